From an optimization exercise on the open Yosys and OpenROAD flow, aimed at small area, a short achievable clock period and few clock cycles; shortcuts taken in it are not production practice. Where RTL was checked, it was by simulation tests only, not by an equivalence proof against the original. Runs are listed by start time; runs that overlapped did not see each other's results, and the first one shown may already differ from the original design. Not every run is shown, and edits may drop behaviour that the tests do not exercise. The RTL of runs 15 to 17, 21 and 22 was laid out without a check of its function. No driver is modelled on the clock port, so clocking that relies on it looks cheaper here than on a real chip. Power figures rest on the tool's default switching activity, not on a simulated workload.

==> run.sh <==
#!/bin/bash
# synth_recipe.tcl (not shown) runs the flow's synth.tcl, then flattens the netlist and writes it again
# the make line also repeats each setting of config.mk as NAME=value (left out here)
make -C /OpenROAD-flow-scripts/flow DESIGN_CONFIG=/design/flow/config.mk WORK_HOME=/design/flow/orfs CLKGATE_MAP_FILE= SYNTH_SCRIPT=/design/flow/synth_recipe.tcl finish
==> config.mk <==
export PLATFORM = sky130hd
export DESIGN_NAME = Top
export DESIGN_NICKNAME = Top
export VERILOG_FILES = /design/flow/design.v
export SDC_FILE = /design/flow/constraint.sdc
export NUM_CORES = 4
export LEC_CHECK = 0
export CAP_MARGIN = 20
export CORE_MARGIN = 2
export CORE_UTILIZATION = 40
export SLEW_MARGIN = 20
==> constraint.sdc <==
create_clock -name core_clock -period 74.0 [get_ports {clk}]
set_input_delay 14.8000 -clock core_clock [delete_from_list [all_inputs] [get_ports {clk}]]
set_output_delay 14.8000 -clock core_clock [all_outputs]
set_load 0.01 [all_outputs]
==> design.v <==
`timescale 1ns / 1ps
module SRegister_Decoder(
    input  [3:0] sel,
    output [7:0] sreg_wr_ctrl_signals   
);
parameter
Rcol = 4'b0001,
Rrow = 4'b0010,
Ri   = 4'b0011, 
Rj   = 4'b0100, 
Rtotal = 4'b0101, 
Raddress = 4'b0110, 
Rbnd = 4'b0111, 
RcolTemp = 4'b1000;
parameter
Rcol_write = 8'b10_00_00_00,
Rrow_write = 8'b01_00_00_00,
Ri_write   = 8'b00_10_00_00,
Rj_write   = 8'b00_01_00_00,
Rtotal_write     = 8'b00_00_10_00,
Raddress_write   = 8'b00_00_01_00,
Rbnd_write       = 8'b00_00_00_10,
RcolTemp_write   = 8'b00_00_00_01 ;
assign sreg_wr_ctrl_signals = (sel == Rcol)? Rcol_write:
                              (sel == Rrow)? Rrow_write: 
                              (sel == Ri)? Ri_write:
                              (sel == Rj)? Rj_write:
                              (sel == Rtotal)? Rtotal_write:
                              (sel == Raddress)? Raddress_write:
                              (sel == Rbnd)? Rbnd_write:
                              (sel == RcolTemp)? RcolTemp_write:
                              8'b0;
endmodule
module AC (
    input clk,
    input rst,
    input write,
    input [17:0] din,
    output reg[17:0] dout
);
always @(posedge clk)
	begin
        if (rst) dout <= 18'b0;
        else if (write) dout <= din;
	end
endmodule
`timescale 1ns / 1ps
module ALU(
    input clk,
    input rst,
    input [3:0] alu_sel,
    input [17:0] a,b,
    output reg[17:0] c,
    output lsb,neg
);
always @(posedge clk) begin
    if (rst) c <= 18'b0;
    else
    case(alu_sel)
    4'b0001: c <= a;
    4'b0010: c <= b;
    4'b0011: c <= b+1;
    4'b0100: c <= b+2;
    4'b0101: c <= b+3;
    4'b0110: c <= b-1;
    4'b0111: c <= b-2;
    4'b1000: c <= b-3;
    4'b1001: c <= b+a;
    4'b1010: c <= b-a;
    4'b1011: c <= b*a;
    4'b1100: c <= b/a;
    4'b1101: c <= {a[8:0],b[8:0]};
    default: c <= c;
    endcase
end
assign lsb = c[0];
assign neg = c[17];
endmodule
`timescale 1ns / 1ps
module ALU_Mux_A(
    input [3:0] select,
    input [17:0] dout1_idr, dout_mdr, 
    dout_rcol, dout_rrow, dout_ri, dout_rj, dout_rtotal, dout_address, dout_rbnd, dout_rcoltemp,
    output [17:0] alu_a
);
parameter 
idr1_sel = 4'b0001,
mdr_sel  = 4'b0010,
rcol_sel = 4'b0011,
rrow_sel = 4'b0100,
ri_sel   = 4'b0101,
rj_sel   = 4'b0110,
rtotal_sel   = 4'b0111,
raddress_sel = 4'b1000,
rbnd_sel     = 4'b1001,
rcoltemp_sel = 4'b1010;
assign alu_a = (select == idr1_sel)? dout1_idr:
               (select == mdr_sel)? dout_mdr:
               (select == rcol_sel)? dout_rcol:
               (select == rrow_sel)? dout_rrow:
               (select == ri_sel)? dout_ri:
               (select == rj_sel)? dout_rj:
               (select == rtotal_sel)? dout_rtotal:
               (select == raddress_sel)? dout_address:
               (select == rbnd_sel)? dout_rbnd:
               (select == rcoltemp_sel)? dout_rcoltemp:
               18'b0;
endmodule 
`timescale 1ns / 1ps
module ALU_Mux_B(
    input [1:0] select,
    input [17:0] dout_tr, dout_ac,
    output [17:0] alu_b
);
parameter 
tr_sel = 2'b01,
ac_sel = 2'b10;
assign alu_b = (select == tr_sel)? dout_tr:
               (select == ac_sel)? dout_ac:
               18'b0;
endmodule 
module control_unit(
input clk,
input rst,
input N_flag,
input lsb,
input [8:0] addr,  
input [8:0] IR,  
output reg [35:0] MIR
);
function [35:0] rom_word;
    input [8:0] a;
    begin
        if (a[8:7] != 2'b00) rom_word = 36'b0;
        else case (a[6:0])
        7'd0: rom_word = 36'b000000001_010000000_0000_0_00_0000_0000_00_0;
        7'd1: rom_word = 36'b000000010_000000001_0000_0_01_0000_0000_00_0;
        7'd2: rom_word = 36'b000000011_010100000_0000_0_00_0000_0000_00_0;
        7'd3: rom_word = 36'b000000000_000000000_0000_0_00_0000_0000_00_0;
        7'd4: rom_word = 36'b000000101_000000001_0000_0_11_0000_0000_00_0;
        7'd5: rom_word = 36'b000000110_001000001_0000_0_01_0000_0000_00_0;
        7'd6: rom_word = 36'b000000111_000000000_0000_0_00_1101_0001_01_0;
        7'd7: rom_word = 36'b000001000_000010000_0000_0_00_0000_0000_00_0;
        7'd8: rom_word = 36'b000001001_000001000_0000_0_00_0000_0000_00_0;
        7'd9: rom_word = 36'b000001010_000000000_0000_0_00_0001_0010_00_0;
        7'd10: rom_word = 36'b000000000_000000010_0000_0_00_0000_0000_00_0;
        7'd11: rom_word = 36'b000001100_000000001_0000_0_01_0000_0000_00_0;
        7'd12: rom_word = 36'b000001101_000100000_0000_0_00_0000_0000_00_0;
        7'd13: rom_word = 36'b000001110_000000000_0000_0_00_0001_0000_00_0;
        7'd14: rom_word = 36'b000001111_000010000_0000_0_00_0000_0000_00_0;
        7'd15: rom_word = 36'b000010000_000001000_0000_0_00_0000_0000_00_0;
        7'd16: rom_word = 36'b000010001_000000000_0000_0_00_0001_0010_00_0;
        7'd17: rom_word = 36'b000000000_000000010_0000_0_00_0000_0000_00_0;
        7'd18: rom_word = 36'b000010011_000000001_0000_0_01_0000_0000_00_0;
        7'd19: rom_word = 36'b000010100_000100000_0000_0_00_0000_0000_00_0;
        7'd20: rom_word = 36'b000010101_000000000_0000_0_00_0001_0000_00_0;
        7'd21: rom_word = 36'b000000000_000000010_0000_0_00_0000_0000_00_0;
        7'd22: rom_word = 36'b000010111_000000001_0000_0_01_0010_0000_10_0;
        7'd23: rom_word = 36'b000011000_000100000_0000_0_00_0000_0000_00_0;
        7'd24: rom_word = 36'b000000000_000000000_0000_0_00_0000_0000_00_0;
        7'd25: rom_word = 36'b000011010_000000001_0000_0_01_0010_0000_10_0;
        7'd26: rom_word = 36'b000011011_000100100_0000_0_00_0000_0000_00_0;
        7'd27: rom_word = 36'b000011100_000000000_0000_0_00_0001_0000_00_0;
        7'd28: rom_word = 36'b000011101_000010000_0000_0_00_0000_0000_00_0;
        7'd29: rom_word = 36'b000000000_000000000_0000_1_00_0000_0000_00_0;
        7'd30: rom_word = 36'b000011111_000000000_0000_0_00_0011_0000_10_0;
        7'd31: rom_word = 36'b000000000_000000010_0000_0_00_0000_0000_00_0;
        7'd32: rom_word = 36'b000100001_000000000_0000_0_00_0100_0000_10_0;
        7'd33: rom_word = 36'b000000000_000000010_0000_0_00_0000_0000_00_0;
        7'd34: rom_word = 36'b000100011_000000000_0000_0_00_0101_0000_10_0;
        7'd35: rom_word = 36'b000000000_000000010_0000_0_00_0000_0000_00_0;
        7'd36: rom_word = 36'b000100101_000000000_0000_0_00_0110_0000_10_0;
        7'd37: rom_word = 36'b000000000_000000010_0000_0_00_0000_0000_00_0;
        7'd38: rom_word = 36'b000100111_000000000_0000_0_00_0111_0000_10_0;
        7'd39: rom_word = 36'b000000000_000000010_0000_0_00_0000_0000_00_0;
        7'd40: rom_word = 36'b000101001_000000000_0000_0_00_1000_0000_10_0;
        7'd41: rom_word = 36'b000000000_000000010_0000_0_00_0000_0000_00_0;
        7'd42: rom_word = 36'b000101011_000000001_0000_0_01_0000_0000_00_0;
        7'd43: rom_word = 36'b000101100_000100000_0000_0_00_0000_0000_00_0;
        7'd44: rom_word = 36'b000101101_000000000_0000_0_00_1001_0000_10_0;
        7'd45: rom_word = 36'b000000000_000000010_0000_0_00_0000_0000_00_0;
        7'd46: rom_word = 36'b000101111_000000001_0000_0_01_0000_0000_00_0;
        7'd47: rom_word = 36'b000110000_000100000_0000_0_00_0000_0000_00_0;
        7'd48: rom_word = 36'b000110001_000000000_0000_0_00_1010_0000_10_0;
        7'd49: rom_word = 36'b000000000_000000010_0000_0_00_0000_0000_00_0;
        7'd50: rom_word = 36'b000110011_000000001_0000_0_01_0000_0000_00_0;
        7'd51: rom_word = 36'b000110100_000000000_0000_0_00_1011_0001_10_0;
        7'd52: rom_word = 36'b000000000_000000010_0000_0_00_0000_0000_00_0;
        7'd53: rom_word = 36'b000110110_000000001_0000_0_01_0000_0000_00_0;
        7'd54: rom_word = 36'b000110111_000000000_0000_0_00_1100_0001_10_0;
        7'd55: rom_word = 36'b000000000_000000010_0000_0_00_0000_0000_00_0;
        7'd56: rom_word = 36'b000111001_000000001_0000_0_01_0000_0000_00_0;
        7'd57: rom_word = 36'b000111010_000000000_0000_0_00_0001_0001_00_0;
        7'd58: rom_word = 36'b000000000_000000010_0000_0_00_0000_0000_00_0;
        7'd59: rom_word = 36'b000111100_000000001_0000_0_01_0000_0000_00_0;
        7'd60: rom_word = 36'b000111101_000100000_0000_0_00_0000_0000_00_0;
        7'd61: rom_word = 36'b000111110_000000000_0000_0_00_1011_0000_10_0;
        7'd62: rom_word = 36'b000000000_000000010_0000_0_00_0000_0000_00_0;
        7'd63: rom_word = 36'b000000000_000000000_0000_0_00_0000_0000_00_0;
        7'd64: rom_word = 36'b001000001_000000001_0000_0_00_0000_0000_00_0;
        7'd65: rom_word = 36'b000000000_100000000_0000_0_00_0000_0000_00_0;
        7'd66: rom_word = 36'b000000000_000000000_0000_0_01_0000_0000_00_0;
        7'd67: rom_word = 36'b000000000_000000000_0000_0_00_0000_0000_00_0;
        7'd68: rom_word = 36'b001000101_000000001_0000_0_00_0000_0000_00_0;
        7'd69: rom_word = 36'b000000000_100000000_0000_0_00_0000_0000_00_0;
        7'd70: rom_word = 36'b000000000_000000000_0000_0_01_0000_0000_00_0;
        7'd71: rom_word = 36'b000000000_000000000_0000_0_00_0000_0000_00_0;
        7'd72: rom_word = 36'b001001001_000000001_0000_0_00_0000_0000_00_0;
        7'd73: rom_word = 36'b000000000_100000000_0000_0_00_0000_0000_00_0;
        7'd74: rom_word = 36'b000000000_000000000_0000_0_01_0000_0000_00_0;
        7'd75: rom_word = 36'b001001011_000000000_0000_0_01_0000_0000_00_1;
        default: rom_word = 36'b0;
        endcase
    end
endfunction
parameter FETCH4 = 9'd3;
parameter JUMPLSB = 9'd63;
parameter JUMPNLSB = 9'd67;
parameter JUMPNNEG = 9'd71;
parameter STORER3 = 9'd24;
parameter LDARC3 = 9'd13;
parameter LOAD3 = 9'd20;
parameter STACR3 = 9'd27;
parameter ADD3 = 9'd44;
parameter MULR3 = 9'd61;
parameter SUB3 = 9'd48;
parameter
Rcol = 9'b000000001,
Rrow = 9'b000000010,
Ri   = 9'b000000011, 
Rj   = 9'b000000100, 
Rtotal = 9'b000000101, 
Raddress = 9'b000000110, 
Rbnd  = 9'b000000111, 
RcolTemp = 9'b000001000;
parameter
rcol_sel = 4'b0011,
rrow_sel = 4'b0100,
ri_sel   = 4'b0101,
rj_sel   = 4'b0110,
rtotal_sel   = 4'b0111,
raddress_sel = 4'b1000,
rbnd_sel     = 4'b1001,
rcoltemp_sel = 4'b1010;
wire [3:0] mux_sel;
wire [35:0] ROMA = rom_word(addr);
assign mux_sel = (IR == Rcol)? rcol_sel :
                (IR == Rrow)? rrow_sel :
                (IR == Ri)? ri_sel :
                (IR == Rj)? rj_sel :
                (IR == Rtotal)? rtotal_sel :
                (IR == Raddress)? raddress_sel :
                (IR == Rbnd)? rbnd_sel :
                (IR == RcolTemp)? rcoltemp_sel:  4'b0;
always @(negedge clk)
begin
    if (rst) MIR <= 36'b0;
    else
        case(addr)
            FETCH4 : MIR <= {IR,ROMA[26:0]};
            JUMPLSB  : if (lsb == 1'b0) MIR <= {9'd64,ROMA[26:0]};
                        else MIR <= {9'd66,ROMA[26:0]};
            JUMPNLSB  : if (lsb == 1'b1) MIR <= {9'd68,ROMA[26:0]};
                        else MIR <= {9'd70,ROMA[26:0]};
            JUMPNNEG  : if (N_flag == 1'b0) MIR <= {9'd72,ROMA[26:0]};
                       else MIR <= {9'd74,ROMA[26:0]};         
            STORER3  : MIR <= {ROMA[35:18],IR[3:0],ROMA[13:0]};
            LDARC3 :  MIR <= {ROMA[35:7],mux_sel,ROMA[2:0]};
            LOAD3  :  MIR <= {ROMA[35:7],mux_sel,ROMA[2:0]};
            STACR3 :  MIR <= {ROMA[35:7],mux_sel,ROMA[2:0]};
            ADD3   :  MIR <= {ROMA[35:7],mux_sel,ROMA[2:0]};
            MULR3  :  MIR <= {ROMA[35:7],mux_sel,ROMA[2:0]};
            SUB3   :  MIR <= {ROMA[35:7],mux_sel,ROMA[2:0]};
            default : MIR <= ROMA;
        endcase
	end
endmodule
module IAR (
    input clk,
    input rst,
    input inc,
    input write,
    input [8:0] din,
    output reg[8:0] dout
);
always @(posedge clk)
	begin
        if (inc) dout <= dout + 9'b000000001;
		if (write) dout <= din;
        if (rst) dout <= 9'b0;
	end
endmodule
module IDR (
    input clk,
    input rst,
    input write,
    input [8:0] din,
    output reg[17:0] dout1,
    output reg[8:0]  dout2
);
always @(posedge clk)
	begin
		if (rst) begin
		  dout2 <= 9'b0;
		  dout1 <= 18'b0;
		end else if (write) begin
		  dout2 <= din;
		  dout1 <= {9'b0,din};
		end
	end
endmodule
module IR (
    input clk,
    input rst,
    input write,
    input [8:0] din,
    output reg[8:0] dout
);
always @(posedge clk)
	begin
		if (rst) dout <= 9'b0;
		else if (write) dout <= din;
	end
endmodule
module MAR (
    input clk,
    input rst,
    input write,
    input [17:0] din,
    output reg[17:0] dout
);
always @(posedge clk)
	begin
        if (rst) dout <= 18'b0;
        else if (write) dout <= din;
	end
endmodule
`timescale 1ns / 1ps
module MDR(
    input clk,
    input rst,
    input write1,
    input write2,
    input [8:0] din1,
    input [17:0] din2,
    output reg[8:0] dout1,
    output reg[17:0] dout2
);
always @(posedge clk)
	begin
        if (write1) begin
            dout1 <= din1;
            dout2 <= {9'b0,din1};
        end
        if (write2) begin
            dout1 <= din2[8:0];
            dout2 <= din2;
        end
        if (rst) begin
            dout1 <= 9'b0;
            dout2 <= 18'b0;
        end
	end
endmodule
module PC(
    input clk,
    input rst,
    input inc,
    input write,
    input [8:0] din,
    output reg[8:0] dout
);
always @(posedge clk)
	begin
        if (inc) dout <= dout + 9'b000000001;
		if (write) dout <= din;
        if (rst) dout <= 9'b0;
	end
endmodule
module RX (
    input clk,
    input rst,
    input write,
    input [17:0] din,
    output reg[17:0] dout
);
always @(posedge clk)
	begin
        if (rst) dout <= 18'b0;
        else if (write) dout <= din;
	end
endmodule
module TR (
    input clk,
    input rst,
    input write,
    input [8:0] din,
    output reg[17:0] dout
);
always @(posedge clk)
	begin
		if (rst) dout <= 18'b0;
		else if (write) dout <= {9'b0,din};
	end
endmodule
`timescale 1ns / 1ps
module Top(
    input clk,
    input rst,
    output [8:0] imem_addr,
    input  [8:0] imem_data,
    output [17:0] dmem_addr,
    input  [8:0]  dmem_rdata,
    output        dmem_we,
    output [8:0]  dmem_wdata,
    output        done
);
wire [8:0]  pc_to_iar;
wire [8:0] iar_to_iram ;
wire [8:0]  idr2_to_pc_tr_ir;
wire [8:0] ir_to_ctrlunit;
wire [8:0] iram_to_idr;
wire [8:0] mdr_to_dram;
wire [17:0] mar_to_dram;
wire [8:0] dram_to_mdr;
wire [17:0] idr_to_muxa, mdr_to_muxa, rcol_to_muxa, rrow_to_muxa, 
ri_to_muxa, rj_to_muxa, rtotal_to_muxa, address_to_muxa, rbnd_to_muxa, rcoltemp_to_muxa;
wire [17:0] muxa_to_alu;
wire [17:0] tr_to_muxb, ac_to_muxb;
wire  [17:0] muxb_to_alu;
wire [17:0] alu_c;
wire lsb,neg;
wire [7:0] decoder_to_sreg_signals;
wire [35:0] all_ctrl_signals;
PC PC(
    .clk(clk),
    .rst(rst),
    .write(all_ctrl_signals[26]),
    .inc(all_ctrl_signals[11]),
    .din(idr2_to_pc_tr_ir),
    .dout(pc_to_iar)
);
IAR IAR(
    .clk(clk),
    .rst(rst),
    .write(all_ctrl_signals[25]),
    .inc(all_ctrl_signals[12]),
    .din(pc_to_iar),
    .dout(iar_to_iram)
);
IDR IDR(
    .clk(clk),
    .rst(rst),
    .write(all_ctrl_signals[18]),
    .din(iram_to_idr),
    .dout1(idr_to_muxa),
    .dout2(idr2_to_pc_tr_ir)
);
TR TR(
    .clk(clk),
    .rst(rst),
    .write(all_ctrl_signals[24]),
    .din(idr2_to_pc_tr_ir),
    .dout(tr_to_muxb)
);
IR IR(
    .clk(clk),
    .rst(rst),
    .write(all_ctrl_signals[23]),
    .din(idr2_to_pc_tr_ir),
    .dout(ir_to_ctrlunit)
);
MAR MAR(
    .clk(clk),
    .rst(rst),
    .write(all_ctrl_signals[22]),
    .din(alu_c),
    .dout(mar_to_dram)
);
MDR MDR(
    .clk(clk),
    .rst(rst),
    .write1(all_ctrl_signals[21]),
    .write2(all_ctrl_signals[20]),
    .din1(dram_to_mdr),
    .din2(alu_c),
    .dout1(mdr_to_dram),
    .dout2(mdr_to_muxa)
);
AC AC(
    .clk(clk),
    .rst(rst),
    .write(all_ctrl_signals[19]),
    .din(alu_c),
    .dout(ac_to_muxb)
);
RX Rcol(
    .clk(clk),
    .rst(rst),
    .write(decoder_to_sreg_signals[7]),
    .din(alu_c),
    .dout(rcol_to_muxa)
);
RX Rrow(
    .clk(clk),
    .rst(rst),
    .write(decoder_to_sreg_signals[6]),
    .din(alu_c),
    .dout(rrow_to_muxa)
);
RX Ri(
    .clk(clk),
    .rst(rst),
    .write(decoder_to_sreg_signals[5]),
    .din(alu_c),
    .dout(ri_to_muxa)
);
RX Rj(
    .clk(clk),
    .rst(rst),
    .write(decoder_to_sreg_signals[4]),
    .din(alu_c),
    .dout(rj_to_muxa)
);
RX Rtotal(
    .clk(clk),
    .rst(rst),
    .write(decoder_to_sreg_signals[3]),
    .din(alu_c),
    .dout(rtotal_to_muxa)
);
RX Raddress(
    .clk(clk),
    .rst(rst),
    .write(decoder_to_sreg_signals[2]),
    .din(alu_c),
    .dout(address_to_muxa)
);
RX Rbnd(
    .clk(clk),
    .rst(rst),
    .write(decoder_to_sreg_signals[1]),
    .din(alu_c),
    .dout(rbnd_to_muxa)
);
RX Rcoltemp(
    .clk(clk),
    .rst(rst),
    .write(decoder_to_sreg_signals[0]),
    .din(alu_c),
    .dout(rcoltemp_to_muxa)
);
ALU_Mux_A ALU_Mux_A(
    .select(all_ctrl_signals[6:3]),
    .dout1_idr(idr_to_muxa), 
    .dout_mdr(mdr_to_muxa), 
    .dout_rcol(rcol_to_muxa), 
    .dout_rrow(rrow_to_muxa), 
    .dout_ri(ri_to_muxa), 
    .dout_rj(rj_to_muxa), 
    .dout_rtotal(rtotal_to_muxa), 
    .dout_address(address_to_muxa), 
    .dout_rbnd(rbnd_to_muxa),
    .dout_rcoltemp(rcoltemp_to_muxa),
    .alu_a(muxa_to_alu)
);
ALU_Mux_B ALU_Mux_B(
    .select(all_ctrl_signals[2:1]),
    .dout_tr(tr_to_muxb), 
    .dout_ac(ac_to_muxb),
    .alu_b(muxb_to_alu)
);
ALU ALU(
    .clk(clk),
    .rst(rst),
    .alu_sel(all_ctrl_signals[10:7]),
    .a(muxa_to_alu),
    .b(muxb_to_alu),
    .c(alu_c),
    .lsb(lsb),
    .neg(neg)
);
SRegister_Decoder  SRegister_Decoder(
    .sel(all_ctrl_signals[17:14]),
    .sreg_wr_ctrl_signals(decoder_to_sreg_signals)
);
control_unit control_unit(
    .clk(clk),
    .rst(rst),
    .N_flag(neg),
    .lsb(lsb),
    .addr(all_ctrl_signals[35:27]),
    .IR(ir_to_ctrlunit),
    .MIR(all_ctrl_signals)
);
assign imem_addr    = iar_to_iram;
assign iram_to_idr  = imem_data;
assign dmem_addr    = mar_to_dram;
assign dram_to_mdr  = dmem_rdata;
assign dmem_we      = all_ctrl_signals[13];
assign dmem_wdata   = mdr_to_dram;
assign done         = all_ctrl_signals[0];
endmodule
==> results.ini, run 1 <==
[synthesis]
syn_inst = 4046
synth-seq-area-share_pct = 21.2
synth_top_family_by_area = compound AO/OA/AOI/OAI gates
synthMuxAreaShare_pct = 4.79
yosys.area_share.simple_pct = 22.1
synth-main-ff-cell = dfxtp_1
ys.warnings.count = 11
synth_xor_area_share_pct = 4.63
synth_compound_area_share_pct = 22.4
synthArstFlopShare_pct = 0
synth_edf_count = 0
syn_area_um2 = 30600
synthAdderAreaFrac_pct = 18.5
avgSynthCellArea_um2 = 7.57
ys_types = 109
synth_nets = 4451
synth_seq_cells = 325

[sta]
slew_violations = 0
setup_violations = 0
max_slew_margin_pct = 21.0
setup_slack_ns = 1.69
finalHoldViolCount = 0
finalClockSkew_ns = 0.0453
hold_ws_ns = 0.416
worst_slew_pin_slew_ns = 1.18

[route]
drt-total-wl_um = 118000
viasPerCell = 5.89
drc = 0
drtAntennaViolNets = 0
drtIter0Drc = 2808
wire_per_inst_um = 22.5
drtPass1Iterations = 7
vias = 30700

[worst_setup_path]
r2r_cells = 160
arrival_ns = 72.78
slowest_stage = or4b_2
cp.required_ns = 74.48
crit_path_max_fanout = 22
start_kind = flop
cpMostUsedCell = ha_1
critPathCaptureType = flop
critPathMaxStageDelay_ns = 0.67
path_class = reg2reg

[cts]
h-tree-depth = 1
root_buffer = clkbuf_16
tritoncts = done
clk_latency_ns = 0.62
clock-sinks = 325
cts_made_buffers = 31
hold_buffers = 0
clkTransAtPathRegs_ns = 0.07
clk_path_buf_depth = 3

[grt]
antenna_found_initial = 0
grt_pass1_vias = 29100
grt_max_degree = 103
grt_pass1_wl_um = 177000
grt_use_total_pct = 29.0
grt-ovfl-total = 0

[placed_design]
place.port_buffers = 57
gp_congestion = 1.02
dp_hpwl_um = 86200
place_worst_setup_slack_ns = -0.926

[worst_hold_path]
hold_depth = 1
hp-class = reg2reg

[floorplan]
die_area_um2 = 78800
start_util_pct = 40.3
rows = 101
chipWidth_um = 281
ios = 58
die_y_um = 281
core_um2 = 75900

[job]
cap_violations = 0

[final_layout]
antenna_cells = 0
nets = 4566
drive_above_1_share_pct = 10.3
fin_util_pct = 45.8
area_growth_pct = 13.6
nFillCells = 7695

[status]
status = complete, no violations

==> cells in the final DEF (no fill, tap or decap), types with 14 or more instances in the layout <==
master           count
nand4_1             27
o21ai_1             16
mux2i_1             92
or2_2               16
o22ai_1             18
mux2_2              41
o21a_1              58
ha_1               273
xor2_1              54
fa_1               111
nor2b_1             33
nand2b_1            38
a21oi_1            373
nand2_1            623
inv_1              307
o31ai_1             22
a211oi_1            32
buf_4              186
a22oi_1             32
a31oi_1             30
o21ai_0            146
and3_1              16
o211ai_1            27
nor4_1              14
nor3b_1             16
nor2_1             412
a22o_1              26
and2_1              38
dfxtp_1            320
clkdlybuf4s50_1     56
a21o_1              47
xnor2_1             90
clkbuf_16           35
nor3_1              98
nand3_1             63
or3_1               24
a211o_1             14
a221oi_1            21
==> final timing paths <==
| path | from | end | slack [ns] |
|---|---|---|---|
| worst min-delay path | flop | control_unit.MIR[21] | 0.42 |
| worst max-delay path | control_unit.MIR[4] | ALU.c[0] | 1.69 |
| worst min register to register | flop | control_unit.MIR[21] | 0.42 |
| worst max register to register | control_unit.MIR[4] | ALU.c[0] | 1.69 |
==> cell usage after synthesis (all sizes together) (36+ instances only) <==
| cell type | n | area (µm²) |
|---|---|---|
| and2 | 39 | 244 |
| nand3 | 65 | 330 |
| a21o | 48 | 360 |
| xor2 | 54 | 473 |
| o21ai | 170 | 855 |
| nor3 | 106 | 547 |
| buf | 58 | 319 |
| fa | 111 | 2220 |
| inv | 250 | 938 |
| clkbuf | 172 | 646 |
| ha | 274 | 3430 |
| a21oi | 387 | 1940 |
| xnor2 | 90 | 788 |
| o21a | 58 | 435 |
| mux2i | 97 | 983 |
| a211oi | 36 | 275 |
| mux2 | 41 | 462 |
| nor2b | 39 | 244 |
| dfxtp | 325 | 6510 |
| nand2 | 624 | 2340 |
| nor2 | 417 | 1570 |
| nand2b | 38 | 238 |
==> layer usage <==
metal | vias to the layer above | routed length, µm | global-route usage, %
met4 | 0 | 5800 | 13.1
met2 | 1353 | 52000 | 46.4
met1 | 14700 | 49800 | 38.4
li1 | 14400 | - | -
met5 | - | 0 | 0
met3 | 266 | 9910 | 4.76
==> registers in the layout (all words and copies together) (netlist names), 18 cells and up, named ones only <==
signal            count
Rj.dout              18
MDR.dout2            18
Rtotal.dout          18
ALU.c                18
Rbnd.dout            18
Raddress.dout        18
Rcoltemp.dout        18
Rcol.dout            18
control_unit.MIR     36
Rrow.dout            18
MAR.dout             18
AC.dout              18
Ri.dout              18
==> repair_timing <==
action                                  4_1_cts  5_1_grt
endpoints found under the setup margin        1        2
pin swaps                                     3       35
resized for setup                             5      103
gates cloned                                  0        1
setup buffers                                 7       22
==> stage by stage <==
step	setup TNS, ns	instance area (µm²)	cells
2_1_floorplan	0	30600	4046
3_3_place_gp	-0.338	32900	5064
3_5_place_dp	-0.926	32900	5065
4_1_cts	0	34200	5193
5_1_grt	-0.409	34800	5216
6_report	0	34800	5216
==> cell families after synthesis <==
family          after synthesis
buf+inv                     489
simple gates               1498
compound gates             1058
mux                         139
fa+ha+maj                   386
xor+xnor                    151
flops                       325
==> final cells by class <==
class | count | area (µm²) | share of cell area (%)
Timing Repair Buffer | 249 | 2080 | 5.97
Clock inverter | 81 | 365 | 1.05
Sequential cell | 325 | 6520 | 18.7
Clock buffer | 41 | 901 | 2.59
Inverter | 258 | 972 | 2.79
Multi-Input combinational cell | 3232 | 22700 | 65.2
Tap cell | 1030 | 1290 | 3.70
==> worst max-delay path: cells and delay by family, from the launching register on <==
family                     cells  cell delay [ns]
AOI/OAI and AO/OA            102            21.05
DFF                            1             0.37
and+or+nand+nor               26             5.65
adders and majority gates     17             4.94
buffers and inverters          8             1.23
muxes                          7             1.90
Testbench counts, summed over its fixed seeds: cycles 609,154.
Power of run 1 is left out: the tool's default activity adds up to more than one toggle a clock period on the data nets, which glitch-free logic cannot reach.
==> run 2, diff against run 1 <==
==> design.v (replaced) <==
`timescale 1ns / 1ps
module Top(
    input clk,
    input rst,
    output [8:0] imem_addr,
    input  [8:0] imem_data,
    output [17:0] dmem_addr,
    input  [8:0]  dmem_rdata,
    output        dmem_we,
    output [8:0]  dmem_wdata,
    output        done
);
localparam DS = 3;             
localparam DN = 18 / DS;       
localparam O_LDACR = 4'd0, O_LOAD = 4'd1, O_STORER = 4'd2, O_STACR = 4'd3,
           O_ADD = 4'd4, O_SUB = 4'd5, O_MUL = 4'd6, O_DIV = 4'd7,
           O_IMM = 4'd8, O_MULR = 4'd9, O_LDAC = 4'd10;
localparam C_NOP = 3'd0, C_INC = 3'd1, C_DEC = 3'd2, C_EXIT = 3'd3,
           C_JLSB = 3'd4, C_JNLSB = 3'd5, C_JNNEG = 3'd6, C_MULTI = 3'd7;
reg        rq;                 
reg [8:0]  pc, iw;
reg [1:0]  k;
reg [3:0]  op;
reg [17:0] ac, mar;
reg        c0, c17;            
reg        we, dn;
reg        ld;                 
reg        dvb;                
reg        mlb;                
reg [3:0]  cnt;
reg [17:0] r1, r2, r3, r4, r5, r6, r7, r8;
assign imem_addr  = pc;
assign dmem_addr  = mar;
assign dmem_we    = we;
assign dmem_wdata = ac[8:0];
assign done       = dn;
reg [2:0] c1;
reg [1:0] n1;
reg [3:0] mc;
always @* begin
    c1 = C_NOP; n1 = 2'd0; mc = O_LDACR;
    case (iw)
        9'd4:  begin c1 = C_MULTI; mc = O_LDAC;   end
        9'd11: begin c1 = C_MULTI; mc = O_LDACR;  end
        9'd18: begin c1 = C_MULTI; mc = O_LOAD;   end
        9'd22: begin c1 = C_MULTI; mc = O_STORER; end
        9'd25: begin c1 = C_MULTI; mc = O_STACR;  end
        9'd30: begin c1 = C_INC; n1 = 2'd1; end
        9'd32: begin c1 = C_INC; n1 = 2'd2; end
        9'd34: begin c1 = C_INC; n1 = 2'd3; end
        9'd36: begin c1 = C_DEC; n1 = 2'd1; end
        9'd38: begin c1 = C_DEC; n1 = 2'd2; end
        9'd40: begin c1 = C_DEC; n1 = 2'd3; end
        9'd42: begin c1 = C_MULTI; mc = O_ADD;  end
        9'd46: begin c1 = C_MULTI; mc = O_SUB;  end
        9'd50: begin c1 = C_MULTI; mc = O_MUL;  end
        9'd53: begin c1 = C_MULTI; mc = O_DIV;  end
        9'd56: begin c1 = C_MULTI; mc = O_IMM;  end
        9'd59: begin c1 = C_MULTI; mc = O_MULR; end
        9'd63: c1 = C_JLSB;
        9'd67: c1 = C_JNLSB;
        9'd71: c1 = C_JNNEG;
        9'd75: c1 = C_EXIT;
        default: c1 = C_NOP;
    endcase
end
reg [17:0] rd;
always @* begin
    case (iw[2:0])
        3'd0: rd = r8;
        3'd1: rd = r1;
        3'd2: rd = r2;
        3'd3: rd = r3;
        3'd4: rd = r4;
        3'd5: rd = r5;
        3'd6: rd = r6;
        default: rd = r7;
    endcase
end
wire busy  = ld | dvb;                     
wire k1x   = (k == 2'd1) && (c1 != C_MULTI);
wire needx = k1x || (k == 2'd2) || (k == 2'd3);
wire isj   = (k == 2'd1) && (c1 == C_JLSB || c1 == C_JNLSB || c1 == C_JNNEG);
wire jt    = (c1 == C_JLSB)  ? ~c0 :
             (c1 == C_JNLSB) ?  c0 : ~c17;
wire x1    = k1x && !busy;                        
wire x2    = (k == 2'd2) && !busy && !mlb;         
wire x3    = (k == 2'd3) && !busy;                 
wire ismul = (op == O_MUL) || (op == O_MULR);
wire        sub  = (k == 2'd1) ? (c1 == C_DEC) : (op == O_SUB);
wire [17:0] addb = (k == 2'd1) ? {16'd0, n1} : rd;
wire [17:0] sum  = ac + (sub ? ~addb : addb) + {17'd0, sub};
wire        mact  = (x2 && ismul) || mlb;
wire [17:0] msrc  = (op == O_MULR) ? rd : {9'd0, iw};
wire [17:0] msh   = msrc >> {cnt, 1'b0};
wire [1:0]  mg    = msh[1:0];
wire        mlast = (msh[17:2] == 16'd0);
wire [17:0] prod  = (mg[0] ? ac : 18'd0) + (mg[1] ? {ac[16:0], 1'b0} : 18'd0)
                  + (mlb ? mar : 18'd0);
wire        dfirst = x2 && (op == O_DIV);
wire [8:0]  dv     = dvb ? mar[8:0] : iw;
reg  [8:0]  drem;
reg  [17:0] dq;
reg  [9:0]  dt;
integer i;
always @* begin
    drem = dvb ? mar[17:9] : 9'd0;
    dq   = ac;
    for (i = 0; i < DS; i = i + 1) begin
        dt = {drem, dq[17]};
        if (dt >= {1'b0, dv}) begin
            drem = dt[8:0] - dv;
            dq   = {dq[16:0], 1'b1};
        end else begin
            drem = dt[8:0];
            dq   = {dq[16:0], 1'b0};
        end
    end
end
wire dlast = (cnt == DN - 1);
wire halt = (k == 2'd1) && (c1 == C_EXIT);
wire adv  = !(needx && busy) && !halt && !(mact && !mlast);
wire [17:0] rwd = ac & {18{~rq}};
wire        rwr = x2 && (op == O_STORER);
always @(posedge clk) begin
    if (rq || (rwr && iw[2:0] == 3'd1)) r1 <= rwd;
    if (rq || (rwr && iw[2:0] == 3'd2)) r2 <= rwd;
    if (rq || (rwr && iw[2:0] == 3'd3)) r3 <= rwd;
    if (rq || (rwr && iw[2:0] == 3'd4)) r4 <= rwd;
    if (rq || (rwr && iw[2:0] == 3'd5)) r5 <= rwd;
    if (rq || (rwr && iw[2:0] == 3'd6)) r6 <= rwd;
    if (rq || (rwr && iw[2:0] == 3'd7)) r7 <= rwd;
    if (rq || (rwr && iw[2:0] == 3'd0)) r8 <= rwd;
end
always @(posedge clk) begin
    rq <= rst;
    if (rq) begin
        pc <= 9'd0; k <= 2'd0;
        ac <= 18'd0; c0 <= 1'b0; c17 <= 1'b0;
        we <= 1'b0; dn <= 1'b0; ld <= 1'b0;
        dvb <= 1'b0; mlb <= 1'b0; cnt <= 4'd0;
    end else begin
        we <= 1'b0;
        ld <= 1'b0;
        if (adv) begin
            iw <= imem_data;
            if (isj) begin
                pc <= jt ? imem_data : pc + 9'd1;
                k  <= 2'd0;
            end else begin
                pc <= pc + 9'd1;
                if (k == 2'd1 && c1 == C_MULTI) begin
                    k  <= 2'd2;
                    op <= mc;
                end else if (k == 2'd2 && op == O_LDAC)
                    k <= 2'd3;
                else
                    k <= 2'd1;
            end
        end
        if (x1) begin
            if (c1 == C_INC || c1 == C_DEC) begin
                ac <= sum; c0 <= sum[0]; c17 <= sum[17];
            end
            if (c1 == C_EXIT) dn <= 1'b1;
        end
        if (x2) begin
            case (op)
                O_LOAD:   begin ac <= rd; c0 <= rd[0]; c17 <= rd[17]; end
                O_STORER: begin c0 <= ac[0]; c17 <= ac[17]; end
                O_ADD, O_SUB:
                          begin ac <= sum; c0 <= sum[0]; c17 <= sum[17]; end
                O_IMM:    begin ac <= {9'd0, iw}; c0 <= iw[0]; c17 <= 1'b0; end
                O_STACR:  begin mar <= rd; we <= 1'b1; c0 <= rd[0]; c17 <= rd[17]; end
                O_LDACR:  begin mar <= rd; ld <= 1'b1; end
                O_LDAC:   mar[8:0] <= iw;
                default: ;
            endcase
        end
        if (x3) begin
            mar[17:9] <= iw;
            ld <= 1'b1;
        end
        if (ld) begin
            ac <= {9'd0, dmem_rdata}; c0 <= dmem_rdata[0]; c17 <= 1'b0;
        end
        if (mact) begin
            if (mlast) begin
                ac <= prod; c0 <= prod[0]; c17 <= prod[17];
                mlb <= 1'b0; cnt <= 4'd0;
            end else begin
                mar <= prod;
                ac  <= {ac[15:0], 2'b00};
                mlb <= 1'b1; cnt <= cnt + 4'd1;
            end
        end
        if (dfirst || dvb) begin
            ac <= dq;
            if (dlast) begin
                c0 <= dq[0]; c17 <= dq[17];
                dvb <= 1'b0; cnt <= 4'd0;
            end else begin
                mar <= {drem, dv};
                dvb <= 1'b1; cnt <= cnt + 4'd1;
            end
        end
    end
end
endmodule
==> results.ini, run 2 <==
[cts]
hold_buffers = 0
h-tree-depth = 1
tritoncts = done
clk_latency_ns = 0.57
root_buffer = clkbuf_16
cts_repair_resize_count = 0
cts_made_buffers = 25
clock-sinks = 216
clkTransAtPathRegs_ns = 0.06
clk_path_buf_depth = 3
post-cts-setup-buffers = 0

[synthesis]
syn_area_um2 = 15700
avgSynthCellArea_um2 = 9.47
synth_common_cells = 175 x edfxtp_1, 165 x nand2_1, 127 x nor2_1
synth_nets = 1759
synth.area.top_cells = edfxtp_1 34%, dfxtp_1 5.2%, ha_1 5.0%
synth-seq-area-share_pct = 38.8
synth_most_common_cell = edfxtp_1
synth-main-ff-cell = edfxtp_1
synth_top_area_share_pct = 33.5
ys.warnings.count = 1
synth_seq_cells = 216
synthArstFlopShare_pct = 0
synth_edf_count = 175
synth_top_area_cell = edfxtp_1
ys_types = 94
syn_inst = 1655

[sta]
setup_slack_ns = 57.44
finalHoldViolCount = 0
slew_violations = 0
setup_violations = 0
hold_ws_ns = 0.500
finalClockSkew_ns = 0.0228
period_minus_slack_ns = 16.56
worst_slew_pin_slew_ns = 1.14
fin_crit_sh_pct = 22.4
grt_setup_unrepaired = no
fmax_ghz = 0.0604
max_slew_margin_pct = 24.0
finalSetupTns_ns = 0

[pwr]
switching_share_pct = 26.8
p_sw_mw = 0.0820
internal_power_mw = 0.224
p_per_area_nw_per_um2 = 17.4
combPwrFrac_pct = 12.7
finalPower_mw = 0.307
power_frac_clock_pct = 42.4
power_frac_seq_pct = 44.9
vdd_drop_max_mv = 0.0198
p_leak_nw = 6.78

[final_layout]
stdcell_count = 2214
area_growth_pct = 12.4
nFillCells = 3663
fin_util_pct = 45.6
stdcell_area_um2 = 17600
drive_above_1_share_pct = 10.4
nets = 1781
layout_common_cells = 175 x edfxtp_1, 165 x nand2_1, 127 x nor2_1
final_common_cell = edfxtp_1
antenna_cells = 0

[route]
drtIter0Drc = 1544
drtAntennaViolNets = 0
drt-total-wl_um = 56300
viasPerCell = 6.25
drtPass1Iterations = 5
wire_per_inst_um = 25.4
vias = 13800
drc = 0

[floorplan]
chipWidth_um = 202
core_um2 = 38600
start_util_pct = 40.5
die_area_um2 = 40800
rows = 72
die_y_um = 202
ios = 58

[placed_design]
place_area_um2 = 16700
gp_congestion = 0.998
place.port_buffers = 57
placedCellCount = 2166
dp_hpwl_um = 39900
place_worst_setup_slack_ns = 57.76

[worst_hold_path]
hold_depth = 2
hp-start = dn
hp-class = reg2reg

[grt]
grt_max_degree = 43
grt_pass1_wl_um = 84400
grt_use_total_pct = 27.2
grt-ovfl-total = 0
antenna_found_initial = 2
grt_pass1_vias = 13300

[worst_setup_path]
critPathCaptureType = output port
cp_top_family = buffers and inverters
path_class = reg2out
arrival_ns = 1.76
r2r_cells = 32
critPathMaxStageDelay_ns = 0.62
slowest_stage = clkdlybuf4s50_1
cp.required_ns = 59.20
start_kind = flop
crit_buf_inv = 1
path_depth = 1
worstSetupStartpoint = ac[8]
reg2reg_from = iw[0]
path_cells = clkdlybuf4s50_1
crit_path_max_fanout = 8

[status]
status = complete, no violations

[job]
cap_violations = 0

-- run 2: changes by cell type in the layout (fill, tap and decap cells not counted), sizes merged, moves of 175 or more --
cell    delta
nand2    -459
dfxtp    -284
nor2     -289
edfxtp   +175
inv      -251
ha       -211
a21oi    -284
-- run 2: cells by family after synthesis --
logic type	count (synthesis)	synth area share [%]
compound gates	470	20.6
fa+ha+maj	84	7.71
flops	216	38.8
xor+xnor	73	4.17
simple gates	525	16.4
mux	106	7.09
buf+inv	181	5.24
-- run 2: routing by layer --
layer  share of wire [%]  up-vias  GRT usage [%]
li1                    -     6217              -
met3                 9.2      151           5.79
met1                  43     6744           37.2
met5               0.032        -              0
met4                 4.7        2           12.1
met2                  43      716           41.4
-- run 2: layout make-up --
| cell class | count | area, µm² | share of cell area (%) |
|---|---|---|---|
| multi-input combinational | 1258 | 8820 | 50.1 |
| tap | 518 | 648 | 3.68 |
| sequential | 216 | 6080 | 34.5 |
| clock buffer | 25 | 626 | 3.55 |
| timing repair buffer | 108 | 968 | 5.50 |
| inverter | 68 | 255 | 1.45 |
| clock inverter | 21 | 221 | 1.26 |
-- run 2: final timing paths --
path	end	slack, ns
hold reg to reg	dn	0.50
setup / recovery	dmem_wdata[8]	57.44
hold / removal	dn	0.50
setup reg to reg	mar[13]	65.32
-- run 2: power by group through the flow --
| stage | Sequential (mW) | Combinational (mW) | Clock, mW |
|---|---|---|---|
| after floorplan | 0.140 | 0.0232 | 0 |
| after global placement | 0.140 | 0.0376 | 0 |
| after detailed placement | 0.140 | 0.0377 | 0 |
| after CTS | 0.138 | 0.0379 | 0.131 |
| after global routing | 0.138 | 0.0414 | 0.135 |
| final | 0.138 | 0.0389 | 0.130 |
Testbench counts for the RTL of run 2, summed over its fixed seeds: cycles 157,355.
==> run 3, diff against run 2 <==
--- a/design.v
+++ b/design.v
@@ -28,5 +28,5 @@
 reg        dvb;                
 reg        mlb;                
-reg [3:0]  cnt;
+reg [4:0]  cnt;
 reg [17:0] r1, r2, r3, r4, r5, r6, r7, r8;
 assign imem_addr  = pc;
@@ -88,14 +88,27 @@
 wire x3    = (k == 2'd3) && !busy;                 
 wire ismul = (op == O_MUL) || (op == O_MULR);
-wire        sub  = (k == 2'd1) ? (c1 == C_DEC) : (op == O_SUB);
-wire [17:0] addb = (k == 2'd1) ? {16'd0, n1} : rd;
-wire [17:0] sum  = ac + (sub ? ~addb : addb) + {17'd0, sub};
-wire        mact  = (x2 && ismul) || mlb;
-wire [17:0] msrc  = (op == O_MULR) ? rd : {9'd0, iw};
-wire [17:0] msh   = msrc >> {cnt, 1'b0};
-wire [1:0]  mg    = msh[1:0];
-wire        mlast = (msh[17:2] == 16'd0);
-wire [17:0] prod  = (mg[0] ? ac : 18'd0) + (mg[1] ? {ac[16:0], 1'b0} : 18'd0)
-                  + (mlb ? mar : 18'd0);
+wire        mfirst = x2 && ismul;
+wire        mact   = mfirst || mlb;
+wire [17:0] msrc   = (op == O_MULR) ? rd : {9'd0, iw};
+wire [17:0] msh    = msrc >> cnt;
+wire        mlast  = mlb ? (msh[17:1] == 17'd0) : (msrc[17:2] == 16'd0);
+wire        sub = (k == 2'd1) ? (c1 == C_DEC) : (op == O_SUB && !mlb);
+wire        xz  = mlb ? 1'b0 :
+                  (k == 2'd1) ? 1'b0 :
+                  (op == O_LOAD || op == O_IMM || op == O_STACR) ? 1'b1 :
+                  ismul ? ~msrc[0] : 1'b0;
+reg  [17:0] addy;
+always @* begin
+    if (mlb)                    addy = msh[0] ? mar : 18'd0;
+    else if (k == 2'd1)         addy = {16'd0, n1};
+    else case (op)
+        O_ADD, O_SUB, O_LOAD, O_STACR: addy = rd;
+        O_IMM:                  addy = {9'd0, iw};
+        O_MUL, O_MULR:          addy = msrc[1] ? {ac[16:0], 1'b0} : 18'd0;
+        default:                addy = 18'd0;         
+    endcase
+end
+wire [17:0] addx = xz ? 18'd0 : ac;
+wire [17:0] sum  = addx + (sub ? ~addy : addy) + {17'd0, sub};
 wire        dfirst = x2 && (op == O_DIV);
 wire [8:0]  dv     = dvb ? mar[8:0] : iw;
@@ -139,5 +152,5 @@
         ac <= 18'd0; c0 <= 1'b0; c17 <= 1'b0;
         we <= 1'b0; dn <= 1'b0; ld <= 1'b0;
-        dvb <= 1'b0; mlb <= 1'b0; cnt <= 4'd0;
+        dvb <= 1'b0; mlb <= 1'b0; cnt <= 5'd0;
     end else begin
         we <= 1'b0;
@@ -167,10 +180,8 @@
         if (x2) begin
             case (op)
-                O_LOAD:   begin ac <= rd; c0 <= rd[0]; c17 <= rd[17]; end
-                O_STORER: begin c0 <= ac[0]; c17 <= ac[17]; end
-                O_ADD, O_SUB:
+                O_LOAD, O_ADD, O_SUB, O_IMM, O_MUL, O_MULR:
                           begin ac <= sum; c0 <= sum[0]; c17 <= sum[17]; end
-                O_IMM:    begin ac <= {9'd0, iw}; c0 <= iw[0]; c17 <= 1'b0; end
-                O_STACR:  begin mar <= rd; we <= 1'b1; c0 <= rd[0]; c17 <= rd[17]; end
+                O_STORER: begin c0 <= sum[0]; c17 <= sum[17]; end
+                O_STACR:  begin mar <= rd; we <= 1'b1; c0 <= sum[0]; c17 <= sum[17]; end
                 O_LDACR:  begin mar <= rd; ld <= 1'b1; end
                 O_LDAC:   mar[8:0] <= iw;
@@ -185,12 +196,13 @@
             ac <= {9'd0, dmem_rdata}; c0 <= dmem_rdata[0]; c17 <= 1'b0;
         end
+        if (mlb) begin
+            ac <= sum; c0 <= sum[0]; c17 <= sum[17];
+        end
         if (mact) begin
             if (mlast) begin
-                ac <= prod; c0 <= prod[0]; c17 <= prod[17];
-                mlb <= 1'b0; cnt <= 4'd0;
+                mlb <= 1'b0; cnt <= 5'd0;
             end else begin
-                mar <= prod;
-                ac  <= {ac[15:0], 2'b00};
-                mlb <= 1'b1; cnt <= cnt + 4'd1;
+                mar <= mlb ? {mar[16:0], 1'b0} : {ac[15:0], 2'b00};
+                mlb <= 1'b1; cnt <= mlb ? cnt + 5'd1 : 5'd2;
             end
         end
@@ -199,8 +211,8 @@
             if (dlast) begin
                 c0 <= dq[0]; c17 <= dq[17];
-                dvb <= 1'b0; cnt <= 4'd0;
+                dvb <= 1'b0; cnt <= 5'd0;
             end else begin
                 mar <= {drem, dv};
-                dvb <= 1'b1; cnt <= cnt + 4'd1;
+                dvb <= 1'b1; cnt <= cnt + 5'd1;
             end
         end
==> results.ini, run 3 <==
[final_layout]
fin_util_pct = 46.0
stdcell_area_um2 = 15900
nFillCells = 3344
drive_above_1_share_pct = 9.42
final_common_cell = edfxtp_1
layout_common_cells = 175 x edfxtp_1, 147 x nor2_1, 131 x a21oi_1
nets = 1559
area_growth_pct = 13.3
stdcell_count = 1964

[floorplan]
chipWidth_um = 191
start_util_pct = 40.6
die_area_um2 = 36600
ios = 58
die_y_um = 191
core_um2 = 34500
rows = 68

[worst_setup_path]
worstSetupStartpoint = ac[8]
arrival_ns = 1.83
r2r_setup_slack_ns = 65.43
crit_path_max_fanout = 7
start_kind = flop
cp.required_ns = 59.20
path_cells = clkdlybuf4s50_1
critPathCaptureType = output port
reg2reg_from = iw[0]
slowest_stage = clkdlybuf4s50_1
path_class = reg2out
critPathMaxStageDelay_ns = 0.66
cp_top_family = buffers and inverters
r2r_end = mar[9]
crit_buf_inv = 1
r2r_cells = 35

[route]
drc = 0
viasPerCell = 6.08
wire_per_inst_um = 23.0
drt-total-wl_um = 45100
drtAntennaViolNets = 0
vias = 11900
drtPass1Iterations = 6
drtIter0Drc = 1282

[synthesis]
syn_inst = 1473
yosys.area_share.simple_pct = 16.9
synth_xor_area_share_pct = 3.24
synth_seq_cells = 217
synthAdderAreaFrac_pct = 4.67
synth-seq-area-share_pct = 43.5
synth_common_cells = 175 x edfxtp_1, 149 x nor2_1, 131 x a21oi_1
synth_most_common_cell = edfxtp_1
synth_top_family_by_area = compound AO/OA/AOI/OAI gates
syn_area_um2 = 14000
avgSynthCellArea_um2 = 9.52
synth-main-ff-cell = edfxtp_1
synth_top_area_cell = edfxtp_1
ys.warnings.count = 1
synth_compound_area_share_pct = 21.3
synth.area.top_cells = edfxtp_1 37%, dfxtp_1 6.0%, a21oi_1 4.7%
synth_top_area_share_pct = 37.5
synth_nets = 1543
synthMuxAreaShare_pct = 5.80
synthArstFlopShare_pct = 0
ys_types = 88
synth_edf_count = 175

[sta]
fmax_ghz = 0.0601
max_slew_margin_pct = 22.1
finalSetupTns_ns = 0
grt_setup_unrepaired = no
finalClockSkew_ns = 0.0301
finalHoldViolCount = 0
setup_violations = 0
worst_slew_pin_slew_ns = 1.16
slew_violations = 0
period_minus_slack_ns = 16.63
fin_crit_sh_pct = 22.5

[grt]
grt-ovfl-total = 0
grt_pass1_vias = 11400
antenna_found_initial = 0
grt_use_total_pct = 24.7
grt_pass1_wl_um = 68900
grt_max_degree = 53

[cts]
cts_repair_resize_count = 0
tritoncts = done
clock-sinks = 217
clk_latency_ns = 0.56
h-tree-depth = 1
root_buffer = clkbuf_16
hold_buffers = 0
clk_path_buf_depth = 3
cts_made_buffers = 25
clkTransAtPathRegs_ns = 0.06
post-cts-setup-buffers = 0

[worst_hold_path]
hp-class = reg2reg
hp-start = dn
hold_depth = 2
min_to = dn

[pwr]
finalPower_mw = 0.296
vdd_drop_max_mv = 0.0156
p_per_area_nw_per_um2 = 18.6
p_leak_nw = 5.84

[job]
cap_violations = 0

[placed_design]
gp_congestion = 0.903
placedCellCount = 1917
place.port_buffers = 57
dp_hpwl_um = 31000
place_area_um2 = 15000

[status]
status = complete, no violations

[run 3: changes by cell type in the layout (fill, tap and decap cells not counted), moves of 16 or more]
| cell | delta |
|---|---|
| ha_1 | -17 |
| nand2_1 | -45 |
| o21ai_1 | +17 |
| a21oi_1 | +28 |
| mux2i_1 | -20 |
| xor2_1 | -17 |
| o21ai_0 | -34 |
| inv_1 | -38 |
| mux2_2 | -16 |
| fa_1 | -17 |
| nor2_1 | +20 |
| nor3_1 | -16 |
[run 3: layout make-up]
type / instances / area (µm²) / share of cell area (%)
flip-flops and latches: 217 / 6100 / 38.4
well taps: 455 / 569 / 3.58
clock inverters: 8 / 131 / 0.826
multi-input cells: 1115 / 7380 / 46.4
repair buffers: 97 / 878 / 5.53
clock buffers: 38 / 716 / 4.50
diodes: 1 / 2.50 / 0.0157
inverters: 33 / 124 / 0.779
[run 3: how the worst max path moves through the flow]
stage                     to  slack, ns  cells after the start
5_1_grt        dmem_wdata[8]      57.37                      1
4_1_cts        dmem_wdata[8]      57.39                      1
6_report       dmem_wdata[8]      57.37                      1
2_1_floorplan          ac[6]      58.63                      3
3_5_place_dp   dmem_wdata[8]      57.99                      1
3_3_place_gp   dmem_wdata[8]      58.00                      1
[run 3: through the flow]
stage,hold WS [ns],setup slack (ns)
after global routing,0.548,57.37
after global placement,0.455,58.00
final,0.485,57.37
after CTS,0.483,57.39
after detailed placement,0.463,57.99
after floorplan,0.485,58.63
[run 3: worst register-to-register path, delay by kind of cell, from the launching register on]
family	cells	cell delay [ns]
compound gates	15	3.39
simple gates	9	1.36
fa+ha+maj	4	1.35
mux	3	1.02
buf+inv	4	0.80
flops	1	0.38
[run 3: kinds of logic (layout without fill, tap and decap cells)]
kind of cell / Yosys count / count (layout)
simple gates: 486 / 486
compound gates: 450 / 450
flops: 217 / 217
buf+inv: 141 / 176
mux: 78 / 78
xor+xnor: 51 / 51
fa+ha+maj: 50 / 50
other cells: 0 / 1
[run 3: layer usage]
metal / track usage [%] / share of wire, %
met5: 0 / 0
met4: 9.50 / 3.8
met3: 5.09 / 9.1
met2: 38.3 / 44
met1: 33.7 / 43
[run 3: power by group]
part / internal [mW] / switching, mW
clock: 0.0775 / 0.0513
sequential: 0.136 / 0.00221
combinational: 0.0106 / 0.0193
Testbench counts for the RTL of run 3, summed over its fixed seeds: cycles 157,379.
==> run 4, diff against run 3 <==
==> flow/run.sh (new file) <==
#!/bin/bash
# Standard layout, with stronger port buffers than the default choice.
set -euo pipefail
export BUFFER_PORTS_ARGS="-buffer_cell sky130_fd_sc_hd__buf_2"
bash standard.sh > standard.log 2>&1
==> standard.sh (new file) <==
#!/bin/bash
# synth_recipe.tcl (not shown) runs the flow's synth.tcl, then flattens the netlist and writes it again
# the make line also repeats each setting of config.mk as NAME=value (left out here)
make -C /OpenROAD-flow-scripts/flow DESIGN_CONFIG=/design/flow/config.mk WORK_HOME=/design/flow/orfs CLKGATE_MAP_FILE= SYNTH_SCRIPT=/design/flow/synth_recipe.tcl "${@:-finish}"
removed: run.sh
==> results.ini, run 4 <==
[floorplan]
start_util_pct = 40.6
ios = 58
die_area_um2 = 36600
chipWidth_um = 191
die_y_um = 191
rows = 68
core_um2 = 34500

[sta]
setup_slack_ns = 57.82
finalClockSkew_ns = 0.0225
setup_violations = 0
grt_setup_unrepaired = no
max_slew_margin_pct = 26.0
finalHoldViolCount = 0
fmax_ghz = 0.0618
slew_violations = 0
worst_slew_pin_slew_ns = 1.11
period_minus_slack_ns = 16.18
fin_crit_sh_pct = 21.9
finalSetupTns_ns = 0

[synthesis]
synth_nets = 1543
synth-seq-area-share_pct = 43.5
synth_top_area_cell = edfxtp_1
ys.warnings.count = 1
avgSynthCellArea_um2 = 9.52
synth_common_cells = 175 x edfxtp_1, 149 x nor2_1, 131 x a21oi_1
synth.area.top_cells = edfxtp_1 37%, dfxtp_1 6.0%, a21oi_1 4.7%
synthArstFlopShare_pct = 0
synth_most_common_cell = edfxtp_1
synth-main-ff-cell = edfxtp_1
synth_edf_count = 175
syn_area_um2 = 14000
syn_inst = 1473
ys_types = 88
synth_seq_cells = 217
synth_top_area_share_pct = 37.5

[cts]
clkTransAtPathRegs_ns = 0.06
clk_latency_ns = 0.55
h-tree-depth = 1
post-cts-setup-buffers = 0
hold_buffers = 0
cts_made_buffers = 25
clock-sinks = 217
cts_repair_resize_count = 0
root_buffer = clkbuf_16
clk_path_buf_depth = 3
tritoncts = done

[worst_setup_path]
critPathMaxStageDelay_ns = 0.60
critPathCaptureType = output port
arrival_ns = 1.38
cp_top_family = flip-flops
path_cells = buf_2
slowest_stage = dfxtp_1
r2r_cells = 35
reg2reg_from = dvb
start_kind = flop
crit_path_max_fanout = 7
r2r_end = mar[9]
r2r_setup_slack_ns = 65.10
cp.required_ns = 59.20
path_class = reg2out
crit_buf_inv = 1

[worst_hold_path]
min_to = dn
hold_depth = 2
hp-class = reg2reg
hp-start = dn

[route]
drtPass1Iterations = 6
wire_per_inst_um = 23.0
drt-total-wl_um = 45200
drtAntennaViolNets = 0
vias = 12100
viasPerCell = 6.18
drtIter0Drc = 1385
drc = 0

[job]
cap_violations = 0

[final_layout]
drive_above_1_share_pct = 13.5
final_common_cell = edfxtp_1
nFillCells = 3374
nets = 1559
layout_common_cells = 175 x edfxtp_1, 147 x nor2_1, 131 x a21oi_1
area_growth_pct = 10.8
stdcell_count = 1964

[pwr]
p_leak_nw = 5.84
combPwrFrac_pct = 10.2
finalPower_mw = 0.285
power_frac_clock_pct = 41.6
p_sw_mw = 0.0743
power_frac_seq_pct = 48.2
switching_share_pct = 26.0
vdd_drop_max_mv = 0.0148
internal_power_mw = 0.211
p_per_area_nw_per_um2 = 18.4

[placed_design]
gp_congestion = 0.919
placedCellCount = 1917
place.port_buffers = 57
place_worst_setup_slack_ns = 58.39
dp_hpwl_um = 31200

[grt]
grt_pass1_wl_um = 68900
grt_pass1_vias = 11500
antenna_found_initial = 2
grt_use_total_pct = 24.6
grt-ovfl-total = 0
grt_max_degree = 53

[status]
status = complete, no violations

run 4: layout make-up:
class	count	area [µm²]	area share (%)
antenna	1	2.50	0.0161
clock buffer	28	637	4.10
clock inverter	18	144	0.926
inverter	33	124	0.797
multi-input combinational	1115	7380	47.5
sequential	217	6100	39.3
tap	455	569	3.66
timing repair buffer	97	586	3.77
run 4: layer usage:
layer	part of all wire (%)	global-route usage, %	routed length, µm
met4	3.5	8.52	1590
met1	45	34.9	20200
met5	0.029	0	13
met3	8.4	4.55	3810
met2	43	37.6	19600
run 4: worst max-delay path by stage:
| stage | startpoint | to | depth (start not counted) |
|---|---|---|---|
| floorplan | dmem_rdata[6] | ac[6] | 3 |
| global placement | ac[4] | dmem_wdata[4] | 1 |
| detailed placement | ac[4] | dmem_wdata[4] | 1 |
| CTS | ac[4] | dmem_wdata[4] | 1 |
| global route | ac[8] | dmem_wdata[8] | 1 |
| finish | ac[1] | dmem_wdata[1] | 1 |
run 4: power groups by stage:
stage	clock network [mW]	logic, mW	registers, mW
floorplan	0	0.0182	0.140
global placement	0	0.0284	0.140
detailed placement	0	0.0286	0.140
CTS	0.120	0.0287	0.137
global route	0.125	0.0312	0.138
finish	0.119	0.0290	0.138
run 4: cells by family after synthesis:
logic type                 share of synthesized area (%)
buffers and inverters                               4.67
AOI/OAI and AO/OA                                   21.3
DFF                                                 43.5
and+or+nand+nor                                     16.9
adders and majority gates                           4.67
xor gates and xnor gates                            3.24
muxes                                               5.80
run 4: through the flow:
step	instance area (µm²)	util, %	hold WS (ns)
after global placement	14700	42.7	0.457
after global routing	15500	45.0	0.558
after detailed placement	14800	42.7	0.462
after floorplan	14000	-	0.485
after CTS	15500	45.0	0.488
final	15500	45.0	0.481
==> run 5, diff against run 4 <==
==> flow/run.sh (replaced) <==
#!/bin/bash
# The standard layout (standard.sh) with three changes:
#  - the port buffers are buf_2 cells,
#  - after CTS, outputs.tcl makes the registers that drive output ports faster
#    (larger drive strength, internal loads moved behind a buffer),
#  - the clock tree uses larger sink clusters (fewer levels).
set -euo pipefail
here=$(pwd)
export BUFFER_PORTS_ARGS="-buffer_cell sky130_fd_sc_hd__buf_2"
export POST_CTS_TCL="$here/flow/outputs.tcl"
bash standard.sh > standard.log 2>&1
==> flow/outputs.tcl (new file) <==
# Registers that drive output ports: upsize them where the cell has a larger
# drive strength, and move their internal loads behind a buffer so that each
# register only drives its output buffer and that one buffer.
set block [ord::get_db_block]
set n_sized 0
set n_buf 0
foreach bterm [$block getBTerms] {
  if {[$bterm getIoType] != "OUTPUT"} { continue }
  set pnet [$bterm getNet]
  set obuf ""
  foreach it [$pnet getITerms] {
    if {[$it isOutputSignal]} { set obuf [$it getInst] }
  }
  if {$obuf == ""} { continue }
  set in_it [$obuf findITerm A]
  set net [$in_it getNet]
  set drv ""
  foreach it [$net getITerms] {
    if {[$it isOutputSignal]} { set drv [$it getInst] }
  }
  if {$drv == ""} { continue }
  set m [[$drv getMaster] getName]
  if {![string match "*df*" $m]} { continue }
  if {$m == "sky130_fd_sc_hd__dfxtp_1" || $m == "sky130_fd_sc_hd__dfxtp_2"} {
    replace_cell [$drv getName] sky130_fd_sc_hd__dfxtp_4
    incr n_sized
  }
  set loads {}
  foreach it [$net getITerms] {
    if {[$it isInputSignal] && [$it getInst] != $obuf} {
      lappend loads [get_pins "[[$it getInst] getName]/[[$it getMTerm] getName]"]
    }
  }
  if {[llength $loads] >= 2} {
    insert_buffer -buffer_cell sky130_fd_sc_hd__buf_2 -net [get_nets [$net getName]] -load_pins $loads
    incr n_buf
  }
}
puts "outputs.tcl: $n_sized registers upsized, $n_buf buffers inserted"
detailed_placement
check_placement -verbose
==> results.ini, run 5 <==
[worst_setup_path]
slowest_stage = dfxtp_1
path_cells = buf_4 > buf_2
arrival_ns = 1.19
r2r_setup_slack_ns = 65.09
crit_path_max_fanout = 7
reg2reg_from = dvb
worstSetupStartpoint = ac[7]
critPathCaptureType = output port
cp.required_ns = 59.20
r2r_end = mar[14]
start_kind = flop
r2r_cells = 34
path_class = reg2out
critPathMaxStageDelay_ns = 0.30

[sta]
fin_crit_sh_pct = 21.6
setup_violations = 0
worst_slew_pin_slew_ns = 1.09
finalSetupTns_ns = 0
grt_setup_unrepaired = no
finalHoldViolCount = 0
period_minus_slack_ns = 15.99
max_slew_margin_pct = 26.8
fmax_ghz = 0.0625
finalClockSkew_ns = 0.0214
slew_violations = 0
setup_slack_ns = 58.01

[synthesis]
syn_inst = 1473
synth_top_area_share_pct = 37.5
ys_types = 88
synth_nets = 1543
synth_common_cells = 175 x edfxtp_1, 149 x nor2_1, 131 x a21oi_1
synth_top_area_cell = edfxtp_1
ys.warnings.count = 1
avgSynthCellArea_um2 = 9.52
synth_most_common_cell = edfxtp_1
synthArstFlopShare_pct = 0
synth-main-ff-cell = edfxtp_1
synth_seq_cells = 217
synth.area.top_cells = edfxtp_1 37%, dfxtp_1 6.0%, a21oi_1 4.7%
synth_edf_count = 175
syn_area_um2 = 14000
synth-seq-area-share_pct = 43.5

[cts]
clkTransAtPathRegs_ns = 0.05
tritoncts = done
clock-sinks = 217
clk_latency_ns = 0.55

[floorplan]
start_util_pct = 40.6
ios = 58
chipWidth_um = 191
rows = 68
die_area_um2 = 36600
die_y_um = 191
core_um2 = 34500

[placed_design]
dp_hpwl_um = 31200
place.port_buffers = 57
gp_congestion = 0.919
place_worst_setup_slack_ns = 58.39

[route]
top_layer = met5
wire_per_inst_um = 23.0
drtIter0Drc = 1449
wl_met1_um = 20000
drt-total-wl_um = 46100
drtPass1Iterations = 8
wl_met2_um = 19900
vias = 12300
drc = 0
drtAntennaViolNets = 0
viasPerCell = 6.15
met3_length_um = 4330

[status]
status = complete, no violations

[grt]
grt_pass1_vias = 11700
grt_max_degree = 53
grt-ovfl-total = 0
grt_pass1_wl_um = 70300
antenna_found_initial = 3
grt_use_total_pct = 25.2

[pwr]
p_per_area_nw_per_um2 = 18.1
vdd_drop_max_mv = 0.0148
p_leak_nw = 6.02

[worst_hold_path]
hp-class = reg2reg
hp-start = dn
min_to = dn
hold_depth = 2

[job]
cap_violations = 0

[final_layout]
nFillCells = 3370
layout_common_cells = 175 x edfxtp_1, 147 x nor2_1, 131 x a21oi_1
final_common_cell = edfxtp_1
nets = 1593
drive_above_1_share_pct = 16.6
area_growth_pct = 12.5
fin_util_pct = 45.7

run 5: cell counts after synthesis:
Identical to the previous run, type by type.
run 5: area by class of cell, without the clock buffers:
| type | instances | area (µm²) | share of cell area [%] |
|---|---|---|---|
| timing repair buffer | 131 | 756 | 4.79 |
| clock inverter | 18 | 144 | 0.912 |
| sequential | 217 | 6170 | 39.1 |
| multi-input combinational | 1115 | 7380 | 46.7 |
| tap | 455 | 569 | 3.61 |
| inverter | 33 | 124 | 0.785 |
| antenna | 2 | 5.00 | 0.0317 |
run 5: worst max-delay path: cells and delay by family, from the launching register on:
family / cells / cell delay [ns]
flops: 1 / 0.30
buf+inv: 2 / 0.35
run 5: worst max-delay path by stage:
stage	cells past startpoint	end
2_1_floorplan	3	ac[6]
3_3_place_gp	1	dmem_wdata[4]
3_5_place_dp	1	dmem_wdata[4]
5_1_grt	2	dmem_wdata[7]
6_report	2	dmem_wdata[7]
run 5: cells by family (layout without fill, tap and decap cells):
group	after synthesis	after routing	share of synthesized area [%]
xor gates and xnor gates	51	51	3.24
muxes	78	78	5.80
other	0	2	0
buffers and inverters	141	210	4.67
adders and majority gates	50	50	4.67
AOI/OAI and AO/OA	450	450	21.3
and+or+nand+nor	486	486	16.9
DFF	217	217	43.5
run 5: power by group:
part,switching (mW),internal (mW)
Clock,0.0527,0.0662
Combinational,0.0205,0.00990
Sequential,0.00139,0.135
Total,0.0745,0.211
run 5: through the flow:
step	power, mW	cell area [µm²]	hold WS (ns)	cells
after floorplan	0.158	14000	0.485	1473
after global placement	0.168	14700	0.457	1917
after detailed placement	0.169	14800	0.462	1917
after global routing	0.294	15800	0.532	1997
final	0.286	15800	0.476	1999
run 5: per-layer routing:
layer | global-route usage [%] | vias up
met4 | 10.1 | 2
li1 | - | 5627
met3 | 5.32 | 92
met2 | 37.9 | 617
met1 | 35.1 | 5949
met5 | 0 | -
==> run 6, diff against run 5 <==
==> flow/run.sh (replaced) <==
#!/bin/bash
# The standard layout (standard.sh) with these changes:
#  - synthesis: flow/synth.tcl, the standard synthesis script with ABC mapping
#    the combinational logic for area (flow/abc_area.script),
#  - the port buffers are buf_2 cells,
#  - after CTS, flow/outputs.tcl makes the registers that drive output ports
#    faster (larger drive strength, internal loads moved behind a buffer).
# The make output goes to flow.log; ORFS keeps each step's log in orfs/logs.
set -euo pipefail
here=$(pwd)
export MY_ABC_SCRIPT="$here/flow/abc_area.script"
export BUFFER_PORTS_ARGS="-buffer_cell sky130_fd_sc_hd__buf_2"
export POST_CTS_TCL="$here/flow/outputs.tcl"
sed "s#SYNTH_SCRIPT=[^ ]*#SYNTH_SCRIPT=$here/flow/synth.tcl#" standard.sh > own.sh
bash own.sh > flow.log 2>&1
==> flow/abc_area.script (new file) <==
strash
&get -n
&fraig -x
&put
dc2
strash
&get -n
&dch -f
&nf -a -R 1000
&put
topo
==> flow/synth.tcl (new file) <==
# synth_recipe.tcl (the standard synthesis) with one change: ABC maps the
# combinational logic with an area-oriented script (MY_ABC_SCRIPT) in place of
# ORFS's delay-oriented one.  Registers are mapped before ABC runs, as in the
# standard synthesis, so they keep their names and cell types.
proc synth {args} { yosys synth -nofsm -noshare {*}$args }
proc abc {args} {
  set i [lsearch -exact $args -script]
  if {$i >= 0} { lset args [expr {$i + 1}] $::env(MY_ABC_SCRIPT) }
  yosys abc {*}$args
}
source $::env(SCRIPTS_DIR)/synth.tcl
# left out here: clear keep_hierarchy, flatten, clean up, hide names made inside functions, write 1_2_yosys.v
==> results.ini, run 6 <==
[sta]
fin_crit_sh_pct = 21.6
max_slew_margin_pct = 26.7
finalHoldViolCount = 0
worst_slew_pin_slew_ns = 1.10
period_minus_slack_ns = 15.96
grt_setup_unrepaired = no
fmax_ghz = 0.0626
finalSetupTns_ns = 0
slew_violations = 0
finalClockSkew_ns = 0.0154
setup_slack_ns = 58.04
setup_violations = 0

[floorplan]
die_area_um2 = 32600
die_y_um = 181
core_um2 = 30700
ios = 58
rows = 64
chipWidth_um = 181
start_util_pct = 40.7

[synthesis]
synthMuxAreaShare_pct = 2.32
synth.area.top_cells = edfxtp_1 42%, dfxtp_1 6.7%, o21ai_0 4.9%
synthAdderAreaFrac_pct = 5.25
synth-seq-area-share_pct = 48.9
synth-main-ff-cell = edfxtp_1
syn_area_um2 = 12500
synth_seq_cells = 217
synth_nets = 1325
synth_top_family_by_area = compound AO/OA/AOI/OAI gates
synth_xor_area_share_pct = 4.07
avgSynthCellArea_um2 = 9.94
synth_common_cells = 175 x edfxtp_1, 161 x nand2_1, 121 x o21ai_0
ys_types = 55
yosys.area_share.simple_pct = 16.4
ys.warnings.count = 1
synth_compound_area_share_pct = 21.8
synthArstFlopShare_pct = 0
synth_edf_count = 175
synth_most_common_cell = edfxtp_1
synth_top_area_share_pct = 42.1
synth_top_area_cell = edfxtp_1
syn_inst = 1255

[worst_setup_path]
cp_top_family = flip-flops
crit_path_max_fanout = 2
critPathCaptureType = output port
critPathMaxStageDelay_ns = 0.44
arrival_ns = 1.16
slowest_stage = edfxtp_1
start_kind = flop
path_cells = buf_2
crit_buf_inv = 1
cp.required_ns = 59.20
path_class = reg2out

[pwr]
vdd_drop_max_mv = 0.0175
p_leak_nw = 5.66
p_per_area_nw_per_um2 = 19.4

[worst_hold_path]
hp-class = reg2reg

[grt]
antenna_found_initial = 0
grt_max_degree = 44
grt_use_total_pct = 25.6
grt-ovfl-total = 0
grt_pass1_wl_um = 64800
grt_pass1_vias = 10700

[placed_design]
gp_congestion = 0.960
placedCellCount = 1726
place.port_buffers = 57
place_worst_setup_slack_ns = 58.37
dp_hpwl_um = 28400

[cts]
tritoncts = done
clock-sinks = 217
clkTransAtPathRegs_ns = 0.07
clk_latency_ns = 0.55

[route]
viasPerCell = 6.19
drt-total-wl_um = 42600
vias = 11200
drtPass1Iterations = 6
wire_per_inst_um = 23.6
drc = 0
drtIter0Drc = 1352
drtAntennaViolNets = 0

[status]
status = complete, no violations

[final_layout]
antenna_cells = 0
stdcell_count = 1808
final_common_cell = edfxtp_1
layout_common_cells = 175 x edfxtp_1, 160 x nand2_1, 120 x o21ai_0
drive_above_1_share_pct = 13.4
area_growth_pct = 16.6
nets = 1464
fin_util_pct = 47.4

[job]
cap_violations = 0

run 6: logic make-up (layout without fill, tap and decap cells):
group,Yosys count,after routing
AND/OR/NAND/NOR,444,444
AO/OA/AOI/OAI,426,426
flip-flops,217,217
XOR/XNOR,58,58
adder cells (fa/ha/maj),50,50
buffers and inverters,32,189
multiplexers,28,28
run 6: path summary, 6_finish.rpt:
path              startpoint            to  slack, ns  cells past startpoint
setup / recovery      mar[4]  dmem_addr[4]      58.04                      1
hold / removal            dn            dn       0.48                      2
setup reg to reg         dvb       mar[16]      64.87                     36
hold reg to reg           dn            dn       0.48                      2
run 6: cell type report, without the clock buffers:
cell class | count | area [µm²]
Fill cell | 2911 | 16100
Multi-Input combinational cell | 1006 | 6290
Sequential cell | 217 | 6170
Timing Repair Buffer | 122 | 698
Tap cell | 396 | 495
Clock inverter | 11 | 154
Inverter | 23 | 86.3
run 6: per-stage QoR:
stage	instance area, µm²	total power [mW]	hold WS [ns]
finish	14600	0.283	0.479
global route	14600	0.290	0.495
detailed placement	13400	0.163	0.458
global placement	13400	0.162	0.451
floorplan	12500	0.152	0.466
run 6: metal layers:
metal | up-vias | share of wire (%) | wire (µm) | global-route usage, %
met5 | - | 0 | 0 | 0
met4 | 0 | 3.3 | 1420 | 8.97
met3 | 93 | 7.8 | 3330 | 2.79
li1 | 5154 | - | - | -
met1 | 5418 | 41 | 17600 | 34.4
met2 | 527 | 48 | 20300 | 42.9
run 6: report_power, final:
group	switching [mW]	internal (mW)
sequential	0.00273	0.135
combinational	0.0159	0.00712
clock	0.0517	0.0701
total	0.0703	0.212
run 6: worst register-to-register path, delay by kind of cell, from the launching register on:
kind | cells | cell delay, ns
AND/OR/NAND/NOR | 9 | 1.64
adder cells (fa/ha/maj) | 4 | 1.11
buffers and inverters | 4 | 0.71
AO/OA/AOI/OAI | 16 | 3.11
flip-flops | 1 | 1.02
multiplexers | 3 | 1.26
==> run 7, diff against run 6 <==
==> flow/run.sh (replaced) <==
#!/bin/bash
# The standard layout (standard.sh) with these changes:
#  - synthesis: flow/synth.tcl, the standard synthesis script with ABC mapping
#    the combinational logic for area (flow/abc_area.script); adders are left
#    to ABC (no full/half adder cell mapping, no Kogge-Stone carry trees),
#  - the port buffers are buf_2 cells,
#  - after CTS, flow/outputs.tcl makes the registers that drive output ports
#    faster (larger drive strength, or internal loads moved behind a buffer),
#  - optional clock tree settings from flow/cts.env.
# The make output goes to flow.log; ORFS keeps each step's log in orfs/logs.
set -euo pipefail
here=$(pwd)
export MY_ABC_SCRIPT="$here/flow/abc_area.script"
export ADDER_MAP_FILE=
export SYNTH_OPERATIONS_ARGS="-nofsm"
export BUFFER_PORTS_ARGS="-buffer_cell sky130_fd_sc_hd__buf_2"
export POST_CTS_TCL="$here/flow/outputs.tcl"
if [[ -f flow/cts.env ]]; then source flow/cts.env; fi
sed "s#SYNTH_SCRIPT=[^ ]*#SYNTH_SCRIPT=$here/flow/synth.tcl#" standard.sh > own.sh
bash own.sh > flow.log 2>&1
--- a/flow/outputs.tcl
+++ b/flow/outputs.tcl
@@ -1,5 +1,5 @@
 # Registers that drive output ports: upsize them where the cell has a larger
-# drive strength, and move their internal loads behind a buffer so that each
-# register only drives its output buffer and that one buffer.
+# drive strength; otherwise move their internal loads behind a buffer so that
+# the register only drives its output buffer and that one buffer.
 set block [ord::get_db_block]
 set n_sized 0
@@ -25,4 +25,5 @@
     replace_cell [$drv getName] sky130_fd_sc_hd__dfxtp_4
     incr n_sized
+    continue
   }
   set loads {}
==> results.ini, run 7 <==
[synthesis]
synthArstFlopShare_pct = 0
syn_inst = 1259
synth_top_area_cell = edfxtp_1
synth_common_cells = 175 x edfxtp_1, 171 x nand2_1, 134 x nor2_1
synth_top_area_share_pct = 43.4
synth_seq_cells = 217
ys.warnings.count = 1
synth_nets = 1279
synth-main-ff-cell = edfxtp_1
ys_types = 53
syn_area_um2 = 12100
avgSynthCellArea_um2 = 9.61
synth-seq-area-share_pct = 50.4
synth.area.top_cells = edfxtp_1 43%, dfxtp_1 7.0%, nand2_1 5.3%
synth_edf_count = 175
synth_most_common_cell = edfxtp_1

[route]
drtAntennaViolNets = 0
vias = 11000
viasPerCell = 6.10
drc = 0
wire_per_inst_um = 22.6
drtPass1Iterations = 6
drt-total-wl_um = 40700
drtIter0Drc = 1388

[sta]
period_minus_slack_ns = 15.93
finalClockSkew_ns = 0.0125
worst_slew_pin_slew_ns = 1.06
fin_crit_sh_pct = 21.5
fmax_ghz = 0.0628
finalSetupTns_ns = 0
hold_ws_ns = 0.493
setup_violations = 0
grt_setup_unrepaired = no
max_slew_margin_pct = 28.8
setup_slack_ns = 58.07
slew_violations = 0
finalHoldViolCount = 0

[floorplan]
chipWidth_um = 178
ios = 58
start_util_pct = 40.7
die_area_um2 = 31700
rows = 63
die_y_um = 178
core_um2 = 29700

[grt]
grt_max_degree = 51
antenna_found_initial = 0
grt-ovfl-total = 0
grt_use_total_pct = 25.5
grt_pass1_wl_um = 60700
grt_pass1_vias = 9826

[final_layout]
final_common_cell = edfxtp_1
antenna_cells = 0
layout_common_cells = 175 x edfxtp_1, 171 x nand2_1, 133 x nor2_1
area_growth_pct = 16.8
drive_above_1_share_pct = 13.0
nets = 1410
stdcell_count = 1798

[worst_setup_path]
arrival_ns = 1.13
cp.required_ns = 59.20
crit_buf_inv = 1
crit_path_max_fanout = 2
critPathMaxStageDelay_ns = 0.42
path_cells = buf_2
path_class = reg2out
slowest_stage = edfxtp_1
cp_top_family = flip-flops
critPathCaptureType = output port
start_kind = flop

[placed_design]
gp_congestion = 0.940
place_worst_setup_slack_ns = 58.52
placedCellCount = 1736
place.port_buffers = 57
dp_hpwl_um = 27700

[cts]
tritoncts = done
clkTransAtPathRegs_ns = 0.06
clk_latency_ns = 0.55
clock-sinks = 217

[worst_hold_path]
hp-class = reg2reg

[pwr]
p_per_area_nw_per_um2 = 20.5
vdd_drop_max_mv = 0.0281
p_leak_nw = 5.05
finalPower_mw = 0.290

[job]
cap_violations = 0

[status]
status = complete, no violations

==> run 7: cells by family (layout without fill, tap and decap cells) <==
logic type	count (synthesis)	count (layout)	synth area share, %
AO/OA/AOI/OAI	421	421	22.1
XOR/XNOR	85	85	6.15
adder cells (fa/ha/maj)	11	11	0.910
buffers and inverters	36	185	1.40
flip-flops	217	217	50.4
multiplexers	24	24	2.00
AND/OR/NAND/NOR	465	465	17.1
==> run 7: path summary, 6_finish.rpt <==
| path | from | end | slack, ns | depth (start not counted) |
|---|---|---|---|---|
| min | dn | dn | 0.49 | 2 |
| max | mar[9] | dmem_addr[9] | 58.07 | 1 |
| min reg2reg | dn | dn | 0.49 | 2 |
| max reg2reg | dvb | mar[9] | 63.93 | 44 |
==> run 7: layout make-up, without the clock buffers <==
cell class | instances | area (µm²)
Tap cell | 390 | 488
Timing Repair Buffer | 114 | 668
Multi-Input combinational cell | 1006 | 5870
Inverter | 27 | 101
Fill cell | 2832 | 15600
Sequential cell | 217 | 6170
Clock inverter | 16 | 199
==> run 7: metal layers <==
layer	vias to the layer above	global-route usage [%]	wire (µm)	share of wire [%]
met2	555	39.4	18400	45
met5	-	0	0	0
met1	5226	36.2	17200	42
met4	0	9.26	1530	3.8
met3	95	3.96	3610	8.9
li1	5089	-	-	-
==> run 7: metrics by stage <==
stage	utilization [%]	area (µm²)
after floorplan	-	12100
after global placement	44.2	13100
after detailed placement	44.2	13100
after global routing	47.6	14100
final	47.6	14100
==> run 7: power by group <==
part | total (mW) | internal, mW | switching (mW) | leakage, nW
clock network | 0.126 | 0.0733 | 0.0526 | 0.404
registers | 0.138 | 0.135 | 0.00238 | 2.15
logic | 0.0261 | 0.00844 | 0.0176 | 2.49
total | 0.290 | 0.217 | 0.0726 | 5.05
==> run 8, diff against run 7 <==
==> flow/cts.env (new file) <==
export CTS_CLUSTER_SIZE=26
export CTS_CLUSTER_DIAMETER=100
==> results.ini, run 8 <==
[status]
status = complete, no violations

[synthesis]
synth_most_common_cell = edfxtp_1
synth_top_area_share_pct = 43.4
yosys.area_share.simple_pct = 17.1
synthArstFlopShare_pct = 0
synth-seq-area-share_pct = 50.4
syn_area_um2 = 12100
synth_edf_count = 175
syn_inst = 1259
synth_top_family_by_area = compound AO/OA/AOI/OAI gates
synth_nets = 1279
avgSynthCellArea_um2 = 9.61
ys.warnings.count = 1
synth_common_cells = 175 x edfxtp_1, 171 x nand2_1, 134 x nor2_1
synth.area.top_cells = edfxtp_1 43%, dfxtp_1 7.0%, nand2_1 5.3%
synth-main-ff-cell = edfxtp_1
synth_top_area_cell = edfxtp_1
synthMuxAreaShare_pct = 2.00
synth_compound_area_share_pct = 22.1
synth_seq_cells = 217
synthAdderAreaFrac_pct = 0.910
synth_xor_area_share_pct = 6.15
ys_types = 53

[sta]
grt_setup_unrepaired = no
max_slew_margin_pct = 29.1
fmax_ghz = 0.0628
finalHoldViolCount = 0
fin_crit_sh_pct = 21.5
worst_slew_pin_slew_ns = 1.06
finalSetupTns_ns = 0
period_minus_slack_ns = 15.92
finalClockSkew_ns = 0.0389
setup_violations = 0
slew_violations = 0

[worst_hold_path]
min_to = dn
hold_depth = 2
hp-start = dn
hp-class = reg2reg

[worst_setup_path]
path_class = reg2out
slowest_stage = edfxtp_1
critPathCaptureType = output port
cp_top_family = flip-flops
crit_path_max_fanout = 2
r2r_end = mar[9]
reg2reg_from = dvb
start_kind = flop
arrival_ns = 1.12
r2r_cells = 44
critPathMaxStageDelay_ns = 0.44
crit_buf_inv = 1
path_cells = buf_2
r2r_setup_slack_ns = 63.97
cp.required_ns = 59.20

[floorplan]
ios = 58
chipWidth_um = 178
core_um2 = 29700
rows = 63
die_area_um2 = 31700
start_util_pct = 40.7
die_y_um = 178

[route]
drtAntennaViolNets = 0
viasPerCell = 6.18
drc = 0
drtIter0Drc = 1379
drtPass1Iterations = 6
drt-total-wl_um = 40500
vias = 10900
wire_per_inst_um = 22.8

[grt]
grt_use_total_pct = 25.3
grt_max_degree = 51
grt-ovfl-total = 0
grt_pass1_vias = 9693
antenna_found_initial = 0
grt_pass1_wl_um = 60500

[pwr]
vdd_drop_max_mv = 0.0194
p_leak_nw = 4.83
p_per_area_nw_per_um2 = 17.7

[placed_design]
place.port_buffers = 57
gp_congestion = 0.940
dp_hpwl_um = 27700

[job]
cap_violations = 0

[final_layout]
area_growth_pct = 13.1
final_common_cell = edfxtp_1
multiInputGateArea_um2 = 5870
drive_above_1_share_pct = 11.7
seqCellArea_um2 = 6170
nets = 1399
nFillCells = 2886
layout_common_cells = 175 x edfxtp_1, 171 x nand2_1, 133 x nor2_1
antenna_cells = 0
fin_util_pct = 46.1

[cts]
clk_latency_ns = 0.52
clkTransAtPathRegs_ns = 0.11
clock-sinks = 217
tritoncts = done

==> run 8: cell counts after synthesis <==
Identical to the previous run, type by type.
==> run 8: worst max-delay path by stage <==
| stage | start | endpoint | slack, ns | depth (start not counted) |
|---|---|---|---|---|
| after floorplan | dmem_rdata[0] | ac[0] | 58.68 | 4 |
| after global placement | dmem_rdata[0] | ac[0] | 58.50 | 5 |
| after detailed placement | dmem_rdata[0] | ac[0] | 58.52 | 5 |
| after global routing | mar[15] | dmem_addr[15] | 58.04 | 1 |
| final | mar[15] | dmem_addr[15] | 58.08 | 1 |
==> run 8: per-layer routing <==
metal	part of all wire (%)	global-route usage, %	vias to the layer above
li1	-	-	5050
met1	43	36.8	5280
met2	45	39.0	527
met3	8.0	3.08	87
met4	3.6	8.81	0
met5	0	0	-
==> run 8: kinds of logic after synthesis <==
family	count (synthesis)
and+or+nand+nor	465
AOI/OAI and AO/OA	421
DFF	217
xor gates and xnor gates	85
buffers and inverters	36
muxes	24
adders and majority gates	11
==> run 8: area by class of cell, without the clock buffers <==
cell class | count | area share, %
Sequential cell | 217 | 45.1
Multi-Input combinational cell | 1006 | 42.9
Timing Repair Buffer | 114 | 4.88
Tap cell | 390 | 3.57
Inverter | 27 | 0.740
Clock inverter | 5 | 0.448
==> run 8: through the flow <==
stage	cell area [µm²]	setup WS, ns	instances	power [mW]	hold slack, ns
floorplan	12100	58.68	1259	0.155	0.466
global placement	13100	58.50	1736	0.166	0.473
detailed placement	13100	58.52	1736	0.166	0.485
global route	13700	58.04	1772	0.248	0.531
finish	13700	58.08	1772	0.242	0.498
==> run 8: report_power, final <==
part	leakage [nW]	switching, mW	internal [mW]
Sequential	2.15	0.00239	0.135
Clock	0.186	0.0445	0.0337
Combinational	2.49	0.0176	0.00844
==> run 9, diff against run 8 <==
==> flow/cts.env (replaced) <==
export CTS_ARGS="-sink_clustering_enable -repair_clock_nets -sink_clustering_size 26 -sink_clustering_max_diameter 100 -dont_use_dummy_load"
==> results.ini, run 9 <==
[cts]
clkTransAtPathRegs_ns = 0.11
clock-sinks = 217
tritoncts = done
clk_latency_ns = 0.51

[floorplan]
die_area_um2 = 31700
rows = 63
start_util_pct = 40.7
core_um2 = 29700
chipWidth_um = 178
die_y_um = 178
ios = 58

[sta]
period_minus_slack_ns = 15.91
fmax_ghz = 0.0628
finalClockSkew_ns = 0.0767
grt_setup_unrepaired = no
finalHoldViolCount = 0
fin_crit_sh_pct = 21.5
worst_slew_pin_slew_ns = 1.09
max_slew_margin_pct = 27.4
hold_ws_ns = 0.495
slew_violations = 0
setup_violations = 0
finalSetupTns_ns = 0

[placed_design]
place.port_buffers = 57
placedCellCount = 1736
gp_congestion = 0.940
dp_hpwl_um = 27700
place_area_um2 = 13100

[route]
drtPass1Iterations = 6
viasPerCell = 6.17
drtIter0Drc = 1501
drtAntennaViolNets = 0
wire_per_inst_um = 22.9
drt-total-wl_um = 40500
drc = 0
vias = 10900

[worst_setup_path]
critPathCaptureType = output port
path_cells = buf_2
r2r_cells = 43
critPathMaxStageDelay_ns = 0.44
reg2reg_from = iw[0]
crit_path_max_fanout = 2
start_kind = flop
r2r_setup_slack_ns = 63.96
arrival_ns = 1.11
r2r_end = mar[9]
slowest_stage = edfxtp_1
cp.required_ns = 59.20
path_class = reg2out
crit_buf_inv = 1
cp_top_family = flip-flops

[synthesis]
synth_top_area_cell = edfxtp_1
synth_edf_count = 175
ys.warnings.count = 1
synthArstFlopShare_pct = 0
synth_seq_cells = 217
ys_types = 53
syn_area_um2 = 12100
avgSynthCellArea_um2 = 9.61
synth.area.top_cells = edfxtp_1 43%, dfxtp_1 7.0%, nand2_1 5.3%
syn_inst = 1259
synth_common_cells = 175 x edfxtp_1, 171 x nand2_1, 134 x nor2_1
synth-seq-area-share_pct = 50.4
synth_nets = 1279
synth_most_common_cell = edfxtp_1
synth_top_area_share_pct = 43.4
synth-main-ff-cell = edfxtp_1

[grt]
grt_pass1_vias = 9712
grt_max_degree = 51
grt_pass1_wl_um = 60500
grt_use_total_pct = 25.3
grt-ovfl-total = 0
antenna_found_initial = 0

[final_layout]
stdcell_area_um2 = 13600
nets = 1399
layout_common_cells = 175 x edfxtp_1, 171 x nand2_1, 133 x nor2_1
multiInputGateArea_um2 = 5870
area_growth_pct = 12.6
fin_util_pct = 45.9
stdcell_count = 1767
drive_above_1_share_pct = 11.4
seqCellArea_um2 = 6170
nFillCells = 2892
antenna_cells = 0
final_common_cell = edfxtp_1

[pwr]
p_leak_nw = 4.80
vdd_drop_max_mv = 0.0195
p_per_area_nw_per_um2 = 17.3

[status]
status = complete, no violations

[job]
cap_violations = 0

[worst_hold_path]
hp-class = reg2reg
hold_depth = 2
min_to = dn
hp-start = dn

-- run 9: changes by cell type in the layout (fill, tap and decap cells not counted) --
cell        previous run  this run
clkinv_4               1         0
inv_16                 1         0
clkinv_8               1         0
inv_6                  1         0
clkinvlp_4             1         0
-- run 9: worst reg2reg max path: cells and delay by family, from the launching register on --
family                   cells  cell delay, ns
adder cells (fa/ha/maj)      7            2.78
AO/OA/AOI/OAI               17            2.69
AND/OR/NAND/NOR             14            2.28
flip-flops                   1            0.69
multiplexers                 1            0.58
buffers and inverters        2            0.43
XOR/XNOR                     2            0.26
-- run 9: cell type report, without the clock buffers --
type                       instances  area share [%]
inverter                          27           0.744
multi-input combinational       1006            43.1
sequential                       217            45.3
tap                              390            3.58
timing repair buffer             114            4.90
-- run 9: cell families after synthesis --
kind of cell	share of synthesized area (%)
buf+inv	1.40
xor+xnor	6.15
compound gates	22.1
fa+ha+maj	0.910
mux	2.00
flops	50.4
simple gates	17.1
-- run 9: worst max path at each step --
stage | cells past startpoint | slack (ns) | endpoint | from
floorplan | 4 | 58.68 | ac[0] | dmem_rdata[0]
global placement | 5 | 58.50 | ac[0] | dmem_rdata[0]
detailed placement | 5 | 58.52 | ac[0] | dmem_rdata[0]
global route | 1 | 58.05 | dmem_addr[15] | mar[15]
finish | 1 | 58.09 | dmem_addr[15] | mar[15]
-- run 9: metrics by stage --
step                      worst slack, ns  power (mW)
after floorplan                     58.68       0.155
after global placement              58.50       0.166
after detailed placement            58.52       0.166
after global routing                58.05       0.242
final                               58.09       0.235
-- run 9: metal layers --
metal	vias up	GRT usage (%)	share of wire [%]	routed length, µm
li1	5044	-	-	-
met1	5249	36.6	43	17500
met2	526	39.3	45	18100
met3	84	3.04	8.3	3360
met4	0	8.61	3.7	1520
met5	-	0	0	0
-- run 9: where the power goes --
group / switching [mW] / internal (mW)
registers: 0.00239 / 0.135
logic: 0.0176 / 0.00844
clock network: 0.0400 / 0.0316
==> run 10, diff against run 9 <==
==> flow/cts.env (replaced) <==
export CTS_ARGS="-sink_clustering_enable -repair_clock_nets -sink_clustering_size 22 -sink_clustering_max_diameter 150 -dont_use_dummy_load"
==> results.ini, run 10 <==
[worst_setup_path]
slowest_stage = edfxtp_1
cp_top_family = flip-flops
crit_path_max_fanout = 2
cp.required_ns = 59.20
path_cells = buf_2
path_class = reg2out
path_depth = 1
r2r_cells = 44
arrival_ns = 1.10
critPathMaxStageDelay_ns = 0.44
start_kind = flop
crit_buf_inv = 1
critPathCaptureType = output port

[synthesis]
syn_inst = 1259
synth_xor_area_share_pct = 6.15
synth_top_area_share_pct = 43.4
synth.area.top_cells = edfxtp_1 43%, dfxtp_1 7.0%, nand2_1 5.3%
avgSynthCellArea_um2 = 9.61
synth_seq_cells = 217
synth_edf_count = 175
synth_most_common_cell = edfxtp_1
synth_nets = 1279
synth_top_area_cell = edfxtp_1
synth_common_cells = 175 x edfxtp_1, 171 x nand2_1, 134 x nor2_1
ys_types = 53
yosys.area_share.simple_pct = 17.1
synth_top_family_by_area = compound AO/OA/AOI/OAI gates
synthArstFlopShare_pct = 0
ys.warnings.count = 1
syn_area_um2 = 12100
synth-main-ff-cell = edfxtp_1
synthAdderAreaFrac_pct = 0.910
synth_compound_area_share_pct = 22.1
synthMuxAreaShare_pct = 2.00
synth-seq-area-share_pct = 50.4

[floorplan]
core_um2 = 29700
die_area_um2 = 31700
die_y_um = 178
ios = 58
rows = 63
start_util_pct = 40.7
chipWidth_um = 178

[pwr]
p_leak_nw = 4.80
p_per_area_nw_per_um2 = 17.2
vdd_drop_max_mv = 0.0184

[final_layout]
stdcell_count = 1767
final_common_cell = edfxtp_1
nets = 1399
drive_above_1_share_pct = 11.4
nFillCells = 2889
area_growth_pct = 12.6
layout_common_cells = 175 x edfxtp_1, 171 x nand2_1, 133 x nor2_1
antenna_cells = 0
seqCellArea_um2 = 6170
multiInputGateArea_um2 = 5870

[status]
status = complete, no violations

[sta]
setup_violations = 0
period_minus_slack_ns = 15.90
grt_setup_unrepaired = no
finalClockSkew_ns = 0.0323
hold_ws_ns = 0.498
slew_violations = 0
setup_slack_ns = 58.10
finalSetupTns_ns = 0
worst_slew_pin_slew_ns = 1.06
fmax_ghz = 0.0629
max_slew_margin_pct = 29.2
fin_crit_sh_pct = 21.5
finalHoldViolCount = 0

[route]
drtIter0Drc = 1427
drtAntennaViolNets = 0
drt-total-wl_um = 40400
viasPerCell = 6.15
drtPass1Iterations = 5
wire_per_inst_um = 22.9
drc = 0
vias = 10900

[grt]
grt_pass1_wl_um = 60300
grt_use_total_pct = 25.2
grt-ovfl-total = 0
grt_max_degree = 51
antenna_found_initial = 0
grt_pass1_vias = 9683

[job]
cap_violations = 0

[placed_design]
gp_congestion = 0.940
place.port_buffers = 57
place_worst_setup_slack_ns = 58.52
dp_hpwl_um = 27700
placedCellCount = 1736

[cts]
clock-sinks = 217
tritoncts = done
clkTransAtPathRegs_ns = 0.11
clk_latency_ns = 0.50

[worst_hold_path]
hold_depth = 2
hp-class = reg2reg

## run 10: cell counts after synthesis
Identical to the previous run, type by type.
## run 10: layer usage
metal | GRT usage [%] | wire [µm]
met5 | 0 | 0
met1 | 36.9 | 17300
met2 | 39.2 | 18200
met3 | 2.53 | 3480
met4 | 8.16 | 1410
## run 10: stage by stage
step / instance area, µm² / power, mW / util (%)
after floorplan: 12100 / 0.155 / -
after global placement: 13100 / 0.166 / 44.2
after detailed placement: 13100 / 0.166 / 44.2
after global routing: 13600 / 0.241 / 45.9
final: 13600 / 0.235 / 45.9
## run 10: path summary, 6_finish.rpt
kind         startpoint       endpoint  slack, ns
max             mar[15]  dmem_addr[15]      58.10
min                  dn             dn       0.50
max reg2reg         dvb         mar[9]      63.92
min reg2reg          dn             dn       0.50
## run 10: cells by family after synthesis
logic type | after synthesis
AOI/OAI and AO/OA | 421
xor gates and xnor gates | 85
adders and majority gates | 11
buffers and inverters | 36
DFF | 217
muxes | 24
and+or+nand+nor | 465
## run 10: cell type report, without the clock buffers
| cell class | count | area share [%] |
|---|---|---|
| repair buffers | 114 | 4.90 |
| well taps | 390 | 3.58 |
| inverters | 27 | 0.744 |
| multi-input cells | 1006 | 43.1 |
| flip-flops and latches | 217 | 45.3 |
## run 10: report_power, final
group,switching [mW],leakage [nW],internal [mW]
clock network,0.0396,0.160,0.0316
registers,0.00239,2.15,0.135
logic,0.0176,2.49,0.00844
==> run 11, diff against run 10 <==
==> flow/cts.env (replaced) <==
export CTS_ARGS="-sink_clustering_enable -repair_clock_nets -sink_clustering_size 22 -sink_clustering_max_diameter 150 -dont_use_dummy_load"
export GPL_TIMING_DRIVEN=0
==> results.ini, run 11 <==
[cts]
clock-sinks = 217
clkTransAtPathRegs_ns = 0.10
clk_latency_ns = 0.48
tritoncts = done

[floorplan]
core_um2 = 29700
ios = 58
rows = 63
chipWidth_um = 178
die_y_um = 178
die_area_um2 = 31700
start_util_pct = 40.7

[grt]
grt_pass1_wl_um = 59800
antenna_found_initial = 0
grt_use_total_pct = 24.8
grt_pass1_vias = 10100
grt_max_degree = 41
grt-ovfl-total = 0

[worst_setup_path]
critPathCaptureType = output port
path_class = reg2out
slowest_stage = dfxtp_1
start_kind = flop
crit_path_max_fanout = 7
arrival_ns = 1.37
critPathMaxStageDelay_ns = 0.59
path_cells = buf_4 > buf_2
cp.required_ns = 59.20

[sta]
period_minus_slack_ns = 16.17
grt_setup_unrepaired = no
fmax_ghz = 0.0618
slew_violations = 0
setup_slack_ns = 57.83
fin_crit_sh_pct = 21.9
finalHoldViolCount = 0
hold_ws_ns = 0.507
worst_slew_pin_slew_ns = 1.12
max_slew_margin_pct = 25.1
setup_violations = 0
finalClockSkew_ns = 0.0179
finalSetupTns_ns = 0

[route]
wire_per_inst_um = 22.4
drtIter0Drc = 1203
viasPerCell = 6.13
drc = 0
drt-total-wl_um = 39300
drtAntennaViolNets = 0
drtPass1Iterations = 5
vias = 10800

[synthesis]
synth.area.top_cells = edfxtp_1 43%, dfxtp_1 7.0%, nand2_1 5.3%
synth-seq-area-share_pct = 50.4
synth_common_cells = 175 x edfxtp_1, 171 x nand2_1, 134 x nor2_1
syn_inst = 1259
synth_seq_cells = 217
synth_nets = 1279
synth_top_area_share_pct = 43.4
ys_types = 53
synth_most_common_cell = edfxtp_1
synth-main-ff-cell = edfxtp_1
synth_top_area_cell = edfxtp_1
syn_area_um2 = 12100
ys.warnings.count = 1
synthArstFlopShare_pct = 0
synth_edf_count = 175
avgSynthCellArea_um2 = 9.61

[placed_design]
place_worst_setup_slack_ns = 58.36
dp_hpwl_um = 26800
gp_congestion = 0.972
place_area_um2 = 13200
place.port_buffers = 57
placedCellCount = 1721

[final_layout]
nFillCells = 2803
antenna_cells = 0
fin_util_pct = 46.0
final_common_cell = edfxtp_1
drive_above_1_share_pct = 10.9
stdcell_area_um2 = 13700
layout_common_cells = 175 x edfxtp_1, 170 x nand2_1, 130 x nor2_1
nets = 1385
stdcell_count = 1753
area_growth_pct = 13.1

[worst_hold_path]
hp-class = reg2reg

[pwr]
finalPower_mw = 0.234
p_leak_nw = 4.79
p_per_area_nw_per_um2 = 17.1
vdd_drop_max_mv = 0.0125

[status]
status = complete, no violations

[job]
cap_violations = 0

## run 11: cell counts after synthesis
Identical to the previous run, type by type.
## run 11: routing by layer
metal  global-route usage [%]  vias to the layer above  part of all wire [%]
li1                         -                     5012                     -
met1                     33.9                     5150                    42
met2                     39.8                      505                    46
met3                     4.28                       85                   8.4
met4                     8.20                        0                   3.1
met5                        0                        -                     0
## run 11: cell families after synthesis
kind of cell               Yosys count  share of synthesized area [%]
and+or+nand+nor                    465                           17.1
AOI/OAI and AO/OA                  421                           22.1
DFF                                217                           50.4
xor gates and xnor gates            85                           6.15
buffers and inverters               36                           1.40
muxes                               24                           2.00
adders and majority gates           11                          0.910
## run 11: final cells by class, without the clock buffers
cell class | count | area [µm²] | area share [%]
sequential | 217 | 6140 | 44.9
multi-input combinational | 1006 | 5950 | 43.5
timing repair buffer | 91 | 606 | 4.43
tap | 390 | 488 | 3.57
inverter | 27 | 103 | 0.750
buffer | 9 | 67.6 | 0.494
## run 11: final timing paths
check        cells after the start  start  slack, ns       endpoint
max                              2  ac[7]      57.83  dmem_wdata[7]
min                              2     dn       0.51             dn
max reg2reg                     43  iw[1]      63.81         mar[9]
min reg2reg                      2     dn       0.51             dn
## run 11: report_power, final
group	internal, mW	switching [mW]
Combinational	0.00862	0.0167
Sequential	0.135	0.00331
Clock	0.0316	0.0387
Total	0.176	0.0588
## run 11: worst max-delay path: cells and delay by family, from the launching register on
family	cells	cell delay [ns]
flip-flops	1	0.59
buffers and inverters	2	0.30
==> run 12, diff against run 11 <==
--- a/config.mk
+++ b/config.mk
@@ -6,6 +6,6 @@
 export NUM_CORES = 4
 export LEC_CHECK = 0
-export CAP_MARGIN = 20
+export CAP_MARGIN = 10
 export CORE_MARGIN = 2
-export CORE_UTILIZATION = 40
-export SLEW_MARGIN = 20
+export CORE_UTILIZATION = 60
+export SLEW_MARGIN = 10
==> results.ini, run 12 <==
[status]
status = complete, no violations

[route]
drt-total-wl_um = 36900
vias = 10900
drtAntennaViolNets = 0
drtIter0Drc = 1289
viasPerCell = 6.67
wire_per_inst_um = 22.6
drc = 0
drtPass1Iterations = 6

[floorplan]
die_y_um = 146
ios = 58
die_area_um2 = 21300
core_um2 = 19700
rows = 51
chipWidth_um = 146
start_util_pct = 61.6

[sta]
fmax_ghz = 0.0618
worst_slew_pin_slew_ns = 1.16
grt_setup_unrepaired = no
finalHoldViolCount = 0
period_minus_slack_ns = 16.18
finalClockSkew_ns = 0.0298
fin_crit_sh_pct = 21.9
setup_violations = 0
max_slew_margin_pct = 22.1
slew_violations = 0
finalSetupTns_ns = 0

[synthesis]
synth_seq_cells = 217
synth-seq-area-share_pct = 50.4
synth-main-ff-cell = edfxtp_1
synth_top_area_cell = edfxtp_1
synth_common_cells = 175 x edfxtp_1, 171 x nand2_1, 134 x nor2_1
ys.warnings.count = 1
synth.area.top_cells = edfxtp_1 43%, dfxtp_1 7.0%, nand2_1 5.3%
synth_nets = 1279
synth_top_area_share_pct = 43.4
synth_most_common_cell = edfxtp_1
syn_area_um2 = 12100
ys_types = 53
synth_edf_count = 175
syn_inst = 1259
avgSynthCellArea_um2 = 9.61
synthArstFlopShare_pct = 0

[cts]
clkTransAtPathRegs_ns = 0.10
tritoncts = done
clk_latency_ns = 0.48
clock-sinks = 217

[worst_setup_path]
cp.required_ns = 59.20
r2r_setup_slack_ns = 63.36
crit_path_max_fanout = 6
r2r_end = mar[9]
path_class = reg2out
start_kind = flop
r2r_cells = 43
reg2reg_from = dvb
critPathCaptureType = output port
arrival_ns = 1.38

[placed_design]
dp_hpwl_um = 25300
placedCellCount = 1597
gp_congestion = 0.949
place.port_buffers = 57

[grt]
grt_pass1_wl_um = 56300
grt_use_total_pct = 33.6
antenna_found_initial = 0
grt_max_degree = 43
grt-ovfl-total = 0
grt_pass1_vias = 10000

[job]
cap_violations = 0

[final_layout]
nFillCells = 1675
fin_util_pct = 68.6
area_growth_pct = 11.4
layout_common_cells = 175 x edfxtp_1, 171 x nand2_1, 132 x nor2_1
stdcell_count = 1629
final_common_cell = edfxtp_1
antenna_cells = 0
nets = 1386
drive_above_1_share_pct = 10.4

[worst_hold_path]
hp-start = dn
hp-class = reg2reg
min_to = dn
hold_depth = 2

[pwr]
vdd_drop_max_mv = 0.0192
p_per_area_nw_per_um2 = 17.2
p_leak_nw = 4.78

run 12: cell counts after synthesis:
Identical to the previous run, type by type.
run 12: per-stage QoR:
| stage | cell area (µm²) | hold slack (ns) | setup slack, ns | total power [mW] |
|---|---|---|---|---|
| 6_report | 13500 | 0.489 | 57.82 | 0.232 |
| 5_1_grt | 13500 | 0.530 | 57.80 | 0.239 |
| 2_1_floorplan | 12100 | 0.466 | 58.68 | 0.155 |
| 3_3_place_gp | 12700 | 0.468 | 58.38 | 0.164 |
| 3_5_place_dp | 13000 | 0.476 | 58.39 | 0.165 |
run 12: worst max path at each step:
stage	start	to	slack (ns)	cells past startpoint
3_3_place_gp	ac[1]	dmem_wdata[1]	58.38	2
5_1_grt	ac[1]	dmem_wdata[1]	57.80	2
3_5_place_dp	ac[1]	dmem_wdata[1]	58.39	2
2_1_floorplan	dmem_rdata[0]	ac[0]	58.68	4
6_report	ac[1]	dmem_wdata[1]	57.82	2
run 12: per-layer routing:
layer	vias to the layer above	share of wire, %	track usage [%]
met2	566	47	53.5
met3	92	10	5.86
met1	5180	40	47.0
met4	0	3.5	11.4
li1	5022	-	-
met5	-	0	0
run 12: layout make-up, without the clock buffers:
cell class                      instances  area, µm²  area share (%)
Sequential cell                       217       6140            45.6
Inverter                               27        103           0.761
Multi-Input combinational cell       1006       5890            43.7
Buffer                                  9       67.6           0.501
Timing Repair Buffer                   92        616            4.57
Tap cell                              265        332            2.46
run 12: cell families after synthesis:
logic type      Yosys count  synth area share, %
flops                   217                 50.4
compound gates          421                 22.1
fa+ha+maj                11                0.910
simple gates            465                 17.1
mux                      24                 2.00
buf+inv                  36                 1.40
xor+xnor                 85                 6.15
run 12: critical path, cell delays in order (launching register included):
cell	delay [ns]
dfxtp_1	0.60
buf_4	0.18
buf_2	0.12
run 12: power by group:
part	total [mW]	internal (mW)	switching [mW]
clock	0.0689	0.0316	0.0373
sequential	0.139	0.135	0.00306
combinational	0.0250	0.00849	0.0165
total	0.232	0.175	0.0568
==> run 13, diff against run 12 <==
--- a/design.v
+++ b/design.v
@@ -11,5 +11,5 @@
     output        done
 );
-localparam DS = 3;             
+localparam DS = 2;             
 localparam DN = 18 / DS;       
 localparam O_LDACR = 4'd0, O_LOAD = 4'd1, O_STORER = 4'd2, O_STACR = 4'd3,
@@ -65,17 +65,9 @@
     endcase
 end
-reg [17:0] rd;
-always @* begin
-    case (iw[2:0])
-        3'd0: rd = r8;
-        3'd1: rd = r1;
-        3'd2: rd = r2;
-        3'd3: rd = r3;
-        3'd4: rd = r4;
-        3'd5: rd = r5;
-        3'd6: rd = r6;
-        default: rd = r7;
-    endcase
-end
+wire [7:0]  rsel = 8'd1 << iw[2:0];
+wire [17:0] rd = ({18{rsel[0]}} & r8) | ({18{rsel[1]}} & r1) |
+                 ({18{rsel[2]}} & r2) | ({18{rsel[3]}} & r3) |
+                 ({18{rsel[4]}} & r4) | ({18{rsel[5]}} & r5) |
+                 ({18{rsel[6]}} & r6) | ({18{rsel[7]}} & r7);
 wire busy  = ld | dvb;                     
 wire k1x   = (k == 2'd1) && (c1 != C_MULTI);
@@ -96,5 +88,6 @@
 wire        xz  = mlb ? 1'b0 :
                   (k == 2'd1) ? 1'b0 :
-                  (op == O_LOAD || op == O_IMM || op == O_STACR) ? 1'b1 :
+                  (op == O_LOAD || op == O_IMM || op == O_STACR ||
+                   op == O_LDACR || (op == O_LDAC && k == 2'd2)) ? 1'b1 :
                   ismul ? ~msrc[0] : 1'b0;
 reg  [17:0] addy;
@@ -103,6 +96,7 @@
     else if (k == 2'd1)         addy = {16'd0, n1};
     else case (op)
-        O_ADD, O_SUB, O_LOAD, O_STACR: addy = rd;
+        O_ADD, O_SUB, O_LOAD, O_STACR, O_LDACR: addy = rd;
         O_IMM:                  addy = {9'd0, iw};
+        O_LDAC:                 addy = (k == 2'd2) ? {9'd0, iw} : {iw, 9'd0};
         O_MUL, O_MULR:          addy = msrc[1] ? {ac[16:0], 1'b0} : 18'd0;
         default:                addy = 18'd0;         
@@ -113,23 +107,24 @@
 wire        dfirst = x2 && (op == O_DIV);
 wire [8:0]  dv     = dvb ? mar[8:0] : iw;
+wire        dz12   = (ac[17:6] == 12'd0);
+wire        dz6    = (ac[17:12] == 6'd0);
+wire [17:0] dskip  = dz12 ? {ac[5:0], 12'd0} : dz6 ? {ac[11:0], 6'd0} : ac;
+wire [4:0]  dcnt0  = dz12 ? 5'd1 + 12 / DS : dz6 ? 5'd1 + 6 / DS : 5'd1;
 reg  [8:0]  drem;
 reg  [17:0] dq;
 reg  [9:0]  dt;
+reg  [10:0] dd;
 integer i;
 always @* begin
     drem = dvb ? mar[17:9] : 9'd0;
-    dq   = ac;
+    dq   = dvb ? ac : dskip;
     for (i = 0; i < DS; i = i + 1) begin
         dt = {drem, dq[17]};
-        if (dt >= {1'b0, dv}) begin
-            drem = dt[8:0] - dv;
-            dq   = {dq[16:0], 1'b1};
-        end else begin
-            drem = dt[8:0];
-            dq   = {dq[16:0], 1'b0};
-        end
+        dd = {1'b0, dt} - {2'b00, dv};         
+        drem = dd[10] ? dt[8:0] : dd[8:0];
+        dq   = {dq[16:0], ~dd[10]};
     end
 end
-wire dlast = (cnt == DN - 1);
+wire dlast = dvb ? (cnt == DN - 1) : (dz12 && DN == 12 / DS + 1);
 wire halt = (k == 2'd1) && (c1 == C_EXIT);
 wire adv  = !(needx && busy) && !halt && !(mact && !mlast);
@@ -183,12 +178,12 @@
                           begin ac <= sum; c0 <= sum[0]; c17 <= sum[17]; end
                 O_STORER: begin c0 <= sum[0]; c17 <= sum[17]; end
-                O_STACR:  begin mar <= rd; we <= 1'b1; c0 <= sum[0]; c17 <= sum[17]; end
-                O_LDACR:  begin mar <= rd; ld <= 1'b1; end
-                O_LDAC:   mar[8:0] <= iw;
+                O_STACR:  begin mar <= sum; we <= 1'b1; c0 <= sum[0]; c17 <= sum[17]; end
+                O_LDACR:  begin mar <= sum; ld <= 1'b1; end
+                O_LDAC:   ac <= sum;           
                 default: ;
             endcase
         end
-        if (x3) begin
-            mar[17:9] <= iw;
+        if (x3) begin                      
+            mar <= sum;
             ld <= 1'b1;
         end
@@ -214,5 +209,5 @@
             end else begin
                 mar <= {drem, dv};
-                dvb <= 1'b1; cnt <= cnt + 5'd1;
+                dvb <= 1'b1; cnt <= dvb ? cnt + 5'd1 : dcnt0;
             end
         end
==> flow/cts.env (replaced) <==
export CTS_ARGS="-sink_clustering_enable -repair_clock_nets -sink_clustering_size 22 -sink_clustering_max_diameter 150 -dont_use_dummy_load"
--- a/config.mk
+++ b/config.mk
@@ -6,6 +6,6 @@
 export NUM_CORES = 4
 export LEC_CHECK = 0
-export CAP_MARGIN = 10
+export CAP_MARGIN = 20
 export CORE_MARGIN = 2
-export CORE_UTILIZATION = 60
-export SLEW_MARGIN = 10
+export CORE_UTILIZATION = 40
+export SLEW_MARGIN = 20
==> results.ini, run 13 <==
[status]
status = complete, no violations

[grt]
grt_use_total_pct = 25.0
grt_pass1_vias = 9721
grt-ovfl-total = 0
grt_pass1_wl_um = 59700
grt_max_degree = 54
antenna_found_initial = 0

[worst_setup_path]
crit_path_max_fanout = 10
arrival_ns = 1.18
r2r_setup_slack_ns = 63.85
start_kind = flop
path_class = reg2out
critPathCaptureType = output port
cp.required_ns = 59.20

[placed_design]
gp_congestion = 0.958
dp_hpwl_um = 26500
place.port_buffers = 57

[floorplan]
die_y_um = 176
rows = 63
chipWidth_um = 176
ios = 58
die_area_um2 = 31100
start_util_pct = 40.3
core_um2 = 29500

[sta]
setup_violations = 0
finalSetupTns_ns = 0
worst_slew_pin_slew_ns = 1.06
finalClockSkew_ns = 0.0177
finalHoldViolCount = 0
grt_setup_unrepaired = no
max_slew_margin_pct = 29.0
fmax_ghz = 0.0626
period_minus_slack_ns = 15.98
hold_ws_ns = 0.487
slew_violations = 0
fin_crit_sh_pct = 21.6

[route]
drtAntennaViolNets = 0
drt-total-wl_um = 39500
drc = 0
wire_per_inst_um = 23.1
drtPass1Iterations = 7
drtIter0Drc = 1091
vias = 10500
viasPerCell = 6.13

[pwr]
combPwrFrac_pct = 8.5
switching_share_pct = 23.9
internal_power_mw = 0.173
power_frac_seq_pct = 60.6
finalPower_mw = 0.227
power_frac_clock_pct = 30.9
p_sw_mw = 0.0542
vdd_drop_max_mv = 0.0217
p_per_area_nw_per_um2 = 17.0
p_leak_nw = 4.48

[synthesis]
avgSynthCellArea_um2 = 9.83
ys_types = 57
synth-main-ff-cell = edfxtp_1
synthArstFlopShare_pct = 0
synth_nets = 1229
ys.warnings.count = 1
synth_most_common_cell = edfxtp_1
synth_seq_cells = 217
synth_edf_count = 175
synth_common_cells = 175 x edfxtp_1, 154 x nand2_1, 129 x nor2_1
synth_top_area_cell = edfxtp_1
synth_top_area_share_pct = 44.2
syn_area_um2 = 11900
synth-seq-area-share_pct = 51.3
synth.area.top_cells = edfxtp_1 44%, dfxtp_1 7.1%, nand2_1 4.9%
syn_inst = 1209

[final_layout]
drive_above_1_share_pct = 11.0
layout_common_cells = 175 x edfxtp_1, 154 x nand2_1, 128 x nor2_1
nets = 1341
final_common_cell = edfxtp_1
nFillCells = 2866
fin_util_pct = 45.3
area_growth_pct = 12.3

[cts]
tritoncts = done
clock-sinks = 217
clk_latency_ns = 0.48
clkTransAtPathRegs_ns = 0.10

[worst_hold_path]
hp-class = reg2reg

[job]
cap_violations = 0

-- run 13: cell types whose count changed after synthesis, moves of 10 or more --
cell	previous run	this run
and2_0	14	3
o21ai_0	122	88
and3_1	9	19
nand2_1	171	154
-- run 13: kinds of logic after synthesis --
family	count (synthesis)	synth area share, %
simple gates	461	17.8
compound gates	391	21.3
flops	217	51.3
xor+xnor	79	5.82
buf+inv	31	1.26
mux	25	2.13
fa+ha+maj	5	0.421
-- run 13: layout make-up, without the clock buffers --
| type | count | area (µm²) | area share, % |
|---|---|---|---|
| Antenna cell | 1 | 2.50 | 0.0188 |
| Timing Repair Buffer | 106 | 608 | 4.56 |
| Inverter | 22 | 82.6 | 0.619 |
| Tap cell | 390 | 488 | 3.66 |
| Multi-Input combinational cell | 961 | 5680 | 42.5 |
| Sequential cell | 217 | 6160 | 46.2 |
-- run 13: metrics by stage --
step / area, µm² / cells / worst slack, ns
after floorplan: 11900 / 1209 / 58.55
after global placement: 12900 / 1678 / 58.35
after detailed placement: 12900 / 1678 / 58.37
after global routing: 13300 / 1709 / 57.98
final: 13300 / 1710 / 58.02
-- run 13: critical path, stage by stage (launching register included) --
cell     delay [ns]
dfxtp_1        0.32
buf_4          0.22
buf_2          0.17
-- run 13: final timing paths --
kind | start | end | cells after the start
worst min-delay path | dn | dn | 2
worst min register to register | dn | dn | 2
worst max register to register | iw[2] | mar[17] | 42
worst max-delay path | ac[3] | dmem_wdata[3] | 2
-- run 13: power groups by stage --
| stage | clock (mW) | sequential, mW | combinational (mW) |
|---|---|---|---|
| after global routing | 0.0748 | 0.138 | 0.0209 |
| after global placement | 0 | 0.141 | 0.0180 |
| after floorplan | 0 | 0.141 | 0.0101 |
| final | 0.0702 | 0.138 | 0.0193 |
| after detailed placement | 0 | 0.141 | 0.0181 |
-- run 13: routing by layer --
metal	track usage [%]	wire, µm
met1	35.3	17200
met2	40.9	18500
met3	3.10	2840
met4	6.23	981
met5	0	0
Testbench counts for the RTL of run 13, summed over its fixed seeds: cycles 154,544.
==> run 14, diff against run 13 <==
--- a/design.v
+++ b/design.v
@@ -11,5 +11,5 @@
     output        done
 );
-localparam DS = 2;             
+localparam DS = 3;             
 localparam DN = 18 / DS;       
 localparam O_LDACR = 4'd0, O_LOAD = 4'd1, O_STORER = 4'd2, O_STACR = 4'd3,
==> results.ini, run 14 <==
[worst_setup_path]
arrival_ns = 1.09
cp_top_family = flip-flops
crit_path_max_fanout = 2
reg2reg_from = ac[15]
crit_buf_inv = 1
critPathCaptureType = output port
path_cells = buf_2
start_kind = flop
path_class = reg2out
cp.required_ns = 59.20
critPathMaxStageDelay_ns = 0.44
slowest_stage = edfxtp_1
worstSetupStartpoint = mar[13]

[placed_design]
place.port_buffers = 57
dp_hpwl_um = 27800
gp_congestion = 0.956

[pwr]
internal_power_mw = 0.176
p_per_area_nw_per_um2 = 17.2
p_leak_nw = 4.63
p_sw_mw = 0.0599
power_frac_seq_pct = 58.6
power_frac_clock_pct = 30.2
combPwrFrac_pct = 11.2
vdd_drop_max_mv = 0.0109
switching_share_pct = 25.4

[grt]
grt_pass1_wl_um = 61500
use_met3_pct = 5.15
grt-ovfl-total = 0
grt_use_total_pct = 25.5
grt-busiest-layer = met2
grt.met1_usage_pct = 35.0
use_met2_pct = 40.6
grt_pass1_vias = 10100
grt_max_degree = 50
antenna_found_initial = 0

[synthesis]
synth.area.top_cells = edfxtp_1 43%, dfxtp_1 6.9%, xnor2_1 4.9%
synth_most_common_cell = edfxtp_1
synth-main-ff-cell = edfxtp_1
synth-seq-area-share_pct = 49.9
synthArstFlopShare_pct = 0
synth_top_area_share_pct = 43.0
synth_common_cells = 175 x edfxtp_1, 154 x nand2_1, 139 x nor2_1
ys_types = 57
ys.warnings.count = 1
syn_inst = 1263
synth_nets = 1283
synth_top_area_cell = edfxtp_1
avgSynthCellArea_um2 = 9.67
synth_seq_cells = 217
syn_area_um2 = 12200
synth_edf_count = 175

[final_layout]
nFillCells = 2852
antenna_cells = 0
nets = 1397
area_growth_pct = 12.2
final_common_cell = edfxtp_1
multiInputGateArea_um2 = 5990
seqCellArea_um2 = 6170
fin_util_pct = 45.9
layout_common_cells = 175 x edfxtp_1, 154 x nand2_1, 137 x nor2_1
drive_above_1_share_pct = 10.9

[worst_hold_path]
hp-class = reg2reg
hp-start = dn

[sta]
slew_violations = 0
fmax_ghz = 0.0629
finalClockSkew_ns = 0.0287
finalSetupTns_ns = 0
max_slew_margin_pct = 22.9
worst_slew_pin_slew_ns = 1.15
period_minus_slack_ns = 15.89
grt_setup_unrepaired = no
finalHoldViolCount = 0
fin_crit_sh_pct = 21.5
setup_violations = 0

[route]
viasPerCell = 6.22
wire_per_inst_um = 23.3
drc = 0
drt-total-wl_um = 41100
drtPass1Iterations = 6
drtIter0Drc = 1584
drtAntennaViolNets = 0
vias = 11000

[cts]
clock-sinks = 217
tritoncts = done
clk_latency_ns = 0.49
clkTransAtPathRegs_ns = 0.11

[floorplan]
core_um2 = 29900
die_y_um = 179
start_util_pct = 40.9
ios = 58
chipWidth_um = 179
rows = 63
die_area_um2 = 31900

[job]
cap_violations = 0

[status]
status = complete, no violations

## run 14: changes by cell type in the layout (fill, tap and decap cells not counted), sizes merged, moves of 6 or more
cell    before  now
o21ai       88  114
a221oi      15    8
maj3         5   11
xnor2       54   69
a31oi       31   39
nand3       51   38
nor2       129  139
## run 14: final cells by class, without the clock buffers
cell class,count,share of cell area (%)
inverters,26,0.712
repair buffers,108,4.60
flip-flops and latches,217,45.1
well taps,390,3.56
multi-input cells,1011,43.7
## run 14: final timing paths
kind,endpoint,slack [ns],cells past startpoint
hold reg to reg,dn,0.49,2
setup / recovery,dmem_addr[13],58.11,1
setup reg to reg,mar[14],63.24,45
hold / removal,dn,0.49,2
## run 14: metrics by stage
stage	hold slack [ns]	instances	total power [mW]	cell area, µm²	setup WS (ns)
6_report	0.485	1765	0.236	13700	58.11
5_1_grt	0.501	1765	0.244	13700	58.10
3_5_place_dp	0.470	1733	0.167	13200	58.44
3_3_place_gp	0.474	1733	0.166	13200	58.46
2_1_floorplan	0.488	1263	0.156	12200	58.61
## run 14: logic make-up after synthesis
logic type	Yosys count	synth area share [%]
DFF	217	49.9
and+or+nand+nor	465	17.4
muxes	25	2.08
adders and majority gates	11	0.902
AOI/OAI and AO/OA	416	21.6
xor gates and xnor gates	94	6.74
buffers and inverters	35	1.35
## run 14: metal layers
layer  part of all wire, %  wire (µm)  vias up
li1                      -          -     5076
met4                   3.6       1460        0
met2                    46      18800      521
met3                   9.6       3930       77
met1                    41      16900     5312
met5                     0          0        -
## run 14: power groups by stage
stage | Sequential, mW | Clock [mW] | Combinational, mW
after detailed placement | 0.142 | 0 | 0.0250
final | 0.138 | 0.0712 | 0.0265
after floorplan | 0.141 | 0 | 0.0152
after global routing | 0.138 | 0.0768 | 0.0287
after global placement | 0.142 | 0 | 0.0249
Testbench counts for the RTL of run 14, summed over its fixed seeds: cycles 151,713.
==> run 15, diff against run 14 <==
--- a/design.v
+++ b/design.v
@@ -11,5 +11,5 @@
     output        done
 );
-localparam DS = 3;             
+localparam DS = 2;             
 localparam DN = 18 / DS;       
 localparam O_LDACR = 4'd0, O_LOAD = 4'd1, O_STORER = 4'd2, O_STACR = 4'd3,
@@ -35,34 +35,25 @@
 assign dmem_wdata = ac[8:0];
 assign done       = dn;
-reg [2:0] c1;
-reg [1:0] n1;
-reg [3:0] mc;
-always @* begin
-    c1 = C_NOP; n1 = 2'd0; mc = O_LDACR;
-    case (iw)
-        9'd4:  begin c1 = C_MULTI; mc = O_LDAC;   end
-        9'd11: begin c1 = C_MULTI; mc = O_LDACR;  end
-        9'd18: begin c1 = C_MULTI; mc = O_LOAD;   end
-        9'd22: begin c1 = C_MULTI; mc = O_STORER; end
-        9'd25: begin c1 = C_MULTI; mc = O_STACR;  end
-        9'd30: begin c1 = C_INC; n1 = 2'd1; end
-        9'd32: begin c1 = C_INC; n1 = 2'd2; end
-        9'd34: begin c1 = C_INC; n1 = 2'd3; end
-        9'd36: begin c1 = C_DEC; n1 = 2'd1; end
-        9'd38: begin c1 = C_DEC; n1 = 2'd2; end
-        9'd40: begin c1 = C_DEC; n1 = 2'd3; end
-        9'd42: begin c1 = C_MULTI; mc = O_ADD;  end
-        9'd46: begin c1 = C_MULTI; mc = O_SUB;  end
-        9'd50: begin c1 = C_MULTI; mc = O_MUL;  end
-        9'd53: begin c1 = C_MULTI; mc = O_DIV;  end
-        9'd56: begin c1 = C_MULTI; mc = O_IMM;  end
-        9'd59: begin c1 = C_MULTI; mc = O_MULR; end
-        9'd63: c1 = C_JLSB;
-        9'd67: c1 = C_JNLSB;
-        9'd71: c1 = C_JNNEG;
-        9'd75: c1 = C_EXIT;
-        default: c1 = C_NOP;
-    endcase
-end
+wire [5:0] oc = iw[6:1];
+wire o_ldac  = (oc == 6'd2),  o_ldacr = (oc == 6'd5),  o_load = (oc == 6'd9);
+wire o_stor  = (oc == 6'd11), o_stacr = (oc == 6'd12);
+wire o_inc1  = (oc == 6'd15), o_inc2  = (oc == 6'd16), o_inc3 = (oc == 6'd17);
+wire o_dec1  = (oc == 6'd18), o_dec2  = (oc == 6'd19), o_dec3 = (oc == 6'd20);
+wire o_add   = (oc == 6'd21), o_sub   = (oc == 6'd23), o_mul  = (oc == 6'd25);
+wire o_div   = (oc == 6'd26), o_imm   = (oc == 6'd28), o_mulr = (oc == 6'd29);
+wire o_jlsb  = (oc == 6'd31), o_jnlsb = (oc == 6'd33), o_jnneg = (oc == 6'd35);
+wire o_exit  = (oc == 6'd37);
+wire o_multi = o_ldac | o_ldacr | o_load | o_stor | o_stacr | o_add | o_sub |
+               o_mul | o_div | o_imm | o_mulr;
+wire o_inc   = o_inc1 | o_inc2 | o_inc3;
+wire o_dec   = o_dec1 | o_dec2 | o_dec3;
+wire [2:0] c1 = o_multi ? C_MULTI : o_inc ? C_INC : o_dec ? C_DEC :
+                o_exit ? C_EXIT : o_jlsb ? C_JLSB : o_jnlsb ? C_JNLSB :
+                o_jnneg ? C_JNNEG : C_NOP;
+wire [1:0] n1 = {o_inc2 | o_inc3 | o_dec2 | o_dec3, o_inc1 | o_inc3 | o_dec1 | o_dec3};
+wire [3:0] mc = o_ldac ? O_LDAC : o_ldacr ? O_LDACR : o_load ? O_LOAD :
+                o_stor ? O_STORER : o_stacr ? O_STACR : o_add ? O_ADD :
+                o_sub ? O_SUB : o_mul ? O_MUL : o_div ? O_DIV :
+                o_imm ? O_IMM : O_MULR;
 wire [7:0]  rsel = 8'd1 << iw[2:0];
 wire [17:0] rd = ({18{rsel[0]}} & r8) | ({18{rsel[1]}} & r1) |
@@ -82,7 +73,10 @@
 wire        mfirst = x2 && ismul;
 wire        mact   = mfirst || mlb;
-wire [17:0] msrc   = (op == O_MULR) ? rd : {9'd0, iw};
-wire [17:0] msh    = msrc >> cnt;
-wire        mlast  = mlb ? (msh[17:1] == 17'd0) : (msrc[17:2] == 16'd0);
+wire        mulr   = (op == O_MULR);
+wire [8:0]  ish    = iw >> cnt;
+wire        mbit   = mulr ? rd[cnt] : ish[0];
+wire [1:0]  mg0    = mulr ? rd[1:0] : iw[1:0];
+wire        mlast  = mulr ? (mlb && cnt == 5'd17) :
+                     mlb ? (ish[8:1] == 8'd0) : (iw[8:2] == 7'd0);
 wire        sub = (k == 2'd1) ? (c1 == C_DEC) : (op == O_SUB && !mlb);
 wire        xz  = mlb ? 1'b0 :
@@ -90,8 +84,8 @@
                   (op == O_LOAD || op == O_IMM || op == O_STACR ||
                    op == O_LDACR || (op == O_LDAC && k == 2'd2)) ? 1'b1 :
-                  ismul ? ~msrc[0] : 1'b0;
+                  ismul ? ~mg0[0] : 1'b0;
 reg  [17:0] addy;
 always @* begin
-    if (mlb)                    addy = msh[0] ? mar : 18'd0;
+    if (mlb)                    addy = mbit ? mar : 18'd0;
     else if (k == 2'd1)         addy = {16'd0, n1};
     else case (op)
@@ -99,5 +93,5 @@
         O_IMM:                  addy = {9'd0, iw};
         O_LDAC:                 addy = (k == 2'd2) ? {9'd0, iw} : {iw, 9'd0};
-        O_MUL, O_MULR:          addy = msrc[1] ? {ac[16:0], 1'b0} : 18'd0;
+        O_MUL, O_MULR:          addy = mg0[1] ? {ac[16:0], 1'b0} : 18'd0;
         default:                addy = 18'd0;         
     endcase
@@ -129,5 +123,5 @@
 wire halt = (k == 2'd1) && (c1 == C_EXIT);
 wire adv  = !(needx && busy) && !halt && !(mact && !mlast);
-wire [17:0] rwd = ac & {18{~rq}};
+wire [17:0] rwd = ac;
 wire        rwr = x2 && (op == O_STORER);
 always @(posedge clk) begin
==> flow/abc_area.script (replaced) <==
strash
&get -n
&fraig -x
&put
dc2
strash
dch -f
amap
strash
dch -f
amap
topo
==> results.ini, run 15 <==
[grt]
antenna_found_initial = 1
grt-ovfl-total = 0
grt_pass1_wl_um = 61000
grt_use_total_pct = 26.5
grt_max_degree = 39
grt_pass1_vias = 9965

[floorplan]
ios = 58
core_um2 = 27900
chipWidth_um = 173
die_area_um2 = 30000
die_y_um = 173
start_util_pct = 40.9
rows = 61

[placed_design]
place_worst_setup_slack_ns = 58.28
placedCellCount = 1673
place_area_um2 = 12400
dp_hpwl_um = 27700
gp_congestion = 0.998
place.port_buffers = 57

[final_layout]
stdcell_count = 1705
area_growth_pct = 13.0
drive_above_1_share_pct = 11.5
stdcell_area_um2 = 12900
nets = 1348
final_common_cell = nor2_1
layout_common_cells = 179 x nor2_1, 175 x edfxtp_1, 142 x nand2_1

[cts]
clock-sinks = 217
clk_latency_ns = 0.48
clkTransAtPathRegs_ns = 0.11
tritoncts = done

[pwr]
finalPower_mw = 0.252
combPwrFrac_pct = 15.0
power_frac_seq_pct = 57.5
p_leak_nw = 4.41
internal_power_mw = 0.183
vdd_drop_max_mv = 0.0122
power_frac_clock_pct = 27.5
switching_share_pct = 27.3
p_sw_mw = 0.0690
p_per_area_nw_per_um2 = 19.5

[sta]
worst_slew_pin_slew_ns = 1.16
finalClockSkew_ns = 0.0232
max_slew_margin_pct = 22.8
finalSetupTns_ns = 0
finalHoldViolCount = 0
slew_violations = 0
fin_crit_sh_pct = 21.7
period_minus_slack_ns = 16.04
grt_setup_unrepaired = no
fmax_ghz = 0.0624
setup_violations = 0
setup_slack_ns = 57.96

[worst_setup_path]
start_kind = flop
arrival_ns = 1.24
path_class = reg2out
cp.required_ns = 59.20
crit_path_max_fanout = 14
critPathCaptureType = output port

[route]
drt-total-wl_um = 40700
drtPass1Iterations = 6
wire_per_inst_um = 23.9
drtIter0Drc = 1118
drtAntennaViolNets = 0
drc = 0
viasPerCell = 6.26
vias = 10700

[job]
cap_violations = 0

[worst_hold_path]
hp-class = reg2reg

[status]
status = complete, no violations

[synthesis]
ys_types = 44
synth_most_common_cell = nor2_1
syn_area_um2 = 11400
ys.warnings.count = 1
synth_seq_cells = 217
synth_common_cells = 180 x nor2_1, 175 x edfxtp_1, 142 x nand2_1
synth_edf_count = 175
synthArstFlopShare_pct = 0
synth-seq-area-share_pct = 53.3
synth_top_area_share_pct = 45.9
synth-main-ff-cell = edfxtp_1
synth.area.top_cells = edfxtp_1 46%, dfxtp_1 7.4%, nor2_1 5.9%
syn_inst = 1212
avgSynthCellArea_um2 = 9.44
synth_top_area_cell = edfxtp_1
synth_nets = 1232

==> run 15: cell types whose count changed in the layout (fill, tap and decap cells not counted), sizes merged, moves of 22 or more <==
cell and change:
o21ai -22, xnor2 -69, o21a +27, xor2 -25
nor2 +41, o22ai +35, nand2b -27, nor2b -25
a21oi -47, mux2i -22, clkinv +79, or2 +27
==> run 15: cell families after synthesis <==
family / Yosys count / synth area share (%)
AOI/OAI and AO/OA: 441 / 26.2
and+or+nand+nor: 440 / 16.5
DFF: 217 / 53.3
buffers and inverters: 114 / 4.04
==> run 15: final cells by class, without the clock buffers <==
cell class | instances | area, µm²
inverter | 105 | 394
sequential | 217 | 6170
tap | 378 | 473
timing repair buffer | 110 | 638
multi-input combinational | 881 | 4920
antenna | 1 | 2.50
fill | 2701 | 15000
==> run 15: power groups by stage <==
| stage | registers, mW | logic (mW) | clock network (mW) |
|---|---|---|---|
| 3_5_place_dp | 0.149 | 0.0356 | 0 |
| 3_3_place_gp | 0.148 | 0.0356 | 0 |
| 5_1_grt | 0.146 | 0.0410 | 0.0749 |
| 2_1_floorplan | 0.147 | 0.0221 | 0 |
| 6_report | 0.145 | 0.0379 | 0.0694 |
==> run 15: worst max-delay path, cell delays in order, from the launching register on <==
cell and delay, ns:
dfxtp_1 0.33, buf_4 0.24, buf_2 0.18
==> run 15: through the flow <==
stage / utilization (%) / hold slack (ns)
after floorplan: - / 0.470
after global placement: 44.5 / 0.467
after detailed placement: 44.5 / 0.470
after global routing: 46.3 / 0.513
final: 46.3 / 0.479
==> run 15: worst paths after layout <==
kind | end | cells after the start | slack [ns] | start
worst max-delay path | dmem_wdata[1] | 2 | 57.96 | ac[1]
worst min-delay path | dn | 2 | 0.48 | dn
worst max register to register | mar[9] | 40 | 64.76 | dvb
worst min register to register | dn | 2 | 0.48 | dn
==> run 15: metal layers <==
metal	up-vias	GRT usage, %	share of wire, %	wire length (µm)
li1	4924	-	-	-
met1	5087	34.4	40	16200
met2	558	44.2	46	18900
met3	100	4.07	9.2	3720
met4	0	11.3	4.5	1820
met5	-	0	0	0
==> run 16, diff against run 15 <==
==> flow/outputs.tcl (replaced) <==
# Registers that drive output ports: connect each port's output buffer
# directly to its register (past any buffers the resizer put in between),
# then upsize the register where the cell has a larger drive strength, or
# else move its other loads behind one buffer so that the register only
# drives its output buffer and that buffer.
set block [ord::get_db_block]
set n_sized 0
set n_buf 0
set n_moved 0
proc driver_of {net} {
  foreach it [$net getITerms] {
    if {[$it isOutputSignal]} { return $it }
  }
  return ""
}
foreach bterm [$block getBTerms] {
  if {[$bterm getIoType] != "OUTPUT"} { continue }
  set pnet [$bterm getNet]
  set od [driver_of $pnet]
  if {$od == ""} { continue }
  set obuf [$od getInst]
  set in_it [$obuf findITerm A]
  set net [$in_it getNet]
  # walk back through plain buffers to the register
  set d [driver_of $net]
  while {$d != "" && [string match "sky130_fd_sc_hd__buf_*" [[[$d getInst] getMaster] getName]]} {
    set net [[[$d getInst] findITerm A] getNet]
    set d [driver_of $net]
  }
  if {$d == ""} { continue }
  set drv [$d getInst]
  set m [[$drv getMaster] getName]
  if {![string match "*df*" $m]} { continue }
  if {[$in_it getNet] != $net} {
    $in_it disconnect
    $in_it connect $net
    incr n_moved
  }
  if {$m == "sky130_fd_sc_hd__dfxtp_1" || $m == "sky130_fd_sc_hd__dfxtp_2"} {
    replace_cell [$drv getName] sky130_fd_sc_hd__dfxtp_4
    incr n_sized
    continue
  }
  set loads {}
  foreach it [$net getITerms] {
    if {[$it isInputSignal] && [$it getInst] != $obuf} {
      lappend loads [get_pins "[[$it getInst] getName]/[[$it getMTerm] getName]"]
    }
  }
  if {[llength $loads] >= 2} {
    insert_buffer -buffer_cell sky130_fd_sc_hd__buf_2 -net [get_nets [$net getName]] -load_pins $loads
    incr n_buf
  }
}
puts "outputs.tcl: $n_moved output buffers moved to their register, $n_sized registers upsized, $n_buf buffers inserted"
detailed_placement
check_placement -verbose
==> results.ini, run 16 <==
[pwr]
switching_share_pct = 27.4
power_frac_seq_pct = 57.5
power_frac_clock_pct = 27.5
vdd_drop_max_mv = 0.0122
internal_power_mw = 0.183
finalPower_mw = 0.253
p_leak_nw = 4.41
p_sw_mw = 0.0692
combPwrFrac_pct = 15.1
p_per_area_nw_per_um2 = 19.5

[grt]
grt_pass1_vias = 9971
antenna_found_initial = 1
grt_use_total_pct = 26.6
grt_pass1_wl_um = 61100
grt-ovfl-total = 0
grt_max_degree = 39

[synthesis]
synth-main-ff-cell = edfxtp_1
synth-seq-area-share_pct = 53.3
synth_top_area_share_pct = 45.9
synth_edf_count = 175
synthArstFlopShare_pct = 0
synth.area.top_cells = edfxtp_1 46%, dfxtp_1 7.4%, nor2_1 5.9%
yosys.area_share.simple_pct = 16.5
synthAdderAreaFrac_pct = 0
synth_common_cells = 180 x nor2_1, 175 x edfxtp_1, 142 x nand2_1
avgSynthCellArea_um2 = 9.44
synth_nets = 1232
ys.warnings.count = 1
synthMuxAreaShare_pct = 0
synth_top_area_cell = edfxtp_1
synth_xor_area_share_pct = 0
syn_area_um2 = 11400
ys_types = 44
synth_compound_area_share_pct = 26.2
syn_inst = 1212
synth_seq_cells = 217
synth_top_family_by_area = compound AO/OA/AOI/OAI gates
synth_most_common_cell = nor2_1

[sta]
hold_ws_ns = 0.478
setup_violations = 0
slew_violations = 0
finalSetupTns_ns = 0
period_minus_slack_ns = 15.96
finalClockSkew_ns = 0.0226
max_slew_margin_pct = 22.1
finalHoldViolCount = 0
grt_setup_unrepaired = no
fmax_ghz = 0.0626
fin_crit_sh_pct = 21.6
worst_slew_pin_slew_ns = 1.17

[worst_setup_path]
slowest_stage = edfxtp_1
arrival_ns = 1.16
crit_buf_inv = 1
cp_top_family = flip-flops
cp.required_ns = 59.20
critPathMaxStageDelay_ns = 0.49
start_kind = flop
critPathCaptureType = output port
path_class = reg2out
path_cells = buf_2
crit_path_max_fanout = 2

[final_layout]
nets = 1348
stdcell_count = 1705
nFillCells = 2700
area_growth_pct = 13.0
fin_util_pct = 46.3
drive_above_1_share_pct = 11.6
layout_common_cells = 179 x nor2_1, 175 x edfxtp_1, 142 x nand2_1
final_common_cell = nor2_1

[floorplan]
start_util_pct = 40.9
die_area_um2 = 30000
ios = 58
die_y_um = 173
rows = 61
core_um2 = 27900
chipWidth_um = 173

[route]
viasPerCell = 6.26
drtPass1Iterations = 6
wl_met2_um = 19000
met3_length_um = 3610
wl_met1_um = 16400
wire_per_inst_um = 24.0
drt-total-wl_um = 40900
vias = 10700
drtAntennaViolNets = 0
drc = 0
drtIter0Drc = 1132
top_layer = met4

[placed_design]
gp_congestion = 0.998
dp_hpwl_um = 27700
placedCellCount = 1673
place.port_buffers = 57

[cts]
tritoncts = done
clk_latency_ns = 0.48
clock-sinks = 217
clkTransAtPathRegs_ns = 0.11

[job]
cap_violations = 0

[status]
status = complete, no violations

[worst_hold_path]
hp-class = reg2reg

run 16: cell counts after synthesis:
Identical to the previous run, type by type.
run 16: cells by family (layout without fill, tap and decap cells):
kind of cell | count (synthesis) | after routing
other | 0 | 1
and+or+nand+nor | 440 | 440
buffers and inverters | 114 | 228
DFF | 217 | 217
AOI/OAI and AO/OA | 441 | 441
run 16: worst register-to-register path: cells and delay by family (launching register included):
| family | cells | cell delay (ns) |
|---|---|---|
| AOI/OAI and AO/OA | 15 | 3.43 |
| buffers and inverters | 4 | 1.42 |
| DFF | 1 | 0.60 |
| and+or+nand+nor | 21 | 3.59 |
run 16: worst paths after layout:
path	from	end	slack, ns	cells after the start
max	mar[6]	dmem_addr[6]	58.04	1
min	dn	dn	0.48	2
max reg2reg	dvb	mar[9]	64.75	40
min reg2reg	dn	dn	0.48	2
run 16: per-layer routing:
metal / vias to the layer above / track usage [%]
met2: 583 / 44.3
met4: 0 / 11.1
li1: 4915 / -
met5: - / 0
met3: 102 / 3.91
met1: 5069 / 34.8
run 16: metrics by stage:
step	worst slack (ns)	area (µm²)
floorplan	58.51	11400
global placement	58.31	12400
detailed placement	58.28	12400
global route	58.00	12900
finish	58.04	12900
run 16: power by group through the flow:
stage / Sequential [mW] / Combinational (mW) / Clock [mW]
finish: 0.145 / 0.0380 / 0.0694
global route: 0.146 / 0.0410 / 0.0749
detailed placement: 0.149 / 0.0356 / 0
global placement: 0.148 / 0.0356 / 0
floorplan: 0.147 / 0.0221 / 0
run 16: layout make-up, without the clock buffers:
class	instances	area (µm²)	share of cell area (%)
diodes	1	2.50	0.0194
flip-flops and latches	217	6170	47.7
inverters	105	394	3.05
well taps	378	473	3.66
repair buffers	110	638	4.94
multi-input cells	881	4920	38.1
==> run 17, diff against run 16 <==
--- a/config.mk
+++ b/config.mk
@@ -8,4 +8,4 @@
 export CAP_MARGIN = 20
 export CORE_MARGIN = 2
-export CORE_UTILIZATION = 40
+export CORE_UTILIZATION = 55
 export SLEW_MARGIN = 20
==> results.ini, run 17 <==
[worst_setup_path]
reg2reg_from = dvb
path_class = reg2out
crit_buf_inv = 1
crit_path_max_fanout = 13
cp.required_ns = 59.20
r2r_end = mar[9]
path_cells = buf_2
r2r_setup_slack_ns = 64.99
start_kind = flop
critPathMaxStageDelay_ns = 0.48
cp_top_family = flip-flops
slowest_stage = dfxtp_4
arrival_ns = 1.13
r2r_cells = 38
critPathCaptureType = output port

[grt]
grt_pass1_vias = 9805
grt_max_degree = 46
grt_use_total_pct = 34.5
grt_pass1_wl_um = 58000
grt-ovfl-total = 0
antenna_found_initial = 0

[synthesis]
ys.warnings.count = 1
syn_area_um2 = 11400
synth_top_area_share_pct = 45.9
synth_seq_cells = 217
synth_edf_count = 175
synth-seq-area-share_pct = 53.3
synth.area.top_cells = edfxtp_1 46%, dfxtp_1 7.4%, nor2_1 5.9%
synth_common_cells = 180 x nor2_1, 175 x edfxtp_1, 142 x nand2_1
syn_inst = 1212
synthArstFlopShare_pct = 0
avgSynthCellArea_um2 = 9.44
synth_most_common_cell = nor2_1
ys_types = 44
synth-main-ff-cell = edfxtp_1
synth_nets = 1232
synth_top_area_cell = edfxtp_1

[sta]
slew_violations = 0
hold_ws_ns = 0.492
finalHoldViolCount = 0
finalClockSkew_ns = 0.0268
fmax_ghz = 0.0628
fin_crit_sh_pct = 21.5
finalSetupTns_ns = 0
setup_violations = 0
grt_setup_unrepaired = no
period_minus_slack_ns = 15.93
max_slew_margin_pct = 23.8
worst_slew_pin_slew_ns = 1.14

[cts]
clk_latency_ns = 0.48
tritoncts = done
clkTransAtPathRegs_ns = 0.10
clock-sinks = 217

[floorplan]
start_util_pct = 56.3
ios = 58
chipWidth_um = 148
core_um2 = 20300
rows = 52
die_area_um2 = 22000
die_y_um = 148

[route]
vias = 10600
drtAntennaViolNets = 0
viasPerCell = 6.68
drtPass1Iterations = 6
drc = 0
drtIter0Drc = 1246
wire_per_inst_um = 24.0
drt-total-wl_um = 38100

[worst_hold_path]
hp-class = reg2reg
hp-start = pc[3]
min_to = pc[3]
hold_depth = 2

[final_layout]
nets = 1341
area_growth_pct = 11.5
antenna_cells = 0
fin_util_pct = 62.8
stdcell_area_um2 = 12700
final_common_cell = nor2_1
nFillCells = 1739
drive_above_1_share_pct = 11.1
layout_common_cells = 180 x nor2_1, 175 x edfxtp_1, 142 x nand2_1

[placed_design]
dp_hpwl_um = 25900
place_area_um2 = 12200
place.port_buffers = 57
gp_congestion = 0.988

[pwr]
vdd_drop_max_mv = 0.0164
p_leak_nw = 4.38
p_per_area_nw_per_um2 = 19.7

[status]
status = complete, no violations

[job]
cap_violations = 0

-- run 17: metal layers --
metal / track usage [%] / up-vias / wire length, µm
li1: - / 4918 / -
met5: 0 / - / 0
met4: 15.3 / 0 / 1770
met2: 55.3 / 623 / 17500
met1: 47.1 / 4978 / 15100
met3: 4.85 / 100 / 3760
-- run 17: worst max-delay path by stage --
stage	cells past startpoint	startpoint	endpoint
after floorplan	4	dmem_rdata[0]	ac[0]
after global routing	1	ac[0]	dmem_wdata[0]
after global placement	1	ac[0]	dmem_wdata[0]
final	1	ac[0]	dmem_wdata[0]
after detailed placement	1	ac[0]	dmem_wdata[0]
-- run 17: stage by stage --
stage	instances	setup slack (ns)	power, mW
global placement	1558	58.30	0.183
floorplan	1212	58.51	0.169
global route	1589	58.05	0.260
detailed placement	1558	58.28	0.184
finish	1589	58.07	0.252
-- run 17: cell type report, without the clock buffers --
cell class              count  area [µm²]  area share, %
repair buffers            103         586           4.59
flip-flops and latches    217        6170           48.4
inverters                 105         394           3.09
well taps                 270         338           2.65
multi-input cells         881        4930           38.7
-- run 17: cell families after synthesis --
logic type,after synthesis,share of synthesized area [%]
compound gates,441,26.2
buf+inv,114,4.04
flops,217,53.3
simple gates,440,16.5
-- run 17: report_power, final --
group	switching (mW)	internal [mW]	leakage [nW]	total (mW)
sequential	0.00557	0.140	2.14	0.145
clock	0.0375	0.0316	0.160	0.0691
combinational	0.0251	0.0122	2.07	0.0373
total	0.0682	0.183	4.38	0.252
==> run 18, diff against run 17 <==
--- a/design.v
+++ b/design.v
@@ -135,4 +135,8 @@
     if (rq || (rwr && iw[2:0] == 3'd0)) r8 <= rwd;
 end
+wire [17:0] mar_d = mact ? (mlb ? {mar[16:0], 1'b0} : {ac[15:0], 2'b00}) :
+                    (dfirst || dvb) ? {drem, dv} : sum;
+always @(posedge clk) mar <= mar_d;
+always @(posedge clk) cnt <= mfirst ? 5'd2 : dfirst ? dcnt0 : cnt + 5'd1;
 always @(posedge clk) begin
     rq <= rst;
@@ -141,5 +145,5 @@
         ac <= 18'd0; c0 <= 1'b0; c17 <= 1'b0;
         we <= 1'b0; dn <= 1'b0; ld <= 1'b0;
-        dvb <= 1'b0; mlb <= 1'b0; cnt <= 5'd0;
+        dvb <= 1'b0; mlb <= 1'b0;
     end else begin
         we <= 1'b0;
@@ -172,14 +176,11 @@
                           begin ac <= sum; c0 <= sum[0]; c17 <= sum[17]; end
                 O_STORER: begin c0 <= sum[0]; c17 <= sum[17]; end
-                O_STACR:  begin mar <= sum; we <= 1'b1; c0 <= sum[0]; c17 <= sum[17]; end
-                O_LDACR:  begin mar <= sum; ld <= 1'b1; end
+                O_STACR:  begin we <= 1'b1; c0 <= sum[0]; c17 <= sum[17]; end
+                O_LDACR:  ld <= 1'b1;
                 O_LDAC:   ac <= sum;           
                 default: ;
             endcase
         end
-        if (x3) begin                      
-            mar <= sum;
-            ld <= 1'b1;
-        end
+        if (x3) ld <= 1'b1;                
         if (ld) begin
             ac <= {9'd0, dmem_rdata}; c0 <= dmem_rdata[0]; c17 <= 1'b0;
@@ -190,8 +191,7 @@
         if (mact) begin
             if (mlast) begin
-                mlb <= 1'b0; cnt <= 5'd0;
+                mlb <= 1'b0;
             end else begin
-                mar <= mlb ? {mar[16:0], 1'b0} : {ac[15:0], 2'b00};
-                mlb <= 1'b1; cnt <= mlb ? cnt + 5'd1 : 5'd2;
+                mlb <= 1'b1;
             end
         end
@@ -200,8 +200,7 @@
             if (dlast) begin
                 c0 <= dq[0]; c17 <= dq[17];
-                dvb <= 1'b0; cnt <= 5'd0;
+                dvb <= 1'b0;
             end else begin
-                mar <= {drem, dv};
-                dvb <= 1'b1; cnt <= dvb ? cnt + 5'd1 : dcnt0;
+                dvb <= 1'b1;
             end
         end
--- a/config.mk
+++ b/config.mk
@@ -8,4 +8,4 @@
 export CAP_MARGIN = 20
 export CORE_MARGIN = 2
-export CORE_UTILIZATION = 55
+export CORE_UTILIZATION = 40
 export SLEW_MARGIN = 20
==> results.ini, run 18 <==
[final_layout]
stdcell_count = 1598
drive_above_1_share_pct = 11.5
multiInputGateArea_um2 = 4650
layout_common_cells = 200 x nor2_1, 157 x edfxtp_1, 135 x nand2_1
nets = 1279
seqCellArea_um2 = 6060
antenna_cells = 0
area_growth_pct = 12.6
fin_util_pct = 45.8
final_common_cell = nor2_1
nFillCells = 2612

[route]
drtIter0Drc = 1529
drtPass1Iterations = 8
viasPerCell = 6.35
drc = 0
vias = 10100
drtAntennaViolNets = 0
wire_per_inst_um = 24.2
drt-total-wl_um = 38600

[cts]
clkTransAtPathRegs_ns = 0.11
tritoncts = done
clk_latency_ns = 0.50
clock-sinks = 217

[pwr]
vdd_drop_max_mv = 0.0131
p_leak_nw = 4.24
finalPower_mw = 0.265
p_per_area_nw_per_um2 = 21.5

[grt]
grt-ovfl-total = 0
grt_pass1_vias = 9186
grt_max_degree = 29
antenna_found_initial = 0
grt_pass1_wl_um = 57600
grt_use_total_pct = 26.6

[sta]
fmax_ghz = 0.0629
setup_violations = 0
slew_violations = 0
max_slew_margin_pct = 26.2
finalClockSkew_ns = 0.0439
worst_slew_pin_slew_ns = 1.10
hold_ws_ns = 0.479
finalHoldViolCount = 0
finalSetupTns_ns = 0
fin_crit_sh_pct = 21.5
grt_setup_unrepaired = no
period_minus_slack_ns = 15.90

[worst_setup_path]
cp_top_family = flip-flops
path_cells = buf_2
cp.required_ns = 59.20
crit_path_max_fanout = 11
crit_buf_inv = 1
path_class = reg2out
arrival_ns = 1.10
start_kind = flop
critPathCaptureType = output port
critPathMaxStageDelay_ns = 0.44
slowest_stage = dfxtp_4

[synthesis]
synth_nets = 1181
syn_inst = 1161
synth-seq-area-share_pct = 54.0
ys_types = 44
synth_most_common_cell = nor2_1
syn_area_um2 = 11000
synth_edf_count = 157
synth-main-ff-cell = edfxtp_1
synth_common_cells = 200 x nor2_1, 157 x edfxtp_1, 136 x nand2_1
synth_top_area_cell = edfxtp_1
synth_top_area_share_pct = 43.0
synthArstFlopShare_pct = 0
ys.warnings.count = 1
avgSynthCellArea_um2 = 9.44
synth.area.top_cells = edfxtp_1 43%, dfxtp_1 11%, nor2_1 6.8%
synth_seq_cells = 217

[floorplan]
chipWidth_um = 170
die_area_um2 = 28700
core_um2 = 27000
ios = 58
start_util_pct = 40.7
die_y_um = 170
rows = 60

[status]
status = complete, no violations

[worst_hold_path]
hp-class = reg2reg

[placed_design]
gp_congestion = 0.962
place.port_buffers = 57
placedCellCount = 1585
dp_hpwl_um = 26300

[job]
cap_violations = 0

## run 18: cell types whose count changed in the layout (fill, tap and decap cells not counted), sizes merged, moves of 11 or more
cell,change
a21oi,+13
edfxtp,-18
o21a,-15
or2,-24
o22ai,-28
a31oi,-23
dfxtp,+18
buf,-11
clkinv,-17
a22oi,+20
nor2,+20
## run 18: worst paths after layout
path	from	endpoint	slack, ns	depth (start not counted)
setup / recovery	ac[5]	dmem_wdata[5]	58.10	1
hold / removal	dn	dn	0.48	2
setup reg to reg	iw[1]	c17	64.83	47
hold reg to reg	dn	dn	0.48	2
## run 18: cell type report, without the clock buffers
type                    instances  area share, %
flip-flops and latches        217           49.1
well taps                     341           3.46
repair buffers                 92           4.44
inverters                      88           2.68
multi-input cells             847           37.7
## run 18: kinds of logic (layout without fill, tap and decap cells)
| logic type | after synthesis | in the layout | share of synthesized area [%] |
|---|---|---|---|
| buffers and inverters | 97 | 193 | 3.63 |
| DFF | 217 | 217 | 54.0 |
| and+or+nand+nor | 434 | 434 | 16.8 |
| AOI/OAI and AO/OA | 413 | 413 | 25.6 |
## run 18: metal layers
layer	GRT usage, %	routed length, µm
met1	38.6	16800
met2	41.3	17200
met3	4.57	3630
met4	6.91	1030
met5	0	0
## run 18: metrics by stage
step	cell area, µm²	worst slack [ns]
2_1_floorplan	11000	58.55
3_3_place_gp	11900	58.38
3_5_place_dp	11900	58.34
5_1_grt	12300	58.07
6_report	12300	58.10
## run 18: where the power goes
group          total [mW]  internal, mW  switching (mW)
clock network      0.0707        0.0316          0.0390
logic              0.0476        0.0157          0.0319
registers           0.147         0.139         0.00792
Testbench counts for the RTL of run 18, summed over its fixed seeds: cycles 154,873.
==> run 19, diff against run 18 <==
--- a/config.mk
+++ b/config.mk
@@ -6,6 +6,6 @@
 export NUM_CORES = 4
 export LEC_CHECK = 0
-export CAP_MARGIN = 20
+export CAP_MARGIN = 0
 export CORE_MARGIN = 2
-export CORE_UTILIZATION = 40
-export SLEW_MARGIN = 20
+export CORE_UTILIZATION = 55
+export SLEW_MARGIN = 0
==> results.ini, run 19 <==
[synthesis]
synth_most_common_cell = nor2_1
synth_edf_count = 157
synth-seq-area-share_pct = 54.0
yosys.area_share.simple_pct = 16.8
syn_inst = 1161
ys.warnings.count = 1
synth_top_family_by_area = compound AO/OA/AOI/OAI gates
synth.area.top_cells = edfxtp_1 43%, dfxtp_1 11%, nor2_1 6.8%
synthMuxAreaShare_pct = 0
synthArstFlopShare_pct = 0
synthAdderAreaFrac_pct = 0
synth_compound_area_share_pct = 25.6
synth_xor_area_share_pct = 0
synth_common_cells = 200 x nor2_1, 157 x edfxtp_1, 136 x nand2_1
synth_top_area_cell = edfxtp_1
ys_types = 44
synth_nets = 1181
synth_top_area_share_pct = 43.0
syn_area_um2 = 11000
synth_seq_cells = 217
synth-main-ff-cell = edfxtp_1
avgSynthCellArea_um2 = 9.44

[sta]
setup_violations = 0
setup_slack_ns = 58.09
slew_violations = 0
period_minus_slack_ns = 15.91
max_slew_margin_pct = 21.6
finalHoldViolCount = 0
worst_slew_pin_slew_ns = 1.17
fmax_ghz = 0.0628
finalClockSkew_ns = 0.0437
finalSetupTns_ns = 0
fin_crit_sh_pct = 21.5
grt_setup_unrepaired = no

[worst_setup_path]
path_cells = buf_2
arrival_ns = 1.11
crit_buf_inv = 1
slowest_stage = dfxtp_4
path_class = reg2out
critPathMaxStageDelay_ns = 0.46
cp_top_family = flip-flops
cp.required_ns = 59.20
crit_path_max_fanout = 12
start_kind = flop
critPathCaptureType = output port

[final_layout]
stdcell_area_um2 = 12200
drive_above_1_share_pct = 10.9
nets = 1272
area_growth_pct = 11.2
final_common_cell = nor2_1
antenna_cells = 0
nFillCells = 1734
fin_util_pct = 62.4
layout_common_cells = 200 x nor2_1, 157 x edfxtp_1, 136 x nand2_1

[route]
drc = 0
drtAntennaViolNets = 0
viasPerCell = 6.71
vias = 10200
drtPass1Iterations = 9
wire_per_inst_um = 24.0
drt-total-wl_um = 36400
drtIter0Drc = 1376

[cts]
clk_latency_ns = 0.49
clkTransAtPathRegs_ns = 0.10
tritoncts = done
clock-sinks = 217

[grt]
grt_pass1_vias = 9127
use_met3_pct = 6.89
grt-ovfl-total = 0
grt.met1_usage_pct = 49.3
grt_use_total_pct = 34.0
grt-busiest-layer = met2
grt_pass1_wl_um = 55200
use_met2_pct = 52.1
antenna_found_initial = 0
grt_max_degree = 29

[placed_design]
place.port_buffers = 57
dp_hpwl_um = 24800
gp_congestion = 0.979
place_worst_setup_slack_ns = 58.35
place_area_um2 = 11700

[floorplan]
start_util_pct = 56.1
ios = 58
rows = 51
die_area_um2 = 21100
chipWidth_um = 145
die_y_um = 145
core_um2 = 19500

[worst_hold_path]
hp-class = reg2reg

[status]
status = complete, no violations

[pwr]
p_leak_nw = 4.20
finalPower_mw = 0.263
p_per_area_nw_per_um2 = 21.6
vdd_drop_max_mv = 0.0174

[job]
cap_violations = 0

run 19: cell types whose count changed in the layout (fill, tap and decap cells not counted), sizes merged:
cell and delta:
buf -8, clkbuf +1
run 19: logic make-up (layout without fill, tap and decap cells):
logic type,after synthesis,in the layout
compound gates,413,413
buf+inv,97,186
flops,217,217
simple gates,434,434
run 19: layer usage:
metal,vias up,routed length [µm]
met4,0,1130
met5,-,0
li1,4660,-
met3,91,4190
met1,4756,15200
met2,660,15800
run 19: cell type report, without the clock buffers:
type / count / area [µm²] / share of cell area, %
Multi-Input combinational cell: 847 / 4650 / 38.1
Sequential cell: 217 / 6060 / 49.7
Tap cell: 265 / 332 / 2.72
Timing Repair Buffer: 85 / 493 / 4.05
Inverter: 88 / 330 / 2.71
run 19: stage by stage:
stage	hold slack (ns)	cells
after floorplan	0.471	1161
after global placement	0.446	1501
after detailed placement	0.471	1501
after global routing	0.509	1515
final	0.488	1515
run 19: worst paths after layout:
check                  end  depth (start not counted)  slack [ns]   from
max reg2reg            c17                         44       63.92  iw[1]
max          dmem_wdata[0]                          1       58.09  ac[0]
min reg2reg             dn                          2        0.49     dn
min                     dn                          2        0.49     dn
run 19: power by group:
part	total, mW	internal (mW)	leakage [nW]	switching (mW)
Sequential	0.148	0.139	2.13	0.00837
Clock	0.0699	0.0316	0.160	0.0383
Combinational	0.0456	0.0152	1.92	0.0305
==> run 20, diff against run 19 <==
--- a/flow/outputs.tcl
+++ b/flow/outputs.tcl
@@ -1,7 +1,7 @@
 # Registers that drive output ports: connect each port's output buffer
 # directly to its register (past any buffers the resizer put in between),
-# then upsize the register where the cell has a larger drive strength, or
-# else move its other loads behind one buffer so that the register only
-# drives its output buffer and that buffer.
+# then upsize the register where the cell has a larger drive strength, and
+# move its other loads (if there are several) behind one buffer so that the
+# register only drives its output buffer and that buffer.
 set block [ord::get_db_block]
 set n_sized 0
@@ -37,8 +37,9 @@
     incr n_moved
   }
+  set min_loads 2
   if {$m == "sky130_fd_sc_hd__dfxtp_1" || $m == "sky130_fd_sc_hd__dfxtp_2"} {
     replace_cell [$drv getName] sky130_fd_sc_hd__dfxtp_4
     incr n_sized
-    continue
+    set min_loads 4
   }
   set loads {}
@@ -48,5 +49,5 @@
     }
   }
-  if {[llength $loads] >= 2} {
+  if {[llength $loads] >= $min_loads} {
     insert_buffer -buffer_cell sky130_fd_sc_hd__buf_2 -net [get_nets [$net getName]] -load_pins $loads
     incr n_buf
--- a/config.mk
+++ b/config.mk
@@ -6,6 +6,6 @@
 export NUM_CORES = 4
 export LEC_CHECK = 0
-export CAP_MARGIN = 0
+export CAP_MARGIN = 20
 export CORE_MARGIN = 2
 export CORE_UTILIZATION = 55
-export SLEW_MARGIN = 0
+export SLEW_MARGIN = 20
==> results.ini, run 20 <==
[sta]
period_minus_slack_ns = 15.81
fin_crit_sh_pct = 21.4
finalClockSkew_ns = 0.0350
hold_ws_ns = 0.485
max_slew_margin_pct = 27.8
finalHoldViolCount = 0
grt_setup_unrepaired = no
fmax_ghz = 0.0633
worst_slew_pin_slew_ns = 1.08
setup_slack_ns = 58.19
finalSetupTns_ns = 0
slew_violations = 0
setup_violations = 0

[route]
drt-total-wl_um = 36900
drc = 0
vias = 10200
drtIter0Drc = 1593
wire_per_inst_um = 24.2
viasPerCell = 6.70
drtPass1Iterations = 6
drtAntennaViolNets = 0

[synthesis]
synth_most_common_cell = nor2_1
synthArstFlopShare_pct = 0
avgSynthCellArea_um2 = 9.44
syn_area_um2 = 11000
synth_edf_count = 157
ys.warnings.count = 1
synth_seq_cells = 217
synth.area.top_cells = edfxtp_1 43%, dfxtp_1 11%, nor2_1 6.8%
synth-main-ff-cell = edfxtp_1
synth_top_area_cell = edfxtp_1
synth-seq-area-share_pct = 54.0
ys_types = 44
syn_inst = 1161
synth_top_area_share_pct = 43.0
synth_nets = 1181
synth_common_cells = 200 x nor2_1, 157 x edfxtp_1, 136 x nand2_1

[final_layout]
layout_common_cells = 200 x nor2_1, 157 x edfxtp_1, 135 x nand2_1
final_common_cell = nor2_1
stdcell_count = 1525
area_growth_pct = 11.7
antenna_cells = 0
drive_above_1_share_pct = 11.7
nFillCells = 1715
nets = 1282
stdcell_area_um2 = 12200

[worst_setup_path]
path_cells = buf_2
critPathMaxStageDelay_ns = 0.39
r2r_end = c17
worstSetupStartpoint = mar[9]
r2r_setup_slack_ns = 63.90
cp.required_ns = 59.20
arrival_ns = 1.01
path_depth = 1
reg2reg_from = iw[1]
crit_end = dmem_addr[9]
critPathCaptureType = output port
path_class = reg2out
crit_buf_inv = 1
crit_path_max_fanout = 4
cp_top_family = flip-flops
start_kind = flop
r2r_cells = 44
slowest_stage = dfxtp_4

[grt]
grt-ovfl-total = 0
grt_pass1_wl_um = 55900
antenna_found_initial = 0
grt_pass1_vias = 9199
grt_max_degree = 29
grt_use_total_pct = 34.3

[pwr]
vdd_drop_max_mv = 0.0174
p_per_area_nw_per_um2 = 21.5
p_leak_nw = 4.26

[floorplan]
start_util_pct = 56.1
ios = 58
die_area_um2 = 21100
die_y_um = 145
chipWidth_um = 145
rows = 51
core_um2 = 19500

[cts]
clock-sinks = 217
clk_latency_ns = 0.49
clkTransAtPathRegs_ns = 0.10
tritoncts = done

[placed_design]
place_area_um2 = 11700
place.port_buffers = 57
dp_hpwl_um = 24800
gp_congestion = 0.979
place_worst_setup_slack_ns = 58.34
placedCellCount = 1501

[worst_hold_path]
hp-class = reg2reg

[job]
cap_violations = 0

[status]
status = complete, no violations

-- run 20: layout make-up, without the clock buffers --
type	instances	area (µm²)	share of cell area, %
inverter	88	330	2.70
sequential	217	6060	49.5
timing repair buffer	95	543	4.43
multi-input combinational	847	4660	38.0
tap	265	332	2.71
-- run 20: worst reg2reg max path: cells and delay by family (launching register included) --
family / cells / cell delay, ns
simple gates: 24 / 3.52
compound gates: 16 / 4.23
buf+inv: 4 / 1.57
flops: 1 / 0.73
-- run 20: worst min path at each step --
stage / start / endpoint / slack (ns) / cells after the start
after floorplan: k[0] / ld / 0.47 / 2
after global placement: dn / dn / 0.45 / 2
after detailed placement: dn / dn / 0.47 / 2
after global routing: dn / dn / 0.51 / 2
final: dn / dn / 0.49 / 2
-- run 20: where the power goes --
| group | internal, mW | switching, mW |
|---|---|---|
| Sequential | 0.139 | 0.00752 |
| Clock | 0.0316 | 0.0382 |
| Combinational | 0.0155 | 0.0316 |
| Total | 0.186 | 0.0773 |
-- run 20: stage by stage --
step                      utilization [%]  power [mW]
after global placement               60.0       0.194
after global routing                 62.7       0.273
after detailed placement             60.0       0.194
after floorplan                         -       0.177
final                                62.7       0.264
-- run 20: cell families after synthesis --
| family | share of synthesized area, % |
|---|---|
| AOI/OAI and AO/OA | 25.6 |
| and+or+nand+nor | 16.8 |
| DFF | 54.0 |
| buffers and inverters | 3.63 |
-- run 20: metal layers --
layer	part of all wire, %	vias up	wire (µm)	GRT usage, %
met4	2.1	0	775	7.70
li1	-	4679	-	-
met5	0	-	0	0
met3	12	70	4260	5.75
met2	45	668	16600	54.2
met1	41	4800	15300	50.2
==> run 21, diff against run 20 <==
--- a/design.v
+++ b/design.v
@@ -74,9 +74,8 @@
 wire        mact   = mfirst || mlb;
 wire        mulr   = (op == O_MULR);
-wire [8:0]  ish    = iw >> cnt;
-wire        mbit   = mulr ? rd[cnt] : ish[0];
+wire        mbit   = mulr ? rd[cnt] : iw[0];
 wire [1:0]  mg0    = mulr ? rd[1:0] : iw[1:0];
 wire        mlast  = mulr ? (mlb && cnt == 5'd17) :
-                     mlb ? (ish[8:1] == 8'd0) : (iw[8:2] == 7'd0);
+                     mlb ? (iw[8:1] == 8'd0) : (iw[8:2] == 7'd0);
 wire        sub = (k == 2'd1) ? (c1 == C_DEC) : (op == O_SUB && !mlb);
 wire        xz  = mlb ? 1'b0 :
@@ -149,4 +148,6 @@
         we <= 1'b0;
         ld <= 1'b0;
+        if (mact && !mulr && !mlast)
+            iw <= mlb ? {1'b0, iw[8:1]} : {2'b00, iw[8:2]};
         if (adv) begin
             iw <= imem_data;
--- a/config.mk
+++ b/config.mk
@@ -6,6 +6,6 @@
 export NUM_CORES = 4
 export LEC_CHECK = 0
-export CAP_MARGIN = 20
+export CAP_MARGIN = 0
 export CORE_MARGIN = 2
 export CORE_UTILIZATION = 55
-export SLEW_MARGIN = 20
+export SLEW_MARGIN = 0
==> results.ini, run 21 <==
[worst_setup_path]
cp.required_ns = 59.20
crit_buf_inv = 1
start_kind = flop
path_class = reg2out
path_cells = buf_2
crit_path_max_fanout = 2
r2r_cells = 46
critPathCaptureType = output port
slowest_stage = dfxtp_4
critPathMaxStageDelay_ns = 0.41
r2r_setup_slack_ns = 65.13
crit_end = dmem_wdata[3]
path_depth = 1
worstSetupStartpoint = ac[3]
arrival_ns = 1.03
cp_top_family = flip-flops
reg2reg_from = ac[17]
r2r_end = mar[9]

[pwr]
p_per_area_nw_per_um2 = 21.8
vdd_drop_max_mv = 0.0127
p_leak_nw = 4.33

[synthesis]
synth_seq_cells = 217
synth_top_area_share_pct = 43.1
synth_nets = 1171
synth_most_common_cell = nor2_1
ys.warnings.count = 1
ys_types = 44
synth-seq-area-share_pct = 54.1
synth_common_cells = 175 x nor2_1, 157 x edfxtp_1, 137 x nand2_1
syn_area_um2 = 10900
synthArstFlopShare_pct = 0
synth-main-ff-cell = edfxtp_1
avgSynthCellArea_um2 = 9.50
synth_top_area_cell = edfxtp_1
syn_inst = 1151
synth.area.top_cells = edfxtp_1 43%, dfxtp_1 11%, nor2_1 6.0%
synth_edf_count = 157

[grt]
grt_use_total_pct = 34.3
grt_pass1_vias = 9325
grt_max_degree = 37
antenna_found_initial = 0
grt_pass1_wl_um = 55700
grt-ovfl-total = 0

[final_layout]
layout_common_cells = 175 x nor2_1, 157 x edfxtp_1, 137 x nand2_1
final_common_cell = nor2_1
area_growth_pct = 12.3
nFillCells = 1707
drive_above_1_share_pct = 12.5
antenna_cells = 0
nets = 1273

[worst_hold_path]
hp-class = reg2reg

[placed_design]
dp_hpwl_um = 24700
gp_congestion = 0.986
place_worst_setup_slack_ns = 58.28
place.port_buffers = 57

[status]
status = complete, no violations

[sta]
finalClockSkew_ns = 0.0224
setup_slack_ns = 58.17
fmax_ghz = 0.0632
setup_violations = 0
grt_setup_unrepaired = no
fin_crit_sh_pct = 21.4
finalHoldViolCount = 0
slew_violations = 0
max_slew_margin_pct = 22.4
worst_slew_pin_slew_ns = 1.16
period_minus_slack_ns = 15.83
finalSetupTns_ns = 0

[route]
drc = 0
drtIter0Drc = 1288
wire_per_inst_um = 24.2
drt-total-wl_um = 36700
vias = 10100
drtPass1Iterations = 6
viasPerCell = 6.66
drtAntennaViolNets = 0

[cts]
clock-sinks = 217
clk_latency_ns = 0.48
tritoncts = done
clkTransAtPathRegs_ns = 0.10

[floorplan]
start_util_pct = 56.2
rows = 51
die_area_um2 = 21000
core_um2 = 19500
ios = 58
die_y_um = 145
chipWidth_um = 145

[job]
cap_violations = 0

-- run 21: final cells by class, without the clock buffers --
class                      count  area, µm²  share of cell area [%]
sequential                   217       6060                    49.3
multi-input combinational    825       4650                    37.9
timing repair buffer          96        541                    4.40
inverter                     100        375                    3.06
tap                          265        332                    2.70
-- run 21: worst min-delay path by stage --
| stage | start | to | slack, ns | depth (start not counted) |
|---|---|---|---|---|
| 3_5_place_dp | dn | dn | 0.47 | 2 |
| 6_report | dn | dn | 0.48 | 2 |
| 3_3_place_gp | dn | dn | 0.45 | 2 |
| 5_1_grt | dn | dn | 0.54 | 2 |
| 2_1_floorplan | k[0] | ld | 0.48 | 2 |
-- run 21: logic make-up (layout without fill, tap and decap cells) --
kind of cell,count (synthesis),count (layout),share of synthesized area [%]
AOI/OAI and AO/OA,419,419,26.2
buffers and inverters,109,209,4.05
DFF,217,217,54.1
and+or+nand+nor,406,406,15.7
-- run 21: where the power goes --
group	total (mW)	internal, mW	switching (mW)
clock network	0.0693	0.0316	0.0378
logic	0.0510	0.0170	0.0340
registers	0.148	0.140	0.00714
total	0.268	0.189	0.0789
-- run 21: metal layers --
metal	GRT usage (%)	part of all wire, %	wire [µm]
met5	0	0	0
met4	13.6	4.3	1590
met3	4.50	10	3700
met2	54.2	45	16500
met1	48.5	41	14900
-- run 21: metrics by stage --
stage / power, mW / instance area [µm²] / utilization, % / hold slack [ns] / std cells
3_3_place_gp: 0.197 / 11700 / 60.3 / 0.451 / 1488
3_5_place_dp: 0.198 / 11700 / 60.3 / 0.470 / 1488
6_report: 0.268 / 12300 / 63.1 / 0.485 / 1516
2_1_floorplan: 0.180 / 10900 / - / 0.476 / 1151
5_1_grt: 0.277 / 12300 / 63.1 / 0.536 / 1516
==> run 22, diff against run 21 <==
--- a/config.mk
+++ b/config.mk
@@ -6,6 +6,6 @@
 export NUM_CORES = 4
 export LEC_CHECK = 0
-export CAP_MARGIN = 0
+export CAP_MARGIN = 20
 export CORE_MARGIN = 2
 export CORE_UTILIZATION = 55
-export SLEW_MARGIN = 0
+export SLEW_MARGIN = 20
==> results.ini, run 22 <==
[final_layout]
nets = 1277
nFillCells = 1702
drive_above_1_share_pct = 12.7
area_growth_pct = 12.8
layout_common_cells = 175 x nor2_1, 157 x edfxtp_1, 137 x nand2_1
antenna_cells = 0
final_common_cell = nor2_1
fin_util_pct = 63.4

[synthesis]
synth-seq-area-share_pct = 54.1
syn_area_um2 = 10900
synth_top_area_cell = edfxtp_1
synth_seq_cells = 217
synth_most_common_cell = nor2_1
synth_nets = 1171
ys_types = 44
avgSynthCellArea_um2 = 9.50
syn_inst = 1151
synth.area.top_cells = edfxtp_1 43%, dfxtp_1 11%, nor2_1 6.0%
synthArstFlopShare_pct = 0
synth_top_area_share_pct = 43.1
synth_common_cells = 175 x nor2_1, 157 x edfxtp_1, 137 x nand2_1
synth-main-ff-cell = edfxtp_1
ys.warnings.count = 1
synth_edf_count = 157

[floorplan]
die_area_um2 = 21000
die_y_um = 145
start_util_pct = 56.2
chipWidth_um = 145
rows = 51
core_um2 = 19500
ios = 58

[sta]
finalSetupTns_ns = 0
finalHoldViolCount = 0
period_minus_slack_ns = 15.83
grt_setup_unrepaired = no
worst_slew_pin_slew_ns = 0.922
finalClockSkew_ns = 0.0235
setup_violations = 0
fin_crit_sh_pct = 21.4
slew_violations = 0
max_slew_margin_pct = 36.9
fmax_ghz = 0.0632

[worst_hold_path]
hp-start = dn
hp-class = reg2reg

[route]
wire_per_inst_um = 24.2
drc = 0
drtIter0Drc = 1296
drtAntennaViolNets = 0
viasPerCell = 6.67
vias = 10100
drtPass1Iterations = 5
drt-total-wl_um = 36800

[grt]
grt-ovfl-total = 0
grt_use_total_pct = 34.3
grt_max_degree = 37
antenna_found_initial = 0
grt_pass1_wl_um = 55700
grt_pass1_vias = 9325

[worst_setup_path]
critPathMaxStageDelay_ns = 0.41
start_kind = flop
crit_path_max_fanout = 2
slowest_stage = dfxtp_4
arrival_ns = 1.03
critPathCaptureType = output port
path_class = reg2out
cp.required_ns = 59.20
worstSetupStartpoint = ac[3]
path_cells = buf_2
cp_top_family = flip-flops
crit_buf_inv = 1
reg2reg_from = ac[17]

[cts]
clock-sinks = 217
clkTransAtPathRegs_ns = 0.10
tritoncts = done
clk_latency_ns = 0.48

[placed_design]
dp_hpwl_um = 24700
gp_congestion = 0.986
place.port_buffers = 57

[pwr]
vdd_drop_max_mv = 0.0127
p_per_area_nw_per_um2 = 21.7
p_leak_nw = 4.36

[status]
status = complete, no violations

[job]
cap_violations = 0

[run 22: layer usage]
layer  global-route usage [%]  vias up  wire length [µm]
li1                         -     4653                 -
met1                     48.5     4760             15000
met2                     54.2      606             16400
met3                     4.50      123              3690
met4                     13.6        0              1700
met5                        0        -                 0
[run 22: final timing paths]
check / endpoint / slack (ns) / cells past startpoint
worst min-delay path: dn / 0.48 / 2
worst max-delay path: dmem_wdata[3] / 58.17 / 1
worst max register to register: mar[9] / 65.08 / 46
worst min register to register: dn / 0.48 / 2
[run 22: final cells by class, without the clock buffers]
class	count	area [µm²]	share of cell area, %
Tap cell	265	332	2.69
Multi-Input combinational cell	825	4660	37.8
Inverter	100	375	3.04
Timing Repair Buffer	100	586	4.75
Sequential cell	217	6060	49.1
[run 22: through the flow]
step	setup WS [ns]	power [mW]	cells	hold slack (ns)	area (µm²)
3_3_place_gp	58.29	0.197	1488	0.451	11700
6_report	58.17	0.268	1520	0.484	12300
2_1_floorplan	58.55	0.180	1151	0.476	10900
3_5_place_dp	58.28	0.198	1488	0.470	11700
5_1_grt	58.16	0.278	1520	0.536	12300
[run 22: cell families after synthesis]
| group | after synthesis | share of synthesized area [%] |
|---|---|---|
| AOI/OAI and AO/OA | 419 | 26.2 |
| buffers and inverters | 109 | 4.05 |
| DFF | 217 | 54.1 |
| and+or+nand+nor | 406 | 15.7 |
[run 22: power breakdown]
part           internal [mW]  leakage [nW]  switching [mW]
logic                 0.0172          2.07          0.0341
registers              0.140          2.13         0.00718
clock network         0.0316         0.160          0.0374
[run 22: worst min-delay path, stage by stage (launching register included)]
cell,delay (ns)
dfxtp_4,0.36
a21oi_1,0.04
nor2_1,0.07
==> run 23, diff against run 22 <==
--- a/design.v
+++ b/design.v
@@ -68,5 +68,8 @@
              (c1 == C_JNLSB) ?  c0 : ~c17;
 wire x1    = k1x && !busy;                        
-wire x2    = (k == 2'd2) && !busy && !mlb;         
+wire        dz12  = (ac[17:6] == 12'd0);     
+wire        dlast = dvb ? (cnt == DN - 1) : (dz12 && DN == 12 / DS + 1);
+wire ovl   = dvb && dlast && (op == O_STACR);
+wire x2    = (k == 2'd2) && (!busy || ovl) && !mlb;   
 wire x3    = (k == 2'd3) && !busy;                 
 wire ismul = (op == O_MUL) || (op == O_MULR);
@@ -74,8 +77,9 @@
 wire        mact   = mfirst || mlb;
 wire        mulr   = (op == O_MULR);
-wire        mbit   = mulr ? rd[cnt] : iw[0];
+wire [8:0]  ish    = iw >> cnt;
+wire        mbit   = mulr ? rd[cnt] : ish[0];
 wire [1:0]  mg0    = mulr ? rd[1:0] : iw[1:0];
 wire        mlast  = mulr ? (mlb && cnt == 5'd17) :
-                     mlb ? (iw[8:1] == 8'd0) : (iw[8:2] == 7'd0);
+                     mlb ? (ish[8:1] == 8'd0) : (iw[8:2] == 7'd0);
 wire        sub = (k == 2'd1) ? (c1 == C_DEC) : (op == O_SUB && !mlb);
 wire        xz  = mlb ? 1'b0 :
@@ -100,5 +104,4 @@
 wire        dfirst = x2 && (op == O_DIV);
 wire [8:0]  dv     = dvb ? mar[8:0] : iw;
-wire        dz12   = (ac[17:6] == 12'd0);
 wire        dz6    = (ac[17:12] == 6'd0);
 wire [17:0] dskip  = dz12 ? {ac[5:0], 12'd0} : dz6 ? {ac[11:0], 6'd0} : ac;
@@ -119,7 +122,6 @@
     end
 end
-wire dlast = dvb ? (cnt == DN - 1) : (dz12 && DN == 12 / DS + 1);
 wire halt = (k == 2'd1) && (c1 == C_EXIT);
-wire adv  = !(needx && busy) && !halt && !(mact && !mlast);
+wire adv  = !(needx && busy && !(ovl && k == 2'd2)) && !halt && !(mact && !mlast);
 wire [17:0] rwd = ac;
 wire        rwr = x2 && (op == O_STORER);
@@ -135,5 +137,5 @@
 end
 wire [17:0] mar_d = mact ? (mlb ? {mar[16:0], 1'b0} : {ac[15:0], 2'b00}) :
-                    (dfirst || dvb) ? {drem, dv} : sum;
+                    (dfirst || (dvb && !dlast)) ? {drem, dv} : sum;
 always @(posedge clk) mar <= mar_d;
 always @(posedge clk) cnt <= mfirst ? 5'd2 : dfirst ? dcnt0 : cnt + 5'd1;
@@ -148,6 +150,4 @@
         we <= 1'b0;
         ld <= 1'b0;
-        if (mact && !mulr && !mlast)
-            iw <= mlb ? {1'b0, iw[8:1]} : {2'b00, iw[8:2]};
         if (adv) begin
             iw <= imem_data;
@@ -200,5 +200,5 @@
             ac <= dq;
             if (dlast) begin
-                c0 <= dq[0]; c17 <= dq[17];
+                if (!ovl) begin c0 <= dq[0]; c17 <= dq[17]; end
                 dvb <= 1'b0;
             end else begin
--- a/config.mk
+++ b/config.mk
@@ -6,6 +6,6 @@
 export NUM_CORES = 4
 export LEC_CHECK = 0
-export CAP_MARGIN = 20
+export CAP_MARGIN = 0
 export CORE_MARGIN = 2
 export CORE_UTILIZATION = 55
-export SLEW_MARGIN = 20
+export SLEW_MARGIN = 0
==> results.ini, run 23 <==
[grt]
grt_max_degree = 31
grt_use_total_pct = 33.8
grt-ovfl-total = 0
antenna_found_initial = 0
grt_pass1_wl_um = 55100
grt_pass1_vias = 9182

[route]
drtPass1Iterations = 8
drt-total-wl_um = 36300
drc = 0
viasPerCell = 6.60
wire_per_inst_um = 23.5
drtAntennaViolNets = 0
drtIter0Drc = 1489
vias = 10200

[pwr]
internal_power_mw = 0.186
finalPower_mw = 0.261
combPwrFrac_pct = 18.1
p_leak_nw = 4.34
switching_share_pct = 29.0
power_frac_clock_pct = 26.4
p_per_area_nw_per_um2 = 21.2
vdd_drop_max_mv = 0.0234
p_sw_mw = 0.0756
power_frac_seq_pct = 55.4

[sta]
finalClockSkew_ns = 0.0182
hold_ws_ns = 0.494
fmax_ghz = 0.0633
grt_setup_unrepaired = no
finalSetupTns_ns = 0
setup_violations = 0
slew_violations = 0
period_minus_slack_ns = 15.79
worst_slew_pin_slew_ns = 0.908
fin_crit_sh_pct = 21.3
finalHoldViolCount = 0
max_slew_margin_pct = 37.9

[floorplan]
ios = 58
rows = 51
chipWidth_um = 145
start_util_pct = 56.1
die_y_um = 145
die_area_um2 = 21100
core_um2 = 19500

[worst_setup_path]
cp.required_ns = 59.20
path_cells = buf_2
critPathMaxStageDelay_ns = 0.38
critPathCaptureType = output port
slowest_stage = dfxtp_4
cp_top_family = flip-flops
crit_buf_inv = 1
path_class = reg2out
start_kind = flop
arrival_ns = 0.99
crit_path_max_fanout = 2

[synthesis]
avgSynthCellArea_um2 = 9.36
synth_common_cells = 183 x nor2_1, 157 x edfxtp_1, 136 x nand2_1
synthArstFlopShare_pct = 0
syn_area_um2 = 11000
synth_top_area_share_pct = 43.0
synth-main-ff-cell = edfxtp_1
ys_types = 41
synth_edf_count = 157
synth-seq-area-share_pct = 54.0
synth_top_area_cell = edfxtp_1
ys.warnings.count = 1
synth_seq_cells = 217
syn_inst = 1171
synth_most_common_cell = nor2_1
synth_nets = 1191
synth.area.top_cells = edfxtp_1 43%, dfxtp_1 11%, nor2_1 6.3%

[job]
cap_violations = 0

[final_layout]
antenna_cells = 0
layout_common_cells = 183 x nor2_1, 157 x edfxtp_1, 136 x nand2_1
stdcell_count = 1541
nets = 1298
drive_above_1_share_pct = 12.6
final_common_cell = nor2_1
area_growth_pct = 12.4

[cts]
clkTransAtPathRegs_ns = 0.10
clk_latency_ns = 0.48
tritoncts = done
clock-sinks = 217

[status]
status = complete, no violations

[worst_hold_path]
hp-class = reg2reg

[placed_design]
gp_congestion = 0.982
dp_hpwl_um = 24700
placedCellCount = 1519
place.port_buffers = 57

run 23: cell types whose count changed after synthesis, sizes merged, moves of 5 or more:
cell,change
nor2,+8
nor3,+21
o221ai,-7
a22oi,-17
o21a,+8
nor2b,-5
o21ai,+22
a211oi,-7
a21oi,-8
run 23: area by class of cell, without the clock buffers:
class	count	area [µm²]
fill	1669	7200
sequential	217	6060
multi-input combinational	842	4630
timing repair buffer	101	593
inverter	103	387
tap	265	332
run 23: cells by family (layout without fill, tap and decap cells):
logic type | Yosys count | in the layout | synth area share (%)
AOI/OAI and AO/OA | 408 | 408 | 25.1
and+or+nand+nor | 434 | 434 | 16.8
buffers and inverters | 112 | 217 | 4.14
DFF | 217 | 217 | 54.0
run 23: worst paths after layout:
path / to / cells past startpoint / startpoint / slack, ns
worst min-delay path: dn / 2 / dn / 0.49
worst max-delay path: dmem_wdata[1] / 1 / ac[1] / 58.21
worst min register to register: dn / 2 / dn / 0.49
worst max register to register: mar[17] / 51 / iw[0] / 64.53
run 23: per-stage QoR:
step | util, % | worst slack [ns] | area, µm²
after floorplan | - | 58.54 | 11000
after detailed placement | 60.5 | 58.26 | 11800
after global placement | 60.5 | 58.29 | 11800
after global routing | 63.1 | 58.18 | 12300
final | 63.1 | 58.21 | 12300
run 23: power groups by stage:
stage	clock network [mW]	logic, mW	registers, mW
3_5_place_dp	0	0.0444	0.148
3_3_place_gp	0	0.0443	0.148
6_report	0.0690	0.0474	0.145
2_1_floorplan	0	0.0287	0.147
5_1_grt	0.0738	0.0515	0.146
run 23: metal layers:
| metal | GRT usage (%) | wire [µm] | up-vias | part of all wire [%] |
|---|---|---|---|---|
| li1 | - | - | 4704 | - |
| met1 | 48.9 | 14700 | 4765 | 41 |
| met2 | 52.3 | 16200 | 609 | 45 |
| met3 | 6.29 | 4060 | 93 | 11 |
| met4 | 10.4 | 1270 | 0 | 3.5 |
| met5 | 0 | 0 | - | 0 |
Testbench counts for the RTL of run 23, summed over its fixed seeds: cycles 153,929.
==> run 24, diff against run 23 <==
--- a/config.mk
+++ b/config.mk
@@ -8,4 +8,4 @@
 export CAP_MARGIN = 0
 export CORE_MARGIN = 2
-export CORE_UTILIZATION = 55
+export CORE_UTILIZATION = 40
 export SLEW_MARGIN = 0
==> results.ini, run 24 <==
[status]
status = complete, no violations

[synthesis]
synth_seq_cells = 217
ys_types = 41
syn_area_um2 = 11000
synth-seq-area-share_pct = 54.0
synth-main-ff-cell = edfxtp_1
synth_nets = 1191
synth_most_common_cell = nor2_1
synth_top_area_cell = edfxtp_1
synthArstFlopShare_pct = 0
synth_top_area_share_pct = 43.0
avgSynthCellArea_um2 = 9.36
synth_edf_count = 157
synth_common_cells = 183 x nor2_1, 157 x edfxtp_1, 136 x nand2_1
ys.warnings.count = 1
syn_inst = 1171
synth.area.top_cells = edfxtp_1 43%, dfxtp_1 11%, nor2_1 6.3%

[final_layout]
drive_above_1_share_pct = 12.8
final_common_cell = nor2_1
nets = 1298
antenna_cells = 0
layout_common_cells = 183 x nor2_1, 157 x edfxtp_1, 136 x nand2_1
area_growth_pct = 13.5
fin_util_pct = 46.2

[worst_hold_path]
hold_depth = 2
hp-class = reg2reg
hp-start = dn

[sta]
slew_violations = 0
worst_slew_pin_slew_ns = 0.997
hold_ws_ns = 0.485
grt_setup_unrepaired = no
finalClockSkew_ns = 0.0310
finalSetupTns_ns = 0
max_slew_margin_pct = 31.8
fin_crit_sh_pct = 21.4
finalHoldViolCount = 0
setup_violations = 0
period_minus_slack_ns = 15.85
fmax_ghz = 0.0631

[grt]
grt_pass1_wl_um = 58700
grt_max_degree = 31
grt_use_total_pct = 27.3
grt_pass1_vias = 9358
antenna_found_initial = 2
grt-ovfl-total = 0

[worst_setup_path]
critPathMaxStageDelay_ns = 0.42
path_depth = 1
cp.required_ns = 59.20
critPathCaptureType = output port
slowest_stage = dfxtp_4
path_class = reg2out
path_cells = buf_2
cp_top_family = flip-flops
reg2reg_from = ac[14]
crit_buf_inv = 1
worstSetupStartpoint = ac[4]
r2r_cells = 43
arrival_ns = 1.05
crit_path_max_fanout = 2
start_kind = flop

[pwr]
power_frac_seq_pct = 55.2
p_leak_nw = 4.34
internal_power_mw = 0.186
p_per_area_nw_per_um2 = 21.1
p_sw_mw = 0.0768
power_frac_clock_pct = 26.6
vdd_drop_max_mv = 0.0170
switching_share_pct = 29.3
combPwrFrac_pct = 18.2

[cts]
clock-sinks = 217
tritoncts = done
clk_latency_ns = 0.49
clkTransAtPathRegs_ns = 0.11

[route]
wire_per_inst_um = 24.3
drtPass1Iterations = 7
drt-total-wl_um = 39300
drtIter0Drc = 1242
vias = 10100
drtAntennaViolNets = 0
viasPerCell = 6.26
drc = 0

[placed_design]
dp_hpwl_um = 27300
gp_congestion = 0.983
place.port_buffers = 57

[floorplan]
chipWidth_um = 170
rows = 60
ios = 58
die_area_um2 = 28700
core_um2 = 27000
start_util_pct = 40.7
die_y_um = 170

[job]
cap_violations = 0

[run 24: power groups by stage]
stage                     sequential, mW  combinational (mW)  clock (mW)
after floorplan                    0.147              0.0287           0
after global placement             0.148              0.0460           0
after detailed placement           0.148              0.0460           0
after global routing               0.146              0.0522      0.0752
final                              0.145              0.0478      0.0698
[run 24: path summary, 6_finish.rpt]
check                        to  slack (ns)
hold reg to reg              dn        0.49
setup / recovery  dmem_wdata[4]       58.15
setup reg to reg         mar[9]       64.86
hold / removal               dn        0.49
[run 24: layer usage]
metal	global-route usage [%]	vias up	part of all wire (%)
met5	0	-	0.059
met4	11.0	4	4.5
li1	-	4708	-
met2	43.2	466	44
met1	36.8	4854	43
met3	5.46	88	8.7
[run 24: stage by stage]
stage / cells / instance area, µm² / setup WS, ns / total power, mW
3_3_place_gp: 1599 / 11900 / 58.33 / 0.194
5_1_grt: 1617 / 12400 / 58.15 / 0.273
6_report: 1617 / 12400 / 58.15 / 0.262
2_1_floorplan: 1171 / 11000 / 58.54 / 0.175
3_5_place_dp: 1599 / 11900 / 58.30 / 0.194
[run 24: area by class of cell, without the clock buffers]
type                       instances  area [µm²]
fill                            2589       14500
sequential                       217        6060
multi-input combinational        842        4640
timing repair buffer             101         603
tap                              341         427
inverter                         103         387
[run 24: logic make-up after synthesis]
logic type	Yosys count	synth area share (%)
buf+inv	112	4.14
compound gates	408	25.1
flops	217	54.0
simple gates	434	16.8
==> run 25, diff against run 24 <==
--- a/config.mk
+++ b/config.mk
@@ -8,4 +8,4 @@
 export CAP_MARGIN = 0
 export CORE_MARGIN = 2
-export CORE_UTILIZATION = 40
+export CORE_UTILIZATION = 70
 export SLEW_MARGIN = 0
==> results.ini, run 25 <==
[route]
drtPass1Iterations = 7
wire_per_inst_um = 24.5
vias = 10800
viasPerCell = 7.28
drt-total-wl_um = 36400
drc = 0
drtIter0Drc = 1982
drtAntennaViolNets = 0

[worst_setup_path]
crit_path_max_fanout = 2
cp.required_ns = 59.20
start_kind = flop
reg2reg_from = iw[0]
path_depth = 1
path_cells = buf_2
slowest_stage = dfxtp_4
crit_buf_inv = 1
cp_top_family = flip-flops
critPathMaxStageDelay_ns = 0.39
arrival_ns = 1.01
r2r_setup_slack_ns = 64.23
crit_end = dmem_wdata[6]
critPathCaptureType = output port
r2r_end = c17
path_class = reg2out
worstSetupStartpoint = ac[6]
r2r_cells = 49

[final_layout]
drive_above_1_share_pct = 12.2
nets = 1292
layout_common_cells = 183 x nor2_1, 157 x edfxtp_1, 136 x nand2_1
stdcell_count = 1482
final_common_cell = nor2_1
area_growth_pct = 11.4

[placed_design]
place.port_buffers = 57
gp_congestion = 1.03
placedCellCount = 1458
dp_hpwl_um = 24000

[sta]
grt_setup_unrepaired = no
finalSetupTns_ns = 0
fin_crit_sh_pct = 21.4
finalClockSkew_ns = 0.0514
fmax_ghz = 0.0632
period_minus_slack_ns = 15.81
finalHoldViolCount = 0
max_slew_margin_pct = 18.2
slew_violations = 0
worst_slew_pin_slew_ns = 1.20
setup_violations = 0

[synthesis]
synth_top_area_cell = edfxtp_1
synth-main-ff-cell = edfxtp_1
avgSynthCellArea_um2 = 9.36
synth-seq-area-share_pct = 54.0
syn_inst = 1171
synthArstFlopShare_pct = 0
synth_seq_cells = 217
synth_edf_count = 157
synth_nets = 1191
ys_types = 41
synth.area.top_cells = edfxtp_1 43%, dfxtp_1 11%, nor2_1 6.3%
syn_area_um2 = 11000
synth_top_area_share_pct = 43.0
ys.warnings.count = 1
synth_most_common_cell = nor2_1
synth_common_cells = 183 x nor2_1, 157 x edfxtp_1, 136 x nand2_1

[floorplan]
start_util_pct = 71.8
die_y_um = 129
core_um2 = 15300
die_area_um2 = 16700
ios = 58
chipWidth_um = 129
rows = 45

[status]
status = complete, no violations

[job]
cap_violations = 0

[grt]
grt_use_total_pct = 43.5
grt_max_degree = 32
grt_pass1_wl_um = 54800
grt-ovfl-total = 0
grt_pass1_vias = 9903
antenna_found_initial = 2

[pwr]
switching_share_pct = 29.0
p_sw_mw = 0.0758
combPwrFrac_pct = 18.2
power_frac_seq_pct = 55.6
p_per_area_nw_per_um2 = 21.4
power_frac_clock_pct = 26.2
p_leak_nw = 4.31
vdd_drop_max_mv = 0.0208
internal_power_mw = 0.185

[cts]
tritoncts = done
clk_latency_ns = 0.49
clkTransAtPathRegs_ns = 0.10
clock-sinks = 217

[worst_hold_path]
hp-class = reg2reg

run 25: cell counts after synthesis:
Identical to the previous run, type by type.
run 25: how the worst min path moves through the flow:
stage	from	end	slack [ns]	cells past startpoint
finish	dn	dn	0.49	2
global route	dn	dn	0.51	2
detailed placement	dn	dn	0.48	2
global placement	dn	dn	0.45	2
floorplan	k[0]	k[0]	0.47	2
run 25: kinds of logic (layout without fill, tap and decap cells):
family	after synthesis	count (layout)	synth area share, %
other	0	1	0
AOI/OAI and AO/OA	408	408	25.1
and+or+nand+nor	434	434	16.8
DFF	217	217	54.0
buffers and inverters	112	211	4.14
run 25: routing by layer:
metal  part of all wire, %  GRT usage, %
met1                    34          58.3
met2                    43          65.4
met3                    16          11.3
met4                   6.8          23.3
met5                 0.036             0
run 25: power groups by stage:
stage | combinational [mW] | clock (mW) | sequential [mW]
after floorplan | 0.0287 | 0 | 0.147
after global placement | 0.0427 | 0 | 0.148
after detailed placement | 0.0433 | 0 | 0.148
after global routing | 0.0508 | 0.0710 | 0.146
final | 0.0474 | 0.0685 | 0.145
run 25: layout make-up, without the clock buffers:
class | instances | area, µm²
Antenna cell | 1 | 2.50
Fill cell | 1017 | 3050
Inverter | 103 | 387
Multi-Input combinational cell | 842 | 4630
Sequential cell | 217 | 6060
Tap cell | 211 | 264
Timing Repair Buffer | 95 | 546
run 25: per-stage QoR:
stage                     power (mW)  setup slack, ns  instance area [µm²]  hold WS, ns  utilization (%)
after floorplan                0.175            58.54                11000        0.468                -
after detailed placement       0.192            58.27                11700        0.479             76.6
final                          0.261            58.19                12200        0.493             80.0
after global routing           0.268            58.18                12200        0.508             80.0
after global placement         0.190            58.33                11700        0.448             76.6

## what the ideal ports hide
Ports are ideal in the flow. The routed layouts listed here were re-timed in OpenROAD. Step 1: set_driving_cell puts a clkbuf_16 on clk and a buf_2 on each other input, an assumption about the parent block. Step 2 also shifts input and output timing later by t, the mid clock arrival at the registers, as if the neighbouring blocks saw the same clock. Slacks: ideal / step 1 / step 2; pairs: ideal / step 1.
| run | t (ns) | setup WS [ns] | latest minus earliest clock arrival (ns) | worst slew at a driven data input, ns |
|---|---|---|---|---|
| run 2 | 0.611 | 57.440 / 57.387 / 57.716 | 0.023 / 0.023 | 0.05 |
| run 3 | 0.601 | 57.372 / 57.316 / 57.917 | 0.030 / 0.030 | 0.04 |
| run 4 | 0.594 | 57.825 / 57.772 / 58.366 | 0.023 / 0.022 | 0.05 |
| run 5 | 0.595 | 58.006 / 57.953 / 58.409 | 0.021 / 0.021 | 0.05 |
| run 6 | 0.595 | 58.037 / 57.985 / 58.366 | 0.015 / 0.015 | 0.04 |
| run 7 | 0.591 | 58.071 / 58.027 / 58.521 | 0.012 / 0.013 | 0.04 |
| run 8 | 0.546 | 58.078 / 58.029 / 58.531 | 0.039 / 0.039 | 0.04 |
| run 9 | 0.522 | 58.087 / 58.036 / 58.530 | 0.077 / 0.077 | 0.04 |
| run 10 | 0.535 | 58.103 / 58.052 / 58.518 | 0.032 / 0.032 | 0.04 |
| run 11 | 0.519 | 57.829 / 57.783 / 58.302 | 0.018 / 0.018 | 0.04 |
| run 12 | 0.517 | 57.825 / 57.777 / 58.294 | 0.030 / 0.030 | 0.04 |
| run 13 | 0.521 | 58.018 / 57.970 / 58.330 | 0.020 / 0.020 | 0.04 |
| run 14 | 0.527 | 58.111 / 58.059 / 58.403 | 0.029 / 0.028 | 0.04 |
| run 15 | 0.526 | 57.964 / 57.908 / 58.341 | 0.023 / 0.023 | 0.04 |
| run 16 | 0.526 | 58.037 / 57.982 / 58.344 | 0.023 / 0.023 | 0.04 |
| run 17 | 0.518 | 58.075 / 58.026 / 58.361 | 0.027 / 0.027 | 0.03 |
| run 18 | 0.522 | 58.096 / 58.052 / 58.323 | 0.044 / 0.043 | 0.04 |
| run 19 | 0.522 | 58.085 / 58.036 / 58.409 | 0.043 / 0.044 | 0.03 |
| run 20 | 0.520 | 58.190 / 58.140 / 58.407 | 0.035 / 0.035 | 0.03 |
| run 21 | 0.518 | 58.172 / 58.121 / 58.412 | 0.022 / 0.023 | 0.03 |
| run 22 | 0.521 | 58.172 / 58.119 / 58.427 | 0.023 / 0.024 | 0.03 |
| run 23 | 0.518 | 58.208 / 58.160 / 58.468 | 0.019 / 0.018 | 0.03 |
| run 24 | 0.524 | 58.152 / 58.102 / 58.475 | 0.031 / 0.031 | 0.03 |
| run 25 | 0.512 | 58.188 / 58.142 / 58.398 | 0.052 / 0.052 | 0.04 |
After both steps every run listed still meets setup and hold.
